From an optimization exercise on the open Yosys and OpenROAD flow, aimed at small area; shortcuts taken in it are not production practice.
Where RTL was checked, it was by simulation tests only, not by an equivalence proof against the original.
The runs stand in the order in which they began. Some may have run side by side, so a run need not build on the results above it, and the first need not be the original design.
Not every run is shown, and edits may drop behaviour that the tests do not exercise.
The RTL of run 1 was laid out without a check of its function.
Power figures rest on the tool's default switching activity, not on a simulated workload.

**design.v**
```verilog
module fir_filt
#(
	parameter sig_width = 12,
	parameter reg_width = 32,
	parameter coef_width = 24,
	parameter coef_count = 8,
	localparam coef_id_w = $clog2(coef_count),
	parameter max_shift = 32,
	localparam max_shift_w = $clog2(max_shift),
	parameter stages = 4,
	localparam op_per_stage = coef_count/stages
)
(
	input rst,         
	input flush,       
	input clk,         
	input [coef_id_w-1:0] addr,          
	input [coef_width-1:0] coef,         
	input coef_ready,                    
	output reg coef_done,                
	output reg [coef_width-1:0] coef_r,  
	input result_shift_ready,						 
	input [max_shift_w-1:0] result_shift_i,			 
	output reg result_shift_done,					 
	output reg [max_shift_w-1:0] result_shift,	 
	input conv_done,								 
	input [sig_width-1:0] adc_in_a,					 
	input [sig_width-1:0] adc_in_b,					 
	output reg [sig_width-1:0] filt_out_a,			 
	output reg [sig_width-1:0] filt_out_b,			 
	output reg filt_done							 
);
	reg [coef_width-1:0] coeffs [0:coef_count-1];		 
	reg [sig_width-1:0] shift_reg_a [0:coef_count-1];	 
	reg [sig_width-1:0] shift_reg_b [0:coef_count-1];	 
	reg [reg_width-1:0] mac_a [stages-1:0];							 
	reg [reg_width-1:0] mac_b [stages-1:0];							 
	reg [stages:0] mac_valid;										 
	reg cc_r; always @(posedge clk) cc_r <= conv_done;
	wire cc_rising = {cc_r, conv_done} == 2'b01;
	integer i;
	always @(posedge clk) begin
		if (rst) begin
			coeffs[0] <= 1;   
			for (i = 1; i < coef_count; i = i + 1) coeffs[i] <= 0;   
			coef_done <= 0;
		end else if (coef_ready) begin
			coeffs[addr] <= coef;
			coef_done <= 1;
		end else begin
			coef_r <= coeffs[addr];
			coef_done <= 0;
		end
	 end
	always @(posedge clk) begin
		if (rst) begin
			result_shift <= 0;
			result_shift_done <= 0;
		end else if (result_shift_ready) begin
			result_shift <= result_shift_i;
			result_shift_done <= 1;
		end else begin
			result_shift_done <= 0;
		end
	end
	integer j, k;
	always @(posedge clk) begin
		if (rst | flush) begin
			for (j = 0; j < coef_count; j = j + 1) begin
				shift_reg_a[j] <= 0;
				shift_reg_b[j] <= 0;
			end
		end else if (cc_rising) begin
			for (k = coef_count-1; k > 0; k = k - 1) begin
				shift_reg_a[k] <= shift_reg_a[k-1];
				shift_reg_b[k] <= shift_reg_b[k-1];
			end
			shift_reg_a[0] <= adc_in_a;
			shift_reg_b[0] <= adc_in_b;
		end
	end
	integer l, m, stage;
	reg [reg_width-1:0] part_a [stages-1:0];
	reg [reg_width-1:0] part_b [stages-1:0];
	always @(*) begin
		for (l = 0; l < stages; l = l + 1) begin
			part_a[l] = (l == 0) ? {reg_width{1'b0}} : mac_a[(l == 0) ? 0 : l - 1];
			part_b[l] = (l == 0) ? {reg_width{1'b0}} : mac_b[(l == 0) ? 0 : l - 1];
		end
		for (m = 0; m < coef_count; m = m + 1) begin
			stage = m / op_per_stage;
			part_a[stage] = part_a[stage] + shift_reg_a[m] * coeffs[m];
			part_b[stage] = part_b[stage] + shift_reg_b[m] * coeffs[m];
		end
	end
	always @(posedge clk) begin
		if (rst | flush) begin
			for (l = 0; l < stages; l = l + 1) begin
				mac_a[l] <= 0;
				mac_b[l] <= 0;
			end
			mac_valid <= 0;
		end else begin
			mac_valid <= {mac_valid[stages-1:0], cc_rising};
			for (l = 0; l < stages; l = l + 1) begin
				if (mac_valid[l]) begin
					mac_a[l] <= part_a[l];
					mac_b[l] <= part_b[l];
				end
			end
		end
	end
	always @(posedge clk) begin
		if (rst | flush) begin
			filt_out_a <= 0;
			filt_out_b <= 0;
			filt_done <= 0;
		end else if (mac_valid[stages]) begin
			if (result_shift != 0) begin
				filt_out_a <= mac_a[stages-1] >> result_shift;
				filt_out_b <= mac_b[stages-1] >> result_shift;
			end else begin
				filt_out_a <= mac_a[stages-1][sig_width-1:0];
				filt_out_b <= mac_b[stages-1][sig_width-1:0];
			end
			filt_done <= 1;
		end else begin
			filt_done <= 0;
		end
	end
endmodule
```
**run.sh**
```bash
#!/bin/bash
# synth_recipe.tcl (not shown) runs the flow's synth.tcl, then flattens the netlist and writes it again
# the make line also repeats each setting of config.mk as NAME=value (left out here)
make -C /OpenROAD-flow-scripts/flow DESIGN_CONFIG=/design/flow/config.mk WORK_HOME=/design/flow/orfs CLKGATE_MAP_FILE= SYNTH_SCRIPT=/design/flow/synth_recipe.tcl finish
```
**config.mk**
```make
export PLATFORM = sky130hd
export DESIGN_NAME = fir_filt
export DESIGN_NICKNAME = fir_filt
export VERILOG_FILES = /design/flow/design.v
export SDC_FILE = /design/flow/constraint.sdc
export NUM_CORES = 4
export LEC_CHECK = 0
export CAP_MARGIN = 20
export CORE_MARGIN = 2
export CORE_UTILIZATION = 40
export SLEW_MARGIN = 20
```
**constraint.sdc**
```tcl
create_clock -name core_clock -period 10.0 [get_ports {clk}]
set_input_delay 2.0000 -clock core_clock [delete_from_list [all_inputs] [get_ports {clk}]]
set_output_delay 2.0000 -clock core_clock [all_outputs]
set_load 0.01 [all_outputs]
```
==> metrics.yaml, run 1 <==
status:
  status: "no timing/DRC/antenna violations"
hold_path:
  min_to: "shift_reg_b[4][3]"
  hold_depth: 2
  worstHoldPathType: "reg2reg"
  min_from: "shift_reg_b[4][3]"
clock_tree:
  clock_path_buffers: 4
  cts_hold_buf: 0
  cts_setup_buffers: 0
  cts_buffers: 103
  cts.sinks: 702
  cts_tree: "yes"
  clock_latency_ns: 0.91
  clk_pin_slew_ns: 0.06
  cts.root.buffer_cell: "clkbuf_16"
  htree_levels: 3
  ctsResizeCount: 0
yosys:
  yosys.area.top_type_share: 0.4796
  syn_nets: 23400
  async_flop_share: 0
  yosysMostFrequentCell: "inv_1"
  synth_warnings: 7
  synth_area_leaders: "fa_1 (48%), inv_1 (9.5%), and2_1 (7.8%)"
  synth_area_sq_um: 169300
  synth_seq_cells: 702
  synth_top_area_cell: "fa_1"
  synth-edff-count: 216
  avgSynthCellArea_sq_um: 9.160
  synth.distinct_cells: 81
  netlist_instances: 18480
  ys_seq_area_frac: 0.09578
  synth.top_cells.by_count: "inv_1 (4294), fa_1 (4056), nand2_1 (2988), and2_1 (2107), clkbuf_1 (1049)"
  synth_ff_type: "dfxtp_1"
critical_path:
  slowest_stage: "edfxtp_1"
  reg2reg_slack_ns: 1.80
  path_class: "reg2reg"
  required_ns: 10.67
  regToRegEndpoint: "mac_a[0][31]"
  critical-path-max-stage-delay_ns: 1.04
  cp.arrival_ns: 8.88
  cpMostUsedCell: "fa_1"
  start_kind: "flop"
  timing.critical_path.fanout_max: 14
  crit_chain: "buf_4 > nand2_1 > fa_1 > fa_1 > inv_1 > fa_1 > fa_1 > fa_1 > fa_1 > inv_1 > fa_1 > inv_1 > ha_1 > nand2_1 > o21ai_0 > a31oi_1 > o31a_1 > o221ai_1 > o41ai_1 > o21ai_0 > xnor2_1 > o21ai_0"
  worstRegToRegCells: 22
  r2r_start: "coeffs[1][2]"
  cp-end-kind: "flop"
pwr:
  power.leakage_nw: 90.04
  powerDensity_nw_per_um2: 48.18
  ir_drop_uv: 144.1
final_layout:
  drive_gt1_frac: 0.04250
  fillers: 41320
  final_area_sq_um: 180600
  register_area_sq_um: 16260
  final_util: 0.4293
  area_growth_syn_to_layout_pct: 6.702
  multi_input_area_sq_um: 133000
  fin_nets: 22980
floorplanning:
  fp.dieH_microns: 654.6
  io_pins: 118
  fp.dieArea_sq_um: 428500
  initial_core_util: 0.4024
  rows: 238
  fp.dieW_microns: 654.6
  core_sq_um: 420800
placement:
  globalplace.congestion: 0.9652
  io_buffers: 117
  dpl.hpwl_microns: 456800
  placed_cell_area_sq_um: 177000
global_route:
  grt.met3_usage: 0.05404
  use_met1: 0.3330
  antenna_found_initial: 65
  grt_max_degree: 170
  groute.layer.met2.usage: 0.4386
  grt_pass1_wl_microns: 859400
  grt_usage: 0.2712
  grt_overflow: 0
  grt_busiest_layer: "met2"
  grt_pass1_vias: 132400
run:
  maxCapViolations: 0
route:
  via_per_inst: 5.242
  drc_errors: 0
  dr.pass1.iters: 6
  route.vias.total: 124900
  avgRoutedWirePerCell_microns: 23.97
  wl_microns: 571400
  drt_iter0_markers: 10190
  detail-route-antenna-nets: 0
sta:
  hold_viol_final: 0
  setup_tns_ns: 0
  hold_slack_ns: 0.4530
  tightest_slew_ns: 1.270
  max-slew-margin-rel: 0.1535
  max_freq_mhz: 121.9
  finalCritPeriodShare: 0.8204
  final-setup-viol-count: 0
  rsz0062_at_grt: "false"
  finalMaxSlewViolations: 0
  fin_skew_ns: 0.1051
  finalCriticalPeriod_ns: 8.204
[per-layer routing]
layer  up-vias  wire length [microns]
li1      52980                      -
met1     65090                 213500
met2      5508                 264800
met3      1353                  48620
met4        18                  44180
met5         -                    203
[logic make-up after synthesis]
| family | Yosys count | synth area share |
|---|---|---|
| adder cells (fa/ha/maj) | 4856 | 0.5387 |
| AO/OA/AOI/OAI | 1012 | 0.03831 |
| XOR/XNOR | 333 | 0.01723 |
| AND/OR/NAND/NOR | 5928 | 0.1694 |
| multiplexers | 272 | 0.02118 |
| buffers and inverters | 5380 | 0.1193 |
| flip-flops | 702 | 0.09578 |
[state kept, by name, summed over array words and instances (netlist names), 12 cells and up]
register,cells
coeffs,192
mac_a,128
mac_b,128
shift_reg_a,96
shift_reg_b,96
coef_r,24
filt_out_a,12
filt_out_b,12
[how the worst max path moves through the flow]
| stage | slack, ns | to | start |
|---|---|---|---|
| CTS | 1.93 | mac_a[0][31] | coeffs[0][6] |
| global route | 1.45 | mac_a[0][31] | coeffs[0][6] |
| global placement | 1.79 | mac_a[0][31] | coeffs[0][2] |
| finish | 1.80 | mac_a[0][31] | coeffs[1][2] |
| detailed placement | 1.96 | mac_a[0][31] | coeffs[1][4] |
| floorplan | 3.12 | mac_b[3][24] | shift_reg_b[7][3] |
[worst max-delay path: cells and delay by family, from the launching register on]
family | cells | cell delay [ns]
DFF | 1 | 1.04
buffers and inverters | 4 | 0.57
and+or+nand+nor | 2 | 0.22
xor gates and xnor gates | 1 | 0.33
adders and majority gates | 8 | 3.83
AOI/OAI and AO/OA | 7 | 1.95
[cell usage in the layout (no fill, tap or decap), drive strengths merged, types with 187 or more instances in the layout]
cell type	n
and2	2107
a21oi	381
fa	4056
nand2	2988
buf	445
inv	4312
dfxtp	486
xnor2	248
ha	800
and3	187
mux2i	194
nor2	331
edfxtp	216
[where the power goes]
| group | internal [W] | leakage [nW] | switching, W | total, W |
|---|---|---|---|---|
| Combinational | 0.000373 | 82.4 | 0.00114 | 0.00151 |
| Clock | 0.00219 | 1.67 | 0.00174 | 0.00393 |
| Sequential | 0.00300 | 6.02 | 0.000257 | 0.00326 |
[per-stage QoR]
step | setup slack, ns | cells | power, W
final | 1.796 | 23840 | 0.008704
after global placement | 1.790 | 23590 | 0.004766
after CTS | 1.934 | 23780 | 0.008724
after detailed placement | 1.964 | 23590 | 0.004782
after global routing | 1.453 | 23810 | 0.008907
after floorplan | 3.123 | 18480 | 0.003863
[cell type report]
class                   instances  area share
diodes                         53   0.0007342
clock buffers                 122     0.01522
clock inverters                65    0.003775
inverters                    4297     0.08933
multi-input cells           12400      0.7361
flip-flops and latches        702     0.09001
well taps                    5640     0.03906
repair buffers                556     0.02581
==> inputs of run 2 (changes only) <==
==> design.v (replaced) <==
module fir_filt
#(
	parameter sig_width = 12,
	parameter reg_width = 32,
	parameter coef_width = 24,
	parameter coef_count = 8,
	localparam coef_id_w = $clog2(coef_count),
	parameter max_shift = 32,
	localparam max_shift_w = $clog2(max_shift)
)
(
	input rst,
	input flush,
	input clk,
	input [coef_id_w-1:0] addr,
	input [coef_width-1:0] coef,
	input coef_ready,
	output reg coef_done,
	output [coef_width-1:0] coef_r,
	input result_shift_ready,
	input [max_shift_w-1:0] result_shift_i,
	output reg result_shift_done,
	output reg [max_shift_w-1:0] result_shift,
	input conv_done,
	input [sig_width-1:0] adc_in_a,
	input [sig_width-1:0] adc_in_b,
	output [sig_width-1:0] filt_out_a,
	output [sig_width-1:0] filt_out_b,
	output reg filt_done
);
	integer i;
	reg cc_r;
	always @(posedge clk) cc_r <= conv_done;
	wire take = conv_done & ~cc_r & ~flush & ~rst;	 
	wire clr = rst | flush;
	reg [coef_width-1:0] coeffs [0:coef_count-1];
	always @(posedge clk) begin
		for (i = 0; i < coef_count; i = i + 1)
			if (rst)
				coeffs[i] <= (i == 0) ? 1 : 0;
			else if (coef_ready && addr == i)
				coeffs[i] <= coef;
		coef_done <= ~rst & coef_ready;
	end
	reg [coef_id_w-1:0] addr_r;
	always @(posedge clk) addr_r <= addr;
	assign coef_r = coeffs[addr_r];
	always @(posedge clk) begin
		if (rst)
			result_shift <= 0;
		else if (result_shift_ready)
			result_shift <= result_shift_i;
		result_shift_done <= ~rst & result_shift_ready;
	end
	reg [2:0] cnt;
	reg live;		 
	wire idle = (cnt == 7);
	always @(posedge clk) begin
		if (rst)
			cnt <= 7;
		else if (take | ~idle)
			cnt <= cnt + 1;
		live <= ~clr & (take | live);
		filt_done <= ~clr & live & (cnt == 5);
	end
	reg [2:0] ha;
	reg [3:0] nv;
	always @(posedge clk) begin
		if (clr) nv <= 0;
		else if (take && nv != 8) nv <= nv + 1;
		if (rst) ha <= 0;
		else ha <= (ha + 1 + take) % 7;
	end
	wire [2:0] hs = idle ? ((ha == 6) ? 0 : ha + 1) : ha;
	wire last = (cnt == 6);			 
	wire [2:0] hage = (hs == 0 && !last) ? 7 : hs;
	wire [3:0] nvs = idle ? ((nv == 8) ? 8 : nv + 1) : nv;
	wire head_ok = {1'b0, hage} < nvs;
	wire ins = (hs == 0) & (take | (cnt < 6));	 
	reg [sig_width-1:0] ring_a [0:6];
	reg [sig_width-1:0] ring_b [0:6];
	reg [sig_width-1:0] stg_a, stg_b;
	wire [sig_width-1:0] head_a = head_ok ? ring_a[6] : 0;
	wire [sig_width-1:0] head_b = head_ok ? ring_b[6] : 0;
	always @(posedge clk) begin
		if (take) begin
			stg_a <= adc_in_a;
			stg_b <= adc_in_b;
		end
		for (i = 1; i < 7; i = i + 1) begin
			ring_a[i] <= ring_a[i-1];
			ring_b[i] <= ring_b[i-1];
		end
		ring_a[0] <= ins ? (take ? adc_in_a : stg_a) : head_a;
		ring_b[0] <= ins ? (take ? adc_in_b : stg_b) : head_b;
	end
	wire [coef_id_w-1:0] cidx = last ? 0 : hage;
	wire [coef_width-1:0] cm = coeffs[cidx];
	wire [sig_width-1:0] xa = last ? stg_a : head_a;
	wire [sig_width-1:0] xb = last ? stg_b : head_b;
	reg [reg_width-1:0] acc_a, acc_b;
	wire [reg_width-1:0] sum_a = (idle ? 0 : acc_a) + xa * cm;
	wire [reg_width-1:0] sum_b = (idle ? 0 : acc_b) + xb * cm;
	always @(posedge clk) begin
		acc_a <= sum_a;
		acc_b <= sum_b;
	end
	wire [reg_width-1:0] sh_a = sum_a >> result_shift;
	wire [reg_width-1:0] sh_b = sum_b >> result_shift;
	assign filt_out_a = sh_a[sig_width-1:0];
	assign filt_out_b = sh_b[sig_width-1:0];
endmodule
==> run 2 against run 1 <==
Against the previous run: the layout now fails its checks (setup timing); non-clock buffer count increased by 356; first-iteration DRC count shrank 70%; routed wire length down 76%; critical path depth rose by 45; setup slack worse by 3.3 ns; cell area down 71%; worst hold slack got worse by 0.14 ns; flip-flop and latch count shrank 231; area after synthesis is 77% lower; largest cell class unchanged; register-to-register slack worse by 3.3 ns; via count is 71% lower; die area down 76%.
==> metrics.yaml, run 2 <==
sta:
  setup_tns_ns: -32.73
  max_freq_mhz: 86.97
  finalCritPeriodShare: 1.150
  max-slew-margin-rel: 0.2553
  fin_ws_ns: -1.498
  hold_viol_final: 0
  rsz0062_at_grt: "true"
  finalMaxSlewViolations: 0
  tightest_slew_ns: 1.114
  fin_skew_ns: 0.04841
  final-setup-viol-count: 25
  finalCriticalPeriod_ns: 11.50
floorplanning:
  initial_core_util: 0.4026
  fp.dieH_microns: 318.3
  fp.dieW_microns: 318.3
  rows: 115
  fp.dieArea_sq_um: 101300
  core_sq_um: 98130
  io_pins: 118
clock_tree:
  clock_latency_ns: 0.65
  cts_tree: "yes"
  cts_buffers: 52
  htree_levels: 2
  clock_path_buffers: 3
  cts.root.buffer_cell: "clkbuf_16"
  clk_pin_slew_ns: 0.07
  cts_hold_buf: 0
  cts.sinks: 471
yosys:
  yosys.area.top_type_share: 0.2483
  ys_seq_area_frac: 0.2387
  yosysMostFrequentCell: "nand2_1"
  synth-edff-count: 0
  synth_seq_cells: 471
  synth_top_area_cell: "fa_1"
  synth_area_sq_um: 39510
  synth.distinct_cells: 86
  synth_area_leaders: "fa_1 (25%), dfxtp_1 (24%), nand2_1 (9.0%)"
  netlist_instances: 4732
  synth.top_cells.by_count: "nand2_1 (944), inv_1 (636), fa_1 (490), dfxtp_1 (471), nor2_1 (374)"
  synth_warnings: 4
  async_flop_share: 0
  avgSynthCellArea_sq_um: 8.349
  synth_ff_type: "dfxtp_1"
  syn_nets: 5421
placement:
  io_buffers: 117
  dp_slack_ns: -1.549
  dpl.hpwl_microns: 100800
  globalplace.congestion: 0.9453
critical_path:
  required_ns: 10.51
  cpMostUsedCell: "buf_4"
  cp.arrival_ns: 12.00
  timing.critical_path.fanout_max: 11
  reg2reg_slack_ns: -1.50
  slowest_stage: "fa_1"
  cp-end-kind: "flop"
  start_kind: "flop"
  critical-path-max-stage-delay_ns: 0.58
  path_class: "reg2reg"
final_layout:
  largest_reg_flops: 192
  diodes: 0
  area_growth_syn_to_layout_pct: 32.28
  fin_nets: 6092
  fillers: 9023
  final_cell_mix: "nand2_1 (905), buf_4 (666), inv_1 (602), fa_1 (465), dfxtp_1 (462)"
  layout_commonest_cell: "nand2_1"
  drive_gt1_frac: 0.2555
  top_regs: "coeffs (192), ring_a (84), ring_b (84)"
  regMostFlops: "coeffs"
hold_path:
  worstHoldPathType: "reg2reg"
route:
  detail-route-antenna-nets: 0
  drc_errors: 0
  wl_microns: 137300
  avgRoutedWirePerCell_microns: 20.40
  dr.pass1.iters: 6
  route.vias.total: 36180
  drt_iter0_markers: 3015
  via_per_inst: 5.374
global_route:
  grt_overflow: 0
  grt_max_degree: 95
  antenna_found_initial: 1
  grt_pass1_wl_microns: 210700
  grt_usage: 0.2670
  grt_pass1_vias: 37060
status:
  status: "failed layout checks"
  failed_checks: "setup timing"
run:
  maxCapViolations: 0
## run 2: worst max-delay path, delay by kind of cell, from the launching register on
kind	cells	cell delay [ns]
adders and majority gates	8	2.94
and+or+nand+nor	6	1.09
buffers and inverters	45	5.63
AOI/OAI and AO/OA	7	1.06
DFF	1	0.35
xor gates and xnor gates	1	0.22
## run 2: kinds of logic (layout without fill, tap and decap cells)
logic type	after synthesis	in the layout	synth area share
compound gates	844	844	0.1378
xor+xnor	70	70	0.01641
fa+ha+maj	627	627	0.2917
buf+inv	933	1646	0.08960
flops	471	471	0.2387
mux	171	171	0.05508
simple gates	1616	1616	0.1708
## run 2: per-stage QoR
stage	hold WS (ns)	cells	cell area, sq um	util
global placement	0.3096	6485	47720	0.4863
floorplan	0.3096	4732	40670	-
global route	0.3222	6732	52260	0.5326
detailed placement	0.3121	6485	47720	0.4863
finish	0.3151	6732	52260	0.5326
CTS	0.3168	6677	51070	0.5204
## run 2: final timing paths
check / from / end / cells past startpoint
worst max register to register: cnt[0] / acc_b[21] / 67
worst max-delay path: cnt[0] / acc_b[21] / 67
worst min register to register: ring_a[5][0] / ring_a[6][0] / 0
worst min-delay path: ring_a[5][0] / ring_a[6][0] / 0
## run 2: timing repair
action                                  CTS  global route
endpoints found under the setup margin   24            25
resized for setup                       289           163
pin swaps                                92           119
setup buffers                            97            55
gates cloned                              3             2
## run 2: metal layers
metal / track usage / share of wire / vias up
li1: - / - / 16570
met1: 0.3352 / 0.40 / 17860
met2: 0.4418 / 0.47 / 1424
met3: 0.04897 / 0.084 / 323
met4: 0.1316 / 0.054 / 2
met5: 0 / 0.000087 / -
## run 2: cell type report
class	instances	area, sq um	area share
Clock buffer	70	1419	0.02715
Clock inverter	26	339.1	0.006488
Inverter	638	2395	0.04582
Multi-Input combinational cell	3328	28740	0.5499
Sequential cell	471	9445	0.1807
Tap cell	1287	1610	0.03081
Timing Repair Buffer	912	8314	0.1591
Power of run 2 is not shown: the default activity estimate is doubtful for this run.
==> inputs of run 3 (changes only) <==
==> design.v (replaced) <==
module fir_filt
#(
	parameter sig_width = 12,
	parameter reg_width = 32,
	parameter coef_width = 24,
	parameter coef_count = 8,
	localparam coef_id_w = $clog2(coef_count),
	parameter max_shift = 32,
	localparam max_shift_w = $clog2(max_shift)
)
(
	input rst,
	input flush,
	input clk,
	input [coef_id_w-1:0] addr,
	input [coef_width-1:0] coef,
	input coef_ready,
	output reg coef_done,
	output [coef_width-1:0] coef_r,
	input result_shift_ready,
	input [max_shift_w-1:0] result_shift_i,
	output reg result_shift_done,
	output reg [max_shift_w-1:0] result_shift,
	input conv_done,
	input [sig_width-1:0] adc_in_a,
	input [sig_width-1:0] adc_in_b,
	output [sig_width-1:0] filt_out_a,
	output [sig_width-1:0] filt_out_b,
	output reg filt_done
);
	integer i;
	reg cc_r;
	always @(posedge clk) cc_r <= conv_done;
	wire take = conv_done & ~cc_r & ~flush & ~rst;	 
	wire clr = rst | flush;
	reg [coef_width-1:0] coeffs [0:coef_count-1];
	wire [coef_width-1:0] wdata = rst ? 0 : coef;
	always @(posedge clk) begin
		for (i = 0; i < coef_count; i = i + 1)
			if (rst | (coef_ready & (addr == i)))
				coeffs[i] <= (i == 0) ? {wdata[coef_width-1:1], wdata[0] | rst} : wdata;
		coef_done <= ~rst & coef_ready;
	end
	reg [coef_count-1:0] addr_oh;
	always @(posedge clk)
		for (i = 0; i < coef_count; i = i + 1)
			addr_oh[i] <= (addr == i);
	reg [coef_width-1:0] coef_rd;
	always @(*) begin
		coef_rd = 0;
		for (i = 0; i < coef_count; i = i + 1)
			coef_rd = coef_rd | ({coef_width{addr_oh[i]}} & coeffs[i]);
	end
	assign coef_r = coef_rd;
	always @(posedge clk) begin
		if (rst | result_shift_ready)
			result_shift <= rst ? 0 : result_shift_i;
		result_shift_done <= ~rst & result_shift_ready;
	end
	reg [2:0] cnt, ha;
	reg [3:0] nv;
	reg live;		 
	wire idle = (cnt == 7);
	reg [2:0] cnt_n, ha_n;
	reg [3:0] nv_n;
	always @(*) begin
		cnt_n = rst ? 3'd7 : (take | ~idle) ? cnt + 3'd1 : cnt;
		ha_n = rst ? 3'd0 : (ha == 6) ? (take ? 3'd1 : 3'd0) : (ha == 5 && take) ? 3'd0 : ha + 3'd1 + take;
		nv_n = clr ? 4'd0 : (take && nv != 8) ? nv + 4'd1 : nv;
	end
	always @(posedge clk) begin
		cnt <= cnt_n;
		ha <= ha_n;
		nv <= nv_n;
		live <= ~clr & (take | live);
		filt_done <= ~clr & live & (cnt == 5);
	end
	reg [2:0] hs_n, hage_n, cidx_n;
	reg [3:0] nvs_n;
	reg idle_nn, last_nn;
	always @(*) begin
		idle_nn = (cnt_n == 7);
		last_nn = (cnt_n == 6);
		hs_n = idle_nn ? ((ha_n == 6) ? 3'd0 : ha_n + 3'd1) : ha_n;
		hage_n = (hs_n == 0 && !last_nn) ? 3'd7 : hs_n;
		nvs_n = idle_nn ? ((nv_n == 8) ? 4'd8 : nv_n + 4'd1) : nv_n;
		cidx_n = last_nn ? 3'd0 : hage_n;
	end
	wire next_ok = {1'b0, hage_n} < nvs_n;
	reg first, last, head_ok, hs0;
	reg [coef_count-1:0] csel;	 
	always @(posedge clk) begin
		first <= idle_nn;
		last <= last_nn;
		head_ok <= next_ok;
		hs0 <= (hs_n == 0);
		for (i = 0; i < coef_count; i = i + 1)
			csel[i] <= (cidx_n == i);
	end
	wire ins = hs0 & (take | ~(first | last));	 
	reg [sig_width-1:0] ring_a [0:6];
	reg [sig_width-1:0] ring_b [0:6];
	reg [sig_width-1:0] stg_a, stg_b;
	wire [sig_width-1:0] head_a = head_ok ? ring_a[6] : 0;
	wire [sig_width-1:0] head_b = head_ok ? ring_b[6] : 0;
	always @(posedge clk) begin
		if (take) begin
			stg_a <= adc_in_a;
			stg_b <= adc_in_b;
		end
		for (i = 1; i < 7; i = i + 1) begin
			ring_a[i] <= ring_a[i-1];
			ring_b[i] <= ring_b[i-1];
		end
		ring_a[0] <= ins ? (take ? adc_in_a : stg_a) : head_a;
		ring_b[0] <= ins ? (take ? adc_in_b : stg_b) : head_b;
	end
	reg [coef_width-1:0] cm;
	always @(*) begin
		cm = 0;
		for (i = 0; i < coef_count; i = i + 1)
			cm = cm | ({coef_width{csel[i]}} & coeffs[i]);
	end
	reg [sig_width-1:0] xa, xb;
	always @(posedge clk) begin
		xa <= last_nn ? stg_a : next_ok ? ring_a[5] : 0;
		xb <= last_nn ? stg_b : next_ok ? ring_b[5] : 0;
	end
	reg [reg_width-1:0] acc_a, acc_b;
	wire [reg_width-1:0] sum_a, sum_b;
	fir_mac mac_a (.x(xa), .c(cm), .a(first ? {reg_width{1'b0}} : acc_a), .y(sum_a));
	fir_mac mac_b (.x(xb), .c(cm), .a(first ? {reg_width{1'b0}} : acc_b), .y(sum_b));
	always @(posedge clk) begin
		acc_a <= sum_a;
		acc_b <= sum_b;
	end
	wire [reg_width-1:0] sh_a = sum_a >> result_shift;
	wire [reg_width-1:0] sh_b = sum_b >> result_shift;
	assign filt_out_a = sh_a[sig_width-1:0];
	assign filt_out_b = sh_b[sig_width-1:0];
endmodule
module fir_mac (input [11:0] x, input [23:0] c, input [31:0] a, output [31:0] y);
	wire pp0_0 = x[0] & c[0];
	wire pp0_1 = x[0] & c[1];
	wire pp0_2 = x[0] & c[2];
	wire pp0_3 = x[0] & c[3];
	wire pp0_4 = x[0] & c[4];
	wire pp0_5 = x[0] & c[5];
	wire pp0_6 = x[0] & c[6];
	wire pp0_7 = x[0] & c[7];
	wire pp0_8 = x[0] & c[8];
	wire pp0_9 = x[0] & c[9];
	wire pp0_10 = x[0] & c[10];
	wire pp0_11 = x[0] & c[11];
	wire pp0_12 = x[0] & c[12];
	wire pp0_13 = x[0] & c[13];
	wire pp0_14 = x[0] & c[14];
	wire pp0_15 = x[0] & c[15];
	wire pp0_16 = x[0] & c[16];
	wire pp0_17 = x[0] & c[17];
	wire pp0_18 = x[0] & c[18];
	wire pp0_19 = x[0] & c[19];
	wire pp0_20 = x[0] & c[20];
	wire pp0_21 = x[0] & c[21];
	wire pp0_22 = x[0] & c[22];
	wire pp0_23 = x[0] & c[23];
	wire pp1_0 = x[1] & c[0];
	wire pp1_1 = x[1] & c[1];
	wire pp1_2 = x[1] & c[2];
	wire pp1_3 = x[1] & c[3];
	wire pp1_4 = x[1] & c[4];
	wire pp1_5 = x[1] & c[5];
	wire pp1_6 = x[1] & c[6];
	wire pp1_7 = x[1] & c[7];
	wire pp1_8 = x[1] & c[8];
	wire pp1_9 = x[1] & c[9];
	wire pp1_10 = x[1] & c[10];
	wire pp1_11 = x[1] & c[11];
	wire pp1_12 = x[1] & c[12];
	wire pp1_13 = x[1] & c[13];
	wire pp1_14 = x[1] & c[14];
	wire pp1_15 = x[1] & c[15];
	wire pp1_16 = x[1] & c[16];
	wire pp1_17 = x[1] & c[17];
	wire pp1_18 = x[1] & c[18];
	wire pp1_19 = x[1] & c[19];
	wire pp1_20 = x[1] & c[20];
	wire pp1_21 = x[1] & c[21];
	wire pp1_22 = x[1] & c[22];
	wire pp1_23 = x[1] & c[23];
	wire pp2_0 = x[2] & c[0];
	wire pp2_1 = x[2] & c[1];
	wire pp2_2 = x[2] & c[2];
	wire pp2_3 = x[2] & c[3];
	wire pp2_4 = x[2] & c[4];
	wire pp2_5 = x[2] & c[5];
	wire pp2_6 = x[2] & c[6];
	wire pp2_7 = x[2] & c[7];
	wire pp2_8 = x[2] & c[8];
	wire pp2_9 = x[2] & c[9];
	wire pp2_10 = x[2] & c[10];
	wire pp2_11 = x[2] & c[11];
	wire pp2_12 = x[2] & c[12];
	wire pp2_13 = x[2] & c[13];
	wire pp2_14 = x[2] & c[14];
	wire pp2_15 = x[2] & c[15];
	wire pp2_16 = x[2] & c[16];
	wire pp2_17 = x[2] & c[17];
	wire pp2_18 = x[2] & c[18];
	wire pp2_19 = x[2] & c[19];
	wire pp2_20 = x[2] & c[20];
	wire pp2_21 = x[2] & c[21];
	wire pp2_22 = x[2] & c[22];
	wire pp2_23 = x[2] & c[23];
	wire pp3_0 = x[3] & c[0];
	wire pp3_1 = x[3] & c[1];
	wire pp3_2 = x[3] & c[2];
	wire pp3_3 = x[3] & c[3];
	wire pp3_4 = x[3] & c[4];
	wire pp3_5 = x[3] & c[5];
	wire pp3_6 = x[3] & c[6];
	wire pp3_7 = x[3] & c[7];
	wire pp3_8 = x[3] & c[8];
	wire pp3_9 = x[3] & c[9];
	wire pp3_10 = x[3] & c[10];
	wire pp3_11 = x[3] & c[11];
	wire pp3_12 = x[3] & c[12];
	wire pp3_13 = x[3] & c[13];
	wire pp3_14 = x[3] & c[14];
	wire pp3_15 = x[3] & c[15];
	wire pp3_16 = x[3] & c[16];
	wire pp3_17 = x[3] & c[17];
	wire pp3_18 = x[3] & c[18];
	wire pp3_19 = x[3] & c[19];
	wire pp3_20 = x[3] & c[20];
	wire pp3_21 = x[3] & c[21];
	wire pp3_22 = x[3] & c[22];
	wire pp3_23 = x[3] & c[23];
	wire pp4_0 = x[4] & c[0];
	wire pp4_1 = x[4] & c[1];
	wire pp4_2 = x[4] & c[2];
	wire pp4_3 = x[4] & c[3];
	wire pp4_4 = x[4] & c[4];
	wire pp4_5 = x[4] & c[5];
	wire pp4_6 = x[4] & c[6];
	wire pp4_7 = x[4] & c[7];
	wire pp4_8 = x[4] & c[8];
	wire pp4_9 = x[4] & c[9];
	wire pp4_10 = x[4] & c[10];
	wire pp4_11 = x[4] & c[11];
	wire pp4_12 = x[4] & c[12];
	wire pp4_13 = x[4] & c[13];
	wire pp4_14 = x[4] & c[14];
	wire pp4_15 = x[4] & c[15];
	wire pp4_16 = x[4] & c[16];
	wire pp4_17 = x[4] & c[17];
	wire pp4_18 = x[4] & c[18];
	wire pp4_19 = x[4] & c[19];
	wire pp4_20 = x[4] & c[20];
	wire pp4_21 = x[4] & c[21];
	wire pp4_22 = x[4] & c[22];
	wire pp4_23 = x[4] & c[23];
	wire pp5_0 = x[5] & c[0];
	wire pp5_1 = x[5] & c[1];
	wire pp5_2 = x[5] & c[2];
	wire pp5_3 = x[5] & c[3];
	wire pp5_4 = x[5] & c[4];
	wire pp5_5 = x[5] & c[5];
	wire pp5_6 = x[5] & c[6];
	wire pp5_7 = x[5] & c[7];
	wire pp5_8 = x[5] & c[8];
	wire pp5_9 = x[5] & c[9];
	wire pp5_10 = x[5] & c[10];
	wire pp5_11 = x[5] & c[11];
	wire pp5_12 = x[5] & c[12];
	wire pp5_13 = x[5] & c[13];
	wire pp5_14 = x[5] & c[14];
	wire pp5_15 = x[5] & c[15];
	wire pp5_16 = x[5] & c[16];
	wire pp5_17 = x[5] & c[17];
	wire pp5_18 = x[5] & c[18];
	wire pp5_19 = x[5] & c[19];
	wire pp5_20 = x[5] & c[20];
	wire pp5_21 = x[5] & c[21];
	wire pp5_22 = x[5] & c[22];
	wire pp5_23 = x[5] & c[23];
	wire pp6_0 = x[6] & c[0];
	wire pp6_1 = x[6] & c[1];
	wire pp6_2 = x[6] & c[2];
	wire pp6_3 = x[6] & c[3];
	wire pp6_4 = x[6] & c[4];
	wire pp6_5 = x[6] & c[5];
	wire pp6_6 = x[6] & c[6];
	wire pp6_7 = x[6] & c[7];
	wire pp6_8 = x[6] & c[8];
	wire pp6_9 = x[6] & c[9];
	wire pp6_10 = x[6] & c[10];
	wire pp6_11 = x[6] & c[11];
	wire pp6_12 = x[6] & c[12];
	wire pp6_13 = x[6] & c[13];
	wire pp6_14 = x[6] & c[14];
	wire pp6_15 = x[6] & c[15];
	wire pp6_16 = x[6] & c[16];
	wire pp6_17 = x[6] & c[17];
	wire pp6_18 = x[6] & c[18];
	wire pp6_19 = x[6] & c[19];
	wire pp6_20 = x[6] & c[20];
	wire pp6_21 = x[6] & c[21];
	wire pp6_22 = x[6] & c[22];
	wire pp6_23 = x[6] & c[23];
	wire pp7_0 = x[7] & c[0];
	wire pp7_1 = x[7] & c[1];
	wire pp7_2 = x[7] & c[2];
	wire pp7_3 = x[7] & c[3];
	wire pp7_4 = x[7] & c[4];
	wire pp7_5 = x[7] & c[5];
	wire pp7_6 = x[7] & c[6];
	wire pp7_7 = x[7] & c[7];
	wire pp7_8 = x[7] & c[8];
	wire pp7_9 = x[7] & c[9];
	wire pp7_10 = x[7] & c[10];
	wire pp7_11 = x[7] & c[11];
	wire pp7_12 = x[7] & c[12];
	wire pp7_13 = x[7] & c[13];
	wire pp7_14 = x[7] & c[14];
	wire pp7_15 = x[7] & c[15];
	wire pp7_16 = x[7] & c[16];
	wire pp7_17 = x[7] & c[17];
	wire pp7_18 = x[7] & c[18];
	wire pp7_19 = x[7] & c[19];
	wire pp7_20 = x[7] & c[20];
	wire pp7_21 = x[7] & c[21];
	wire pp7_22 = x[7] & c[22];
	wire pp7_23 = x[7] & c[23];
	wire pp8_0 = x[8] & c[0];
	wire pp8_1 = x[8] & c[1];
	wire pp8_2 = x[8] & c[2];
	wire pp8_3 = x[8] & c[3];
	wire pp8_4 = x[8] & c[4];
	wire pp8_5 = x[8] & c[5];
	wire pp8_6 = x[8] & c[6];
	wire pp8_7 = x[8] & c[7];
	wire pp8_8 = x[8] & c[8];
	wire pp8_9 = x[8] & c[9];
	wire pp8_10 = x[8] & c[10];
	wire pp8_11 = x[8] & c[11];
	wire pp8_12 = x[8] & c[12];
	wire pp8_13 = x[8] & c[13];
	wire pp8_14 = x[8] & c[14];
	wire pp8_15 = x[8] & c[15];
	wire pp8_16 = x[8] & c[16];
	wire pp8_17 = x[8] & c[17];
	wire pp8_18 = x[8] & c[18];
	wire pp8_19 = x[8] & c[19];
	wire pp8_20 = x[8] & c[20];
	wire pp8_21 = x[8] & c[21];
	wire pp8_22 = x[8] & c[22];
	wire pp8_23 = x[8] & c[23];
	wire pp9_0 = x[9] & c[0];
	wire pp9_1 = x[9] & c[1];
	wire pp9_2 = x[9] & c[2];
	wire pp9_3 = x[9] & c[3];
	wire pp9_4 = x[9] & c[4];
	wire pp9_5 = x[9] & c[5];
	wire pp9_6 = x[9] & c[6];
	wire pp9_7 = x[9] & c[7];
	wire pp9_8 = x[9] & c[8];
	wire pp9_9 = x[9] & c[9];
	wire pp9_10 = x[9] & c[10];
	wire pp9_11 = x[9] & c[11];
	wire pp9_12 = x[9] & c[12];
	wire pp9_13 = x[9] & c[13];
	wire pp9_14 = x[9] & c[14];
	wire pp9_15 = x[9] & c[15];
	wire pp9_16 = x[9] & c[16];
	wire pp9_17 = x[9] & c[17];
	wire pp9_18 = x[9] & c[18];
	wire pp9_19 = x[9] & c[19];
	wire pp9_20 = x[9] & c[20];
	wire pp9_21 = x[9] & c[21];
	wire pp9_22 = x[9] & c[22];
	wire pp10_0 = x[10] & c[0];
	wire pp10_1 = x[10] & c[1];
	wire pp10_2 = x[10] & c[2];
	wire pp10_3 = x[10] & c[3];
	wire pp10_4 = x[10] & c[4];
	wire pp10_5 = x[10] & c[5];
	wire pp10_6 = x[10] & c[6];
	wire pp10_7 = x[10] & c[7];
	wire pp10_8 = x[10] & c[8];
	wire pp10_9 = x[10] & c[9];
	wire pp10_10 = x[10] & c[10];
	wire pp10_11 = x[10] & c[11];
	wire pp10_12 = x[10] & c[12];
	wire pp10_13 = x[10] & c[13];
	wire pp10_14 = x[10] & c[14];
	wire pp10_15 = x[10] & c[15];
	wire pp10_16 = x[10] & c[16];
	wire pp10_17 = x[10] & c[17];
	wire pp10_18 = x[10] & c[18];
	wire pp10_19 = x[10] & c[19];
	wire pp10_20 = x[10] & c[20];
	wire pp10_21 = x[10] & c[21];
	wire pp11_0 = x[11] & c[0];
	wire pp11_1 = x[11] & c[1];
	wire pp11_2 = x[11] & c[2];
	wire pp11_3 = x[11] & c[3];
	wire pp11_4 = x[11] & c[4];
	wire pp11_5 = x[11] & c[5];
	wire pp11_6 = x[11] & c[6];
	wire pp11_7 = x[11] & c[7];
	wire pp11_8 = x[11] & c[8];
	wire pp11_9 = x[11] & c[9];
	wire pp11_10 = x[11] & c[10];
	wire pp11_11 = x[11] & c[11];
	wire pp11_12 = x[11] & c[12];
	wire pp11_13 = x[11] & c[13];
	wire pp11_14 = x[11] & c[14];
	wire pp11_15 = x[11] & c[15];
	wire pp11_16 = x[11] & c[16];
	wire pp11_17 = x[11] & c[17];
	wire pp11_18 = x[11] & c[18];
	wire pp11_19 = x[11] & c[19];
	wire pp11_20 = x[11] & c[20];
	wire t1 = pp0_8 ^ pp1_7;
	wire t2 = pp0_8 & pp1_7;
	wire t3 = pp0_9 ^ pp1_8 ^ pp2_7;
	wire t4 = (pp0_9 & pp1_8) | (pp0_9 & pp2_7) | (pp1_8 & pp2_7);
	wire t5 = pp3_6 ^ pp4_5;
	wire t6 = pp3_6 & pp4_5;
	wire t7 = pp0_10 ^ pp1_9 ^ pp2_8;
	wire t8 = (pp0_10 & pp1_9) | (pp0_10 & pp2_8) | (pp1_9 & pp2_8);
	wire t9 = pp3_7 ^ pp4_6 ^ pp5_5;
	wire t10 = (pp3_7 & pp4_6) | (pp3_7 & pp5_5) | (pp4_6 & pp5_5);
	wire t11 = pp6_4 ^ pp7_3;
	wire t12 = pp6_4 & pp7_3;
	wire t13 = pp0_11 ^ pp1_10 ^ pp2_9;
	wire t14 = (pp0_11 & pp1_10) | (pp0_11 & pp2_9) | (pp1_10 & pp2_9);
	wire t15 = pp3_8 ^ pp4_7 ^ pp5_6;
	wire t16 = (pp3_8 & pp4_7) | (pp3_8 & pp5_6) | (pp4_7 & pp5_6);
	wire t17 = pp6_5 ^ pp7_4 ^ pp8_3;
	wire t18 = (pp6_5 & pp7_4) | (pp6_5 & pp8_3) | (pp7_4 & pp8_3);
	wire t19 = pp9_2 ^ pp10_1;
	wire t20 = pp9_2 & pp10_1;
	wire t21 = pp0_12 ^ pp1_11 ^ pp2_10;
	wire t22 = (pp0_12 & pp1_11) | (pp0_12 & pp2_10) | (pp1_11 & pp2_10);
	wire t23 = pp3_9 ^ pp4_8 ^ pp5_7;
	wire t24 = (pp3_9 & pp4_8) | (pp3_9 & pp5_7) | (pp4_8 & pp5_7);
	wire t25 = pp6_6 ^ pp7_5 ^ pp8_4;
	wire t26 = (pp6_6 & pp7_5) | (pp6_6 & pp8_4) | (pp7_5 & pp8_4);
	wire t27 = pp9_3 ^ pp10_2 ^ pp11_1;
	wire t28 = (pp9_3 & pp10_2) | (pp9_3 & pp11_1) | (pp10_2 & pp11_1);
	wire t29 = pp0_13 ^ pp1_12 ^ pp2_11;
	wire t30 = (pp0_13 & pp1_12) | (pp0_13 & pp2_11) | (pp1_12 & pp2_11);
	wire t31 = pp3_10 ^ pp4_9 ^ pp5_8;
	wire t32 = (pp3_10 & pp4_9) | (pp3_10 & pp5_8) | (pp4_9 & pp5_8);
	wire t33 = pp6_7 ^ pp7_6 ^ pp8_5;
	wire t34 = (pp6_7 & pp7_6) | (pp6_7 & pp8_5) | (pp7_6 & pp8_5);
	wire t35 = pp9_4 ^ pp10_3 ^ pp11_2;
	wire t36 = (pp9_4 & pp10_3) | (pp9_4 & pp11_2) | (pp10_3 & pp11_2);
	wire t37 = pp0_14 ^ pp1_13 ^ pp2_12;
	wire t38 = (pp0_14 & pp1_13) | (pp0_14 & pp2_12) | (pp1_13 & pp2_12);
	wire t39 = pp3_11 ^ pp4_10 ^ pp5_9;
	wire t40 = (pp3_11 & pp4_10) | (pp3_11 & pp5_9) | (pp4_10 & pp5_9);
	wire t41 = pp6_8 ^ pp7_7 ^ pp8_6;
	wire t42 = (pp6_8 & pp7_7) | (pp6_8 & pp8_6) | (pp7_7 & pp8_6);
	wire t43 = pp9_5 ^ pp10_4 ^ pp11_3;
	wire t44 = (pp9_5 & pp10_4) | (pp9_5 & pp11_3) | (pp10_4 & pp11_3);
	wire t45 = pp0_15 ^ pp1_14 ^ pp2_13;
	wire t46 = (pp0_15 & pp1_14) | (pp0_15 & pp2_13) | (pp1_14 & pp2_13);
	wire t47 = pp3_12 ^ pp4_11 ^ pp5_10;
	wire t48 = (pp3_12 & pp4_11) | (pp3_12 & pp5_10) | (pp4_11 & pp5_10);
	wire t49 = pp6_9 ^ pp7_8 ^ pp8_7;
	wire t50 = (pp6_9 & pp7_8) | (pp6_9 & pp8_7) | (pp7_8 & pp8_7);
	wire t51 = pp9_6 ^ pp10_5 ^ pp11_4;
	wire t52 = (pp9_6 & pp10_5) | (pp9_6 & pp11_4) | (pp10_5 & pp11_4);
	wire t53 = pp0_16 ^ pp1_15 ^ pp2_14;
	wire t54 = (pp0_16 & pp1_15) | (pp0_16 & pp2_14) | (pp1_15 & pp2_14);
	wire t55 = pp3_13 ^ pp4_12 ^ pp5_11;
	wire t56 = (pp3_13 & pp4_12) | (pp3_13 & pp5_11) | (pp4_12 & pp5_11);
	wire t57 = pp6_10 ^ pp7_9 ^ pp8_8;
	wire t58 = (pp6_10 & pp7_9) | (pp6_10 & pp8_8) | (pp7_9 & pp8_8);
	wire t59 = pp9_7 ^ pp10_6 ^ pp11_5;
	wire t60 = (pp9_7 & pp10_6) | (pp9_7 & pp11_5) | (pp10_6 & pp11_5);
	wire t61 = pp0_17 ^ pp1_16 ^ pp2_15;
	wire t62 = (pp0_17 & pp1_16) | (pp0_17 & pp2_15) | (pp1_16 & pp2_15);
	wire t63 = pp3_14 ^ pp4_13 ^ pp5_12;
	wire t64 = (pp3_14 & pp4_13) | (pp3_14 & pp5_12) | (pp4_13 & pp5_12);
	wire t65 = pp6_11 ^ pp7_10 ^ pp8_9;
	wire t66 = (pp6_11 & pp7_10) | (pp6_11 & pp8_9) | (pp7_10 & pp8_9);
	wire t67 = pp9_8 ^ pp10_7 ^ pp11_6;
	wire t68 = (pp9_8 & pp10_7) | (pp9_8 & pp11_6) | (pp10_7 & pp11_6);
	wire t69 = pp0_18 ^ pp1_17 ^ pp2_16;
	wire t70 = (pp0_18 & pp1_17) | (pp0_18 & pp2_16) | (pp1_17 & pp2_16);
	wire t71 = pp3_15 ^ pp4_14 ^ pp5_13;
	wire t72 = (pp3_15 & pp4_14) | (pp3_15 & pp5_13) | (pp4_14 & pp5_13);
	wire t73 = pp6_12 ^ pp7_11 ^ pp8_10;
	wire t74 = (pp6_12 & pp7_11) | (pp6_12 & pp8_10) | (pp7_11 & pp8_10);
	wire t75 = pp9_9 ^ pp10_8 ^ pp11_7;
	wire t76 = (pp9_9 & pp10_8) | (pp9_9 & pp11_7) | (pp10_8 & pp11_7);
	wire t77 = pp0_19 ^ pp1_18 ^ pp2_17;
	wire t78 = (pp0_19 & pp1_18) | (pp0_19 & pp2_17) | (pp1_18 & pp2_17);
	wire t79 = pp3_16 ^ pp4_15 ^ pp5_14;
	wire t80 = (pp3_16 & pp4_15) | (pp3_16 & pp5_14) | (pp4_15 & pp5_14);
	wire t81 = pp6_13 ^ pp7_12 ^ pp8_11;
	wire t82 = (pp6_13 & pp7_12) | (pp6_13 & pp8_11) | (pp7_12 & pp8_11);
	wire t83 = pp9_10 ^ pp10_9 ^ pp11_8;
	wire t84 = (pp9_10 & pp10_9) | (pp9_10 & pp11_8) | (pp10_9 & pp11_8);
	wire t85 = pp0_20 ^ pp1_19 ^ pp2_18;
	wire t86 = (pp0_20 & pp1_19) | (pp0_20 & pp2_18) | (pp1_19 & pp2_18);
	wire t87 = pp3_17 ^ pp4_16 ^ pp5_15;
	wire t88 = (pp3_17 & pp4_16) | (pp3_17 & pp5_15) | (pp4_16 & pp5_15);
	wire t89 = pp6_14 ^ pp7_13 ^ pp8_12;
	wire t90 = (pp6_14 & pp7_13) | (pp6_14 & pp8_12) | (pp7_13 & pp8_12);
	wire t91 = pp9_11 ^ pp10_10 ^ pp11_9;
	wire t92 = (pp9_11 & pp10_10) | (pp9_11 & pp11_9) | (pp10_10 & pp11_9);
	wire t93 = pp0_21 ^ pp1_20 ^ pp2_19;
	wire t94 = (pp0_21 & pp1_20) | (pp0_21 & pp2_19) | (pp1_20 & pp2_19);
	wire t95 = pp3_18 ^ pp4_17 ^ pp5_16;
	wire t96 = (pp3_18 & pp4_17) | (pp3_18 & pp5_16) | (pp4_17 & pp5_16);
	wire t97 = pp6_15 ^ pp7_14 ^ pp8_13;
	wire t98 = (pp6_15 & pp7_14) | (pp6_15 & pp8_13) | (pp7_14 & pp8_13);
	wire t99 = pp9_12 ^ pp10_11 ^ pp11_10;
	wire t100 = (pp9_12 & pp10_11) | (pp9_12 & pp11_10) | (pp10_11 & pp11_10);
	wire t101 = pp0_22 ^ pp1_21 ^ pp2_20;
	wire t102 = (pp0_22 & pp1_21) | (pp0_22 & pp2_20) | (pp1_21 & pp2_20);
	wire t103 = pp3_19 ^ pp4_18 ^ pp5_17;
	wire t104 = (pp3_19 & pp4_18) | (pp3_19 & pp5_17) | (pp4_18 & pp5_17);
	wire t105 = pp6_16 ^ pp7_15 ^ pp8_14;
	wire t106 = (pp6_16 & pp7_15) | (pp6_16 & pp8_14) | (pp7_15 & pp8_14);
	wire t107 = pp9_13 ^ pp10_12 ^ pp11_11;
	wire t108 = (pp9_13 & pp10_12) | (pp9_13 & pp11_11) | (pp10_12 & pp11_11);
	wire t109 = pp0_23 ^ pp1_22 ^ pp2_21;
	wire t110 = (pp0_23 & pp1_22) | (pp0_23 & pp2_21) | (pp1_22 & pp2_21);
	wire t111 = pp3_20 ^ pp4_19 ^ pp5_18;
	wire t112 = (pp3_20 & pp4_19) | (pp3_20 & pp5_18) | (pp4_19 & pp5_18);
	wire t113 = pp6_17 ^ pp7_16 ^ pp8_15;
	wire t114 = (pp6_17 & pp7_16) | (pp6_17 & pp8_15) | (pp7_16 & pp8_15);
	wire t115 = pp9_14 ^ pp10_13 ^ pp11_12;
	wire t116 = (pp9_14 & pp10_13) | (pp9_14 & pp11_12) | (pp10_13 & pp11_12);
	wire t117 = pp1_23 ^ pp2_22 ^ pp3_21;
	wire t118 = (pp1_23 & pp2_22) | (pp1_23 & pp3_21) | (pp2_22 & pp3_21);
	wire t119 = pp4_20 ^ pp5_19 ^ pp6_18;
	wire t120 = (pp4_20 & pp5_19) | (pp4_20 & pp6_18) | (pp5_19 & pp6_18);
	wire t121 = pp7_17 ^ pp8_16 ^ pp9_15;
	wire t122 = (pp7_17 & pp8_16) | (pp7_17 & pp9_15) | (pp8_16 & pp9_15);
	wire t123 = pp10_14 ^ pp11_13;
	wire t124 = pp10_14 & pp11_13;
	wire t125 = pp2_23 ^ pp3_22 ^ pp4_21;
	wire t126 = (pp2_23 & pp3_22) | (pp2_23 & pp4_21) | (pp3_22 & pp4_21);
	wire t127 = pp5_20 ^ pp6_19 ^ pp7_18;
	wire t128 = (pp5_20 & pp6_19) | (pp5_20 & pp7_18) | (pp6_19 & pp7_18);
	wire t129 = pp8_17 ^ pp9_16 ^ pp10_15;
	wire t130 = (pp8_17 & pp9_16) | (pp8_17 & pp10_15) | (pp9_16 & pp10_15);
	wire t131 = pp3_23 ^ pp4_22 ^ pp5_21;
	wire t132 = (pp3_23 & pp4_22) | (pp3_23 & pp5_21) | (pp4_22 & pp5_21);
	wire t133 = pp6_20 ^ pp7_19 ^ pp8_18;
	wire t134 = (pp6_20 & pp7_19) | (pp6_20 & pp8_18) | (pp7_19 & pp8_18);
	wire t135 = pp4_23 ^ pp5_22 ^ pp6_21;
	wire t136 = (pp4_23 & pp5_22) | (pp4_23 & pp6_21) | (pp5_22 & pp6_21);
	wire t137 = pp0_5 ^ pp1_4;
	wire t138 = pp0_5 & pp1_4;
	wire t139 = pp0_6 ^ pp1_5 ^ pp2_4;
	wire t140 = (pp0_6 & pp1_5) | (pp0_6 & pp2_4) | (pp1_5 & pp2_4);
	wire t141 = pp3_3 ^ pp4_2;
	wire t142 = pp3_3 & pp4_2;
	wire t143 = pp0_7 ^ pp1_6 ^ pp2_5;
	wire t144 = (pp0_7 & pp1_6) | (pp0_7 & pp2_5) | (pp1_6 & pp2_5);
	wire t145 = pp3_4 ^ pp4_3 ^ pp5_2;
	wire t146 = (pp3_4 & pp4_3) | (pp3_4 & pp5_2) | (pp4_3 & pp5_2);
	wire t147 = pp6_1 ^ pp7_0;
	wire t148 = pp6_1 & pp7_0;
	wire t149 = pp2_6 ^ pp3_5 ^ pp4_4;
	wire t150 = (pp2_6 & pp3_5) | (pp2_6 & pp4_4) | (pp3_5 & pp4_4);
	wire t151 = pp5_3 ^ pp6_2 ^ pp7_1;
	wire t152 = (pp5_3 & pp6_2) | (pp5_3 & pp7_1) | (pp6_2 & pp7_1);
	wire t153 = pp8_0 ^ a[8] ^ t1;
	wire t154 = (pp8_0 & a[8]) | (pp8_0 & t1) | (a[8] & t1);
	wire t155 = pp5_4 ^ pp6_3 ^ pp7_2;
	wire t156 = (pp5_4 & pp6_3) | (pp5_4 & pp7_2) | (pp6_3 & pp7_2);
	wire t157 = pp8_1 ^ pp9_0 ^ a[9];
	wire t158 = (pp8_1 & pp9_0) | (pp8_1 & a[9]) | (pp9_0 & a[9]);
	wire t159 = t2 ^ t3 ^ t5;
	wire t160 = (t2 & t3) | (t2 & t5) | (t3 & t5);
	wire t161 = pp8_2 ^ pp9_1 ^ pp10_0;
	wire t162 = (pp8_2 & pp9_1) | (pp8_2 & pp10_0) | (pp9_1 & pp10_0);
	wire t163 = a[10] ^ t4 ^ t6;
	wire t164 = (a[10] & t4) | (a[10] & t6) | (t4 & t6);
	wire t165 = t7 ^ t9 ^ t11;
	wire t166 = (t7 & t9) | (t7 & t11) | (t9 & t11);
	wire t167 = pp11_0 ^ a[11] ^ t8;
	wire t168 = (pp11_0 & a[11]) | (pp11_0 & t8) | (a[11] & t8);
	wire t169 = t10 ^ t12 ^ t13;
	wire t170 = (t10 & t12) | (t10 & t13) | (t12 & t13);
	wire t171 = t15 ^ t17 ^ t19;
	wire t172 = (t15 & t17) | (t15 & t19) | (t17 & t19);
	wire t173 = a[12] ^ t14 ^ t16;
	wire t174 = (a[12] & t14) | (a[12] & t16) | (t14 & t16);
	wire t175 = t18 ^ t20 ^ t21;
	wire t176 = (t18 & t20) | (t18 & t21) | (t20 & t21);
	wire t177 = t23 ^ t25 ^ t27;
	wire t178 = (t23 & t25) | (t23 & t27) | (t25 & t27);
	wire t179 = a[13] ^ t22 ^ t24;
	wire t180 = (a[13] & t22) | (a[13] & t24) | (t22 & t24);
	wire t181 = t26 ^ t28 ^ t29;
	wire t182 = (t26 & t28) | (t26 & t29) | (t28 & t29);
	wire t183 = t31 ^ t33 ^ t35;
	wire t184 = (t31 & t33) | (t31 & t35) | (t33 & t35);
	wire t185 = a[14] ^ t30 ^ t32;
	wire t186 = (a[14] & t30) | (a[14] & t32) | (t30 & t32);
	wire t187 = t34 ^ t36 ^ t37;
	wire t188 = (t34 & t36) | (t34 & t37) | (t36 & t37);
	wire t189 = t39 ^ t41 ^ t43;
	wire t190 = (t39 & t41) | (t39 & t43) | (t41 & t43);
	wire t191 = a[15] ^ t38 ^ t40;
	wire t192 = (a[15] & t38) | (a[15] & t40) | (t38 & t40);
	wire t193 = t42 ^ t44 ^ t45;
	wire t194 = (t42 & t44) | (t42 & t45) | (t44 & t45);
	wire t195 = t47 ^ t49 ^ t51;
	wire t196 = (t47 & t49) | (t47 & t51) | (t49 & t51);
	wire t197 = a[16] ^ t46 ^ t48;
	wire t198 = (a[16] & t46) | (a[16] & t48) | (t46 & t48);
	wire t199 = t50 ^ t52 ^ t53;
	wire t200 = (t50 & t52) | (t50 & t53) | (t52 & t53);
	wire t201 = t55 ^ t57 ^ t59;
	wire t202 = (t55 & t57) | (t55 & t59) | (t57 & t59);
	wire t203 = a[17] ^ t54 ^ t56;
	wire t204 = (a[17] & t54) | (a[17] & t56) | (t54 & t56);
	wire t205 = t58 ^ t60 ^ t61;
	wire t206 = (t58 & t60) | (t58 & t61) | (t60 & t61);
	wire t207 = t63 ^ t65 ^ t67;
	wire t208 = (t63 & t65) | (t63 & t67) | (t65 & t67);
	wire t209 = a[18] ^ t62 ^ t64;
	wire t210 = (a[18] & t62) | (a[18] & t64) | (t62 & t64);
	wire t211 = t66 ^ t68 ^ t69;
	wire t212 = (t66 & t68) | (t66 & t69) | (t68 & t69);
	wire t213 = t71 ^ t73 ^ t75;
	wire t214 = (t71 & t73) | (t71 & t75) | (t73 & t75);
	wire t215 = a[19] ^ t70 ^ t72;
	wire t216 = (a[19] & t70) | (a[19] & t72) | (t70 & t72);
	wire t217 = t74 ^ t76 ^ t77;
	wire t218 = (t74 & t76) | (t74 & t77) | (t76 & t77);
	wire t219 = t79 ^ t81 ^ t83;
	wire t220 = (t79 & t81) | (t79 & t83) | (t81 & t83);
	wire t221 = a[20] ^ t78 ^ t80;
	wire t222 = (a[20] & t78) | (a[20] & t80) | (t78 & t80);
	wire t223 = t82 ^ t84 ^ t85;
	wire t224 = (t82 & t84) | (t82 & t85) | (t84 & t85);
	wire t225 = t87 ^ t89 ^ t91;
	wire t226 = (t87 & t89) | (t87 & t91) | (t89 & t91);
	wire t227 = a[21] ^ t86 ^ t88;
	wire t228 = (a[21] & t86) | (a[21] & t88) | (t86 & t88);
	wire t229 = t90 ^ t92 ^ t93;
	wire t230 = (t90 & t92) | (t90 & t93) | (t92 & t93);
	wire t231 = t95 ^ t97 ^ t99;
	wire t232 = (t95 & t97) | (t95 & t99) | (t97 & t99);
	wire t233 = a[22] ^ t94 ^ t96;
	wire t234 = (a[22] & t94) | (a[22] & t96) | (t94 & t96);
	wire t235 = t98 ^ t100 ^ t101;
	wire t236 = (t98 & t100) | (t98 & t101) | (t100 & t101);
	wire t237 = t103 ^ t105 ^ t107;
	wire t238 = (t103 & t105) | (t103 & t107) | (t105 & t107);
	wire t239 = a[23] ^ t102 ^ t104;
	wire t240 = (a[23] & t102) | (a[23] & t104) | (t102 & t104);
	wire t241 = t106 ^ t108 ^ t109;
	wire t242 = (t106 & t108) | (t106 & t109) | (t108 & t109);
	wire t243 = t111 ^ t113 ^ t115;
	wire t244 = (t111 & t113) | (t111 & t115) | (t113 & t115);
	wire t245 = a[24] ^ t110 ^ t112;
	wire t246 = (a[24] & t110) | (a[24] & t112) | (t110 & t112);
	wire t247 = t114 ^ t116 ^ t117;
	wire t248 = (t114 & t116) | (t114 & t117) | (t116 & t117);
	wire t249 = t119 ^ t121 ^ t123;
	wire t250 = (t119 & t121) | (t119 & t123) | (t121 & t123);
	wire t251 = pp11_14 ^ a[25] ^ t118;
	wire t252 = (pp11_14 & a[25]) | (pp11_14 & t118) | (a[25] & t118);
	wire t253 = t120 ^ t122 ^ t124;
	wire t254 = (t120 & t122) | (t120 & t124) | (t122 & t124);
	wire t255 = t125 ^ t127 ^ t129;
	wire t256 = (t125 & t127) | (t125 & t129) | (t127 & t129);
	wire t257 = pp9_17 ^ pp10_16 ^ pp11_15;
	wire t258 = (pp9_17 & pp10_16) | (pp9_17 & pp11_15) | (pp10_16 & pp11_15);
	wire t259 = a[26] ^ t126 ^ t128;
	wire t260 = (a[26] & t126) | (a[26] & t128) | (t126 & t128);
	wire t261 = t130 ^ t131 ^ t133;
	wire t262 = (t130 & t131) | (t130 & t133) | (t131 & t133);
	wire t263 = pp7_20 ^ pp8_19 ^ pp9_18;
	wire t264 = (pp7_20 & pp8_19) | (pp7_20 & pp9_18) | (pp8_19 & pp9_18);
	wire t265 = pp10_17 ^ pp11_16 ^ a[27];
	wire t266 = (pp10_17 & pp11_16) | (pp10_17 & a[27]) | (pp11_16 & a[27]);
	wire t267 = t132 ^ t134 ^ t135;
	wire t268 = (t132 & t134) | (t132 & t135) | (t134 & t135);
	wire t269 = pp5_23 ^ pp6_22 ^ pp7_21;
	wire t270 = (pp5_23 & pp6_22) | (pp5_23 & pp7_21) | (pp6_22 & pp7_21);
	wire t271 = pp8_20 ^ pp9_19 ^ pp10_18;
	wire t272 = (pp8_20 & pp9_19) | (pp8_20 & pp10_18) | (pp9_19 & pp10_18);
	wire t273 = pp11_17 ^ a[28] ^ t136;
	wire t274 = (pp11_17 & a[28]) | (pp11_17 & t136) | (a[28] & t136);
	wire t275 = pp6_23 ^ pp7_22 ^ pp8_21;
	wire t276 = (pp6_23 & pp7_22) | (pp6_23 & pp8_21) | (pp7_22 & pp8_21);
	wire t277 = pp9_20 ^ pp10_19 ^ pp11_18;
	wire t278 = (pp9_20 & pp10_19) | (pp9_20 & pp11_18) | (pp10_19 & pp11_18);
	wire t279 = pp7_23 ^ pp8_22 ^ pp9_21;
	wire t280 = (pp7_23 & pp8_22) | (pp7_23 & pp9_21) | (pp8_22 & pp9_21);
	wire t281 = pp0_3 ^ pp1_2;
	wire t282 = pp0_3 & pp1_2;
	wire t283 = pp0_4 ^ pp1_3 ^ pp2_2;
	wire t284 = (pp0_4 & pp1_3) | (pp0_4 & pp2_2) | (pp1_3 & pp2_2);
	wire t285 = pp3_1 ^ pp4_0;
	wire t286 = pp3_1 & pp4_0;
	wire t287 = pp2_3 ^ pp3_2 ^ pp4_1;
	wire t288 = (pp2_3 & pp3_2) | (pp2_3 & pp4_1) | (pp3_2 & pp4_1);
	wire t289 = pp5_0 ^ a[5] ^ t137;
	wire t290 = (pp5_0 & a[5]) | (pp5_0 & t137) | (a[5] & t137);
	wire t291 = pp5_1 ^ pp6_0 ^ a[6];
	wire t292 = (pp5_1 & pp6_0) | (pp5_1 & a[6]) | (pp6_0 & a[6]);
	wire t293 = t138 ^ t139 ^ t141;
	wire t294 = (t138 & t139) | (t138 & t141) | (t139 & t141);
	wire t295 = a[7] ^ t140 ^ t142;
	wire t296 = (a[7] & t140) | (a[7] & t142) | (t140 & t142);
	wire t297 = t143 ^ t145 ^ t147;
	wire t298 = (t143 & t145) | (t143 & t147) | (t145 & t147);
	wire t299 = t144 ^ t146 ^ t148;
	wire t300 = (t144 & t146) | (t144 & t148) | (t146 & t148);
	wire t301 = t149 ^ t151 ^ t153;
	wire t302 = (t149 & t151) | (t149 & t153) | (t151 & t153);
	wire t303 = t150 ^ t152 ^ t154;
	wire t304 = (t150 & t152) | (t150 & t154) | (t152 & t154);
	wire t305 = t155 ^ t157 ^ t159;
	wire t306 = (t155 & t157) | (t155 & t159) | (t157 & t159);
	wire t307 = t156 ^ t158 ^ t160;
	wire t308 = (t156 & t158) | (t156 & t160) | (t158 & t160);
	wire t309 = t161 ^ t163 ^ t165;
	wire t310 = (t161 & t163) | (t161 & t165) | (t163 & t165);
	wire t311 = t162 ^ t164 ^ t166;
	wire t312 = (t162 & t164) | (t162 & t166) | (t164 & t166);
	wire t313 = t167 ^ t169 ^ t171;
	wire t314 = (t167 & t169) | (t167 & t171) | (t169 & t171);
	wire t315 = t168 ^ t170 ^ t172;
	wire t316 = (t168 & t170) | (t168 & t172) | (t170 & t172);
	wire t317 = t173 ^ t175 ^ t177;
	wire t318 = (t173 & t175) | (t173 & t177) | (t175 & t177);
	wire t319 = t174 ^ t176 ^ t178;
	wire t320 = (t174 & t176) | (t174 & t178) | (t176 & t178);
	wire t321 = t179 ^ t181 ^ t183;
	wire t322 = (t179 & t181) | (t179 & t183) | (t181 & t183);
	wire t323 = t180 ^ t182 ^ t184;
	wire t324 = (t180 & t182) | (t180 & t184) | (t182 & t184);
	wire t325 = t185 ^ t187 ^ t189;
	wire t326 = (t185 & t187) | (t185 & t189) | (t187 & t189);
	wire t327 = t186 ^ t188 ^ t190;
	wire t328 = (t186 & t188) | (t186 & t190) | (t188 & t190);
	wire t329 = t191 ^ t193 ^ t195;
	wire t330 = (t191 & t193) | (t191 & t195) | (t193 & t195);
	wire t331 = t192 ^ t194 ^ t196;
	wire t332 = (t192 & t194) | (t192 & t196) | (t194 & t196);
	wire t333 = t197 ^ t199 ^ t201;
	wire t334 = (t197 & t199) | (t197 & t201) | (t199 & t201);
	wire t335 = t198 ^ t200 ^ t202;
	wire t336 = (t198 & t200) | (t198 & t202) | (t200 & t202);
	wire t337 = t203 ^ t205 ^ t207;
	wire t338 = (t203 & t205) | (t203 & t207) | (t205 & t207);
	wire t339 = t204 ^ t206 ^ t208;
	wire t340 = (t204 & t206) | (t204 & t208) | (t206 & t208);
	wire t341 = t209 ^ t211 ^ t213;
	wire t342 = (t209 & t211) | (t209 & t213) | (t211 & t213);
	wire t343 = t210 ^ t212 ^ t214;
	wire t344 = (t210 & t212) | (t210 & t214) | (t212 & t214);
	wire t345 = t215 ^ t217 ^ t219;
	wire t346 = (t215 & t217) | (t215 & t219) | (t217 & t219);
	wire t347 = t216 ^ t218 ^ t220;
	wire t348 = (t216 & t218) | (t216 & t220) | (t218 & t220);
	wire t349 = t221 ^ t223 ^ t225;
	wire t350 = (t221 & t223) | (t221 & t225) | (t223 & t225);
	wire t351 = t222 ^ t224 ^ t226;
	wire t352 = (t222 & t224) | (t222 & t226) | (t224 & t226);
	wire t353 = t227 ^ t229 ^ t231;
	wire t354 = (t227 & t229) | (t227 & t231) | (t229 & t231);
	wire t355 = t228 ^ t230 ^ t232;
	wire t356 = (t228 & t230) | (t228 & t232) | (t230 & t232);
	wire t357 = t233 ^ t235 ^ t237;
	wire t358 = (t233 & t235) | (t233 & t237) | (t235 & t237);
	wire t359 = t234 ^ t236 ^ t238;
	wire t360 = (t234 & t236) | (t234 & t238) | (t236 & t238);
	wire t361 = t239 ^ t241 ^ t243;
	wire t362 = (t239 & t241) | (t239 & t243) | (t241 & t243);
	wire t363 = t240 ^ t242 ^ t244;
	wire t364 = (t240 & t242) | (t240 & t244) | (t242 & t244);
	wire t365 = t245 ^ t247 ^ t249;
	wire t366 = (t245 & t247) | (t245 & t249) | (t247 & t249);
	wire t367 = t246 ^ t248 ^ t250;
	wire t368 = (t246 & t248) | (t246 & t250) | (t248 & t250);
	wire t369 = t251 ^ t253 ^ t255;
	wire t370 = (t251 & t253) | (t251 & t255) | (t253 & t255);
	wire t371 = t252 ^ t254 ^ t256;
	wire t372 = (t252 & t254) | (t252 & t256) | (t254 & t256);
	wire t373 = t257 ^ t259 ^ t261;
	wire t374 = (t257 & t259) | (t257 & t261) | (t259 & t261);
	wire t375 = t258 ^ t260 ^ t262;
	wire t376 = (t258 & t260) | (t258 & t262) | (t260 & t262);
	wire t377 = t263 ^ t265 ^ t267;
	wire t378 = (t263 & t265) | (t263 & t267) | (t265 & t267);
	wire t379 = t264 ^ t266 ^ t268;
	wire t380 = (t264 & t266) | (t264 & t268) | (t266 & t268);
	wire t381 = t269 ^ t271 ^ t273;
	wire t382 = (t269 & t271) | (t269 & t273) | (t271 & t273);
	wire t383 = a[29] ^ t270 ^ t272;
	wire t384 = (a[29] & t270) | (a[29] & t272) | (t270 & t272);
	wire t385 = t274 ^ t275 ^ t277;
	wire t386 = (t274 & t275) | (t274 & t277) | (t275 & t277);
	wire t387 = pp10_20 ^ pp11_19 ^ a[30];
	wire t388 = (pp10_20 & pp11_19) | (pp10_20 & a[30]) | (pp11_19 & a[30]);
	wire t389 = t276 ^ t278 ^ t279;
	wire t390 = (t276 & t278) | (t276 & t279) | (t278 & t279);
	wire t391 = pp8_23 ^ pp9_22 ^ pp10_21;
	wire t392 = (pp8_23 & pp9_22) | (pp8_23 & pp10_21) | (pp9_22 & pp10_21);
	wire t393 = pp11_20 ^ a[31] ^ t280;
	wire t394 = (pp11_20 & a[31]) | (pp11_20 & t280) | (a[31] & t280);
	wire t395 = pp0_2 ^ pp1_1;
	wire t396 = pp0_2 & pp1_1;
	wire t397 = pp2_1 ^ pp3_0 ^ a[3];
	wire t398 = (pp2_1 & pp3_0) | (pp2_1 & a[3]) | (pp3_0 & a[3]);
	wire t399 = a[4] ^ t282 ^ t283;
	wire t400 = (a[4] & t282) | (a[4] & t283) | (t282 & t283);
	wire t401 = t284 ^ t286 ^ t287;
	wire t402 = (t284 & t286) | (t284 & t287) | (t286 & t287);
	wire t403 = t288 ^ t290 ^ t291;
	wire t404 = (t288 & t290) | (t288 & t291) | (t290 & t291);
	wire t405 = t292 ^ t294 ^ t295;
	wire t406 = (t292 & t294) | (t292 & t295) | (t294 & t295);
	wire t407 = t296 ^ t298 ^ t299;
	wire t408 = (t296 & t298) | (t296 & t299) | (t298 & t299);
	wire t409 = t300 ^ t302 ^ t303;
	wire t410 = (t300 & t302) | (t300 & t303) | (t302 & t303);
	wire t411 = t304 ^ t306 ^ t307;
	wire t412 = (t304 & t306) | (t304 & t307) | (t306 & t307);
	wire t413 = t308 ^ t310 ^ t311;
	wire t414 = (t308 & t310) | (t308 & t311) | (t310 & t311);
	wire t415 = t312 ^ t314 ^ t315;
	wire t416 = (t312 & t314) | (t312 & t315) | (t314 & t315);
	wire t417 = t316 ^ t318 ^ t319;
	wire t418 = (t316 & t318) | (t316 & t319) | (t318 & t319);
	wire t419 = t320 ^ t322 ^ t323;
	wire t420 = (t320 & t322) | (t320 & t323) | (t322 & t323);
	wire t421 = t324 ^ t326 ^ t327;
	wire t422 = (t324 & t326) | (t324 & t327) | (t326 & t327);
	wire t423 = t328 ^ t330 ^ t331;
	wire t424 = (t328 & t330) | (t328 & t331) | (t330 & t331);
	wire t425 = t332 ^ t334 ^ t335;
	wire t426 = (t332 & t334) | (t332 & t335) | (t334 & t335);
	wire t427 = t336 ^ t338 ^ t339;
	wire t428 = (t336 & t338) | (t336 & t339) | (t338 & t339);
	wire t429 = t340 ^ t342 ^ t343;
	wire t430 = (t340 & t342) | (t340 & t343) | (t342 & t343);
	wire t431 = t344 ^ t346 ^ t347;
	wire t432 = (t344 & t346) | (t344 & t347) | (t346 & t347);
	wire t433 = t348 ^ t350 ^ t351;
	wire t434 = (t348 & t350) | (t348 & t351) | (t350 & t351);
	wire t435 = t352 ^ t354 ^ t355;
	wire t436 = (t352 & t354) | (t352 & t355) | (t354 & t355);
	wire t437 = t356 ^ t358 ^ t359;
	wire t438 = (t356 & t358) | (t356 & t359) | (t358 & t359);
	wire t439 = t360 ^ t362 ^ t363;
	wire t440 = (t360 & t362) | (t360 & t363) | (t362 & t363);
	wire t441 = t364 ^ t366 ^ t367;
	wire t442 = (t364 & t366) | (t364 & t367) | (t366 & t367);
	wire t443 = t368 ^ t370 ^ t371;
	wire t444 = (t368 & t370) | (t368 & t371) | (t370 & t371);
	wire t445 = t372 ^ t374 ^ t375;
	wire t446 = (t372 & t374) | (t372 & t375) | (t374 & t375);
	wire t447 = t376 ^ t378 ^ t379;
	wire t448 = (t376 & t378) | (t376 & t379) | (t378 & t379);
	wire t449 = t380 ^ t382 ^ t383;
	wire t450 = (t380 & t382) | (t380 & t383) | (t382 & t383);
	wire t451 = t384 ^ t386 ^ t387;
	wire t452 = (t384 & t386) | (t384 & t387) | (t386 & t387);
	wire t453 = t388 ^ t390 ^ t391;
	wire t454 = (t388 & t390) | (t388 & t391) | (t390 & t391);
	wire t455 = pp0_1 ^ pp1_0;
	wire t456 = pp0_1 & pp1_0;
	wire t457 = pp2_0 ^ a[2] ^ t395;
	wire t458 = (pp2_0 & a[2]) | (pp2_0 & t395) | (a[2] & t395);
	wire t459 = t281 ^ t396 ^ t397;
	wire t460 = (t281 & t396) | (t281 & t397) | (t396 & t397);
	wire t461 = t285 ^ t398 ^ t399;
	wire t462 = (t285 & t398) | (t285 & t399) | (t398 & t399);
	wire t463 = t289 ^ t400 ^ t401;
	wire t464 = (t289 & t400) | (t289 & t401) | (t400 & t401);
	wire t465 = t293 ^ t402 ^ t403;
	wire t466 = (t293 & t402) | (t293 & t403) | (t402 & t403);
	wire t467 = t297 ^ t404 ^ t405;
	wire t468 = (t297 & t404) | (t297 & t405) | (t404 & t405);
	wire t469 = t301 ^ t406 ^ t407;
	wire t470 = (t301 & t406) | (t301 & t407) | (t406 & t407);
	wire t471 = t305 ^ t408 ^ t409;
	wire t472 = (t305 & t408) | (t305 & t409) | (t408 & t409);
	wire t473 = t309 ^ t410 ^ t411;
	wire t474 = (t309 & t410) | (t309 & t411) | (t410 & t411);
	wire t475 = t313 ^ t412 ^ t413;
	wire t476 = (t313 & t412) | (t313 & t413) | (t412 & t413);
	wire t477 = t317 ^ t414 ^ t415;
	wire t478 = (t317 & t414) | (t317 & t415) | (t414 & t415);
	wire t479 = t321 ^ t416 ^ t417;
	wire t480 = (t321 & t416) | (t321 & t417) | (t416 & t417);
	wire t481 = t325 ^ t418 ^ t419;
	wire t482 = (t325 & t418) | (t325 & t419) | (t418 & t419);
	wire t483 = t329 ^ t420 ^ t421;
	wire t484 = (t329 & t420) | (t329 & t421) | (t420 & t421);
	wire t485 = t333 ^ t422 ^ t423;
	wire t486 = (t333 & t422) | (t333 & t423) | (t422 & t423);
	wire t487 = t337 ^ t424 ^ t425;
	wire t488 = (t337 & t424) | (t337 & t425) | (t424 & t425);
	wire t489 = t341 ^ t426 ^ t427;
	wire t490 = (t341 & t426) | (t341 & t427) | (t426 & t427);
	wire t491 = t345 ^ t428 ^ t429;
	wire t492 = (t345 & t428) | (t345 & t429) | (t428 & t429);
	wire t493 = t349 ^ t430 ^ t431;
	wire t494 = (t349 & t430) | (t349 & t431) | (t430 & t431);
	wire t495 = t353 ^ t432 ^ t433;
	wire t496 = (t353 & t432) | (t353 & t433) | (t432 & t433);
	wire t497 = t357 ^ t434 ^ t435;
	wire t498 = (t357 & t434) | (t357 & t435) | (t434 & t435);
	wire t499 = t361 ^ t436 ^ t437;
	wire t500 = (t361 & t436) | (t361 & t437) | (t436 & t437);
	wire t501 = t365 ^ t438 ^ t439;
	wire t502 = (t365 & t438) | (t365 & t439) | (t438 & t439);
	wire t503 = t369 ^ t440 ^ t441;
	wire t504 = (t369 & t440) | (t369 & t441) | (t440 & t441);
	wire t505 = t373 ^ t442 ^ t443;
	wire t506 = (t373 & t442) | (t373 & t443) | (t442 & t443);
	wire t507 = t377 ^ t444 ^ t445;
	wire t508 = (t377 & t444) | (t377 & t445) | (t444 & t445);
	wire t509 = t381 ^ t446 ^ t447;
	wire t510 = (t381 & t446) | (t381 & t447) | (t446 & t447);
	wire t511 = t385 ^ t448 ^ t449;
	wire t512 = (t385 & t448) | (t385 & t449) | (t448 & t449);
	wire t513 = t389 ^ t450 ^ t451;
	wire t514 = (t389 & t450) | (t389 & t451) | (t450 & t451);
	wire t515 = t393 ^ t452 ^ t453;
	wire t516 = (t393 & t452) | (t393 & t453) | (t452 & t453);
	wire [31:0] r0 = {t514, t512, t510, t508, t506, t504, t502, t500, t498, t496, t494, t492, t490, t488, t486, t484, t482, t480, t478, t476, t474, t472, t470, t468, t466, t464, t462, t460, t458, t456, a[1], pp0_0};
	wire [31:0] r1 = {t515, t513, t511, t509, t507, t505, t503, t501, t499, t497, t495, t493, t491, t489, t487, t485, t483, t481, t479, t477, t475, t473, t471, t469, t467, t465, t463, t461, t459, t457, t455, a[0]};
	assign y = r0 + r1;
endmodule
--- a/config.mk
+++ b/config.mk
@@ -9,3 +9,5 @@
 export CORE_MARGIN = 2
-export CORE_UTILIZATION = 40
+export CORE_UTILIZATION = 65
+export CTS_CLUSTER_DIAMETER = 100
+export CTS_CLUSTER_SIZE = 30
 export SLEW_MARGIN = 20
==> run 3 against run 2 <==
Against the previous run: the layout still fails its checks (setup timing); final cell count shrank 29%; synthesized cell count shrank 19%; flip-flop and latch count up 40; non-clock buffer count decreased by 589; sequential share of layout area up 10 points; count of clock-buffer cells in the layout decreased by 39; critical path type is now reg2out; critical endpoint is now filt_out_b[1].
==> metrics.yaml, run 3 <==
clock_tree:
  htree_levels: 1
  cts.root.buffer_cell: "clkbuf_16"
  cts_tree: "yes"
  clk_pin_slew_ns: 0.11
  clock_latency_ns: 0.63
  cts_hold_buf: 0
  cts.sinks: 511
  cts_buffers: 25
  clock_path_buffers: 3
critical_path:
  required_ns: 8.00
  worstRegToRegCells: 23
  cp.arrival_ns: 8.20
  reg2reg_slack_ns: 3.52
  regToRegEndpoint: "acc_a[28]"
  path_class: "reg2out"
  cp-end-kind: "primary output"
  r2r_start: "csel[5]"
  timing.critical_path.fanout_max: 12
  start_kind: "flop"
sta:
  final-setup-viol-count: 1
  finalCriticalPeriod_ns: 10.20
  max-slew-margin-rel: 0.1872
  fin_ws_ns: -0.2025
  max_freq_mhz: 98.02
  hold_slack_ns: 0.3249
  finalMaxSlewViolations: 0
  tightest_slew_ns: 1.210
  hold_viol_final: 0
  finalCritPeriodShare: 1.020
  fin_skew_ns: 0.05091
  setup_tns_ns: -0.2025
  rsz0062_at_grt: "true"
hold_path:
  min_to: "ring_b[1][5]"
  hold_depth: 0
  min_from: "ring_b[0][5]"
  worstHoldPathType: "reg2reg"
yosys:
  syn_nets: 4499
  synth_top_area_cell: "fa_1"
  yosys.area.top_type_share: 0.2527
  synth_warnings: 4
  netlist_instances: 3854
  avgSynthCellArea_sq_um: 9.989
  synth.distinct_cells: 86
  synth_ff_type: "dfxtp_1"
  synth.top_cells.by_count: "inv_1 (544), fa_1 (486), nand2_1 (382), and2_1 (379), dfxtp_1 (314)"
  synth-edff-count: 197
  yosysMostFrequentCell: "inv_1"
  synth_area_sq_um: 38500
  ys_seq_area_frac: 0.3169
  async_flop_share: 0
  synth_seq_cells: 511
  synth_area_leaders: "fa_1 (25%), dfxtp_1 (16%), edfxtp_1 (15%)"
floorplanning:
  fp.dieH_microns: 247.4
  fp.dieArea_sq_um: 61190
  initial_core_util: 0.6548
  io_pins: 118
  rows: 89
  core_sq_um: 58800
  fp.dieW_microns: 247.4
final_layout:
  top_regs: "coeffs (192), ring_a (84), ring_b (84)"
  area_growth_syn_to_layout_pct: 12.60
  layout_commonest_cell: "inv_1"
  largest_reg_flops: 192
  fin_nets: 4635
  final_cell_mix: "inv_1 (544), fa_1 (477), nand2_1 (381), and2_1 (379), dfxtp_1 (304)"
  drive_gt1_frac: 0.1232
  regMostFlops: "coeffs"
  final_cells: 4780
global_route:
  grt_max_degree: 66
  grt_pass1_vias: 31650
  grt_usage: 0.3899
  grt_overflow: 0
  antenna_found_initial: 3
  grt_pass1_wl_microns: 180000
placement:
  dpl.hpwl_microns: 83350
  dp_slack_ns: -0.07146
  globalplace.congestion: 0.9891
  place_inst: 4680
  io_buffers: 117
route:
  via_per_inst: 6.278
  wl_microns: 119000
  drc_errors: 0
  route.vias.total: 30010
  avgRoutedWirePerCell_microns: 24.89
  drt_iter0_markers: 2998
  dr.pass1.iters: 8
  detail-route-antenna-nets: 0
status:
  failed_checks: "setup timing"
  status: "failed layout checks"
run:
  maxCapViolations: 0
[run 3: how the worst max path moves through the flow]
stage                 start       endpoint  slack [ns]  cells past startpoint
detailed placement  csel[5]  filt_out_b[1]       -0.07                     26
global placement    csel[0]  filt_out_b[1]        0.04                     26
global route        csel[5]  filt_out_b[1]       -0.34                     27
floorplan           csel[0]  filt_out_a[3]        1.09                     25
finish              csel[5]  filt_out_b[1]       -0.20                     25
CTS                 csel[7]  filt_out_b[1]       -0.06                     27
[run 3: critical path, cell delays in order, from the launching register on]
cell and delay, ns:
dfxtp_4 0.39, buf_12 0.16, a22oi_1 0.18, nand4_1 0.13, buf_4 0.21, buf_4 0.18, and2_1 0.16, ha_1 0.29
fa_1 0.54, inv_1 0.06, fa_1 0.42, inv_1 0.09, fa_1 0.44, fa_1 0.50, ha_1 0.43, nand2_1 0.08
o21ai_0 0.24, a21oi_1 0.10, xnor2_1 0.79, mux2i_2 0.48, a211oi_1 0.40, a211o_1 0.18, o31ai_2 0.11, a2111oi_4 0.31
buf_4 0.16, clkdlybuf4s50_1 0.52
[run 3: layer usage]
metal	up-vias	track usage	wire length, microns
met1	14880	0.4889	43260
met5	-	0	0
met3	430	0.08196	12420
met4	0	0.2434	8571
li1	12840	-	-
met2	1860	0.6223	54750
[run 3: cells by family after synthesis]
kind of cell	share of synthesized area
DFF	0.3169
buffers and inverters	0.07514
adders and majority gates	0.2842
AOI/OAI and AO/OA	0.1048
xor gates and xnor gates	0.01755
muxes	0.03429
and+or+nand+nor	0.1670
[run 3: stage by stage]
stage                       util  area, sq um
after floorplan                -        38500
after global placement    0.6993        41120
after detailed placement  0.6993        41120
after CTS                 0.7214        42420
after global routing      0.7371        43340
final                     0.7373        43350
[run 3: layout make-up]
type / count / area, sq um
antenna: 4 / 10.01
timing repair buffer: 323 / 3040
inverter: 548 / 2059
clock buffer: 31 / 658.1
sequential: 511 / 12220
tap: 773 / 967.2
clock inverter: 9 / 168.9
fill: 4096 / 15450
multi-input combinational: 2581 / 24220
[run 3: timing repair]
action	in CTS	in global routing
pin swaps	21	42
resized for setup	87	150
buffers inserted	18	33
gates cloned	0	5
setup endpoints to repair	24	24
Power of run 3 is not shown: the default activity estimate is doubtful for this run.
==> inputs of run 4 (changes only) <==
--- a/config.mk
+++ b/config.mk
@@ -9,5 +9,3 @@
 export CORE_MARGIN = 2
-export CORE_UTILIZATION = 65
-export CTS_CLUSTER_DIAMETER = 100
-export CTS_CLUSTER_SIZE = 30
+export CORE_UTILIZATION = 40
 export SLEW_MARGIN = 20
==> run 4 against run 3 <==
Against the previous run: now clean on timing, DRC and antenna; via count is 4.0% lower; non-clock buffer count is 17 lower; count of clock-buffer cells in the layout grew 48.
==> metrics.yaml, run 4 <==
sta:
  final-setup-viol-count: 0
  max-slew-margin-rel: 0.3334
  finalCriticalPeriod_ns: 9.932
  tightest_slew_ns: 0.9986
  hold_slack_ns: 0.3023
  fin_skew_ns: 0.04928
  max_freq_mhz: 100.7
  hold_viol_final: 0
  setup_tns_ns: 0
  rsz0062_at_grt: "true"
  finalMaxSlewViolations: 0
  finalCritPeriodShare: 0.9932
yosys:
  synth_area_sq_um: 38500
  synth_seq_cells: 511
  yosysMostFrequentCell: "inv_1"
  yosys.area.top_type_share: 0.2527
  synth_top_area_cell: "fa_1"
  avgSynthCellArea_sq_um: 9.989
  netlist_instances: 3854
  syn_nets: 4499
  synth_ff_type: "dfxtp_1"
  async_flop_share: 0
  ys_seq_area_frac: 0.3169
  synth.distinct_cells: 86
  synth.top_cells.by_count: "inv_1 (544), fa_1 (486), nand2_1 (382), and2_1 (379), dfxtp_1 (314)"
  synth_area_leaders: "fa_1 (25%), dfxtp_1 (16%), edfxtp_1 (15%)"
  synth_warnings: 4
  synth-edff-count: 197
global_route:
  grt_pass1_vias: 30180
  antenna_found_initial: 1
  grt_overflow: 0
  grt_max_degree: 66
  grt_pass1_wl_microns: 176000
  grt_usage: 0.2308
clock_tree:
  clk_pin_slew_ns: 0.06
  cts_tree: "yes"
  cts.sinks: 511
  clock_path_buffers: 3
  htree_levels: 2
  cts.root.buffer_cell: "clkbuf_16"
  cts_buffers: 55
  clock_latency_ns: 0.65
final_layout:
  top_regs: "coeffs (192), ring_a (84), ring_b (84)"
  regMostFlops: "coeffs"
  layout_commonest_cell: "inv_1"
  largest_reg_flops: 192
  area_growth_syn_to_layout_pct: 16.52
  drive_gt1_frac: 0.1290
  fin_nets: 4648
  final_util: 0.4714
  final_cell_mix: "inv_1 (544), fa_1 (471), nand2_1 (380), and2_1 (379), dfxtp_1 (313)"
hold_path:
  worstHoldPathType: "reg2reg"
route:
  dr.max_layer_used: "met4"
  m1WireLength_microns: 48470
  drt_iter0_markers: 2683
  dr.pass1.iters: 5
  wl_microns: 112800
  dr_wl_met3_microns: 6908
  detail-route-antenna-nets: 0
  met2_wirelength_microns: 53080
  avgRoutedWirePerCell_microns: 21.22
  route.vias.total: 28820
  via_per_inst: 5.423
  drc_errors: 0
critical_path:
  timing.critical_path.fanout_max: 24
  slowest_stage: "fa_1"
  cp-end-kind: "primary output"
  cpMostUsedCell: "fa_1"
  critical-path-max-stage-delay_ns: 0.60
  start_kind: "flop"
  path_class: "reg2out"
  required_ns: 8.00
  cp.arrival_ns: 7.93
floorplanning:
  core_sq_um: 95150
  fp.dieArea_sq_um: 98740
  fp.dieH_microns: 314.2
  initial_core_util: 0.4046
  fp.dieW_microns: 314.2
  io_pins: 118
  rows: 113
placement:
  dpl.hpwl_microns: 79960
  globalplace.congestion: 0.9033
  io_buffers: 117
status:
  status: "no timing/DRC/antenna violations"
run:
  maxCapViolations: 0
## run 4: cell counts after synthesis
Identical to the previous run, type by type.
## run 4: metal layers
layer | vias up | track usage
met5 | - | 0
met4 | 0 | 0.08145
met3 | 219 | 0.03169
met2 | 1056 | 0.3821
met1 | 14630 | 0.3104
li1 | 12910 | -
## run 4: path summary, 6_finish.rpt
kind                                    from             to  slack, ns  depth (start not counted)
worst max-delay path                 csel[4]  filt_out_a[2]       0.07                         27
worst min-delay path            ring_b[2][4]   ring_b[3][4]       0.30                          0
worst max register to register       csel[4]      acc_a[28]       3.49                         25
worst min register to register  ring_b[2][4]   ring_b[3][4]       0.30                          0
## run 4: through the flow
stage	setup slack [ns]	instance area, sq um	std cells
floorplan	1.085	38500	3854
global placement	0.1557	41890	5173
detailed placement	0.09819	41890	5173
CTS	-0.01643	44300	5296
global route	-0.2179	44860	5313
finish	0.06776	44860	5314
## run 4: cell families (layout without fill, tap and decap cells)
family          count (synthesis)  after routing  synth area share
other cells                     0              1                 0
simple gates                 1231           1231            0.1670
buf+inv                       762            956           0.07514
xor+xnor                       74             74           0.01755
fa+ha+maj                     583            583            0.2842
mux                           109            109           0.03429
compound gates                584            584            0.1048
flops                         511            511            0.3169
## run 4: timing repair
| item | CTS | global route |
|---|---|---|
| setup buffers | 19 | 16 |
| cloned | 2 | 1 |
| pin swaps | 19 | 25 |
| hold endpoints to repair | 0 | 0 |
| hold buffers | 0 | 0 |
| gates resized for setup | 95 | 133 |
| endpoints found under the setup margin | 24 | 24 |
## run 4: final cells by class
| class | count | area, sq um |
|---|---|---|
| diodes | 1 | 2.502 |
| repair buffers | 306 | 2962 |
| clock inverters | 23 | 232.7 |
| multi-input cells | 2581 | 24210 |
| well taps | 1265 | 1583 |
| flip-flops and latches | 511 | 12200 |
| fillers | 8917 | 50290 |
| inverters | 548 | 2059 |
| clock buffers | 79 | 1608 |
## run 4: critical path, delay by kind of cell (launching register included)
| kind | cells | cell delay (ns) |
|---|---|---|
| fa+ha+maj | 6 | 2.83 |
| compound gates | 7 | 1.62 |
| buf+inv | 8 | 1.42 |
| simple gates | 5 | 0.93 |
| flops | 1 | 0.32 |
| xor+xnor | 1 | 0.16 |
Power of run 4 is not shown: the default activity estimate is doubtful for this run.
==> inputs of run 5 (changes only) <==
==> flow/run.sh (new file) <==
#!/bin/bash
# The standard synthesis, then polarity.py drops inverters from its netlist
# (full adders and gates with a complemented twin change polarity), then the
# standard layout of that netlist.
set -euo pipefail
R=orfs/results/${FLOW_PLATFORM}/fir_filt/base
LIB=${FLOW_HOME}/platforms/${FLOW_PLATFORM}/lib/sky130_fd_sc_hd__tt_025C_1v80.lib
bash standard.sh synth > synth.log 2>&1
cp $R/1_2_yosys.v $R/1_2_yosys.standard.v
python3 flow/polarity.py $LIB $R/1_2_yosys.standard.v $R/1_2_yosys.v > polarity.log 2>&1
rm -f $R/1_synth.odb $R/1_synth.sdc
bash standard.sh > layout.log 2>&1
==> flow/polarity.py (new file) <==
#!/usr/bin/env python3
"""Re-chooses the output polarity of full adders and of gates that have a
complemented twin in the library, to drop inverters from a mapped netlist.

A full adder is self-dual: with all three inputs inverted, both outputs come
out inverted. A gate such as and2 has a twin, nand2, with the same inputs and
the complemented output. Every inverter of the netlist is taken out; each
signal is then driven in one polarity, and one inverter is put back for a
signal only where some load needs the other polarity. A local search picks
the polarities that minimise the area of the cells that change.

usage: polarity.py LIB IN.v OUT.v
"""
import re, sys, random, collections

LIB, SRC, DST = sys.argv[1:4]
P = "sky130_fd_sc_hd__"

# --- library: area, pins, and functions of one-output cells ---------------
lib = open(LIB).read()
cells = {}
for m in re.finditer(r'\n\s*cell\s*\(\s*"?(\w+)"?\s*\)\s*\{', lib):
    name = m.group(1)
    start = m.end()
    # find the end of this cell: next "cell (" at the same level
    nxt = re.search(r'\n\s*cell\s*\(', lib[start:])
    body = lib[start:start + nxt.start()] if nxt else lib[start:]
    area = float(re.search(r'area\s*:\s*([\d.]+)', body).group(1))
    pins = {}
    for pm in re.finditer(r'\n\s*pin\s*\(\s*"?(\w+)"?\s*\)\s*\{', body):
        pb = body[pm.end():pm.end() + 4000]
        d = re.search(r'direction\s*:\s*"?(\w+)"?', pb).group(1)
        f = re.search(r'function\s*:\s*"([^"]*)"', pb.split('\n\s*pin')[0]) if d == 'output' else None
        pins[pm.group(1)] = (d, f.group(1) if f else None)
    cells[name] = dict(area=area, pins=pins, ff=('ff (' in body or 'ff(' in body or 'latch' in body))

def truth(func, ins):
    expr = func.replace('!', ' not ').replace('&', ' and ').replace('|', ' or ').replace('+', ' or ')
    expr = re.sub(r'\b([A-Z]\w*)\b', lambda m: f'v["{m.group(1)}"]', expr)
    tt = 0
    for i in range(1 << len(ins)):
        v = {p: bool((i >> k) & 1) for k, p in enumerate(ins)}
        tt |= int(bool(eval(expr))) << i
    return tt

bad = re.compile(r'lpflow|probe|dly|clkdly|conb|tap|fill|decap|diode|sdf|dfx|dfr|dfs|dfb|edf|dl[xr]|ebuf|einv|mux2i|macro')
func1 = {}
for n, c in cells.items():
    if not n.startswith(P) or bad.search(n) or c['ff']:
        continue
    outs = [p for p, (d, f) in c['pins'].items() if d == 'output']
    ins = sorted(p for p, (d, f) in c['pins'].items() if d == 'input')
    if len(outs) != 1 or c['pins'][outs[0]][1] is None or len(ins) > 6:
        continue
    try:
        tt = truth(c['pins'][outs[0]][1], ins)
    except Exception:
        continue
    func1[n] = (tuple(ins), outs[0], tt)

twin = {}
for n, (ins, o, tt) in func1.items():
    comp = tt ^ ((1 << (1 << len(ins))) - 1)
    best = None
    for m, (ins2, o2, tt2) in func1.items():
        if ins2 == ins and tt2 == comp:
            if best is None or cells[m]['area'] < cells[best]['area']:
                best = m
    if best:
        twin[n] = (best, o, func1[best][1])

INV = P + "inv_1"
A_INV = cells[INV]['area']

# --- netlist ----------------------------------------------------------------
src = open(SRC).read()
mods = re.findall(r'\nmodule ', src)
assert len(mods) <= 1 and src.count('module ') == 1, "one module expected"
assert not re.search(r'^\s*assign\s', src, re.M), "assign statements not handled"
assert not re.search(r"\d'[bh]", src), "constants not handled"
head_end = re.search(r'\n\s*' + P + r'\w+\s+\S+\s*\(', src).start()
head = src[:head_end]
tail = '\nendmodule\n'
inst = []
for m in re.finditer(r'\n\s*(' + P + r'\w+)\s+(\S+)\s*\((.*?)\);', src[head_end:], re.S):
    t, name, body = m.groups()
    pins = {}
    for pm in re.finditer(r'\.(\w+)\(\s*([^()]*?)\s*\)', body):
        pins[pm.group(1)] = pm.group(2)
    inst.append([t, name, pins])

ports_out = set()
ports_in = set()
for m in re.finditer(r'^\s*(input|output)\s*(\[(\d+):(\d+)\])?\s*(\w+);', head, re.M):
    d, _, hi, lo, nm = m.groups()
    names = [nm] if hi is None else [f"{nm}[{i}]" for i in range(int(lo), int(hi) + 1)]
    (ports_out if d == 'output' else ports_in).update(names)

def outpins(t):
    return [p for p, (d, f) in cells[t]['pins'].items() if d == 'output']

driver = {}
loads = collections.defaultdict(list)
for i, (t, name, pins) in enumerate(inst):
    ops = outpins(t)
    for p, n in pins.items():
        if n == '':
            continue
        if p in ops:
            driver[n] = (i, p)
        else:
            loads[n].append((i, p))

is_inv = lambda t: re.fullmatch(P + r'(inv|clkinv)_\d+', t) is not None
is_fa = lambda t: re.fullmatch(P + r'fa_\d+', t) is not None

# base signal of each net through inverters
base = {}
def get_base(n):
    if n in base:
        return base[n]
    d = driver.get(n)
    if d is not None and is_inv(inst[d[0]][0]) and n not in ports_out:
        b, k = get_base(inst[d[0]][2]['A'])
        r = (b, k ^ 1)
    else:
        r = (n, 0)
    base[n] = r
    return r

nets = set(driver) | set(loads)
for n in nets:
    get_base(n)

# variables: FA cells (flip all) and twin cells (flip output)
var = {}
for i, (t, name, pins) in enumerate(inst):
    if is_fa(t) or (t in twin and not is_inv(t)):
        var[i] = 0
# a driver whose signal reaches an output port keeps its polarity
fixed = set()
for n in ports_out:
    b, k = base.get(n, (n, 0))
    d = driver.get(b)
    if d is not None and d[0] in var:
        fixed.add(d[0])

# loads of each base signal: (cell index, pin, parity); cell -1 = output port
bl = collections.defaultdict(list)
for n in nets:
    b, k = base[n]
    for (i, p) in loads[n]:
        if is_inv(inst[i][0]) and inst[i][2]['Y'] not in ports_out:
            continue
        bl[b].append((i, p, k))
    if n in ports_out:
        bl[b].append((-1, n, k))

def produced(b):
    d = driver.get(b)
    if d is None:
        return 0
    return var.get(d[0], 0)

def need(i, k):
    return k ^ (var.get(i, 0) if i >= 0 and is_fa(inst[i][0]) else 0)

def cost_b(b):
    q = produced(b)
    return A_INV if any(need(i, k) != q for (i, p, k) in bl[b]) else 0.0

def cell_cost(i):
    t = inst[i][0]
    if var.get(i) and t in twin:
        return cells[twin[t][0]]['area'] - cells[t]['area']
    return 0.0

# bases touched by a variable
touch = collections.defaultdict(set)
for i in var:
    t, name, pins = inst[i]
    for p, n in pins.items():
        if n == '' or n not in base:
            continue
        b = base[n][0]
        if p in outpins(t):
            touch[i].add(b)
        elif is_fa(t):
            touch[i].add(b)

def total():
    return sum(cost_b(b) for b in bl) + sum(cell_cost(i) for i in var)

before = total() + 0.0
orig_inv = sum(A_INV if is_inv(t) else 0 for t, _, _ in inst)
random.seed(1)
order = [i for i in var if i not in fixed]
def delta_flip(i):
    old = sum(cost_b(b) for b in touch[i]) + cell_cost(i)
    var[i] ^= 1
    new = sum(cost_b(b) for b in touch[i]) + cell_cost(i)
    return new - old
# simulated annealing over single flips, then greedy descent
import math
cur = total()
best = cur
best_var = dict(var)
steps = 400 * len(order)
for s_ in range(steps):
    T = 4.0 * (0.002 ** (s_ / steps))
    i = random.choice(order)
    d = delta_flip(i)
    if d <= 0 or random.random() < math.exp(-d / T):
        cur += d
        if cur < best - 1e-9:
            best = cur
            best_var = dict(var)
    else:
        var[i] ^= 1
var.update(best_var)
for it in range(30):
    random.shuffle(order)
    changed = 0
    for i in order:
        d = delta_flip(i)
        if d < -1e-9:
            changed += 1
        else:
            var[i] ^= 1
    if not changed:
        break
after = total()

# --- rebuild ----------------------------------------------------------------
newinst = []
extra_wires = []
cnt = [0]
inv_net = {}
def inverted(b):
    if b not in inv_net:
        cnt[0] += 1
        w = f"_pol{cnt[0]}_"
        extra_wires.append(w)
        src_net = b
        newinst.append([INV, f"_polinv{cnt[0]}_", {"A": src_net, "Y": w}])
        inv_net[b] = w
    return inv_net[b]

# net names: a base's driver keeps the base's net name, carrying its produced
# polarity; the other polarity is an inverter's output.
out_port_driver = {}
for i, (t, name, pins) in enumerate(inst):
    if is_inv(t) and pins['Y'] not in ports_out:
        continue
    t2 = t
    np = {}
    flip_out = var.get(i, 0) and t in twin
    if flip_out:
        t2, oldo, newo = twin[t]
    for p, n in pins.items():
        if n == '' or n not in base:
            np[p] = n
            continue
        if p in outpins(t):
            np[newo if flip_out and p == oldo else p] = n
            continue
        b, k = base[n]
        want = need(i, k)
        np[p] = b if want == produced(b) else inverted(b)
    newinst.append([t2, name, np])

# output ports: the port net must carry the true value
for n in ports_out:
    b, k = base.get(n, (n, 0))
    if b == n:
        continue
    q = produced(b)
    srcn = b if k == q else inverted(b)
    # drive the port from srcn with an inverter pair would add cells; instead
    # re-point: the port net name is driven by an inverter of the other polarity
    if k != q:
        raise SystemExit("port polarity case not handled")
    cnt[0] += 1
    newinst.append([P + "buf_1", f"_polbuf{cnt[0]}_", {"A": b, "X": n}])

def fmt(n):
    return n + ' ' if n.startswith('\\') else n
out = [head]
for w in extra_wires:
    out.append(f"  wire {w};\n")
for t, name, pins in newinst:
    ps = ",\n".join(f"    .{p}({fmt(n)})" for p, n in pins.items())
    out.append(f"  {t} {fmt(name)} (\n{ps}\n  );\n")
out.append("endmodule\n")
open(DST, 'w').write("".join(out))
nfa = sum(1 for i in var if is_fa(inst[i][0]) and var[i])
ntw = sum(1 for i in var if not is_fa(inst[i][0]) and var[i])
print(f"inverters before {orig_inv/A_INV:.0f}, after {len(inv_net)}; flipped {nfa} adders, {ntw} gates; "
      f"area change {after - before - orig_inv + 0.0:+.1f} (model {before:.1f} -> {after:.1f})")
==> standard.sh (new file) <==
#!/bin/bash
# synth_recipe.tcl (not shown) runs the flow's synth.tcl, then flattens the netlist and writes it again
# the make line also repeats each setting of config.mk as NAME=value (left out here)
make -C /OpenROAD-flow-scripts/flow DESIGN_CONFIG=/design/flow/config.mk WORK_HOME=/design/flow/orfs CLKGATE_MAP_FILE= SYNTH_SCRIPT=/design/flow/synth_recipe.tcl "${@:-finish}"
--- a/config.mk
+++ b/config.mk
@@ -9,3 +9,3 @@
 export CORE_MARGIN = 2
-export CORE_UTILIZATION = 40
+export CORE_UTILIZATION = 55
 export SLEW_MARGIN = 20
removed: run.sh
==> run 5 against run 4 <==
Against the previous run: via count is 1.4% lower; critical endpoint is now filt_out_b[9]; critical path depth is 1 lower; final cell count is 14% lower; worst hold slack better by 0.020 ns.
==> metrics.yaml, run 5 <==
status:
  status: "no timing/DRC/antenna violations"
yosys:
  netlist_instances: 3471
  syn_nets: 4116
  synth_area_sq_um: 36830
  avgSynthCellArea_sq_um: 10.61
  synth_warnings: 4
route:
  wl_microns: 118700
  drc_errors: 0
  detail-route-antenna-nets: 0
  route.vias.total: 28430
  via_per_inst: 6.221
  drt_iter0_markers: 3162
  dr.pass1.iters: 8
  avgRoutedWirePerCell_microns: 25.98
critical_path:
  path_class: "reg2out"
  timing.critical_path.fanout_max: 24
  start_kind: "flop"
  cp.arrival_ns: 7.92
  required_ns: 8.00
  worstRegToRegCells: 22
  cp-end-kind: "primary output"
final_layout:
  fillers: 5079
  area_growth_syn_to_layout_pct: 17.29
  diodes: 0
  final_cell_mix: "fa_1 (472), nand2_1 (450), dfxtp_1 (307), and2_1 (225), edfxtp_1 (197)"
  largest_reg_flops: 192
  top_regs: "coeffs (192), ring_a (84), ring_b (84)"
  layout_commonest_cell: "fa_1"
  regMostFlops: "coeffs"
  final_util: 0.6547
  multi_input_area_sq_um: 23950
  fin_nets: 4304
  register_area_sq_um: 12220
  drive_gt1_frac: 0.1474
  final_area_sq_um: 43200
global_route:
  grt_pass1_vias: 29700
  grt_max_degree: 66
  grt_pass1_wl_microns: 178100
  grt_overflow: 0
  grt_usage: 0.3362
  antenna_found_initial: 2
placement:
  io_buffers: 117
  globalplace.congestion: 0.9084
  placed_cell_area_sq_um: 39750
  dpl.hpwl_microns: 82650
  dp_slack_ns: -0.09596
run:
  maxCapViolations: 0
clock_tree:
  cts_tree: "yes"
  cts.root.buffer_cell: "clkbuf_16"
  cts_buffers: 55
  clock_path_buffers: 3
  cts.sinks: 511
  clk_pin_slew_ns: 0.07
  clock_latency_ns: 0.65
  htree_levels: 2
floorplanning:
  fp.dieArea_sq_um: 69050
  initial_core_util: 0.5582
  core_sq_um: 65980
  rows: 94
  io_pins: 118
  fp.dieW_microns: 262.8
  fp.dieH_microns: 262.8
hold_path:
  worstHoldPathType: "reg2reg"
  hold_depth: 0
sta:
  finalCriticalPeriod_ns: 9.921
  max-slew-margin-rel: 0.2916
  max_freq_mhz: 100.8
  rsz0062_at_grt: "true"
  final-setup-viol-count: 0
  fin_skew_ns: 0.04315
  hold_viol_final: 0
  finalCritPeriodShare: 0.9921
  fin_ws_ns: 0.07899
  tightest_slew_ns: 1.061
  setup_tns_ns: 0
  finalMaxSlewViolations: 0
-- run 5: cell count changes in the layout (fill, tap and decap cells not counted), sizes merged, moves of 20 or more --
| cell | before | now |
|---|---|---|
| buf | 190 | 210 |
| inv | 554 | 173 |
| nand2 | 382 | 451 |
| and2 | 379 | 310 |
-- run 5: metrics by stage --
step / hold WS, ns / std cells
after detailed placement: 0.3121 / 4408
final: 0.3221 / 4569
after floorplan: 0.3096 / 3471
after global routing: 0.3237 / 4569
after global placement: 0.3098 / 4408
after CTS: 0.3159 / 4521
-- run 5: final timing paths --
| check | slack, ns | to | start |
|---|---|---|---|
| hold / removal | 0.32 | ring_b[3][9] | ring_b[2][9] |
| setup / recovery | 0.08 | filt_out_b[9] | csel[0] |
| hold reg to reg | 0.32 | ring_b[3][9] | ring_b[2][9] |
| setup reg to reg | 3.52 | acc_a[28] | csel[4] |
-- run 5: cell type report --
type | instances | share of cell area
Tap cell | 864 | 0.02502
Timing Repair Buffer | 338 | 0.07745
Inverter | 172 | 0.01495
Clock inverter | 34 | 0.009268
Sequential cell | 511 | 0.2829
Clock buffer | 69 | 0.03592
Multi-Input combinational cell | 2581 | 0.5545
-- run 5: timing repair --
action / in CTS / in global routing
hold buffers: 0 / 0
cloned: 0 / 12
endpoints found under the setup margin: 24 / 24
buffers inserted: 10 / 36
gates resized for setup: 69 / 158
pin swaps: 6 / 57
-- run 5: metal layers --
| layer | part of all wire | GRT usage | wire length (microns) | up-vias |
|---|---|---|---|---|
| met3 | 0.085 | 0.05875 | 10140 | 369 |
| met2 | 0.46 | 0.5443 | 54830 | 1568 |
| met1 | 0.39 | 0.4376 | 46560 | 14270 |
| met4 | 0.060 | 0.1699 | 7171 | 2 |
| li1 | - | - | - | 12210 |
| met5 | 0.00011 | 0 | 13 | - |
-- run 5: critical path, cell delays in order, from the launching register on --
cell	delay, ns
dfxtp_1	0.39
buf_6	0.19
buf_4	0.13
a22oi_1	0.06
nand4_1	0.14
buf_12	0.22
nand2_1	0.10
fa_1	0.59
fa_2	0.46
fa_1	0.46
fa_1	0.52
fa_1	0.60
inv_1	0.09
ha_4	0.27
a21o_1	0.18
o21bai_1	0.18
or2_2	0.32
or2_1	0.26
o21a_1	0.25
a21oi_2	0.16
xnor2_1	0.13
buf_4	0.22
nand2_1	0.11
o221ai_2	0.23
o31ai_2	0.13
o22ai_1	0.26
clkdlybuf4s50_1	0.60
Power of run 5 is not shown: the default activity estimate is doubtful for this run.
==> inputs of run 6 (changes only) <==
--- a/flow/run.sh
+++ b/flow/run.sh
@@ -11,2 +11,2 @@
 rm -f $R/1_synth.odb $R/1_synth.sdc
-bash standard.sh > layout.log 2>&1
+bash standard.sh "BUFFER_PORTS_ARGS=-buffer_cell sky130_fd_sc_hd__buf_2" finish > layout.log 2>&1
--- a/config.mk
+++ b/config.mk
@@ -9,3 +9,4 @@
 export CORE_MARGIN = 2
-export CORE_UTILIZATION = 55
+export CORE_UTILIZATION = 60
+export CTS_BUF_LIST = sky130_fd_sc_hd__clkbuf_8
 export SLEW_MARGIN = 20
==> run 6 against run 5 <==
Against the previous run: setup slack improved by 0.12 ns; area after synthesis unchanged; fmax increased by 1.2%; largest cell class unchanged; non-clock buffer count decreased by 17; first-iteration DRC count decreased by 25%; synthesized cell count unchanged; cell area decreased by 3.7%; final cell count decreased by 1.1%; worst hold slack got worse by 0.046 ns; still clean on timing, DRC and antenna; count of clock-buffer cells in the layout increased by 27; sequential share of layout area increased by 1.1 points; global-route usage increased by 2.1 points.
==> metrics.yaml, run 6 <==
status:
  status: "no timing/DRC/antenna violations"
sta:
  rsz0062_at_grt: "true"
  hold_slack_ns: 0.2760
  tightest_slew_ns: 1.066
  finalMaxSlewViolations: 0
  fin_skew_ns: 0.06593
  fin_ws_ns: 0.1990
  finalCritPeriodShare: 0.9801
  final-setup-viol-count: 0
  hold_viol_final: 0
  max_freq_mhz: 102.0
  finalCriticalPeriod_ns: 9.801
  max-slew-margin-rel: 0.2882
final_layout:
  largest_reg_flops: 192
  final_cells: 4518
  layout_commonest_cell: "fa_1"
  final_area_sq_um: 41600
  fillers: 4554
  drive_gt1_frac: 0.1617
  top_regs: "coeffs (192), ring_a (84), ring_b (84)"
  diodes: 0
  regMostFlops: "coeffs"
  final_cell_mix: "fa_1 (484), nand2_1 (451), dfxtp_1 (306), and2_1 (225), edfxtp_1 (197)"
  fin_nets: 4315
  area_growth_syn_to_layout_pct: 12.96
clock_tree:
  clock_path_buffers: 3
  clock_latency_ns: 0.72
  cts_hold_buf: 0
  cts.root.buffer_cell: "clkbuf_8"
  cts_tree: "yes"
  cts_buffers: 83
  cts.sinks: 511
  htree_levels: 3
  clk_pin_slew_ns: 0.07
yosys:
  syn_nets: 4116
  synth_warnings: 4
  synth_area_sq_um: 36830
  avgSynthCellArea_sq_um: 10.61
  netlist_instances: 3471
global_route:
  grt_pass1_vias: 29880
  grt_overflow: 0
  antenna_found_initial: 3
  grt_usage: 0.3573
  grt_max_degree: 66
  grt_pass1_wl_microns: 172500
floorplanning:
  fp.dieW_microns: 251.8
  core_sq_um: 60470
  io_pins: 118
  fp.dieArea_sq_um: 63380
  initial_core_util: 0.6091
  fp.dieH_microns: 251.8
  rows: 90
route:
  drt_iter0_markers: 2385
  detail-route-antenna-nets: 0
  avgRoutedWirePerCell_microns: 24.81
  dr.pass1.iters: 6
  route.vias.total: 28220
  via_per_inst: 6.246
  drc_errors: 0
  wl_microns: 112100
placement:
  globalplace.congestion: 0.9231
  dpl.hpwl_microns: 80180
  placed_cell_area_sq_um: 39120
  io_buffers: 117
  dp_slack_ns: 0.3021
  place_inst: 4330
critical_path:
  timing.critical_path.fanout_max: 24
  path_class: "reg2out"
  cp.arrival_ns: 7.80
  required_ns: 8.00
  start_kind: "flop"
  cp-end-kind: "primary output"
hold_path:
  worstHoldPathType: "reg2reg"
run:
  maxCapViolations: 0
## run 6: layout make-up
class	count	area (sq um)	share of cell area
clock inverter	55	432.9	0.01041
tap	782	978.4	0.02352
multi-input combinational	2581	23490	0.5647
timing repair buffer	321	2506	0.06024
sequential	511	12230	0.2939
clock buffer	96	1321	0.03176
inverter	172	645.6	0.01552
## run 6: worst paths after layout
kind | to | slack [ns] | from | depth (start not counted)
min | ring_b[3][5] | 0.28 | ring_b[2][5] | 0
max | filt_out_a[3] | 0.20 | csel[5] | 24
max reg2reg | acc_b[29] | 3.71 | csel[5] | 21
min reg2reg | ring_b[3][5] | 0.28 | ring_b[2][5] | 0
## run 6: what timing repair did
item	in CTS	in global routing
resized for setup	14	88
gates cloned	0	3
setup buffers	1	33
endpoints found under the hold margin	0	0
pin swaps	1	23
endpoints found under the setup margin	24	24
## run 6: worst max-delay path, stage by stage, from the launching register on
cell	delay [ns]
dfxtp_4	0.46
clkbuf_8	0.24
a22oi_1	0.10
nand4_1	0.17
buf_12	0.22
nand2_1	0.10
fa_1	0.55
fa_1	0.47
fa_1	0.51
fa_1	0.55
inv_1	0.06
fa_1	0.47
ha_1	0.42
and4_1	0.33
nor2b_1	0.17
o211ai_1	0.17
a21oi_2	0.22
a21o_1	0.24
a31oi_1	0.16
xnor2_2	0.34
o22ai_1	0.16
a221o_1	0.35
o2111a_1	0.26
nor4_1	0.17
buf_2	0.18
## run 6: metal layers
layer / GRT usage / part of all wire / vias to the layer above / wire length, microns
li1: - / - / 12240 / -
met1: 0.4555 / 0.39 / 14160 / 43360
met2: 0.5843 / 0.47 / 1462 / 52910
met3: 0.06561 / 0.082 / 355 / 9247
met4: 0.1900 / 0.059 / 2 / 6579
met5: 0 / 0.00011 / - / 12
## run 6: stage by stage
step             util  setup TNS [ns]
2_1_floorplan       -               0
3_3_place_gp   0.6469               0
3_5_place_dp   0.6469               0
4_1_cts        0.6766               0
5_1_grt        0.6880         -0.4176
6_report       0.6880               0
Power of run 6 is not shown: the default activity estimate is doubtful for this run.
==> inputs of run 7 (changes only) <==
--- a/config.mk
+++ b/config.mk
@@ -9,4 +9,3 @@
 export CORE_MARGIN = 2
-export CORE_UTILIZATION = 60
-export CTS_BUF_LIST = sky130_fd_sc_hd__clkbuf_8
+export CORE_UTILIZATION = 55
 export SLEW_MARGIN = 20
==> run 7 against run 6 <==
Against the previous run: worst hold slack improved by 0.045 ns; count of clock-buffer cells in the layout decreased by 25; first-iteration DRC count increased by 21%; core utilization decreased by 6.0 points; largest cell class unchanged; still clean on timing, DRC and antenna.
==> metrics.yaml, run 7 <==
status:
  status: "no timing/DRC/antenna violations"
placement:
  dpl.hpwl_microns: 83740
  io_buffers: 117
  placed_cell_area_sq_um: 39290
  globalplace.congestion: 0.9548
route:
  route.vias.total: 28000
  avgRoutedWirePerCell_microns: 25.45
  drc_errors: 0
  dr.pass1.iters: 6
  via_per_inst: 6.176
  drt_iter0_markers: 2878
  wl_microns: 115400
  detail-route-antenna-nets: 0
final_layout:
  area_growth_syn_to_layout_pct: 12.43
  regMostFlops: "coeffs"
  final_cell_mix: "fa_1 (486), nand2_1 (451), dfxtp_1 (307), and2_1 (225), edfxtp_1 (197)"
  largest_reg_flops: 192
  fillers: 5351
  final_area_sq_um: 41410
  layout_commonest_cell: "fa_1"
  diodes: 0
  fin_nets: 4270
  drive_gt1_frac: 0.1469
  top_regs: "coeffs (192), ring_a (84), ring_b (84)"
floorplanning:
  fp.dieH_microns: 262.8
  io_pins: 118
  fp.dieW_microns: 262.8
  core_sq_um: 65980
  rows: 94
  fp.dieArea_sq_um: 69050
  initial_core_util: 0.5582
critical_path:
  cp.arrival_ns: 7.78
  cp-end-kind: "primary output"
  critical-path-max-stage-delay_ns: 0.53
  start_kind: "flop"
  critPathTopFamily: "adder cells"
  slowest_stage: "fa_1"
  path_class: "reg2out"
  timing.critical_path.fanout_max: 11
  required_ns: 8.00
  worst-path-buf-inv: 6
run:
  maxCapViolations: 0
clock_tree:
  htree_levels: 2
  cts.root.buffer_cell: "clkbuf_16"
  cts_buffers: 53
  clock_path_buffers: 3
  clk_pin_slew_ns: 0.06
  clock_latency_ns: 0.64
  cts.sinks: 511
  cts_tree: "yes"
  cts_hold_buf: 0
yosys:
  syn_nets: 4116
  synth_warnings: 4
  avgSynthCellArea_sq_um: 10.61
  synth_area_sq_um: 36830
  netlist_instances: 3471
global_route:
  grt_pass1_wl_microns: 176700
  grt_max_degree: 66
  antenna_found_initial: 3
  grt_overflow: 0
  grt_pass1_vias: 29850
  grt_usage: 0.3354
sta:
  max_freq_mhz: 102.3
  hold_viol_final: 0
  finalCritPeriodShare: 0.9775
  max-slew-margin-rel: 0.2657
  finalCriticalPeriod_ns: 9.775
  finalMaxSlewViolations: 0
  tightest_slew_ns: 1.100
  rsz0062_at_grt: "true"
  final-setup-viol-count: 0
  fin_skew_ns: 0.03480
  hold_slack_ns: 0.3205
hold_path:
  worstHoldPathType: "reg2reg"
run 7: final timing paths:
| kind | depth (start not counted) | from | slack [ns] | endpoint |
|---|---|---|---|---|
| max | 26 | csel[0] | 0.22 | filt_out_b[10] |
| min | 0 | ring_a[3][10] | 0.32 | ring_a[4][10] |
| max reg2reg | 21 | csel[3] | 3.56 | acc_a[28] |
| min reg2reg | 0 | ring_a[3][10] | 0.32 | ring_a[4][10] |
run 7: per-layer routing:
metal / global-route usage / wire length (microns) / up-vias
met1: 0.4359 / 45290 / 14250
met4: 0.1746 / 6395 / 4
met2: 0.5498 / 54880 / 1360
met3: 0.04798 / 8792 / 271
met5: 0 / 19 / -
li1: - / - / 12110
run 7: area by class of cell:
type	count	area [sq um]	share of cell area
Inverter	172	645.6	0.01559
Clock buffer	71	1414	0.03415
Timing Repair Buffer	306	2248	0.05430
Multi-Input combinational cell	2581	23530	0.5682
Sequential cell	511	12220	0.2951
Tap cell	864	1081	0.02611
Clock inverter	28	274.0	0.006618
run 7: per-stage QoR:
stage                     TNS (ns)  utilization  std cells  worst slack [ns]
after global placement           0       0.5954       4426            0.4484
after detailed placement         0       0.5954       4426            0.4112
after CTS                        0       0.6216       4527          0.003403
after floorplan                  0            -       3471             1.102
final                            0       0.6276       4533            0.2249
after global routing       -0.1689       0.6276       4533          -0.05252
run 7: repair_timing:
action	4_1_cts	5_1_grt
setup buffers	2	5
setup endpoints to repair	23	24
resized for setup	8	79
gates cloned	0	1
pin swaps	2	10
Power of run 7 is not shown: the default activity estimate is doubtful for this run.
==> inputs of run 8 (changes only) <==
--- a/design.v
+++ b/design.v
@@ -88,3 +88,2 @@
 	end
-	wire next_ok = {1'b0, hage_n} < nvs_n;
 	reg first, last, head_ok, hs0;
@@ -94,3 +93,3 @@
 		last <= last_nn;
-		head_ok <= next_ok;
+		head_ok <= {1'b0, hage_n} < nvs_n;
 		hs0 <= (hs_n == 0);
@@ -123,7 +122,4 @@
 	end
-	reg [sig_width-1:0] xa, xb;
-	always @(posedge clk) begin
-		xa <= last_nn ? stg_a : next_ok ? ring_a[5] : 0;
-		xb <= last_nn ? stg_b : next_ok ? ring_b[5] : 0;
-	end
+	wire [sig_width-1:0] xa = last ? stg_a : head_a;
+	wire [sig_width-1:0] xb = last ? stg_b : head_b;
 	reg [reg_width-1:0] acc_a, acc_b;
--- a/config.mk
+++ b/config.mk
@@ -10,2 +10,3 @@
 export CORE_UTILIZATION = 55
+export GPL_TIMING_DRIVEN = 0
 export SLEW_MARGIN = 20
==> run 8 against run 7 <==
Against the previous run: core utilization rose by 4.1 points; flip-flop and latch count fell by 23; routed wire length rose by 23%; sequential share of layout area fell by 2.3 points; largest cell class unchanged; global-route usage rose by 8.2 points; die area fell by 1.9%; now fails the layout checks on setup timing; worst hold slack got worse by 0.0035 ns; cell area rose by 4.4%; critical path depth fell by 1; synthesized cell count fell by 0.43%; highest routed layer is now met4; first-iteration DRC count rose by 36%.
==> metrics.yaml, run 8 <==
status:
  status: "failed layout checks"
  failed_checks: "setup timing"
route:
  dr.pass1.iters: 9
  wl_microns: 141800
  detail-route-antenna-nets: 0
  route.vias.total: 30940
  drc_errors: 0
  avgRoutedWirePerCell_microns: 30.35
  drt_iter0_markers: 3916
  via_per_inst: 6.621
hold_path:
  min_from: "ring_a[4][11]"
  worstHoldPathType: "reg2reg"
  hold_depth: 0
  min_to: "ring_a[5][11]"
clock_tree:
  cts_hold_buf: 0
  htree_levels: 2
  cts_buffers: 52
  clock_path_buffers: 3
  clk_pin_slew_ns: 0.08
  clock_latency_ns: 0.64
  cts.sinks: 488
  cts_tree: "yes"
  cts.root.buffer_cell: "clkbuf_16"
sta:
  fin_ws_ns: -0.04658
  rsz0062_at_grt: "true"
  max-slew-margin-rel: 0.2068
  finalCriticalPeriod_ns: 10.05
  finalCritPeriodShare: 1.005
  max_freq_mhz: 99.54
  tightest_slew_ns: 1.190
  hold_viol_final: 0
  finalMaxSlewViolations: 0
  final-setup-viol-count: 2
  fin_skew_ns: 0.02408
  hold_slack_ns: 0.3171
critical_path:
  cp-end-kind: "primary output"
  reg2reg_slack_ns: 3.48
  timing.critical_path.fanout_max: 11
  start_kind: "flop"
  regToRegEndpoint: "acc_b[29]"
  path_class: "reg2out"
  cp.arrival_ns: 8.05
  r2r_start: "csel[7]"
  required_ns: 8.00
  worstRegToRegCells: 22
floorplanning:
  core_sq_um: 64700
  rows: 93
  io_pins: 118
  initial_core_util: 0.5584
  fp.dieW_microns: 260.3
  fp.dieArea_sq_um: 67750
  fp.dieH_microns: 260.3
final_layout:
  area_growth_syn_to_layout_pct: 19.72
  fillers: 4939
  drive_gt1_frac: 0.2057
  fin_nets: 4420
  final_area_sq_um: 43250
  largest_reg_flops: 192
  regMostFlops: "coeffs"
  final_cell_mix: "nor2_1 (516), fa_1 (453), dfxtp_1 (281), nand2_1 (251), edfxtp_1 (197)"
  layout_commonest_cell: "nor2_1"
  top_regs: "coeffs (192), ring_a (84), ring_b (84)"
yosys:
  avgSynthCellArea_sq_um: 10.45
  synth_warnings: 4
  synth_area_sq_um: 36130
  syn_nets: 4101
  netlist_instances: 3456
global_route:
  antenna_found_initial: 2
  grt_overflow: 0
  grt_pass1_vias: 31480
  grt_pass1_wl_microns: 204900
  grt_usage: 0.4169
  grt_max_degree: 25
run:
  maxCapViolations: 0
placement:
  globalplace.congestion: 1.032
  io_buffers: 116
  dpl.hpwl_microns: 104600
  placed_cell_area_sq_um: 37980
[run 8: through the flow]
step / setup TNS (ns) / worst slack (ns) / util / std cells
after global routing: -1.230 / -0.1928 / 0.6684 / 4671
after CTS: 0 / 0.003883 / 0.6473 / 4594
after detailed placement: -34.89 / -1.730 / 0.5871 / 4435
after floorplan: 0 / 0.6183 / - / 3456
after global placement: -35.32 / -1.805 / 0.5839 / 4427
final: -0.07158 / -0.04658 / 0.6685 / 4673
[run 8: what timing repair did]
action,4_1_cts,5_1_grt
setup buffers,90,73
gates cloned,0,8
gates resized for setup,418,201
endpoints found under the setup margin,24,24
pin swaps,62,88
[run 8: worst max-delay path by stage]
stage	startpoint	end	slack, ns	depth (start not counted)
6_report	csel[7]	filt_out_a[7]	-0.05	25
5_1_grt	csel[6]	filt_out_a[7]	-0.19	26
4_1_cts	csel[0]	filt_out_a[7]	0.004	27
3_5_place_dp	csel[7]	filt_out_b[3]	-1.73	26
3_3_place_gp	csel[7]	filt_out_b[3]	-1.81	26
2_1_floorplan	csel[6]	filt_out_a[7]	0.62	28
[run 8: critical path, cell delays in order (launching register included)]
cell       delay [ns]
dfxtp_4          0.38
clkbuf_16        0.18
clkbuf_16        0.18
a22oi_1          0.22
nand4_1          0.35
buf_6            0.28
and2_0           0.17
fa_1             0.51
fa_1             0.43
fa_1             0.53
fa_1             0.47
fa_1             0.54
ha_2             0.32
a21o_4           0.25
a211oi_2         0.26
a32oi_2          0.18
or4b_1           0.54
inv_1            0.08
o21ai_1          0.09
o221ai_1         0.24
nor2_1           0.11
mux4_2           0.51
a221o_1          0.34
inv_1            0.06
nor2_1           0.04
buf_2            0.14
[run 8: cell type report]
type / count / area [sq um] / area share
Timing Repair Buffer: 295 / 2275 / 0.05259
Sequential cell: 488 / 11780 / 0.2723
Inverter: 93 / 356.6 / 0.008245
Buffer: 181 / 1516 / 0.03506
Tap cell: 855 / 1070 / 0.02474
Clock inverter: 29 / 326.6 / 0.007551
Multi-Input combinational cell: 2664 / 24500 / 0.5665
Clock buffer: 66 / 1425 / 0.03295
Antenna cell: 2 / 5.005 / 0.0001157
[run 8: layer usage]
layer | up-vias | GRT usage | routed length, microns
met5 | - | 0 | 0
met4 | 0 | 0.3086 | 13360
met2 | 2329 | 0.6397 | 62130
met3 | 622 | 0.09664 | 16020
met1 | 15320 | 0.5180 | 50300
li1 | 12670 | - | -
Power of run 8 is left out: the tool's default activity adds up to more than one toggle a clock period on the data nets, which glitch-free logic cannot reach.
==> inputs of run 9 (changes only) <==
--- a/config.mk
+++ b/config.mk
@@ -10,3 +10,2 @@
 export CORE_UTILIZATION = 55
-export GPL_TIMING_DRIVEN = 0
 export SLEW_MARGIN = 20
==> run 9 against run 8 <==
Against the previous run: now clean on timing, DRC and antenna; area after synthesis unchanged; routed wire length shrank 12%; clock skew rose by 0.0067 ns; setup slack better by 0.24 ns; synthesized cell count unchanged; final cell count down 2.3%; critical endpoint is now filt_out_b[3]; largest cell class unchanged.
==> metrics.yaml, run 9 <==
status:
  status: "no timing/DRC/antenna violations"
critical_path:
  start_kind: "flop"
  slowest_stage: "fa_1"
  r2r_start: "csel[1]"
  path_class: "reg2out"
  crit_chain: "buf_4 > a22oi_1 > and4_4 > buf_12 > nor2_1 > fa_1 > fa_1 > fa_1 > fa_1 > fa_1 > ha_2 > and4_2 > nand2_1 > a211o_1 > inv_2 > o21ai_2 > a311o_1 > a21oi_4 > xor2_1 > mux2i_1 > a2111oi_2 > a311o_1 > buf_2"
  reg2reg_slack_ns: 3.59
  cp-end-kind: "primary output"
  regToRegEndpoint: "acc_b[29]"
  worst-path-buf-inv: 4
  cpMostUsedCell: "fa_1"
  worstRegToRegCells: 20
  crit_start: "csel[1]"
  timing.critical_path.fanout_max: 16
  cp.arrival_ns: 7.81
  critPathTopFamily: "adder cells"
  critical-path-max-stage-delay_ns: 0.55
  required_ns: 8.00
hold_path:
  worstHoldPathType: "reg2reg"
  min_from: "ring_a[3][8]"
  hold_depth: 0
  min_to: "ring_a[4][8]"
sta:
  max_freq_mhz: 102.0
  finalCritPeriodShare: 0.9808
  finalCriticalPeriod_ns: 9.808
  max-slew-margin-rel: 0.2551
  tightest_slew_ns: 1.117
  rsz0062_at_grt: "true"
  final-setup-viol-count: 0
  fin_ws_ns: 0.1921
  hold_viol_final: 0
  finalMaxSlewViolations: 0
  fin_skew_ns: 0.03077
floorplanning:
  fp.dieH_microns: 260.3
  io_pins: 118
  fp.dieArea_sq_um: 67750
  core_sq_um: 64700
  fp.dieW_microns: 260.3
  rows: 93
  initial_core_util: 0.5584
final_layout:
  top_regs: "coeffs (192), ring_a (84), ring_b (84)"
  regMostFlops: "coeffs"
  layout_commonest_cell: "nor2_1"
  drive_gt1_frac: 0.1602
  final_cell_mix: "nor2_1 (523), fa_1 (483), dfxtp_1 (287), nand2_1 (263), buf_4 (238)"
  area_growth_syn_to_layout_pct: 13.37
  fin_nets: 4317
  final_util: 0.6330
  largest_reg_flops: 192
route:
  route.vias.total: 29310
  met2_wirelength_microns: 54750
  dr_wl_met3_microns: 13360
  wl_microns: 124400
  m1WireLength_microns: 49020
  drc_errors: 0
  dr.pass1.iters: 6
  via_per_inst: 6.421
  drt_iter0_markers: 3346
  detail-route-antenna-nets: 0
  avgRoutedWirePerCell_microns: 27.25
  dr.max_layer_used: "met4"
placement:
  io_buffers: 117
  dp_slack_ns: 0.2997
  dpl.hpwl_microns: 92650
  globalplace.congestion: 0.9568
clock_tree:
  cts_tree: "yes"
  cts_buffers: 50
  clock_path_buffers: 3
  clock_latency_ns: 0.62
  htree_levels: 2
  cts.root.buffer_cell: "clkbuf_16"
  cts_hold_buf: 0
  cts.sinks: 488
  clk_pin_slew_ns: 0.06
yosys:
  synth_area_sq_um: 36130
  avgSynthCellArea_sq_um: 10.45
  syn_nets: 4101
  synth_warnings: 4
  netlist_instances: 3456
global_route:
  grt_max_degree: 62
  grt_pass1_wl_microns: 187600
  antenna_found_initial: 1
  grt_pass1_vias: 30510
  grt_overflow: 0
  grt_usage: 0.3716
run:
  maxCapViolations: 0
-- run 9: worst register-to-register path, cell delays in order (launching register included) --
cell,delay (ns)
dfxtp_4,0.42
buf_4,0.20
a22oi_1,0.25
and4_4,0.33
buf_12,0.19
nor2_1,0.09
fa_1,0.53
fa_1,0.47
fa_1,0.50
fa_1,0.52
fa_1,0.55
ha_2,0.41
and4_2,0.29
nand2_1,0.07
a211o_1,0.23
inv_2,0.13
o21ai_2,0.10
a311o_1,0.40
a21oi_4,0.27
xor2_1,0.25
buf_4,0.16
-- run 9: per-stage QoR --
stage	area, sq um	cells	hold WS, ns	TNS (ns)
after detailed placement	38880	4454	0.3121	0
final	40950	4564	0.3175	0
after floorplan	36130	3456	0.3096	0
after CTS	40560	4552	0.3169	0
after global routing	40950	4563	0.3289	-0.1667
after global placement	38880	4454	0.3098	0
-- run 9: worst max path at each step --
stage               endpoint  slack [ns]  depth (start not counted)
2_1_floorplan  filt_out_a[7]        0.62                         28
5_1_grt        filt_out_a[7]       -0.09                         28
4_1_cts        filt_out_a[7]       0.004                         25
3_5_place_dp   filt_out_b[2]        0.30                         22
6_report       filt_out_b[3]        0.19                         23
3_3_place_gp   filt_out_b[2]        0.34                         22
-- run 9: routing by layer --
metal / vias to the layer above / global-route usage
li1: 12440 / -
met1: 14590 / 0.4997
met2: 1883 / 0.5726
met3: 396 / 0.08644
met4: 0 / 0.1771
met5: - / 0
-- run 9: timing repair --
action / CTS / global route
setup buffers: 10 / 10
endpoints found under the setup margin: 19 / 23
pin swaps: 4 / 15
resized for setup: 12 / 96
-- run 9: area by class of cell --
cell class,instances,area [sq um]
clock buffers,66,1374
well taps,855,1070
fillers,5285,23740
inverters,93,349.1
multi-input cells,2664,23540
flip-flops and latches,488,11750
repair buffers,375,2676
diodes,1,2.502
clock inverters,22,187.7
Power of run 9 is not shown: the default activity estimate is doubtful for this run.
==> inputs of run 10 (changes only) <==
--- a/design.v
+++ b/design.v
@@ -132,6 +132,12 @@
 	end
-	wire [reg_width-1:0] sh_a = sum_a >> result_shift;
-	wire [reg_width-1:0] sh_b = sum_b >> result_shift;
-	assign filt_out_a = sh_a[sig_width-1:0];
-	assign filt_out_b = sh_b[sig_width-1:0];
+	wire [26:0] a4 = result_shift[4] ? {11'd0, sum_a[31:16]} : sum_a[26:0];
+	wire [18:0] a3 = result_shift[3] ? a4[26:8] : a4[18:0];
+	wire [14:0] a2 = result_shift[2] ? a3[18:4] : a3[14:0];
+	wire [12:0] a1 = result_shift[1] ? a2[14:2] : a2[12:0];
+	assign filt_out_a = result_shift[0] ? a1[12:1] : a1[11:0];
+	wire [26:0] b4 = result_shift[4] ? {11'd0, sum_b[31:16]} : sum_b[26:0];
+	wire [18:0] b3 = result_shift[3] ? b4[26:8] : b4[18:0];
+	wire [14:0] b2 = result_shift[2] ? b3[18:4] : b3[14:0];
+	wire [12:0] b1 = result_shift[1] ? b2[14:2] : b2[12:0];
+	assign filt_out_b = result_shift[0] ? b1[12:1] : b1[11:0];
 endmodule
@@ -938,3 +944,196 @@
 	wire [31:0] r1 = {t515, t513, t511, t509, t507, t505, t503, t501, t499, t497, t495, t493, t491, t489, t487, t485, t483, t481, t479, t477, t475, t473, t471, t469, t467, t465, t463, t461, t459, t457, t455, a[0]};
-	assign y = r0 + r1;
+	wire [31:0] g0 = r0 & r1;
+	wire [31:0] p0 = r0 ^ r1;
+	wire G1 = g0[1] | (p0[1] & g0[0]);
+	wire P1 = p0[1] & p0[0];
+	wire G2 = g0[3] | (p0[3] & g0[2]);
+	wire P2 = p0[3] & p0[2];
+	wire G3 = g0[5] | (p0[5] & g0[4]);
+	wire P3 = p0[5] & p0[4];
+	wire G4 = g0[7] | (p0[7] & g0[6]);
+	wire P4 = p0[7] & p0[6];
+	wire G5 = g0[9] | (p0[9] & g0[8]);
+	wire P5 = p0[9] & p0[8];
+	wire G6 = g0[11] | (p0[11] & g0[10]);
+	wire P6 = p0[11] & p0[10];
+	wire G7 = g0[13] | (p0[13] & g0[12]);
+	wire P7 = p0[13] & p0[12];
+	wire G8 = g0[15] | (p0[15] & g0[14]);
+	wire P8 = p0[15] & p0[14];
+	wire G9 = g0[17] | (p0[17] & g0[16]);
+	wire P9 = p0[17] & p0[16];
+	wire G10 = g0[19] | (p0[19] & g0[18]);
+	wire P10 = p0[19] & p0[18];
+	wire G11 = g0[21] | (p0[21] & g0[20]);
+	wire P11 = p0[21] & p0[20];
+	wire G12 = g0[23] | (p0[23] & g0[22]);
+	wire P12 = p0[23] & p0[22];
+	wire G13 = g0[25] | (p0[25] & g0[24]);
+	wire P13 = p0[25] & p0[24];
+	wire G14 = g0[27] | (p0[27] & g0[26]);
+	wire P14 = p0[27] & p0[26];
+	wire G15 = g0[29] | (p0[29] & g0[28]);
+	wire P15 = p0[29] & p0[28];
+	wire G16 = g0[31] | (p0[31] & g0[30]);
+	wire P16 = p0[31] & p0[30];
+	wire G17 = g0[2] | (p0[2] & G1);
+	wire P17 = p0[2] & P1;
+	wire G18 = G2 | (P2 & G1);
+	wire P18 = P2 & P1;
+	wire G19 = g0[6] | (p0[6] & G3);
+	wire P19 = p0[6] & P3;
+	wire G20 = G4 | (P4 & G3);
+	wire P20 = P4 & P3;
+	wire G21 = g0[10] | (p0[10] & G5);
+	wire P21 = p0[10] & P5;
+	wire G22 = G6 | (P6 & G5);
+	wire P22 = P6 & P5;
+	wire G23 = g0[14] | (p0[14] & G7);
+	wire P23 = p0[14] & P7;
+	wire G24 = G8 | (P8 & G7);
+	wire P24 = P8 & P7;
+	wire G25 = g0[18] | (p0[18] & G9);
+	wire P25 = p0[18] & P9;
+	wire G26 = G10 | (P10 & G9);
+	wire P26 = P10 & P9;
+	wire G27 = g0[22] | (p0[22] & G11);
+	wire P27 = p0[22] & P11;
+	wire G28 = G12 | (P12 & G11);
+	wire P28 = P12 & P11;
+	wire G29 = g0[26] | (p0[26] & G13);
+	wire P29 = p0[26] & P13;
+	wire G30 = G14 | (P14 & G13);
+	wire P30 = P14 & P13;
+	wire G31 = g0[30] | (p0[30] & G15);
+	wire P31 = p0[30] & P15;
+	wire G32 = G16 | (P16 & G15);
+	wire P32 = P16 & P15;
+	wire G33 = g0[4] | (p0[4] & G18);
+	wire P33 = p0[4] & P18;
+	wire G34 = G3 | (P3 & G18);
+	wire P34 = P3 & P18;
+	wire G35 = G19 | (P19 & G18);
+	wire P35 = P19 & P18;
+	wire G36 = G20 | (P20 & G18);
+	wire P36 = P20 & P18;
+	wire G37 = g0[12] | (p0[12] & G22);
+	wire P37 = p0[12] & P22;
+	wire G38 = G7 | (P7 & G22);
+	wire P38 = P7 & P22;
+	wire G39 = G23 | (P23 & G22);
+	wire P39 = P23 & P22;
+	wire G40 = G24 | (P24 & G22);
+	wire P40 = P24 & P22;
+	wire G41 = g0[20] | (p0[20] & G26);
+	wire P41 = p0[20] & P26;
+	wire G42 = G11 | (P11 & G26);
+	wire P42 = P11 & P26;
+	wire G43 = G27 | (P27 & G26);
+	wire P43 = P27 & P26;
+	wire G44 = G28 | (P28 & G26);
+	wire P44 = P28 & P26;
+	wire G45 = g0[28] | (p0[28] & G30);
+	wire P45 = p0[28] & P30;
+	wire G46 = G15 | (P15 & G30);
+	wire P46 = P15 & P30;
+	wire G47 = G31 | (P31 & G30);
+	wire P47 = P31 & P30;
+	wire G48 = G32 | (P32 & G30);
+	wire P48 = P32 & P30;
+	wire G49 = g0[8] | (p0[8] & G36);
+	wire P49 = p0[8] & P36;
+	wire G50 = G5 | (P5 & G36);
+	wire P50 = P5 & P36;
+	wire G51 = G21 | (P21 & G36);
+	wire P51 = P21 & P36;
+	wire G52 = G22 | (P22 & G36);
+	wire P52 = P22 & P36;
+	wire G53 = G37 | (P37 & G36);
+	wire P53 = P37 & P36;
+	wire G54 = G38 | (P38 & G36);
+	wire P54 = P38 & P36;
+	wire G55 = G39 | (P39 & G36);
+	wire P55 = P39 & P36;
+	wire G56 = G40 | (P40 & G36);
+	wire P56 = P40 & P36;
+	wire G57 = g0[24] | (p0[24] & G44);
+	wire P57 = p0[24] & P44;
+	wire G58 = G13 | (P13 & G44);
+	wire P58 = P13 & P44;
+	wire G59 = G29 | (P29 & G44);
+	wire P59 = P29 & P44;
+	wire G60 = G30 | (P30 & G44);
+	wire P60 = P30 & P44;
+	wire G61 = G45 | (P45 & G44);
+	wire P61 = P45 & P44;
+	wire G62 = G46 | (P46 & G44);
+	wire P62 = P46 & P44;
+	wire G63 = G47 | (P47 & G44);
+	wire P63 = P47 & P44;
+	wire G64 = G48 | (P48 & G44);
+	wire P64 = P48 & P44;
+	wire G65 = g0[16] | (p0[16] & G56);
+	wire P65 = p0[16] & P56;
+	wire G66 = G9 | (P9 & G56);
+	wire P66 = P9 & P56;
+	wire G67 = G25 | (P25 & G56);
+	wire P67 = P25 & P56;
+	wire G68 = G26 | (P26 & G56);
+	wire P68 = P26 & P56;
+	wire G69 = G41 | (P41 & G56);
+	wire P69 = P41 & P56;
+	wire G70 = G42 | (P42 & G56);
+	wire P70 = P42 & P56;
+	wire G71 = G43 | (P43 & G56);
+	wire P71 = P43 & P56;
+	wire G72 = G44 | (P44 & G56);
+	wire P72 = P44 & P56;
+	wire G73 = G57 | (P57 & G56);
+	wire P73 = P57 & P56;
+	wire G74 = G58 | (P58 & G56);
+	wire P74 = P58 & P56;
+	wire G75 = G59 | (P59 & G56);
+	wire P75 = P59 & P56;
+	wire G76 = G60 | (P60 & G56);
+	wire P76 = P60 & P56;
+	wire G77 = G61 | (P61 & G56);
+	wire P77 = P61 & P56;
+	wire G78 = G62 | (P62 & G56);
+	wire P78 = P62 & P56;
+	wire G79 = G63 | (P63 & G56);
+	wire P79 = P63 & P56;
+	wire G80 = G64 | (P64 & G56);
+	wire P80 = P64 & P56;
+	assign y[0] = p0[0];
+	assign y[1] = p0[1] ^ g0[0];
+	assign y[2] = p0[2] ^ G1;
+	assign y[3] = p0[3] ^ G17;
+	assign y[4] = p0[4] ^ G18;
+	assign y[5] = p0[5] ^ G33;
+	assign y[6] = p0[6] ^ G34;
+	assign y[7] = p0[7] ^ G35;
+	assign y[8] = p0[8] ^ G36;
+	assign y[9] = p0[9] ^ G49;
+	assign y[10] = p0[10] ^ G50;
+	assign y[11] = p0[11] ^ G51;
+	assign y[12] = p0[12] ^ G52;
+	assign y[13] = p0[13] ^ G53;
+	assign y[14] = p0[14] ^ G54;
+	assign y[15] = p0[15] ^ G55;
+	assign y[16] = p0[16] ^ G56;
+	assign y[17] = p0[17] ^ G65;
+	assign y[18] = p0[18] ^ G66;
+	assign y[19] = p0[19] ^ G67;
+	assign y[20] = p0[20] ^ G68;
+	assign y[21] = p0[21] ^ G69;
+	assign y[22] = p0[22] ^ G70;
+	assign y[23] = p0[23] ^ G71;
+	assign y[24] = p0[24] ^ G72;
+	assign y[25] = p0[25] ^ G73;
+	assign y[26] = p0[26] ^ G74;
+	assign y[27] = p0[27] ^ G75;
+	assign y[28] = p0[28] ^ G76;
+	assign y[29] = p0[29] ^ G77;
+	assign y[30] = p0[30] ^ G78;
+	assign y[31] = p0[31] ^ G79;
 endmodule
==> run 10 against run 9 <==
Against the previous run: setup slack gained 0.024 ns; synthesized cell count shrank 6.8%; sequential share of layout area grew 0.80 points; largest cell class unchanged; core utilization grew 0.16 points; fmax grew 0.25%; via count shrank 7.3%.
==> metrics.yaml, run 10 <==
critical_path:
  timing.critical_path.fanout_max: 13
  required_ns: 8.00
  cp-end-kind: "primary output"
  start_kind: "flop"
  cp.arrival_ns: 7.78
  path_class: "reg2out"
route:
  avgRoutedWirePerCell_microns: 27.16
  route.vias.total: 27160
  via_per_inst: 6.244
  drc_errors: 0
  dr.pass1.iters: 6
  wl_microns: 118100
  drt_iter0_markers: 2920
  detail-route-antenna-nets: 0
floorplanning:
  fp.dieArea_sq_um: 65230
  core_sq_um: 62740
  fp.dieW_microns: 255.4
  fp.dieH_microns: 255.4
  io_pins: 118
  rows: 92
  initial_core_util: 0.5541
clock_tree:
  cts_buffers: 50
  cts_tree: "yes"
  clock_latency_ns: 0.63
  htree_levels: 2
  cts.root.buffer_cell: "clkbuf_16"
  clk_pin_slew_ns: 0.07
  cts.sinks: 488
  clock_path_buffers: 3
status:
  status: "no timing/DRC/antenna violations"
sta:
  setup_tns_ns: 0
  max-slew-margin-rel: 0.3542
  fin_skew_ns: 0.03623
  finalCriticalPeriod_ns: 9.784
  rsz0062_at_grt: "true"
  hold_slack_ns: 0.3048
  finalMaxSlewViolations: 0
  tightest_slew_ns: 0.9677
  final-setup-viol-count: 0
  max_freq_mhz: 102.2
  fin_ws_ns: 0.2164
  hold_viol_final: 0
  finalCritPeriodShare: 0.9784
final_layout:
  diodes: 0
  fillers: 5059
  largest_reg_flops: 192
  regMostFlops: "coeffs"
  drive_gt1_frac: 0.1590
  final_cell_mix: "fa_1 (494), nor2_1 (429), nand2_1 (300), dfxtp_1 (287), buf_4 (222)"
  top_regs: "coeffs (192), ring_a (84), ring_b (84)"
  fin_nets: 4113
  area_growth_syn_to_layout_pct: 14.54
  final_area_sq_um: 39810
  layout_commonest_cell: "fa_1"
yosys:
  netlist_instances: 3221
  avgSynthCellArea_sq_um: 10.79
  synth_warnings: 4
  syn_nets: 3872
  synth_area_sq_um: 34760
global_route:
  grt_usage: 0.3617
  antenna_found_initial: 2
  grt_max_degree: 65
  grt_pass1_wl_microns: 176100
  grt_pass1_vias: 28180
  grt_overflow: 0
hold_path:
  worstHoldPathType: "reg2reg"
placement:
  globalplace.congestion: 0.9613
  dpl.hpwl_microns: 87270
  io_buffers: 117
  placed_cell_area_sq_um: 37790
  dp_slack_ns: 0.3111
run:
  maxCapViolations: 0
run 10: cell types whose count changed in the layout (fill, tap and decap cells not counted), sizes merged, moves of 13 or more:
| cell | before | now |
|---|---|---|
| o21a | 35 | 48 |
| mux2i | 51 | 33 |
| nand2 | 265 | 300 |
| nor2 | 525 | 430 |
| a21oi | 124 | 69 |
| o21ai | 94 | 60 |
| nand3 | 40 | 17 |
| inv | 91 | 123 |
| and2 | 133 | 146 |
run 10: routing by layer:
metal | up-vias | global-route usage | routed length [microns]
met3 | 381 | 0.06984 | 12200
met1 | 13570 | 0.4924 | 46500
li1 | 11530 | - | -
met2 | 1678 | 0.5573 | 52010
met4 | 2 | 0.1812 | 7408
met5 | - | 0 | 13
run 10: path summary, 6_finish.rpt:
| check | startpoint | to | slack, ns | depth (start not counted) |
|---|---|---|---|---|
| min | ring_a[0][2] | ring_a[1][2] | 0.30 | 0 |
| max | csel[3] | filt_out_b[7] | 0.22 | 24 |
| min reg2reg | ring_a[0][2] | ring_a[1][2] | 0.30 | 0 |
| max reg2reg | csel[3] | acc_b[28] | 3.63 | 17 |
run 10: what timing repair did:
item	4_1_cts	5_1_grt
hold buffers	0	0
gates resized for setup	17	57
setup buffers	3	11
pin swaps	2	17
gates cloned	0	1
endpoints found under the setup margin	24	24
run 10: final cells by class:
cell class	count	area [sq um]	area share
repair buffers	366	2766	0.06949
clock inverters	25	235.2	0.005908
flip-flops and latches	488	11750	0.2950
inverters	120	450.4	0.01131
multi-input cells	2436	22140	0.5560
well taps	846	1059	0.02659
clock buffers	68	1420	0.03567
run 10: metrics by stage:
| step | util | std cells |
|---|---|---|
| floorplan | - | 3221 |
| global placement | 0.6024 | 4241 |
| detailed placement | 0.6024 | 4241 |
| CTS | 0.6296 | 4337 |
| global route | 0.6346 | 4349 |
| finish | 0.6346 | 4349 |
run 10: critical path: stages (launching register included):
cell and delay (ns):
dfxtp_2 0.38, buf_4 0.22, buf_4 0.18, a22oi_1 0.21, and4_4 0.44, nor2_1 0.11
fa_1 0.51, fa_1 0.46, fa_1 0.49, fa_1 0.52, fa_1 0.49, ha_1 0.34
a21o_1 0.19, a21o_1 0.25, a221o_1 0.38, buf_4 0.16, and2_1 0.17, a211o_1 0.28
inv_1 0.10, a21oi_1 0.11, and2_1 0.19, or4_1 0.50, o21a_1 0.14, a22oi_1 0.17
buf_2 0.16
Power of run 10 is not shown: default switching activity piles up to over one toggle a cycle in this logic, so the estimate is an artifact.
==> inputs of run 11 (changes only) <==
--- a/config.mk
+++ b/config.mk
@@ -7,5 +7,5 @@
 export LEC_CHECK = 0
-export CAP_MARGIN = 20
+export CAP_MARGIN = 5
 export CORE_MARGIN = 2
 export CORE_UTILIZATION = 55
-export SLEW_MARGIN = 20
+export SLEW_MARGIN = 5
==> run 11 against run 10 <==
Against the previous run: die area is the same; area after synthesis is the same; via count is the same; largest cell class unchanged; still clean; routed wire length is the same; fmax is the same; synthesized cell count is the same; flip-flop and latch count is the same; register-to-register slack is essentially flat; non-clock buffer count is the same; setup slack is the same; core utilization is the same; sequential share of layout area is the same.
==> metrics.yaml, run 11 <==
status:
  status: "no timing/DRC/antenna violations"
route:
  avgRoutedWirePerCell_microns: 27.16
  dr_wl_met3_microns: 12200
  route.vias.total: 27160
  drt_iter0_markers: 2920
  met2_wirelength_microns: 52010
  dr.pass1.iters: 6
  detail-route-antenna-nets: 0
  via_per_inst: 6.244
  m1WireLength_microns: 46500
  wl_microns: 118100
  drc_errors: 0
  dr.max_layer_used: "met5"
yosys:
  syn_nets: 3872
  synth_area_sq_um: 34760
  synth_warnings: 4
  netlist_instances: 3221
  avgSynthCellArea_sq_um: 10.79
clock_tree:
  clock_path_buffers: 3
  cts.root.buffer_cell: "clkbuf_16"
  cts_buffers: 50
  cts_tree: "yes"
  htree_levels: 2
  clk_pin_slew_ns: 0.07
  clock_latency_ns: 0.63
  cts.sinks: 488
global_route:
  grt_pass1_wl_microns: 176100
  grt_pass1_vias: 28180
  antenna_found_initial: 2
  grt_max_degree: 65
  grt_usage: 0.3617
  grt_overflow: 0
critical_path:
  required_ns: 8.00
  path_class: "reg2out"
  slowest_stage: "fa_1"
  regToRegEndpoint: "acc_b[28]"
  timing.critical_path.fanout_max: 13
  crit_chain: "buf_4 > buf_4 > a22oi_1 > and4_4 > nor2_1 > fa_1 > fa_1 > fa_1 > fa_1 > fa_1 > ha_1 > a21o_1 > a21o_1 > a221o_1 > buf_4 > and2_1 > a211o_1 > inv_1 > a21oi_1 > and2_1 > or4_1 > o21a_1 > a22oi_1 > buf_2"
  worst-path-buf-inv: 5
  cp-end-kind: "primary output"
  start_kind: "flop"
  cpMostUsedCell: "fa_1"
  reg2reg_slack_ns: 3.63
  critical-path-max-stage-delay_ns: 0.52
  r2r_start: "csel[3]"
  critPathTopFamily: "adder cells"
  worstRegToRegCells: 17
  cp.arrival_ns: 7.78
floorplanning:
  core_sq_um: 62740
  fp.dieW_microns: 255.4
  fp.dieH_microns: 255.4
  rows: 92
  io_pins: 118
  initial_core_util: 0.5541
  fp.dieArea_sq_um: 65230
final_layout:
  area_growth_syn_to_layout_pct: 14.54
  layout_commonest_cell: "fa_1"
  fin_nets: 4113
  final_cell_mix: "fa_1 (494), nor2_1 (429), nand2_1 (300), dfxtp_1 (287), buf_4 (222)"
  drive_gt1_frac: 0.1590
  regMostFlops: "coeffs"
  fillers: 5059
  top_regs: "coeffs (192), ring_a (84), ring_b (84)"
  largest_reg_flops: 192
  diodes: 0
sta:
  finalCritPeriodShare: 0.9784
  rsz0062_at_grt: "true"
  finalCriticalPeriod_ns: 9.784
  hold_slack_ns: 0.3048
  fin_skew_ns: 0.03623
  hold_viol_final: 0
  final-setup-viol-count: 0
  tightest_slew_ns: 0.9677
  max_freq_mhz: 102.2
  max-slew-margin-rel: 0.3542
  finalMaxSlewViolations: 0
placement:
  io_buffers: 117
  globalplace.congestion: 0.9613
  dpl.hpwl_microns: 87270
hold_path:
  min_to: "ring_a[1][2]"
  worstHoldPathType: "reg2reg"
  min_from: "ring_a[0][2]"
  hold_depth: 0
run:
  maxCapViolations: 0
-- run 11: how the worst max path moves through the flow --
stage                               end  startpoint  depth (start not counted)
after global routing      filt_out_b[1]        last                         26
after floorplan           filt_out_b[7]        last                         27
final                     filt_out_b[7]     csel[3]                         24
after global placement    filt_out_a[5]     csel[3]                         27
after CTS                 filt_out_b[1]     csel[3]                         23
after detailed placement  filt_out_b[2]     csel[3]                         22
-- run 11: layout make-up --
cell class                 instances  area, sq um  area share
timing repair buffer             366         2766     0.06949
clock inverter                    25        235.2    0.005908
clock buffer                      68         1420     0.03567
inverter                         120        450.4     0.01131
sequential                       488        11750      0.2950
multi-input combinational       2436        22140      0.5560
tap                              846         1059     0.02659
-- run 11: timing repair --
action                     4_1_cts  5_1_grt
cloned                           0        1
setup endpoints to repair       24       24
resized for setup               17       57
hold buffers                     0        0
pin swaps                        2       17
setup buffers                    3       11
-- run 11: per-layer routing --
layer / vias up / GRT usage
li1: 11530 / -
met1: 13570 / 0.4924
met4: 2 / 0.1812
met3: 381 / 0.06984
met2: 1678 / 0.5573
met5: - / 0
-- run 11: through the flow --
stage / worst slack [ns] / cell area (sq um) / setup TNS, ns / std cells / utilization
CTS: 0.001712 / 39500 / 0 / 4337 / 0.6296
floorplan: 0.2801 / 34760 / 0 / 3221 / -
finish: 0.2164 / 39810 / 0 / 4349 / 0.6346
detailed placement: 0.3111 / 37790 / 0 / 4241 / 0.6024
global placement: 0.4046 / 37790 / 0 / 4241 / 0.6024
global route: -0.01476 / 39810 / -0.02395 / 4349 / 0.6346
Power of run 11 is left out for the same reason.
==> inputs of run 12 (changes only) <==
--- a/config.mk
+++ b/config.mk
@@ -7,5 +7,8 @@
 export LEC_CHECK = 0
-export CAP_MARGIN = 5
+export ABC_AREA = 1
+export CAP_MARGIN = 20
 export CORE_MARGIN = 2
 export CORE_UTILIZATION = 55
-export SLEW_MARGIN = 5
+export CTS_CLUSTER_DIAMETER = 80
+export CTS_CLUSTER_SIZE = 20
+export SLEW_MARGIN = 20
==> run 12 against run 11 <==
Against the previous run: still clean; first-iteration DRC count fell by 14%; flip-flop and latch count did not move; final cell count rose by 6.8%; fmax rose by 1.5%; cell area fell by 5.0%; die area fell by 1.0%; setup slack improved by 0.15 ns; critical path type unchanged.
==> metrics.yaml, run 12 <==
yosys:
  netlist_instances: 3631
  synth_warnings: 4
  syn_nets: 4282
  avgSynthCellArea_sq_um: 9.471
  synth_area_sq_um: 34390
clock_tree:
  cts.root.buffer_cell: "clkbuf_16"
  htree_levels: 2
  clk_pin_slew_ns: 0.09
  clock_path_buffers: 3
  clock_latency_ns: 0.61
  cts.sinks: 488
  cts_buffers: 34
  cts_tree: "yes"
  cts_hold_buf: 0
global_route:
  antenna_found_initial: 1
  grt_usage: 0.3506
  grt_max_degree: 49
  grt_overflow: 0
  grt_pass1_wl_microns: 166700
  grt_pass1_vias: 27930
final_layout:
  diodes: 0
  largest_reg_flops: 192
  top_regs: "coeffs (192), ring_a (84), ring_b (84)"
  drive_gt1_frac: 0.09771
  fin_nets: 4442
  final_cell_mix: "nand2_1 (777), fa_1 (494), nor2_1 (476), inv_1 (307), dfxtp_1 (289)"
  fillers: 5260
  area_growth_syn_to_layout_pct: 9.991
  layout_commonest_cell: "nand2_1"
  regMostFlops: "coeffs"
hold_path:
  hold_depth: 0
  worstHoldPathType: "reg2reg"
critical_path:
  cp.arrival_ns: 7.64
  path_class: "reg2out"
  start_kind: "flop"
  cp-end-kind: "primary output"
  required_ns: 8.00
  timing.critical_path.fanout_max: 24
  critical-path-max-stage-delay_ns: 0.48
  slowest_stage: "fa_1"
  cpMostUsedCell: "nand2_1"
  worstRegToRegCells: 21
route:
  avgRoutedWirePerCell_microns: 23.83
  detail-route-antenna-nets: 0
  dr.pass1.iters: 6
  drt_iter0_markers: 2501
  drc_errors: 0
  via_per_inst: 5.815
  wl_microns: 110700
  route.vias.total: 27000
floorplanning:
  fp.dieArea_sq_um: 64540
  fp.dieH_microns: 254.1
  core_sq_um: 61710
  fp.dieW_microns: 254.1
  initial_core_util: 0.5573
  rows: 91
  io_pins: 118
sta:
  rsz0062_at_grt: "false"
  finalMaxSlewViolations: 0
  tightest_slew_ns: 1.031
  fin_skew_ns: 0.04166
  finalCritPeriodShare: 0.9635
  finalCriticalPeriod_ns: 9.635
  max-slew-margin-rel: 0.3122
  setup_tns_ns: 0
  final-setup-viol-count: 0
  max_freq_mhz: 103.8
  hold_viol_final: 0
placement:
  globalplace.congestion: 0.9536
  dpl.hpwl_microns: 82230
  io_buffers: 117
status:
  status: "no timing/DRC/antenna violations"
run:
  maxCapViolations: 0
[run 12: what timing repair did]
| item | 4_1_cts | 5_1_grt |
|---|---|---|
| setup buffers | 0 | 26 |
| hold endpoints to repair | 0 | 0 |
| resized for setup | 0 | 30 |
| setup endpoints to repair | 0 | 24 |
[run 12: layer usage]
layer	track usage	share of wire	vias to the layer above
met5	0	0.00012	-
met4	0.1536	0.049	2
met3	0.06904	0.089	305
met2	0.5642	0.46	1358
met1	0.4638	0.40	13430
li1	-	-	11910
[run 12: path summary, 6_finish.rpt]
check | from | to | slack [ns]
max | csel[6] | filt_out_a[7] | 0.36
min | ring_a[3][7] | ring_a[4][7] | 0.32
max reg2reg | csel[6] | acc_a[18] | 3.68
min reg2reg | ring_a[3][7] | ring_a[4][7] | 0.32
[run 12: worst max-delay path, delay by kind of cell (launching register included)]
kind / cells / cell delay (ns)
buffers and inverters: 5 / 1.27
adders and majority gates: 6 / 2.59
AOI/OAI and AO/OA: 4 / 0.78
and+or+nand+nor: 15 / 2.05
DFF: 1 / 0.32
[run 12: final cells by class]
| class | count | area, sq um | area share |
|---|---|---|---|
| clock buffers | 40 | 873.3 | 0.02309 |
| clock inverters | 12 | 196.4 | 0.005193 |
| inverters | 334 | 1299 | 0.03433 |
| multi-input cells | 2661 | 20880 | 0.5519 |
| flip-flops and latches | 488 | 11740 | 0.3105 |
| well taps | 837 | 1047 | 0.02769 |
| repair buffers | 271 | 1782 | 0.04710 |
| repair inverters | 1 | 7.507 | 0.0001985 |
[run 12: metrics by stage]
stage | util | setup slack, ns | area (sq um) | cells | hold WS, ns
6_report | 0.6130 | 0.3648 | 37830 | 4644 | 0.3232
5_1_grt | 0.6130 | 0.007347 | 37830 | 4644 | 0.3336
4_1_cts | 0.6078 | 0.1101 | 37510 | 4616 | 0.3279
3_5_place_dp | 0.5905 | 0.6844 | 36440 | 4564 | 0.3121
3_3_place_gp | 0.5905 | 0.8386 | 36440 | 4564 | 0.3096
2_1_floorplan | - | 1.567 | 34390 | 3631 | 0.3096
Power of run 12 is left out for the same reason.
==> inputs of run 13 (changes only) <==
--- a/config.mk
+++ b/config.mk
@@ -11,4 +11,2 @@
 export CORE_UTILIZATION = 55
-export CTS_CLUSTER_DIAMETER = 80
-export CTS_CLUSTER_SIZE = 20
 export SLEW_MARGIN = 20
==> run 13 against run 12 <==
Against the previous run: global-route usage rose by 0.29 points; cell area rose by 2.1%; highest routed layer unchanged; area after synthesis did not move; core utilization rose by 1.3 points; still clean.
==> metrics.yaml, run 13 <==
final_layout:
  final_cells: 4694
  largest_reg_flops: 192
  layout_commonest_cell: "nand2_1"
  final_cell_mix: "nand2_1 (776), fa_1 (494), nor2_1 (476), inv_1 (305), dfxtp_1 (289)"
  regMostFlops: "coeffs"
  fillers: 5190
  drive_gt1_frac: 0.1097
  area_growth_syn_to_layout_pct: 12.26
  fin_nets: 4467
  diodes: 0
  final_area_sq_um: 38610
  top_regs: "coeffs (192), ring_a (84), ring_b (84)"
sta:
  max_freq_mhz: 103.7
  fin_skew_ns: 0.02379
  tightest_slew_ns: 1.077
  max-slew-margin-rel: 0.2812
  hold_slack_ns: 0.3181
  finalCritPeriodShare: 0.9643
  final-setup-viol-count: 0
  finalMaxSlewViolations: 0
  setup_tns_ns: 0
  finalCriticalPeriod_ns: 9.643
  hold_viol_final: 0
floorplanning:
  initial_core_util: 0.5573
  io_pins: 118
  fp.dieW_microns: 254.1
  fp.dieArea_sq_um: 64540
  fp.dieH_microns: 254.1
  rows: 91
  core_sq_um: 61710
global_route:
  grt_usage: 0.3535
  grt_pass1_vias: 28160
  grt_pass1_wl_microns: 168000
  antenna_found_initial: 1
  grt_overflow: 0
  grt_max_degree: 49
clock_tree:
  clock_path_buffers: 3
  cts_buffers: 51
  cts_tree: "yes"
  clk_pin_slew_ns: 0.06
  htree_levels: 2
  cts.root.buffer_cell: "clkbuf_16"
  clock_latency_ns: 0.62
  cts.sinks: 488
route:
  drc_errors: 0
  route.vias.total: 27170
  detail-route-antenna-nets: 0
  drt_iter0_markers: 2478
  dr.pass1.iters: 6
  via_per_inst: 5.789
  avgRoutedWirePerCell_microns: 23.77
  wl_microns: 111600
critical_path:
  cp.arrival_ns: 7.64
  critical-path-max-stage-delay_ns: 0.57
  start_kind: "flop"
  path_class: "reg2out"
  worst-path-buf-inv: 5
  r2r_start: "last"
  slowest_stage: "fa_1"
  cp-end-kind: "primary output"
  regToRegEndpoint: "acc_b[17]"
  worstRegToRegCells: 23
  timing.critical_path.fanout_max: 8
  reg2reg_slack_ns: 3.72
  required_ns: 8.00
  critPathTopFamily: "adder cells"
placement:
  globalplace.congestion: 0.9536
  placed_cell_area_sq_um: 36440
  io_buffers: 117
  place_inst: 4564
  dpl.hpwl_microns: 82230
hold_path:
  worstHoldPathType: "reg2reg"
  hold_depth: 0
  min_to: "ring_a[6][1]"
  min_from: "ring_a[5][1]"
status:
  status: "no timing/DRC/antenna violations"
yosys:
  netlist_instances: 3631
  synth_warnings: 4
  avgSynthCellArea_sq_um: 9.471
  synth_area_sq_um: 34390
  syn_nets: 4282
run:
  maxCapViolations: 0
==> run 13: metrics by stage <==
step | util | setup slack, ns
floorplan | - | 1.567
global placement | 0.5905 | 0.8386
detailed placement | 0.5905 | 0.6844
CTS | 0.6190 | 0.07883
global route | 0.6256 | -0.007337
finish | 0.6256 | 0.3566
==> run 13: final cells by class <==
class / count / area (sq um) / area share
sequential: 488 / 11740 / 0.3042
inverter: 334 / 1306 / 0.03383
multi-input combinational: 2661 / 20890 / 0.5410
clock buffer: 71 / 1524 / 0.03947
clock inverter: 23 / 237.7 / 0.006158
timing repair inverter: 1 / 7.507 / 0.0001945
tap: 837 / 1047 / 0.02713
timing repair buffer: 279 / 1854 / 0.04803
==> run 13: routing by layer <==
metal	GRT usage	vias up	part of all wire
li1	-	11990	-
met2	0.5661	1389	0.47
met1	0.4661	13490	0.39
met3	0.07057	303	0.095
met4	0.1629	2	0.050
met5	0	-	0.00012
==> run 13: repair_timing <==
action / in CTS / in global routing
gates resized for setup: 0 / 34
hold buffers: 0 / 0
setup buffers: 0 / 34
setup endpoints to repair: 0 / 24
==> run 13: worst max path at each step <==
stage / from / endpoint / slack, ns / depth (start not counted)
4_1_cts: csel[7] / filt_out_b[7] / 0.08 / 28
3_3_place_gp: csel[3] / filt_out_b[6] / 0.84 / 28
2_1_floorplan: last / filt_out_b[0] / 1.57 / 29
3_5_place_dp: csel[7] / filt_out_b[7] / 0.68 / 28
5_1_grt: last / filt_out_a[7] / -0.007 / 31
6_report: csel[2] / filt_out_a[7] / 0.36 / 30
Power of run 13 is left out for the same reason.
==> inputs of run 14 (changes only) <==
--- a/config.mk
+++ b/config.mk
@@ -11,2 +11,4 @@
 export CORE_UTILIZATION = 55
+export CTS_CLUSTER_DIAMETER = 100
+export CTS_CLUSTER_SIZE = 30
 export SLEW_MARGIN = 20
==> run 14 against run 13 <==
Against the previous run: clock skew up 0.0060 ns; non-clock buffer count fell by 10; die area unchanged; first-iteration DRC count is 4.2% higher; global-route usage fell by 0.41 points; core utilization is 1.7 points lower; fmax up 0.38%; still clean; flip-flop and latch count did not move; critical path depth is the same.
==> metrics.yaml, run 14 <==
status:
  status: "no timing/DRC/antenna violations"
clock_tree:
  htree_levels: 1
  clock_path_buffers: 3
  clock_latency_ns: 0.62
  clk_pin_slew_ns: 0.11
  cts_tree: "yes"
  cts_hold_buf: 0
  cts.sinks: 488
  cts.root.buffer_cell: "clkbuf_16"
  cts_buffers: 24
route:
  detail-route-antenna-nets: 0
  drt_iter0_markers: 2581
  dr.pass1.iters: 6
  route.vias.total: 26920
  drc_errors: 0
  wl_microns: 110200
  avgRoutedWirePerCell_microns: 23.80
  via_per_inst: 5.814
sta:
  fin_skew_ns: 0.02982
  max_freq_mhz: 104.1
  rsz0062_at_grt: "true"
  max-slew-margin-rel: 0.3061
  hold_viol_final: 0
  finalCriticalPeriod_ns: 9.607
  hold_slack_ns: 0.3240
  fin_ws_ns: 0.3928
  final-setup-viol-count: 0
  finalMaxSlewViolations: 0
  tightest_slew_ns: 1.040
  finalCritPeriodShare: 0.9607
  setup_tns_ns: 0
critical_path:
  start_kind: "flop"
  slowest_stage: "fa_1"
  path_class: "reg2out"
  regToRegEndpoint: "acc_a[18]"
  timing.critical_path.fanout_max: 15
  required_ns: 8.00
  reg2reg_slack_ns: 3.69
  r2r_start: "csel[3]"
  critical-path-max-stage-delay_ns: 0.57
  worstRegToRegCells: 21
  cp.arrival_ns: 7.61
  cp-end-kind: "primary output"
  cpMostUsedCell: "nand2_1"
floorplanning:
  fp.dieW_microns: 254.1
  io_pins: 118
  core_sq_um: 61710
  rows: 91
  initial_core_util: 0.5573
  fp.dieArea_sq_um: 64540
  fp.dieH_microns: 254.1
final_layout:
  layout_commonest_cell: "nand2_1"
  top_regs: "coeffs (192), ring_a (84), ring_b (84)"
  largest_reg_flops: 192
  fillers: 5284
  multi_input_area_sq_um: 20890
  area_growth_syn_to_layout_pct: 9.230
  final_cells: 4630
  register_area_sq_um: 11750
  final_cell_mix: "nand2_1 (778), fa_1 (494), nor2_1 (476), inv_1 (307), dfxtp_1 (288)"
  fin_nets: 4429
  regMostFlops: "coeffs"
  drive_gt1_frac: 0.09415
placement:
  globalplace.congestion: 0.9536
  place_inst: 4564
  dpl.hpwl_microns: 82230
  dp_slack_ns: 0.6844
  io_buffers: 117
global_route:
  grt_pass1_vias: 27820
  antenna_found_initial: 2
  grt_usage: 0.3494
  grt_pass1_wl_microns: 166400
  grt_overflow: 0
  grt_max_degree: 49
yosys:
  syn_nets: 4282
  synth_area_sq_um: 34390
  netlist_instances: 3631
  synth_warnings: 4
  avgSynthCellArea_sq_um: 9.471
hold_path:
  min_from: "ring_b[2][1]"
  worstHoldPathType: "reg2reg"
  hold_depth: 0
  min_to: "ring_b[3][1]"
run:
  maxCapViolations: 0
==> run 14: how the worst max path moves through the flow <==
stage            start             to  cells after the start
5_1_grt           last  filt_out_b[8]                     33
6_report       csel[4]  filt_out_a[7]                     30
2_1_floorplan     last  filt_out_b[0]                     29
4_1_cts        csel[3]  filt_out_b[7]                     28
3_5_place_dp   csel[7]  filt_out_b[7]                     28
3_3_place_gp   csel[3]  filt_out_b[6]                     28
==> run 14: metal layers <==
layer  part of all wire  up-vias  global-route usage
met5                  0        -                   0
met4              0.050        0              0.1556
met3              0.090      281             0.06361
met2               0.46     1345              0.5605
met1               0.40    13410              0.4662
li1                   -    11880                   -
==> run 14: through the flow <==
stage	instance area [sq um]	util
floorplan	34390	-
CTS	37260	0.6038
detailed placement	36440	0.5905
finish	37560	0.6087
global route	37560	0.6087
global placement	36440	0.5905
==> run 14: worst max-delay path: cells and delay by family, from the launching register on <==
kind,cells,cell delay (ns)
AO/OA/AOI/OAI,4,0.98
AND/OR/NAND/NOR,15,1.95
adder cells (fa/ha/maj),6,2.69
flip-flops,1,0.34
buffers and inverters,5,1.03
==> run 14: final cells by class <==
class	count	share of cell area
Antenna cell	1	0.00006662
Clock buffer	31	0.01725
Clock inverter	9	0.004630
Inverter	334	0.03447
Multi-Input combinational cell	2661	0.5560
Sequential cell	488	0.3127
Tap cell	837	0.02788
Timing Repair Buffer	269	0.04703
==> run 14: timing repair <==
action | CTS | global route
endpoints found under the setup margin | 0 | 24
gates resized for setup | 0 | 31
endpoints found under the hold margin | 0 | 0
setup buffers | 0 | 24
Power of run 14 is left out for the same reason.
==> inputs of run 15 (changes only) <==
--- a/flow/run.sh
+++ b/flow/run.sh
@@ -11,2 +11,2 @@
 rm -f $R/1_synth.odb $R/1_synth.sdc
-bash standard.sh "BUFFER_PORTS_ARGS=-buffer_cell sky130_fd_sc_hd__buf_2" finish > layout.log 2>&1
+bash standard.sh "BUFFER_PORTS_ARGS=-buffer_cell sky130_fd_sc_hd__buf_1" finish > layout.log 2>&1
--- a/config.mk
+++ b/config.mk
@@ -10,5 +10,5 @@
 export CORE_MARGIN = 2
-export CORE_UTILIZATION = 55
-export CTS_CLUSTER_DIAMETER = 100
-export CTS_CLUSTER_SIZE = 30
+export CORE_UTILIZATION = 62
+export CTS_CLUSTER_DIAMETER = 80
+export CTS_CLUSTER_SIZE = 20
 export SLEW_MARGIN = 20
==> run 15 against run 14 <==
Against the previous run: still clean; worst hold slack lost 0.00090 ns; flip-flop and latch count stayed put; final cell count decreased by 1.7%; routed wire length fell by 0.12%; critical path depth fell by 4; die area down 11%; non-clock buffer count decreased by 5; core utilization rose by 7.3 points; global-route usage up 4.3 points; count of clock-buffer cells in the layout is 11 higher; first-iteration DRC count is 8.4% higher; critical path type unchanged; highest routed layer is now met5.
==> metrics.yaml, run 15 <==
final_layout:
  regMostFlops: "coeffs"
  layout_commonest_cell: "nand2_1"
  largest_reg_flops: 192
  final_area_sq_um: 37490
  top_regs: "coeffs (192), ring_a (84), ring_b (84)"
  area_growth_syn_to_layout_pct: 9.023
  fin_nets: 4434
  final_cells: 4552
  final_cell_mix: "nand2_1 (784), fa_1 (494), nor2_1 (475), inv_1 (307), dfxtp_1 (286)"
  drive_gt1_frac: 0.06523
  fillers: 4358
critical_path:
  crit_start: "head_ok"
  path_class: "reg2out"
  r2r_start: "csel[6]"
  critical-path-max-stage-delay_ns: 0.65
  worst-path-stages: 26
  worst-path-buf-inv: 4
  timing.critical_path.fanout_max: 14
  start_kind: "flop"
  worstRegToRegCells: 23
  critPathTopFamily: "adder cells"
  required_ns: 8.00
  cp.arrival_ns: 7.62
  endpoint: "filt_out_b[10]"
  slowest_stage: "o21a_1"
  regToRegEndpoint: "acc_a[26]"
  reg2reg_slack_ns: 3.74
  cp-end-kind: "primary output"
route:
  dr_wl_met3_microns: 12130
  met2_wirelength_microns: 49860
  wl_microns: 110100
  m1WireLength_microns: 41010
  via_per_inst: 6.057
  drc_errors: 0
  drt_iter0_markers: 2797
  avgRoutedWirePerCell_microns: 24.18
  detail-route-antenna-nets: 0
  dr.max_layer_used: "met5"
  route.vias.total: 27570
  dr.pass1.iters: 6
status:
  status: "no timing/DRC/antenna violations"
clock_tree:
  clock_path_buffers: 3
  htree_levels: 2
  cts_buffers: 34
  clock_latency_ns: 0.60
  cts.root.buffer_cell: "clkbuf_16"
  cts_tree: "yes"
  clk_pin_slew_ns: 0.09
  cts.sinks: 488
yosys:
  avgSynthCellArea_sq_um: 9.471
  netlist_instances: 3631
  synth_area_sq_um: 34390
  syn_nets: 4282
  synth_warnings: 4
hold_path:
  worstHoldPathType: "reg2reg"
global_route:
  antenna_found_initial: 2
  grt_max_degree: 49
  grt_pass1_vias: 28560
  grt_overflow: 0
  grt_pass1_wl_microns: 166400
  grt_usage: 0.3927
floorplanning:
  core_sq_um: 54990
  rows: 86
  initial_core_util: 0.6254
  fp.dieH_microns: 239.5
  fp.dieW_microns: 239.5
  fp.dieArea_sq_um: 57370
  io_pins: 118
placement:
  globalplace.congestion: 0.9774
  io_buffers: 117
  dpl.hpwl_microns: 82140
  placed_cell_area_sq_um: 36220
  place_inst: 4481
sta:
  setup_tns_ns: 0
  final-setup-viol-count: 0
  fin_skew_ns: 0.03193
  finalCriticalPeriod_ns: 9.619
  finalMaxSlewViolations: 0
  max-slew-margin-rel: 0.3332
  hold_viol_final: 0
  max_freq_mhz: 104.0
  rsz0062_at_grt: "false"
  finalCritPeriodShare: 0.9619
  tightest_slew_ns: 0.9992
run:
  maxCapViolations: 0
## run 15: through the flow
step           worst slack [ns]  hold WS [ns]  utilization
2_1_floorplan             1.567        0.3096            -
3_3_place_gp             0.4732        0.3100       0.6587
3_5_place_dp             0.4905        0.3121       0.6588
4_1_cts                  0.1541        0.3202       0.6778
5_1_grt                 0.01230        0.3311       0.6818
6_report                 0.3807        0.3231       0.6819
## run 15: worst min path at each step
stage | startpoint | endpoint | slack [ns] | cells after the start
final | ring_b[3][7] | ring_b[4][7] | 0.32 | 0
after global routing | ring_b[2][1] | ring_b[3][1] | 0.33 | 0
after CTS | ring_b[3][7] | ring_b[4][7] | 0.32 | 0
after detailed placement | ring_a[1][7] | ring_a[2][7] | 0.31 | 0
after global placement | ring_b[4][5] | ring_b[5][5] | 0.31 | 0
after floorplan | ring_a[0][0] | ring_a[1][0] | 0.31 | 0
## run 15: metal layers
| layer | vias up | global-route usage |
|---|---|---|
| met2 | 1766 | 0.6144 |
| met4 | 2 | 0.2188 |
| met3 | 425 | 0.08482 |
| li1 | 11930 | - |
| met5 | - | 0 |
| met1 | 13450 | 0.5125 |
## run 15: repair_timing
item                       CTS  global route
setup buffers                1            10
resized for setup            3            37
setup endpoints to repair   12            24
gates cloned                 0             2
pin swaps                    1             1
hold buffers                 0             0
## run 15: final cells by class
| class | count | area [sq um] | share of cell area |
|---|---|---|---|
| Antenna cell | 2 | 5.005 | 0.0001335 |
| Clock buffer | 42 | 880.8 | 0.02349 |
| Clock inverter | 13 | 156.4 | 0.004171 |
| Inverter | 334 | 1287 | 0.03434 |
| Multi-Input combinational cell | 2661 | 20890 | 0.5571 |
| Sequential cell | 488 | 11750 | 0.3133 |
| Tap cell | 748 | 935.9 | 0.02496 |
| Timing Repair Buffer | 264 | 1593 | 0.04248 |
## run 15: worst register-to-register path: stages, from the launching register on
cell and delay [ns]:
dfxtp_1 0.43, buf_4 0.26, a22o_1 0.20, a221oi_1 0.23
nand2_1 0.17, inv_1 0.33, buf_4 0.27, nor2_1 0.08
fa_1 0.46, fa_1 0.51, fa_1 0.44, fa_1 0.56
fa_1 0.42, ha_1 0.35, a21oi_1 0.21, inv_1 0.08
nand3_1 0.07, nand2_1 0.13, nand2_1 0.09, nand3_1 0.22
a21boi_0 0.31, nand2_1 0.08, nand2_1 0.08, nand2_1 0.12
Power of run 15 is left out for the same reason.
==> inputs of run 16 (changes only) <==
--- a/flow/run.sh
+++ b/flow/run.sh
@@ -2,4 +2,4 @@
 # The standard synthesis, then polarity.py drops inverters from its netlist
-# (full adders and gates with a complemented twin change polarity), then the
-# standard layout of that netlist.
+# (full adders, half adders and gates change polarity), then the standard
+# layout of that netlist, with buf_1 cells as the port buffers.
 set -euo pipefail
==> flow/polarity.py (replaced) <==
#!/usr/bin/env python3
"""Re-chooses the polarity of the signals of a mapped netlist to drop inverters.

Every inverter of the netlist is taken out. Each signal is then driven in one
polarity, and one inverter is put back for a signal only where some load needs
the other polarity. A cell may change so that it needs all its inputs inverted
or gives its output inverted:
  - a full adder is self-dual: with all inputs inverted, both outputs invert;
  - a one-output gate may become the library gate that computes the same
    function of inverted inputs and/or with an inverted output (and2 -> nand2,
    and2 -> nor2 of inverted inputs, ...), with the same input pins;
  - a half adder may take both inputs inverted, as an xor2 and a nor2.
A simulated annealing search picks the choices that minimise the area.
Registers, ports and every other cell keep their polarity.

usage: polarity.py LIB IN.v OUT.v
"""
import re, sys, random, math, collections

LIB, SRC, DST = sys.argv[1:4]
P = "sky130_fd_sc_hd__"

# --- library ---------------------------------------------------------------
lib = open(LIB).read()
cells = {}
heads = list(re.finditer(r'\n\s*cell\s*\(\s*"?(\w+)"?\s*\)\s*\{', lib))
for k, m in enumerate(heads):
    body = lib[m.end():heads[k + 1].start() if k + 1 < len(heads) else len(lib)]
    area = float(re.search(r'area\s*:\s*([\d.]+)', body).group(1))
    pins = {}
    pm_all = list(re.finditer(r'\n\s*pin\s*\(\s*"?(\w+)"?\s*\)\s*\{', body))
    for q, pm in enumerate(pm_all):
        pb = body[pm.end():pm_all[q + 1].start() if q + 1 < len(pm_all) else len(body)]
        d = re.search(r'direction\s*:\s*"?(\w+)"?', pb).group(1)
        f = re.search(r'function\s*:\s*"([^"]*)"', pb) if d == 'output' else None
        pins[pm.group(1)] = (d, f.group(1) if f else None)
    cells[m.group(1)] = dict(area=area, pins=pins,
                             seq=bool(re.search(r'\b(ff|latch|statetable)\s*\(', body)))

def truth(func, ins):
    expr = func.replace('!', ' not ').replace('&', ' and ').replace('|', ' or ').replace('+', ' or ')
    expr = re.sub(r'\b([A-Z]\w*)\b', lambda m: f'v["{m.group(1)}"]', expr)
    tt = 0
    for i in range(1 << len(ins)):
        v = {p: bool((i >> k) & 1) for k, p in enumerate(ins)}
        tt |= int(bool(eval(expr))) << i
    return tt

bad = re.compile(r'lpflow|probe|dly|conb|tap|fill|decap|diode|ebuf|einv|macro|clk')
func1 = {}
for n, c in cells.items():
    if not n.startswith(P) or bad.search(n) or c['seq']:
        continue
    outs = [p for p, (d, f) in c['pins'].items() if d == 'output']
    ins = tuple(sorted(p for p, (d, f) in c['pins'].items() if d == 'input'))
    if len(outs) != 1 or c['pins'][outs[0]][1] is None or not 1 <= len(ins) <= 6:
        continue
    try:
        func1[n] = (ins, outs[0], truth(c['pins'][outs[0]][1], ins))
    except Exception:
        pass
by_func = {}
for n, (ins, o, tt) in func1.items():
    key = (ins, tt)
    if key not in by_func or cells[n]['area'] < cells[by_func[key]]['area']:
        by_func[key] = n

def variants(t):
    """(in_inv, out_inv) -> replacement cell for a one-output gate t."""
    if t not in func1:
        return {}
    ins, o, tt = func1[t]
    N = 1 << len(ins)
    full = (1 << N) - 1
    res = {(0, 0): t}
    for ii in (0, 1):
        for oo in (0, 1):
            if (ii, oo) == (0, 0):
                continue
            t2 = 0
            for x in range(N):
                bit = (tt >> (x ^ (full if ii else 0) & (N - 1))) & 1
                t2 |= (bit ^ oo) << x
            r = by_func.get((ins, t2))
            if r:
                res[(ii, oo)] = r
    return res

INV = P + "inv_1"
A_INV = cells[INV]['area']
XOR2, NOR2 = P + "xor2_1", P + "nor2_1"

# --- netlist ----------------------------------------------------------------
src = open(SRC).read()
assert src.count('\nmodule ') + src.startswith('module ') == 1, "one module expected"
assert not re.search(r'^\s*assign\s', src, re.M), "assign statements not handled"
assert not re.search(r"\d'[bh]", src), "constants not handled"
head_end = re.search(r'\n\s*' + P + r'\w+\s+\S+\s*\(', src).start()
head = src[:head_end]
inst = []
for m in re.finditer(r'\n\s*(' + P + r'\w+)\s+(\S+)\s*\((.*?)\);', src[head_end:], re.S):
    t, name, body = m.groups()
    pins = {pm.group(1): pm.group(2) for pm in re.finditer(r'\.(\w+)\(\s*([^()]*?)\s*\)', body)}
    inst.append([t, name, pins])

ports_out = set()
for m in re.finditer(r'^\s*output\s*(\[(\d+):(\d+)\])?\s*(\w+);', head, re.M):
    _, hi, lo, nm = m.groups()
    ports_out.update([nm] if hi is None else [f"{nm}[{i}]" for i in range(int(lo), int(hi) + 1)])

def outpins(t):
    return [p for p, (d, f) in cells[t]['pins'].items() if d == 'output']

driver = {}
loads = collections.defaultdict(list)
for i, (t, name, pins) in enumerate(inst):
    ops = outpins(t)
    for p, n in pins.items():
        if n == '':
            continue
        if p in ops:
            driver[n] = (i, p)
        else:
            loads[n].append((i, p))

is_inv = lambda t: re.fullmatch(P + r'(inv|clkinv)_\d+', t) is not None
is_fa = lambda t: re.fullmatch(P + r'fa_\d+', t) is not None
is_ha = lambda t: re.fullmatch(P + r'ha_\d+', t) is not None
removable = lambda i: is_inv(inst[i][0]) and inst[i][2]['Y'] not in ports_out

base = {}
def get_base(n):
    if n not in base:
        d = driver.get(n)
        if d is not None and removable(d[0]):
            b, k = get_base(inst[d[0]][2]['A'])
            base[n] = (b, k ^ 1)
        else:
            base[n] = (n, 0)
    return base[n]
nets = set(driver) | set(loads)
for n in nets:
    get_base(n)

# states of each flexible cell: list of (in_inv, out_inv, area change)
states = {}
for i, (t, name, pins) in enumerate(inst):
    if removable(i):
        continue
    a0 = cells[t]['area']
    if is_fa(t):
        states[i] = [(0, 0, 0.0), (1, 1, 0.0)]
    elif is_ha(t):
        states[i] = [(0, 0, 0.0), (1, 0, cells[XOR2]['area'] + cells[NOR2]['area'] - a0)]
    else:
        v = variants(t)
        if len(v) > 1:
            states[i] = [(0, 0, 0.0)] + [(ii, oo, cells[r]['area'] - a0)
                                         for (ii, oo), r in v.items() if (ii, oo) != (0, 0)]
# a driver whose signal reaches an output port keeps its output polarity;
# a cell with an unconnected pin keeps its form
for i in list(states):
    t, name, pins = inst[i]
    if any(n == '' for n in pins.values()) or any(pins.get(p) in ports_out for p in outpins(t)):
        states[i] = [s for s in states[i] if s[1] == 0 and not (is_ha(t) and s[0])]
        if len(states[i]) <= 1:
            del states[i]
sel = {i: 0 for i in states}

def in_inv(i):
    return states[i][sel[i]][0] if i in sel else 0
def out_inv(i):
    return states[i][sel[i]][1] if i in sel else 0

bl = collections.defaultdict(list)
for n in nets:
    b, k = base[n]
    for (i, p) in loads[n]:
        if removable(i):
            continue
        bl[b].append((i, k))
    if n in ports_out:
        bl[b].append((-1, k))

def produced(b):
    d = driver.get(b)
    return out_inv(d[0]) if d is not None else 0

def cost_b(b):
    q = produced(b)
    for (i, k) in bl[b]:
        if (k ^ (in_inv(i) if i >= 0 else 0)) != q:
            return A_INV
    return 0.0

def cell_cost(i):
    return states[i][sel[i]][2]

touch = collections.defaultdict(set)
for i in states:
    t, name, pins = inst[i]
    for p, n in pins.items():
        if n in base:
            touch[i].add(base[n][0])

def total():
    return sum(cost_b(b) for b in bl) + sum(cell_cost(i) for i in states)

orig_inv = sum(1 for i in range(len(inst)) if removable(i))
before = total()
random.seed(1)
order = list(states)
def local(i):
    return sum(cost_b(b) for b in touch[i]) + cell_cost(i)
cur = before
best, best_sel = cur, dict(sel)
steps = 300 * len(order)
for s_ in range(steps):
    T = 4.0 * (0.002 ** (s_ / steps))
    i = random.choice(order)
    old_s = sel[i]
    new_s = random.randrange(len(states[i]) - 1)
    new_s += new_s >= old_s
    old = local(i)
    sel[i] = new_s
    d = local(i) - old
    if d <= 0 or random.random() < math.exp(-d / T):
        cur += d
        if cur < best - 1e-9:
            best, best_sel = cur, dict(sel)
    else:
        sel[i] = old_s
sel.update(best_sel)
for it in range(30):
    changed = 0
    random.shuffle(order)
    for i in order:
        for s in range(len(states[i])):
            if s == sel[i]:
                continue
            old_s = sel[i]
            old = local(i)
            sel[i] = s
            if local(i) < old - 1e-9:
                changed += 1
            else:
                sel[i] = old_s
    if not changed:
        break
after = total()

# --- rebuild ----------------------------------------------------------------
newinst = []
extra = []
inv_net = {}
def inverted(b):
    if b not in inv_net:
        k = len(inv_net) + 1
        w = f"_pol{k}_"
        extra.append(w)
        newinst.append([INV, f"_polinv{k}_", {"A": b, "Y": w}])
        inv_net[b] = w
    return inv_net[b]

def input_net(i, n):
    b, k = base[n]
    want = k ^ in_inv(i)
    return b if want == produced(b) else inverted(b)

def rename(name, suffix):
    return name[:-1] + suffix + '_' if name.endswith('_') and not name.startswith('\\') else name + suffix

nflip = collections.Counter()
for i, (t, name, pins) in enumerate(inst):
    if removable(i):
        continue
    ii, oo = in_inv(i), out_inv(i)
    if (ii, oo) != (0, 0):
        nflip['fa' if is_fa(t) else 'ha' if is_ha(t) else 'gate'] += 1
    if is_ha(t) and ii:
        a, b_ = input_net(i, pins['A']), input_net(i, pins['B'])
        newinst.append([XOR2, rename(name, 'x'), {"A": a, "B": b_, "X": pins['SUM']}])
        newinst.append([NOR2, rename(name, 'n'), {"A": a, "B": b_, "Y": pins['COUT']}])
        continue
    t2 = t
    if i in states and not is_fa(t) and (ii, oo) != (0, 0):
        t2 = variants(t)[(ii, oo)]
    np = {}
    ops = outpins(t)
    for p, n in pins.items():
        if n == '' or n not in base:
            np[p] = n
        elif p in ops:
            np[outpins(t2)[0] if t2 != t else p] = n
        else:
            np[p] = input_net(i, n)
    newinst.append([t2, name, np])

def fmt(n):
    return n + ' ' if n.startswith('\\') else n
out = [head]
for w in extra:
    out.append(f"  wire {w};\n")
for t, name, pins in newinst:
    ps = ",\n".join(f"    .{p}({fmt(n)})" for p, n in pins.items())
    out.append(f"  {t} {fmt(name)} (\n{ps}\n  );\n")
out.append("endmodule\n")
open(DST, 'w').write("".join(out))
print(f"inverters before {orig_inv}, after {len(inv_net)}; changed {dict(nflip)}; "
      f"model cost {before:.1f} -> {after:.1f}")
==> run 16 against run 15 <==
Against the previous run: still clean; area after synthesis decreased by 1.0%; global-route usage decreased by 0.13 points; non-clock buffer count increased by 52; count of clock-buffer cells in the layout increased by 3; sequential share of layout area decreased by 0.69 points; final cell count decreased by 2.6%; critical path depth increased by 3; setup slack got worse by 0.15 ns; critical endpoint is now filt_out_b[9].
==> metrics.yaml, run 16 <==
final_layout:
  area_growth_syn_to_layout_pct: 12.75
  top_regs: "coeffs (192), ring_a (84), ring_b (84)"
  final_util: 0.7102
  final_area_sq_um: 38370
  fin_nets: 4359
  layout_commonest_cell: "nor2_1"
  final_cell_mix: "nor2_1 (630), nand2_1 (604), fa_1 (491), dfxtp_1 (285), edfxtp_1 (197)"
  regMostFlops: "coeffs"
  largest_reg_flops: 192
  drive_gt1_frac: 0.1054
  diodes: 0
critical_path:
  required_ns: 8.00
  start_kind: "flop"
  critical-path-max-stage-delay_ns: 0.54
  cp.arrival_ns: 7.77
  cp-end-kind: "primary output"
  worst-path-buf-inv: 9
  cpMostUsedCell: "fa_1"
  timing.critical_path.fanout_max: 8
  slowest_stage: "fa_1"
  critPathTopFamily: "adder cells"
  path_class: "reg2out"
sta:
  tightest_slew_ns: 1.024
  finalCritPeriodShare: 0.9767
  max_freq_mhz: 102.4
  fin_skew_ns: 0.04032
  max-slew-margin-rel: 0.3167
  finalMaxSlewViolations: 0
  fin_ws_ns: 0.2332
  finalCriticalPeriod_ns: 9.767
  setup_tns_ns: 0
  final-setup-viol-count: 0
  hold_viol_final: 0
global_route:
  antenna_found_initial: 4
  grt_max_degree: 49
  grt_overflow: 0
  grt_pass1_vias: 28600
  grt_usage: 0.3913
  grt_pass1_wl_microns: 165400
placement:
  dpl.hpwl_microns: 81000
  dp_slack_ns: 0.2106
  globalplace.congestion: 1.018
  io_buffers: 117
  placed_cell_area_sq_um: 35890
route:
  avgRoutedWirePerCell_microns: 24.82
  drt_iter0_markers: 2530
  dr.pass1.iters: 6
  detail-route-antenna-nets: 0
  wl_microns: 110000
  route.vias.total: 27350
  via_per_inst: 6.169
  drc_errors: 0
floorplanning:
  core_sq_um: 54030
  initial_core_util: 0.6299
  rows: 85
  fp.dieH_microns: 238.3
  io_pins: 118
  fp.dieArea_sq_um: 56780
  fp.dieW_microns: 238.3
clock_tree:
  cts_buffers: 37
  cts.sinks: 488
  cts_hold_buf: 0
  clock_latency_ns: 0.60
  cts.root.buffer_cell: "clkbuf_16"
  htree_levels: 2
  cts_tree: "yes"
  clk_pin_slew_ns: 0.08
  clock_path_buffers: 3
run:
  maxCapViolations: 0
yosys:
  syn_nets: 4144
  netlist_instances: 3501
  synth_warnings: 4
  avgSynthCellArea_sq_um: 9.720
  synth_area_sq_um: 34030
status:
  status: "no timing/DRC/antenna violations"
hold_path:
  worstHoldPathType: "reg2reg"
## run 16: cell count changes in the layout (fill, tap and decap cells not counted), moves of 15 or more
cell        previous run  this run
buf_12                 1        16
nand3_1              262       149
and2_0               148       127
nand2_1              784       604
nor2_1               475       630
or3_1                  0        40
or2_0                  2        43
clkinvlp_4            11        30
buf_4                137       168
inv_1                307       158
nor3_1                13        44
and3_1                 8        42
## run 16: per-stage QoR
step | hold WS, ns | instances
floorplan | 0.3096 | 3501
global placement | 0.3097 | 4300
detailed placement | 0.3121 | 4300
CTS | 0.3105 | 4379
global route | 0.3122 | 4434
finish | 0.3006 | 4434
## run 16: layer usage
layer  global-route usage  share of wire  vias up
met1               0.4849           0.36    13380
li1                     -              -    11800
met3              0.09475           0.11      415
met2               0.6328           0.47     1758
met4               0.2222          0.065        6
met5                    0        0.00031        -
## run 16: final timing paths
check / to / startpoint / slack [ns] / depth (start not counted)
setup / recovery: filt_out_b[9] / last / 0.23 / 29
hold / removal: ring_a[2][10] / ring_a[1][10] / 0.30 / 0
setup reg to reg: acc_a[19] / csel[7] / 3.81 / 24
hold reg to reg: ring_a[2][10] / ring_a[1][10] / 0.30 / 0
## run 16: repair_timing
item,CTS,global route
setup buffers,18,50
resized for setup,47,144
setup endpoints to repair,22,24
pin swaps,0,19
gates cloned,0,4
## run 16: cell type report
type                       instances  area (sq um)
multi-input combinational       2669         21430
fill                            3972         15660
sequential                       488         11760
timing repair buffer             316          2231
clock buffer                      45         977.2
inverter                         202         877.1
tap                              696         870.8
clock inverter                    16         210.2
timing repair inverter             2         12.51
Power of run 16 is left out for the same reason.
==> inputs of run 17 (changes only) <==
--- a/config.mk
+++ b/config.mk
@@ -10,5 +10,5 @@
 export CORE_MARGIN = 2
-export CORE_UTILIZATION = 62
-export CTS_CLUSTER_DIAMETER = 80
-export CTS_CLUSTER_SIZE = 20
+export CORE_UTILIZATION = 68
+export CTS_CLUSTER_DIAMETER = 90
+export CTS_CLUSTER_SIZE = 24
 export SLEW_MARGIN = 20
==> run 17 against run 16 <==
Against the previous run: first-iteration DRC count grew 47%; register-to-register slack lost 0.02 ns; count of clock-buffer cells in the layout shrank 8; via count grew 2.4%; still clean on timing, DRC and antenna; routed wire length grew 0.34%; worst hold slack gained 0.021 ns; highest routed layer unchanged; critical path type unchanged.
==> metrics.yaml, run 17 <==
floorplanning:
  fp.dieW_microns: 227.7
  fp.dieArea_sq_um: 51850
  rows: 81
  fp.dieH_microns: 227.7
  initial_core_util: 0.6923
  io_pins: 118
  core_sq_um: 49150
yosys:
  synth_area_sq_um: 34030
  synth_warnings: 4
  netlist_instances: 3501
  avgSynthCellArea_sq_um: 9.720
  syn_nets: 4144
placement:
  io_buffers: 117
  placed_cell_area_sq_um: 35910
  dpl.hpwl_microns: 78040
  globalplace.congestion: 1.089
sta:
  fin_skew_ns: 0.03284
  finalMaxSlewViolations: 0
  finalCriticalPeriod_ns: 9.844
  max-slew-margin-rel: 0.2771
  hold_viol_final: 0
  finalCritPeriodShare: 0.9844
  max_freq_mhz: 101.6
  tightest_slew_ns: 1.084
  final-setup-viol-count: 0
route:
  drc_errors: 0
  avgRoutedWirePerCell_microns: 25.00
  route.vias.total: 28010
  detail-route-antenna-nets: 0
  via_per_inst: 6.340
  wl_microns: 110400
  drt_iter0_markers: 3709
  dr.pass1.iters: 9
clock_tree:
  cts_buffers: 28
  cts_hold_buf: 0
  clock_latency_ns: 0.64
  cts_tree: "yes"
  clk_pin_slew_ns: 0.09
  cts.root.buffer_cell: "clkbuf_16"
  htree_levels: 1
  cts.sinks: 488
  clock_path_buffers: 3
final_layout:
  layout_commonest_cell: "nor2_1"
  top_regs: "coeffs (192), ring_a (84), ring_b (84)"
  final_cell_mix: "nor2_1 (624), nand2_1 (606), fa_1 (485), dfxtp_1 (286), edfxtp_1 (197)"
  final_area_sq_um: 38570
  regMostFlops: "coeffs"
  area_growth_syn_to_layout_pct: 13.35
  fin_nets: 4379
  final_util: 0.7848
  drive_gt1_frac: 0.1125
  fillers: 3165
  largest_reg_flops: 192
global_route:
  antenna_found_initial: 2
  grt_overflow: 0
  grt_usage: 0.4174
  grt_pass1_vias: 29160
  grt_max_degree: 43
  grt_pass1_wl_microns: 165000
critical_path:
  cp-end-kind: "primary output"
  critical-path-max-stage-delay_ns: 0.58
  cp.arrival_ns: 7.84
  cpMostUsedCell: "fa_1"
  start_kind: "flop"
  slowest_stage: "fa_1"
  path_class: "reg2out"
  required_ns: 8.00
  timing.critical_path.fanout_max: 23
hold_path:
  worstHoldPathType: "reg2reg"
status:
  status: "no timing/DRC/antenna violations"
run:
  maxCapViolations: 0
## run 17: what timing repair did
action / CTS / global route
pin swaps: 0 / 25
setup buffers: 18 / 72
cloned: 1 / 7
setup endpoints to repair: 24 / 24
resized for setup: 42 / 160
## run 17: worst max-delay path, delay by kind of cell (launching register included)
family | cells | cell delay, ns
buffers and inverters | 7 | 1.07
DFF | 1 | 0.36
AOI/OAI and AO/OA | 3 | 0.90
and+or+nand+nor | 14 | 2.19
adders and majority gates | 6 | 2.66
## run 17: worst paths after layout
kind | from | end | slack (ns) | cells after the start
min reg2reg | ring_b[5][7] | ring_b[6][7] | 0.32 | 0
max | head_ok | filt_out_a[3] | 0.16 | 30
min | ring_b[5][7] | ring_b[6][7] | 0.32 | 0
max reg2reg | csel[3] | acc_b[17] | 3.79 | 23
## run 17: routing by layer
| metal | global-route usage | vias to the layer above | wire (microns) |
|---|---|---|---|
| li1 | - | 11810 | - |
| met1 | 0.5289 | 13520 | 38090 |
| met2 | 0.6463 | 2094 | 48670 |
| met3 | 0.1231 | 576 | 15070 |
| met4 | 0.2379 | 2 | 8576 |
| met5 | 0 | - | 13 |
## run 17: cell type report
type / instances / area [sq um] / area share
multi-input combinational: 2669 / 21600 / 0.5599
sequential: 488 / 11750 / 0.3047
timing repair buffer: 344 / 2606 / 0.06756
inverter: 202 / 875.8 / 0.02271
tap: 664 / 830.8 / 0.02154
clock buffer: 37 / 734.5 / 0.01904
clock inverter: 9 / 152.6 / 0.003957
timing repair inverter: 3 / 20.02 / 0.0005190
antenna: 1 / 2.502 / 0.00006487
## run 17: metrics by stage
stage          std cells  setup TNS, ns  hold WS [ns]  worst slack [ns]
6_report            4417              0        0.3218            0.1557
5_1_grt             4416        -0.5668        0.3271           -0.1021
4_1_cts             4337      -0.002683        0.3268         -0.001648
3_3_place_gp        4272              0        0.3096            0.4632
3_5_place_dp        4272              0        0.3121            0.3579
2_1_floorplan       3501              0        0.3096             1.120
Power of run 17 is left out for the same reason.
==> inputs of run 18 (changes only) <==
==> flow/run.sh (replaced) <==
#!/bin/bash
# The standard synthesis, then polarity.py drops inverters from its netlist
# (full adders and gates with a complemented twin change polarity), then the
# standard layout of that netlist.
set -euo pipefail
R=orfs/results/${FLOW_PLATFORM}/fir_filt/base
LIB=${FLOW_HOME}/platforms/${FLOW_PLATFORM}/lib/sky130_fd_sc_hd__tt_025C_1v80.lib
bash standard.sh synth > synth.log 2>&1
cp $R/1_2_yosys.v $R/1_2_yosys.standard.v
python3 flow/polarity.py $LIB $R/1_2_yosys.standard.v $R/1_2_yosys.v > polarity.log 2>&1
rm -f $R/1_synth.odb $R/1_synth.sdc
bash standard.sh "BUFFER_PORTS_ARGS=-buffer_cell sky130_fd_sc_hd__buf_1" GPL_KEEP_OVERFLOW=0 finish > layout.log 2>&1
==> flow/polarity.py: back to that of run 5 <==
--- a/config.mk
+++ b/config.mk
@@ -10,5 +10,5 @@
 export CORE_MARGIN = 2
-export CORE_UTILIZATION = 68
-export CTS_CLUSTER_DIAMETER = 90
-export CTS_CLUSTER_SIZE = 24
+export CORE_UTILIZATION = 62
+export CTS_CLUSTER_DIAMETER = 80
+export CTS_CLUSTER_SIZE = 20
 export SLEW_MARGIN = 20
==> run 18 against run 17 <==
Against the previous run: register-to-register slack worse by 0.08 ns; via count is 0.54% lower; worst hold slack better by 0.0012 ns; setup slack better by 0.15 ns; largest cell class unchanged; highest routed layer unchanged.
==> metrics.yaml, run 18 <==
sta:
  fin_ws_ns: 0.3040
  hold_viol_final: 0
  finalMaxSlewViolations: 0
  max-slew-margin-rel: 0.2613
  fin_skew_ns: 0.04732
  finalCritPeriodShare: 0.9696
  setup_tns_ns: 0
  tightest_slew_ns: 1.107
  hold_slack_ns: 0.3230
  final-setup-viol-count: 0
  finalCriticalPeriod_ns: 9.696
  max_freq_mhz: 103.1
final_layout:
  largest_reg_flops: 192
  drive_gt1_frac: 0.09151
  top_regs: "coeffs (192), ring_a (84), ring_b (84)"
  final_util: 0.6931
  diodes: 0
  layout_commonest_cell: "nand2_1"
  fin_nets: 4437
  area_growth_syn_to_layout_pct: 10.82
  final_cell_mix: "nand2_1 (759), fa_1 (493), nor2_1 (475), inv_1 (279), dfxtp_1 (274)"
  regMostFlops: "coeffs"
  fillers: 4289
yosys:
  syn_nets: 4282
  synth_area_sq_um: 34390
  netlist_instances: 3631
  avgSynthCellArea_sq_um: 9.471
  synth_warnings: 4
clock_tree:
  clock_path_buffers: 3
  cts.root.buffer_cell: "clkbuf_16"
  htree_levels: 1
  cts_tree: "yes"
  clk_pin_slew_ns: 0.08
  clock_latency_ns: 0.65
  cts_buffers: 31
  cts_hold_buf: 0
  cts.sinks: 488
floorplanning:
  initial_core_util: 0.6254
  fp.dieW_microns: 239.5
  rows: 86
  io_pins: 118
  fp.dieArea_sq_um: 57370
  core_sq_um: 54990
  fp.dieH_microns: 239.5
hold_path:
  min_to: "ring_a[5][3]"
  hold_depth: 0
  worstHoldPathType: "reg2reg"
  min_from: "ring_a[4][3]"
route:
  avgRoutedWirePerCell_microns: 24.42
  wl_microns: 111100
  drc_errors: 0
  via_per_inst: 6.120
  dr.pass1.iters: 6
  route.vias.total: 27850
  drt_iter0_markers: 3014
  detail-route-antenna-nets: 0
global_route:
  grt_pass1_vias: 28370
  grt_max_degree: 42
  grt_overflow: 0
  antenna_found_initial: 1
  grt_usage: 0.3913
  grt_pass1_wl_microns: 166500
critical_path:
  regToRegEndpoint: "acc_a[16]"
  critPathTopFamily: "adder cells"
  start_kind: "flop"
  reg2reg_slack_ns: 3.71
  required_ns: 8.00
  slowest_stage: "fa_1"
  critical-path-max-stage-delay_ns: 0.69
  cp.arrival_ns: 7.70
  path_class: "reg2out"
  worst-path-buf-inv: 5
  worstRegToRegCells: 18
  cpMostUsedCell: "fa_1"
  cp-end-kind: "primary output"
  r2r_start: "csel[1]"
  timing.critical_path.fanout_max: 24
placement:
  globalplace.congestion: 0.9668
  dpl.hpwl_microns: 78830
  io_buffers: 117
  dp_slack_ns: -0.5249
status:
  status: "no timing/DRC/antenna violations"
run:
  maxCapViolations: 0
[run 18: what timing repair did]
action / in CTS / in global routing
gates resized for setup: 58 / 67
pin swaps: 0 / 18
buffers inserted: 56 / 73
gates cloned: 3 / 1
endpoints found under the setup margin: 24 / 24
[run 18: worst max-delay path by stage]
stage                 start             to  depth (start not counted)
floorplan              last  filt_out_b[0]                         29
global placement       last  filt_out_a[6]                         26
detailed placement     last  filt_out_b[7]                         27
CTS                 csel[4]  filt_out_b[7]                         27
global route        csel[2]  filt_out_b[0]                         28
finish              csel[1]  filt_out_a[0]                         27
[run 18: metal layers]
metal  global-route usage  share of wire  vias to the layer above  routed length [microns]
li1                     -              -                    11930                        -
met1               0.4968           0.36                    13600                    40000
met2               0.6164           0.45                     1865                    50500
met3               0.1044           0.12                      461                    13800
met4               0.2097          0.061                        2                     6833
met5                    0        0.00012                        -                       13
[run 18: per-stage QoR]
step                cell area (sq um)  instances
floorplan                       34390       3631
global placement                35200       4348
global route                    38110       4551
CTS                             37150       4474
finish                          38110       4551
detailed placement              35590       4365
[run 18: cell type report]
| type | instances | area [sq um] | share of cell area |
|---|---|---|---|
| repair inverters | 4 | 31.28 | 0.0008207 |
| repair buffers | 266 | 1867 | 0.04898 |
| inverters | 334 | 1419 | 0.03723 |
| multi-input cells | 2661 | 21130 | 0.5545 |
| clock inverters | 10 | 120.1 | 0.003152 |
| flip-flops and latches | 488 | 11790 | 0.3093 |
| clock buffers | 40 | 819.5 | 0.02150 |
| well taps | 748 | 935.9 | 0.02456 |
Power of run 18 is left out for the same reason.
==> inputs of run 19 (changes only) <==
--- a/flow/run.sh
+++ b/flow/run.sh
@@ -11,2 +11,2 @@
 rm -f $R/1_synth.odb $R/1_synth.sdc
-bash standard.sh "BUFFER_PORTS_ARGS=-buffer_cell sky130_fd_sc_hd__buf_1" GPL_KEEP_OVERFLOW=0 finish > layout.log 2>&1
+bash standard.sh "BUFFER_PORTS_ARGS=-buffer_cell sky130_fd_sc_hd__buf_1" finish > layout.log 2>&1
--- a/config.mk
+++ b/config.mk
@@ -10,5 +10,5 @@
 export CORE_MARGIN = 2
-export CORE_UTILIZATION = 62
-export CTS_CLUSTER_DIAMETER = 80
-export CTS_CLUSTER_SIZE = 20
+export CORE_UTILIZATION = 68
+export CTS_CLUSTER_DIAMETER = 90
+export CTS_CLUSTER_SIZE = 24
 export SLEW_MARGIN = 20
==> run 19 against run 18 <==
Against the previous run: setup slack got worse by 0.065 ns; non-clock buffer count did not move; count of clock-buffer cells in the layout fell by 5; critical path depth rose by 2; clock skew is 0.023 ns lower; routed wire length fell by 0.76%; fmax shrank 0.67%; critical endpoint is now filt_out_a[8]; largest cell class unchanged; highest routed layer unchanged.
==> metrics.yaml, run 19 <==
placement:
  dp_slack_ns: 0.6227
  globalplace.congestion: 1.002
  io_buffers: 117
  dpl.hpwl_microns: 81620
  place_inst: 4391
sta:
  max_freq_mhz: 102.4
  final-setup-viol-count: 0
  tightest_slew_ns: 1.044
  max-slew-margin-rel: 0.2999
  fin_skew_ns: 0.02428
  rsz0062_at_grt: "true"
  fin_ws_ns: 0.2388
  finalMaxSlewViolations: 0
  finalCritPeriodShare: 0.9761
  hold_viol_final: 0
  finalCriticalPeriod_ns: 9.761
route:
  route.vias.total: 28020
  avgRoutedWirePerCell_microns: 24.72
  detail-route-antenna-nets: 0
  dr.pass1.iters: 6
  drc_errors: 0
  wl_microns: 110300
  drt_iter0_markers: 3207
  via_per_inst: 6.277
final_layout:
  top_regs: "coeffs (192), ring_a (84), ring_b (84)"
  fin_nets: 4428
  regMostFlops: "coeffs"
  final_cells: 4463
  largest_reg_flops: 192
  drive_gt1_frac: 0.06304
  area_growth_syn_to_layout_pct: 8.211
  final_cell_mix: "nand2_1 (781), fa_1 (494), nor2_1 (474), inv_1 (304), dfxtp_1 (288)"
  layout_commonest_cell: "nand2_1"
  diodes: 0
critical_path:
  cpMostUsedCell: "fa_1"
  start_kind: "flop"
  required_ns: 8.00
  critical-path-max-stage-delay_ns: 0.56
  cp-end-kind: "primary output"
  path_class: "reg2out"
  cp.arrival_ns: 7.76
  timing.critical_path.fanout_max: 15
  slowest_stage: "fa_1"
floorplanning:
  fp.dieH_microns: 228.9
  fp.dieW_microns: 228.9
  fp.dieArea_sq_um: 52390
  initial_core_util: 0.6869
  core_sq_um: 50070
  io_pins: 118
  rows: 82
yosys:
  syn_nets: 4282
  netlist_instances: 3631
  synth_warnings: 4
  synth_area_sq_um: 34390
  avgSynthCellArea_sq_um: 9.471
global_route:
  grt_overflow: 0
  grt_pass1_wl_microns: 167500
  grt_pass1_vias: 29070
  grt_max_degree: 49
  antenna_found_initial: 3
  grt_usage: 0.4280
clock_tree:
  clock_latency_ns: 0.64
  cts.root.buffer_cell: "clkbuf_16"
  cts_tree: "yes"
  htree_levels: 1
  clock_path_buffers: 3
  cts_buffers: 26
  cts_hold_buf: 0
  clk_pin_slew_ns: 0.09
  cts.sinks: 488
hold_path:
  worstHoldPathType: "reg2reg"
run:
  maxCapViolations: 0
status:
  status: "no timing/DRC/antenna violations"
[run 19: critical path: cells and delay by family (launching register included)]
kind            cells  cell delay, ns
buf+inv             6            1.06
flops               1            0.42
xor+xnor            1            0.17
fa+ha+maj           7            3.16
simple gates       10            1.22
compound gates      5            1.03
[run 19: cell type report]
class,instances,area (sq um)
clock buffer,35,684.4
clock inverter,7,125.1
fill,3569,12850
inverter,334,1310
multi-input combinational,2661,20890
sequential,488,11750
tap,672,840.8
timing repair buffer,266,1618
[run 19: timing repair]
item / 4_1_cts / 5_1_grt
setup buffers: 0 / 29
pin swaps: 0 / 1
resized for setup: 3 / 36
gates cloned: 0 / 0
endpoints found under the setup margin: 11 / 24
[run 19: path summary, 6_finish.rpt]
check | startpoint | to | slack, ns | cells after the start
setup / recovery | csel[7] | filt_out_a[8] | 0.24 | 29
hold / removal | ring_b[3][4] | ring_b[4][4] | 0.32 | 0
setup reg to reg | csel[7] | acc_a[24] | 3.64 | 23
hold reg to reg | ring_b[3][4] | ring_b[4][4] | 0.32 | 0
[run 19: through the flow]
stage	hold slack [ns]	instance area, sq um	TNS [ns]	utilization
5_1_grt	0.3298	37210	-0.4592	0.7433
3_5_place_dp	0.3121	36020	0	0.7194
4_1_cts	0.3278	36840	0	0.7358
2_1_floorplan	0.3096	34390	0	-
3_3_place_gp	0.3099	36020	0	0.7194
6_report	0.3214	37210	0	0.7433
[run 19: metal layers]
metal	global-route usage	up-vias	routed length, microns
met5	0	-	37
met4	0.2628	6	8448
met3	0.1067	519	13980
met2	0.6750	2031	50090
li1	-	11900	-
met1	0.5370	13560	37750
Power of run 19 is left out for the same reason.
==> inputs of run 20 (changes only) <==
--- a/flow/run.sh
+++ b/flow/run.sh
@@ -2,4 +2,4 @@
 # The standard synthesis, then polarity.py drops inverters from its netlist
-# (full adders and gates with a complemented twin change polarity), then the
-# standard layout of that netlist.
+# (full adders, half adders and gates change polarity), then the standard
+# layout of that netlist, with buf_1 cells as the port buffers.
 set -euo pipefail
==> flow/polarity.py (replaced) <==
#!/usr/bin/env python3
"""Re-chooses the polarity of the signals of a mapped netlist to drop inverters.

Every inverter of the netlist is taken out. Each signal is then driven in one
polarity, and one inverter is put back for a signal only where some load needs
the other polarity. A cell may change so that it needs all its inputs inverted
or gives its output inverted:
  - a full adder is self-dual: with all inputs inverted, both outputs invert;
  - a one-output gate may become the library gate that computes the same
    function of inverted inputs and/or with an inverted output (and2 -> nand2,
    and2 -> nor2 of inverted inputs, ...), with the same input pins;
  - a half adder may take both inputs inverted, as an xor2 and a nor2.
A simulated annealing search picks the choices that minimise the area.
Registers, ports and every other cell keep their polarity.

usage: polarity.py LIB IN.v OUT.v
"""
import re, sys, random, math, collections

LIB, SRC, DST = sys.argv[1:4]
P = "sky130_fd_sc_hd__"

# --- library ---------------------------------------------------------------
lib = open(LIB).read()
cells = {}
heads = list(re.finditer(r'\n\s*cell\s*\(\s*"?(\w+)"?\s*\)\s*\{', lib))
for k, m in enumerate(heads):
    body = lib[m.end():heads[k + 1].start() if k + 1 < len(heads) else len(lib)]
    area = float(re.search(r'area\s*:\s*([\d.]+)', body).group(1))
    pins = {}
    pm_all = list(re.finditer(r'\n\s*pin\s*\(\s*"?(\w+)"?\s*\)\s*\{', body))
    for q, pm in enumerate(pm_all):
        pb = body[pm.end():pm_all[q + 1].start() if q + 1 < len(pm_all) else len(body)]
        d = re.search(r'direction\s*:\s*"?(\w+)"?', pb).group(1)
        f = re.search(r'function\s*:\s*"([^"]*)"', pb) if d == 'output' else None
        pins[pm.group(1)] = (d, f.group(1) if f else None)
    cells[m.group(1)] = dict(area=area, pins=pins,
                             seq=bool(re.search(r'\b(ff|latch|statetable)\s*\(', body)))

def truth(func, ins):
    expr = func.replace('!', ' not ').replace('&', ' and ').replace('|', ' or ').replace('+', ' or ')
    expr = re.sub(r'\b([A-Z]\w*)\b', lambda m: f'v["{m.group(1)}"]', expr)
    tt = 0
    for i in range(1 << len(ins)):
        v = {p: bool((i >> k) & 1) for k, p in enumerate(ins)}
        tt |= int(bool(eval(expr))) << i
    return tt

bad = re.compile(r'lpflow|probe|dly|conb|tap|fill|decap|diode|ebuf|einv|macro|clk|_0$')
func1 = {}
for n, c in cells.items():
    if not n.startswith(P) or bad.search(n) or c['seq']:
        continue
    outs = [p for p, (d, f) in c['pins'].items() if d == 'output']
    ins = tuple(sorted(p for p, (d, f) in c['pins'].items() if d == 'input'))
    if len(outs) != 1 or c['pins'][outs[0]][1] is None or not 1 <= len(ins) <= 6:
        continue
    try:
        func1[n] = (ins, outs[0], truth(c['pins'][outs[0]][1], ins))
    except Exception:
        pass
by_func = {}
for n, (ins, o, tt) in func1.items():
    key = (ins, tt)
    if key not in by_func or cells[n]['area'] < cells[by_func[key]]['area']:
        by_func[key] = n

def variants(t):
    """(in_inv, out_inv) -> replacement cell for a one-output gate t."""
    if t not in func1:
        return {}
    ins, o, tt = func1[t]
    N = 1 << len(ins)
    full = (1 << N) - 1
    res = {(0, 0): t}
    for ii in (0, 1):
        for oo in (0, 1):
            if (ii, oo) == (0, 0):
                continue
            t2 = 0
            for x in range(N):
                bit = (tt >> (x ^ (full if ii else 0) & (N - 1))) & 1
                t2 |= (bit ^ oo) << x
            r = by_func.get((ins, t2))
            if r:
                res[(ii, oo)] = r
    return res

INV = P + "inv_1"
CHANGE = 1.0
A_INV = cells[INV]['area']
XOR2, NOR2 = P + "xor2_1", P + "nor2_1"

# --- netlist ----------------------------------------------------------------
src = open(SRC).read()
assert src.count('\nmodule ') + src.startswith('module ') == 1, "one module expected"
assert not re.search(r'^\s*assign\s', src, re.M), "assign statements not handled"
assert not re.search(r"\d'[bh]", src), "constants not handled"
head_end = re.search(r'\n\s*' + P + r'\w+\s+\S+\s*\(', src).start()
head = src[:head_end]
inst = []
for m in re.finditer(r'\n\s*(' + P + r'\w+)\s+(\S+)\s*\((.*?)\);', src[head_end:], re.S):
    t, name, body = m.groups()
    pins = {pm.group(1): pm.group(2) for pm in re.finditer(r'\.(\w+)\(\s*([^()]*?)\s*\)', body)}
    inst.append([t, name, pins])

ports_out = set()
for m in re.finditer(r'^\s*output\s*(\[(\d+):(\d+)\])?\s*(\w+);', head, re.M):
    _, hi, lo, nm = m.groups()
    ports_out.update([nm] if hi is None else [f"{nm}[{i}]" for i in range(int(lo), int(hi) + 1)])

def outpins(t):
    return [p for p, (d, f) in cells[t]['pins'].items() if d == 'output']

driver = {}
loads = collections.defaultdict(list)
for i, (t, name, pins) in enumerate(inst):
    ops = outpins(t)
    for p, n in pins.items():
        if n == '':
            continue
        if p in ops:
            driver[n] = (i, p)
        else:
            loads[n].append((i, p))

is_inv = lambda t: re.fullmatch(P + r'(inv|clkinv)_\d+', t) is not None
is_fa = lambda t: re.fullmatch(P + r'fa_\d+', t) is not None
is_ha = lambda t: re.fullmatch(P + r'ha_\d+', t) is not None
removable = lambda i: is_inv(inst[i][0]) and inst[i][2]['Y'] not in ports_out

base = {}
def get_base(n):
    if n not in base:
        d = driver.get(n)
        if d is not None and removable(d[0]):
            b, k = get_base(inst[d[0]][2]['A'])
            base[n] = (b, k ^ 1)
        else:
            base[n] = (n, 0)
    return base[n]
nets = set(driver) | set(loads)
for n in nets:
    get_base(n)

# states of each flexible cell: list of (in_inv, out_inv, area change)
states = {}
for i, (t, name, pins) in enumerate(inst):
    if removable(i):
        continue
    a0 = cells[t]['area']
    if is_fa(t):
        states[i] = [(0, 0, 0.0), (1, 1, 0.0)]
    elif is_ha(t):
        states[i] = [(0, 0, 0.0), (1, 0, cells[XOR2]['area'] + cells[NOR2]['area'] - a0 + CHANGE)]
    else:
        v = variants(t)
        if len(v) > 1:
            states[i] = [(0, 0, 0.0)] + [(ii, oo, cells[r]['area'] - a0 + CHANGE)
                                         for (ii, oo), r in v.items() if (ii, oo) != (0, 0)]
# a driver whose signal reaches an output port keeps its output polarity;
# a cell with an unconnected pin keeps its form
for i in list(states):
    t, name, pins = inst[i]
    if any(n == '' for n in pins.values()) or any(pins.get(p) in ports_out for p in outpins(t)):
        states[i] = [s for s in states[i] if s[1] == 0 and not (is_ha(t) and s[0])]
        if len(states[i]) <= 1:
            del states[i]
sel = {i: 0 for i in states}

def in_inv(i):
    return states[i][sel[i]][0] if i in sel else 0
def out_inv(i):
    return states[i][sel[i]][1] if i in sel else 0

bl = collections.defaultdict(list)
for n in nets:
    b, k = base[n]
    for (i, p) in loads[n]:
        if removable(i):
            continue
        bl[b].append((i, k))
    if n in ports_out:
        bl[b].append((-1, k))

def produced(b):
    d = driver.get(b)
    return out_inv(d[0]) if d is not None else 0

def cost_b(b):
    q = produced(b)
    for (i, k) in bl[b]:
        if (k ^ (in_inv(i) if i >= 0 else 0)) != q:
            return A_INV
    return 0.0

def cell_cost(i):
    return states[i][sel[i]][2]

touch = collections.defaultdict(set)
for i in states:
    t, name, pins = inst[i]
    for p, n in pins.items():
        if n in base:
            touch[i].add(base[n][0])

def total():
    return sum(cost_b(b) for b in bl) + sum(cell_cost(i) for i in states)

orig_inv = sum(1 for i in range(len(inst)) if removable(i))
before = total()
random.seed(1)
order = list(states)
def local(i):
    return sum(cost_b(b) for b in touch[i]) + cell_cost(i)
cur = before
best, best_sel = cur, dict(sel)
steps = 300 * len(order)
for s_ in range(steps):
    T = 4.0 * (0.002 ** (s_ / steps))
    i = random.choice(order)
    old_s = sel[i]
    new_s = random.randrange(len(states[i]) - 1)
    new_s += new_s >= old_s
    old = local(i)
    sel[i] = new_s
    d = local(i) - old
    if d <= 0 or random.random() < math.exp(-d / T):
        cur += d
        if cur < best - 1e-9:
            best, best_sel = cur, dict(sel)
    else:
        sel[i] = old_s
sel.update(best_sel)
for it in range(30):
    changed = 0
    random.shuffle(order)
    for i in order:
        for s in range(len(states[i])):
            if s == sel[i]:
                continue
            old_s = sel[i]
            old = local(i)
            sel[i] = s
            if local(i) < old - 1e-9:
                changed += 1
            else:
                sel[i] = old_s
    if not changed:
        break
after = total()

# --- rebuild ----------------------------------------------------------------
newinst = []
extra = []
inv_net = {}
def inverted(b):
    if b not in inv_net:
        k = len(inv_net) + 1
        w = f"_pol{k}_"
        extra.append(w)
        newinst.append([INV, f"_polinv{k}_", {"A": b, "Y": w}])
        inv_net[b] = w
    return inv_net[b]

def input_net(i, n):
    b, k = base[n]
    want = k ^ in_inv(i)
    return b if want == produced(b) else inverted(b)

def rename(name, suffix):
    return name[:-1] + suffix + '_' if name.endswith('_') and not name.startswith('\\') else name + suffix

nflip = collections.Counter()
for i, (t, name, pins) in enumerate(inst):
    if removable(i):
        continue
    ii, oo = in_inv(i), out_inv(i)
    if (ii, oo) != (0, 0):
        nflip['fa' if is_fa(t) else 'ha' if is_ha(t) else 'gate'] += 1
    if is_ha(t) and ii:
        a, b_ = input_net(i, pins['A']), input_net(i, pins['B'])
        newinst.append([XOR2, rename(name, 'x'), {"A": a, "B": b_, "X": pins['SUM']}])
        newinst.append([NOR2, rename(name, 'n'), {"A": a, "B": b_, "Y": pins['COUT']}])
        continue
    t2 = t
    if i in states and not is_fa(t) and (ii, oo) != (0, 0):
        t2 = variants(t)[(ii, oo)]
    np = {}
    ops = outpins(t)
    for p, n in pins.items():
        if n == '' or n not in base:
            np[p] = n
        elif p in ops:
            np[outpins(t2)[0] if t2 != t else p] = n
        else:
            np[p] = input_net(i, n)
    newinst.append([t2, name, np])

def fmt(n):
    return n + ' ' if n.startswith('\\') else n
out = [head]
for w in extra:
    out.append(f"  wire {w};\n")
for t, name, pins in newinst:
    ps = ",\n".join(f"    .{p}({fmt(n)})" for p, n in pins.items())
    out.append(f"  {t} {fmt(name)} (\n{ps}\n  );\n")
out.append("endmodule\n")
open(DST, 'w').write("".join(out))
print(f"inverters before {orig_inv}, after {len(inv_net)}; changed {dict(nflip)}; "
      f"model cost {before:.1f} -> {after:.1f}")
--- a/config.mk
+++ b/config.mk
@@ -10,5 +10,5 @@
 export CORE_MARGIN = 2
-export CORE_UTILIZATION = 68
-export CTS_CLUSTER_DIAMETER = 90
-export CTS_CLUSTER_SIZE = 24
+export CORE_UTILIZATION = 62
+export CTS_CLUSTER_DIAMETER = 80
+export CTS_CLUSTER_SIZE = 20
 export SLEW_MARGIN = 20
==> run 20 against run 19 <==
Against the previous run: critical path type unchanged; worst hold slack better by 0.0026 ns; still clean on timing, DRC and antenna; critical endpoint is now filt_out_a[9]; clock skew is essentially flat; non-clock buffer count fell by 9.
==> metrics.yaml, run 20 <==
status:
  status: "no timing/DRC/antenna violations"
global_route:
  antenna_found_initial: 0
  grt_pass1_vias: 27450
  grt_overflow: 0
  groute.layer.met2.usage: 0.6053
  grt_max_degree: 49
  grt_usage: 0.3754
  grt_pass1_wl_microns: 158400
  grt.met3_usage: 0.09476
  use_met1: 0.4846
  grt_busiest_layer: "met2"
critical_path:
  required_ns: 8.00
  slowest_stage: "fa_1"
  worst-path-buf-inv: 6
  critPathTopFamily: "adder cells"
  critical-path-max-stage-delay_ns: 0.55
  path_class: "reg2out"
  cp.arrival_ns: 7.67
  cp-end-kind: "primary output"
  cpMostUsedCell: "fa_1"
  timing.critical_path.fanout_max: 16
  start_kind: "flop"
placement:
  dpl.hpwl_microns: 76030
  io_buffers: 117
  place_inst: 4254
  globalplace.congestion: 0.9924
sta:
  finalCriticalPeriod_ns: 9.666
  hold_viol_final: 0
  rsz0062_at_grt: "false"
  finalMaxSlewViolations: 0
  hold_slack_ns: 0.3240
  tightest_slew_ns: 0.9395
  final-setup-viol-count: 0
  setup_tns_ns: 0
  fin_skew_ns: 0.02477
  max_freq_mhz: 103.5
  finalCritPeriodShare: 0.9666
  max-slew-margin-rel: 0.3730
final_layout:
  regMostFlops: "coeffs"
  final_cells: 4363
  final_util: 0.6874
  drive_gt1_frac: 0.07065
  final_cell_mix: "nand2_1 (681), nor2_1 (616), fa_1 (494), dfxtp_1 (282), nand3_1 (258)"
  fin_nets: 4295
  largest_reg_flops: 192
  top_regs: "coeffs (192), ring_a (84), ring_b (84)"
  layout_commonest_cell: "nand2_1"
  area_growth_syn_to_layout_pct: 9.504
yosys:
  avgSynthCellArea_sq_um: 9.652
  netlist_instances: 3500
  synth_warnings: 4
  synth_area_sq_um: 33780
  syn_nets: 4149
clock_tree:
  cts.sinks: 488
  cts.root.buffer_cell: "clkbuf_16"
  clock_latency_ns: 0.60
  clk_pin_slew_ns: 0.08
  clock_path_buffers: 3
  cts_tree: "yes"
  cts_buffers: 36
  htree_levels: 2
route:
  route.vias.total: 26630
  avgRoutedWirePerCell_microns: 23.71
  drt_iter0_markers: 3122
  dr.pass1.iters: 7
  wl_microns: 103400
  detail-route-antenna-nets: 0
  drc_errors: 0
  via_per_inst: 6.104
floorplanning:
  io_pins: 118
  initial_core_util: 0.6277
  fp.dieArea_sq_um: 56370
  core_sq_um: 53810
  rows: 85
  fp.dieW_microns: 237.4
  fp.dieH_microns: 237.4
run:
  maxCapViolations: 0
hold_path:
  worstHoldPathType: "reg2reg"
[run 20: final timing paths]
kind / slack [ns] / to / cells after the start / startpoint
min reg2reg: 0.32 / ring_b[6][9] / 0 / ring_b[5][9]
max reg2reg: 3.66 / acc_b[24] / 21 / csel[7]
min: 0.32 / ring_b[6][9] / 0 / ring_b[5][9]
max: 0.33 / filt_out_a[9] / 28 / csel[6]
[run 20: repair_timing]
| action | in CTS | in global routing |
|---|---|---|
| setup endpoints to repair | 24 | 24 |
| gates resized for setup | 11 | 48 |
| hold buffers | 0 | 0 |
| setup buffers | 0 | 48 |
| cloned | 0 | 1 |
[run 20: routing by layer]
layer  up-vias  routed length (microns)
li1      11640                        -
met5         -                        0
met2      1553                    48340
met1     13110                    39010
met4         0                     4730
met3       321                    11360
[run 20: worst reg2reg max path, stage by stage (launching register included)]
cell	delay, ns
dfxtp_2	0.55
buf_4	0.27
a22o_1	0.15
a221oi_1	0.06
nand2_1	0.28
clkinvlp_4	0.36
nor2_1	0.24
fa_1	0.47
fa_1	0.46
fa_1	0.50
fa_1	0.54
fa_1	0.49
ha_1	0.37
and2_1	0.21
and2_1	0.17
and2_1	0.17
nand2_1	0.12
inv_1	0.16
a21o_1	0.22
or2_1	0.22
nand2_1	0.15
inv_1	0.09
[run 20: area by class of cell]
| class | count | area [sq um] |
|---|---|---|
| multi-input cells | 2663 | 20770 |
| fillers | 4176 | 16820 |
| flip-flops and latches | 488 | 11770 |
| repair buffers | 257 | 1551 |
| clock buffers | 47 | 984.7 |
| well taps | 696 | 870.8 |
| inverters | 199 | 855.8 |
| clock inverters | 11 | 173.9 |
| repair inverters | 1 | 7.507 |
| diodes | 1 | 2.502 |
[run 20: stage by stage]
step / instance area, sq um / worst slack [ns]
floorplan: 33780 / 1.509
global placement: 35220 / 0.5501
detailed placement: 35220 / 0.4462
CTS: 36410 / 0.004018
global route: 36990 / 0.003735
finish: 36990 / 0.3343
Power of run 20 is left out for the same reason.
==> inputs of run 21 (changes only) <==
--- a/config.mk
+++ b/config.mk
@@ -10,5 +10,5 @@
 export CORE_MARGIN = 2
-export CORE_UTILIZATION = 62
-export CTS_CLUSTER_DIAMETER = 80
-export CTS_CLUSTER_SIZE = 20
+export CORE_UTILIZATION = 68
+export CTS_CLUSTER_DIAMETER = 90
+export CTS_CLUSTER_SIZE = 24
 export SLEW_MARGIN = 20
==> run 21 against run 20 <==
Against the previous run: setup slack worse by 0.14 ns; final cell count down 0.64%; critical path depth down 1; area after synthesis unchanged; die area down 8.7%; flip-flop and latch count unchanged; core utilization up 6.8 points; critical endpoint is now filt_out_b[6]; still clean on timing, DRC and antenna; fmax down 1.4%; synthesized cell count unchanged.
==> metrics.yaml, run 21 <==
floorplanning:
  rows: 81
  initial_core_util: 0.6901
  core_sq_um: 48950
  fp.dieW_microns: 226.9
  io_pins: 118
  fp.dieArea_sq_um: 51480
  fp.dieH_microns: 226.9
final_layout:
  layout_commonest_cell: "nand2_1"
  largest_reg_flops: 192
  fin_nets: 4301
  multi_input_area_sq_um: 20830
  final_cells: 4335
  fillers: 3464
  top_regs: "coeffs (192), ring_a (84), ring_b (84)"
  regMostFlops: "coeffs"
  register_area_sq_um: 11770
  drive_gt1_frac: 0.07684
  area_growth_syn_to_layout_pct: 9.508
  final_util: 0.7557
  final_cell_mix: "nand2_1 (679), nor2_1 (615), fa_1 (494), dfxtp_1 (282), nand3_1 (258)"
sta:
  tightest_slew_ns: 1.237
  hold_slack_ns: 0.3237
  finalCriticalPeriod_ns: 9.806
  max-slew-margin-rel: 0.1752
  fin_skew_ns: 0.03075
  finalMaxSlewViolations: 0
  final-setup-viol-count: 0
  max_freq_mhz: 102.0
  finalCritPeriodShare: 0.9806
  hold_viol_final: 0
clock_tree:
  cts.sinks: 488
  cts.root.buffer_cell: "clkbuf_16"
  cts_buffers: 30
  htree_levels: 1
  cts_tree: "yes"
  clock_latency_ns: 0.64
  clk_pin_slew_ns: 0.09
  clock_path_buffers: 3
  cts_hold_buf: 0
route:
  route.vias.total: 27460
  drt_iter0_markers: 3526
  dr.pass1.iters: 13
  drc_errors: 0
  wl_microns: 104300
  via_per_inst: 6.334
  detail-route-antenna-nets: 0
  avgRoutedWirePerCell_microns: 24.05
critical_path:
  reg2reg_slack_ns: 3.55
  required_ns: 8.00
  worstRegToRegCells: 20
  crit_start: "csel[3]"
  r2r_start: "csel[3]"
  regToRegEndpoint: "acc_b[17]"
  start_kind: "flop"
  cp.arrival_ns: 7.81
  timing.critical_path.fanout_max: 15
  path_class: "reg2out"
  cp-end-kind: "primary output"
placement:
  io_buffers: 117
  place_inst: 4213
  globalplace.congestion: 0.9813
  dpl.hpwl_microns: 75060
yosys:
  synth_area_sq_um: 33780
  avgSynthCellArea_sq_um: 9.652
  netlist_instances: 3500
  synth_warnings: 4
  syn_nets: 4149
hold_path:
  min_from: "ring_a[4][2]"
  worstHoldPathType: "reg2reg"
  hold_depth: 0
  min_to: "ring_a[5][2]"
global_route:
  grt_pass1_vias: 28030
  antenna_found_initial: 2
  grt_pass1_wl_microns: 157600
  grt_usage: 0.4116
  grt_overflow: 0
  grt_max_degree: 49
status:
  status: "no timing/DRC/antenna violations"
run:
  maxCapViolations: 0
[run 21: what timing repair did]
action / in CTS / in global routing
setup endpoints to repair: 24 / 24
cloned: 0 / 3
pin swaps: 0 / 0
resized for setup: 17 / 70
buffers inserted: 1 / 66
[run 21: cell type report]
| cell class | count | area share |
|---|---|---|
| repair inverters | 3 | 0.0005412 |
| clock buffers | 39 | 0.02121 |
| diodes | 1 | 0.00006765 |
| flip-flops and latches | 488 | 0.3180 |
| inverters | 199 | 0.02344 |
| well taps | 664 | 0.02246 |
| multi-input cells | 2663 | 0.5631 |
| clock inverters | 11 | 0.005547 |
| repair buffers | 267 | 0.04563 |
[run 21: worst max-delay path by stage]
stage,cells after the start,endpoint
2_1_floorplan,28,filt_out_b[2]
3_3_place_gp,26,filt_out_a[7]
3_5_place_dp,26,filt_out_a[3]
4_1_cts,29,filt_out_b[10]
5_1_grt,27,filt_out_b[6]
6_report,27,filt_out_b[6]
[run 21: metal layers]
layer / track usage / vias to the layer above / part of all wire
li1: - / 11630 / -
met1: 0.5278 / 13220 / 0.35
met2: 0.6400 / 2078 / 0.45
met3: 0.1061 / 520 / 0.13
met4: 0.2303 / 6 / 0.067
met5: 0.02835 / - / 0.0017
[run 21: critical path, stage by stage (launching register included)]
cell,delay [ns]
dfxtp_4,0.42
buf_4,0.23
a22o_1,0.23
a221oi_1,0.39
nand2_2,0.24
clkinvlp_4,0.17
buf_4,0.16
nor2_1,0.07
fa_1,0.51
fa_1,0.45
fa_1,0.51
fa_1,0.53
fa_1,0.50
ha_1,0.36
a21oi_1,0.25
o21ai_0,0.11
a21oi_1,0.17
nand2_2,0.27
fa_1,0.49
inv_1,0.07
xnor2_1,0.19
nand3_1,0.17
nand3_1,0.14
nand3_1,0.10
nand2_1,0.13
nand2_1,0.06
nand2_1,0.09
buf_1,0.15
[run 21: stage by stage]
stage	TNS, ns	cell area, sq um	setup slack [ns]
finish	0	36990	0.1944
global route	-0.6430	36990	-0.07267
CTS	0	36160	0.02297
detailed placement	0	35120	0.4296
global placement	0	35110	0.4446
floorplan	0	33780	1.509
Power of run 21 is left out for the same reason.
==> inputs of run 22 (changes only) <==
--- a/config.mk
+++ b/config.mk
@@ -10,5 +10,6 @@
 export CORE_MARGIN = 2
-export CORE_UTILIZATION = 68
-export CTS_CLUSTER_DIAMETER = 90
-export CTS_CLUSTER_SIZE = 24
+export CORE_UTILIZATION = 62
+export CTS_CLUSTER_DIAMETER = 80
+export CTS_CLUSTER_SIZE = 20
+export PLACE_DENSITY = 0.72
 export SLEW_MARGIN = 20
==> run 22 against run 21 <==
Against the previous run: area after synthesis did not move; setup slack improved by 0.16 ns; sequential share of layout area barely moved; clock skew rose by 0.029 ns; via count fell by 1.9%; core utilization fell by 6.9 points; worst hold slack got worse by 0.016 ns; highest routed layer is now met4.
==> metrics.yaml, run 22 <==
critical_path:
  critical-path-max-stage-delay_ns: 0.58
  start_kind: "flop"
  cpMostUsedCell: "nand2_1"
  timing.critical_path.fanout_max: 14
  cp-end-kind: "primary output"
  worst-path-buf-inv: 3
  cp.arrival_ns: 7.64
  critPathTopFamily: "adder cells"
  required_ns: 8.00
  slowest_stage: "dfxtp_2"
  path_class: "reg2out"
sta:
  fin_skew_ns: 0.05987
  finalCriticalPeriod_ns: 9.641
  finalMaxSlewViolations: 0
  tightest_slew_ns: 0.9703
  hold_slack_ns: 0.3079
  final-setup-viol-count: 0
  hold_viol_final: 0
  finalCritPeriodShare: 0.9641
  max-slew-margin-rel: 0.3524
  max_freq_mhz: 103.7
final_layout:
  final_cells: 4360
  regMostFlops: "coeffs"
  fillers: 4153
  final_area_sq_um: 36950
  largest_reg_flops: 192
  final_cell_mix: "nand2_1 (683), nor2_1 (616), fa_1 (494), dfxtp_1 (283), nand3_1 (258)"
  final_util: 0.6866
  drive_gt1_frac: 0.06860
  fin_nets: 4285
  top_regs: "coeffs (192), ring_a (84), ring_b (84)"
  layout_commonest_cell: "nand2_1"
  area_growth_syn_to_layout_pct: 9.378
yosys:
  avgSynthCellArea_sq_um: 9.652
  synth_warnings: 4
  netlist_instances: 3500
  syn_nets: 4149
  synth_area_sq_um: 33780
clock_tree:
  cts.sinks: 488
  clk_pin_slew_ns: 0.08
  cts_tree: "yes"
  htree_levels: 2
  cts.root.buffer_cell: "clkbuf_16"
  cts_buffers: 36
  clock_path_buffers: 3
  clock_latency_ns: 0.61
status:
  status: "no timing/DRC/antenna violations"
placement:
  place_inst: 4257
  globalplace.congestion: 1.011
  io_buffers: 117
  dpl.hpwl_microns: 75340
  placed_cell_area_sq_um: 35270
floorplanning:
  fp.dieW_microns: 237.4
  rows: 85
  fp.dieH_microns: 237.4
  io_pins: 118
  core_sq_um: 53810
  initial_core_util: 0.6277
  fp.dieArea_sq_um: 56370
route:
  route.vias.total: 26930
  via_per_inst: 6.178
  avgRoutedWirePerCell_microns: 23.59
  wl_microns: 102900
  dr.pass1.iters: 6
  drc_errors: 0
  detail-route-antenna-nets: 0
  drt_iter0_markers: 2709
global_route:
  grt_usage: 0.3723
  antenna_found_initial: 2
  grt_overflow: 0
  grt_pass1_vias: 27810
  grt_max_degree: 49
  grt_pass1_wl_microns: 158000
run:
  maxCapViolations: 0
hold_path:
  worstHoldPathType: "reg2reg"
run 22: cell types whose count changed in the layout (fill, tap and decap cells not counted), sizes merged, moves of 3 or more:
cell / before / now
clkinvlp: 35 / 28
inv: 173 / 176
clkbuf: 39 / 48
clkinv: 5 / 8
buf: 267 / 247
diode: 1 / 5
run 22: final timing paths:
path | startpoint | endpoint | slack [ns] | cells after the start
worst max-delay path | csel[1] | filt_out_b[11] | 0.36 | 29
worst min-delay path | ring_a[0][10] | ring_a[1][10] | 0.31 | 0
worst max register to register | csel[1] | acc_b[31] | 3.65 | 22
worst min register to register | ring_a[0][10] | ring_a[1][10] | 0.31 | 0
run 22: what timing repair did:
action,in CTS,in global routing
resized for setup,4,54
setup endpoints to repair,24,24
pin swaps,0,0
hold endpoints to repair,0,0
buffers inserted,0,35
gates cloned,0,1
hold buffers,0,0
run 22: cell type report:
class                           count  area (sq um)  area share
Antenna cell                        5         12.51   0.0003386
Clock buffer                       48         967.2     0.02618
Clock inverter                     13         185.2    0.005012
Inverter                          199         844.6     0.02286
Multi-Input combinational cell   2663         20780      0.5625
Sequential cell                   488         11760      0.3182
Tap cell                          696         870.8     0.02357
Timing Repair Buffer              247          1523     0.04121
Timing Repair inverter              1         5.005   0.0001355
run 22: layer usage:
| metal | vias up | track usage | wire [microns] |
|---|---|---|---|
| li1 | 11640 | - | - |
| met1 | 13080 | 0.4842 | 38220 |
| met2 | 1795 | 0.5835 | 46380 |
| met3 | 419 | 0.09918 | 12170 |
| met4 | 0 | 0.1839 | 6092 |
| met5 | - | 0 | 0 |
run 22: worst register-to-register path, delay by kind of cell, from the launching register on:
family | cells | cell delay, ns
DFF | 1 | 0.58
adders and majority gates | 6 | 2.76
AOI/OAI and AO/OA | 3 | 0.25
buffers and inverters | 2 | 0.66
and+or+nand+nor | 11 | 1.98
run 22: per-stage QoR:
step	setup TNS, ns	worst slack [ns]
floorplan	0	1.509
global placement	0	0.5549
detailed placement	0	0.4885
CTS	0	0.01973
global route	-0.1197	-0.02779
finish	0	0.3588
Power of run 22 is left out for the same reason.

[afterwards: timing with drivers on the ports]
Ports are ideal in the flow. The routed layouts listed here were re-timed in OpenROAD.
Step 1 assumes that a clkbuf_16 drives the clock port and a buf_2 every other input.
Step 2 moves the port delays by t, midway between the first and last clock arrival at a register: inputs arrive t later, outputs are due t later. That takes back most of the time a late clock gives input paths.
Slacks: no drivers / after step 1 / after step 2; pairs: no drivers / after step 1.
run	shift t [ns]	setup WS [ns]	worst setup path at the end	worst slew at a driven data input, ns
run 1	0.963	1.796 / 1.796 / 1.796	register to register	0.19
run 2	0.694	-1.498 / -1.528 / -1.498	register to register	0.10
run 3	0.665	-0.202 / -0.266 / 0.399	register to output	0.04
run 4	0.696	0.068 / -0.001 / 0.695	register to output	0.05
run 5	0.701	0.079 / 0.012 / 0.713	register to output	0.05
run 6	0.747	0.199 / 0.139 / 0.886	register to output	0.04
run 7	0.688	0.225 / 0.159 / 0.846	register to output	0.04
run 8	0.699	-0.047 / -0.114 / 0.585	register to output	0.04
run 9	0.669	0.192 / 0.125 / 0.794	register to output	0.06
run 10	0.680	0.216 / 0.150 / 0.831	register to output	0.05
run 11	0.680	0.216 / 0.150 / 0.831	register to output	0.05
run 12	0.650	0.365 / 0.302 / 0.952	register to output	0.04
run 13	0.673	0.357 / 0.291 / 0.964	register to output	0.04
run 14	0.666	0.393 / 0.328 / 0.994	register to output	0.04
run 15	0.649	0.381 / 0.318 / 0.967	register to output	0.04
run 16	0.643	0.233 / 0.170 / 0.814	register to output	0.05
run 17	0.684	0.156 / 0.092 / 0.777	register to output	0.04
run 18	0.690	0.304 / 0.239 / 0.929	register to output	0.04
run 19	0.698	0.239 / 0.174 / 0.872	register to output	0.04
run 20	0.649	0.334 / 0.274 / 0.924	register to output	0.04
run 21	0.683	0.194 / 0.132 / 0.816	register to output	0.05
run 22	0.639	0.359 / 0.294 / 0.934	register to output	0.05
